This design comes from an exercise in tuning for a short achievable clock period and few clock cycles on the open sky130 flow, not from production work.
Only simulation tests tie the RTL to the original design; equivalence was not proved.
Order is by start time. A run may have started before the one above it ended, and the first run may already hold edits.
The series may have gaps, and a smaller design here may also do less where the tests do not look.
Power figures rest on the tool's default switching activity, not on a simulated workload.

==> design/flow/design.v <==
module ALU(
  input [31:0] Data1,
  input [31:0] Data2,
  input [31:0] Instruction,
  input [3:0] Opcode_ALU,
  output reg [31:0] Result
);
  wire [15:0] Immediate_Branch;             
  assign Immediate_Branch= Instruction[15:0];
  always @(*) begin
    Result = 32'd0;
    case (Opcode_ALU)
      4'b0000: Result = Data1 + Data2;  
      4'b0001: Result = Data1 - Data2;  
      4'b0010: Result = Data1 + Data2;  
      4'b0011: Result = Data1 - Data2;  
      4'b0110: Result = Data1 & Data2;  
      4'b0111: Result = Data1 | Data2;  
      4'b0100: Result = Data1 + {{16{Immediate_Branch[15]}}, Immediate_Branch[15:0]};  
      4'b0101: Result = Data1 + {{16{1'b0}}, Immediate_Branch[15:0]};  
      4'b1000: Result = Data1 & {{16{Immediate_Branch[15]}}, Data2[15:0]};  
      4'b1001: Result = Data1 | {{16{Immediate_Branch[15]}}, Data2[15:0]};  
      4'b1010: Result = Data1 << Data2[4:0];  
      4'b1011: Result = Data1 >> Data2[4:0];  
      4'b1100: Result = ($signed(Data1) < $signed(Data2)) ? 1:0;  
      4'b1101:  Result = ($signed(Data1) < $signed({{16{1'b0}}, Immediate_Branch[15:0]}))?1:0 ;  
      default: Result = 32'd0;
    endcase
  end
endmodule
module Branching(
  input [31:0] Data1,
  input [31:0] Data2,
  input [31:0] Instruction,
  input [9:0] PC,    
  input [3:0] Opcode_Branch,
  output reg [9:0] Next_PC
);
wire [25:0] Immediate_Jump;
assign Immediate_Jump= Instruction[25:0];
wire [15:0] Immediate_Branch;
assign Immediate_Branch= Instruction[15:0];
  always @(*) begin
    Next_PC = PC;
    case (Opcode_Branch)
    4'b0000:Next_PC = ($signed(Data1) == $signed(Data2)) ? (PC + $signed(Immediate_Branch)) : PC ;    
    4'b0001: Next_PC = ($signed(Data1) != $signed(Data2)) ? (PC + $signed(Immediate_Branch)) : PC;    
    4'b0010:Next_PC = ($signed(Data1) > $signed(Data2)) ? (PC + $signed(Immediate_Branch)) :PC ;    
    4'b0011:Next_PC = ($signed(Data1) >= $signed(Data2)) ? (PC + $signed(Immediate_Branch)) : PC;     
    4'b0100:Next_PC = ($signed(Data1) < $signed(Data2)) ? (PC + $signed(Immediate_Branch)) : PC;    
    4'b0101:Next_PC = ($signed(Data1) <= $signed(Data2)) ? (PC + $signed(Immediate_Branch)) : PC;     
    4'b0110: Next_PC= Immediate_Jump-1;       
    4'b0111: Next_PC= Data1-1;         
    4'b1000:   begin
        Next_PC= $signed(Immediate_Jump)-1;      
    end
    default: Next_PC = PC;
    endcase
end
endmodule
module Decode(
  input [31:0] Instruction,
  output reg [3:0] Opcode_ALU, Opcode_Branch,
  output reg Opcode_Data,
  output reg[2:0] Mode
);
wire [5:0] opcode, func;
assign opcode= Instruction[31:26];
assign func= Instruction[5:0];
  always @(*) begin
    Mode = 3'b000;
    Opcode_Data = 0;   
    Opcode_ALU = 4'b0000;
    Opcode_Branch = 4'b1111;
    if(opcode == 6'b000000) begin
      Mode=3'b001;
      case(func)
        6'b100000: begin 
          Opcode_ALU = 4'b0000;    
        end
        6'b100010: begin             
          Opcode_ALU = 4'b0001; 
        end
        6'b100001: begin           
        Opcode_ALU = 4'b0010;
        end 
        6'b100011: begin           
          Opcode_ALU = 4'b0011; 
        end
        6'b100100: begin             
          Opcode_ALU = 4'b0110;
        end 
        6'b100101: begin              
          Opcode_ALU = 4'b0111;
        end 
        6'b000000: begin               
          Opcode_ALU = 4'b1010; 
        end
        6'b000010: begin             
          Opcode_ALU = 4'b1011; 
        end
        6'b101010: begin               
          Opcode_ALU = 4'b1100;
        end 
        6'b001000: begin             
          Mode = 3'b000;
          Opcode_Branch = 4'b0111;
        end
        default: Mode = 3'b101;
      endcase
    end
    else if(opcode == 6'b000010)begin
      Opcode_Branch = 4'b0110;  
    end
    else if(opcode == 6'b000011)begin
      Opcode_Branch= 4'b1000;  
    end
    else begin
      case(opcode)
        6'b001000: begin  
          Opcode_ALU = 4'b0100;
          Mode = 3'b010; 
          end 
        6'b001001: begin  
          Opcode_ALU = 4'b0101; 
          Mode = 3'b010; 
          end 
        6'b001100: begin  
          Opcode_ALU = 4'b1000; 
          Mode = 3'b010; 
          end  
        6'b001101: begin  
          Opcode_ALU = 4'b1001; 
          Mode = 3'b010; 
          end  
        6'b101011: begin  
          Opcode_Data = 1'b1; 
          Mode = 3'b011; 
          end 
        6'b100011: begin  
          Opcode_Data = 1'b0; 
          Mode = 3'b100; 
          end
        6'b001010: begin   
          Opcode_ALU = 4'b1101; 
          Mode = 3'b010; 
          end  
        6'b000100: Opcode_Branch = 4'b0000;   
        6'b000101: Opcode_Branch = 4'b0001;   
        6'b000111: Opcode_Branch = 4'b0010;   
        6'b011000: Opcode_Branch = 4'b0011;   
        6'b011001: Opcode_Branch = 4'b0100;   
        6'b010101: Opcode_Branch = 4'b0101;   
        default: Mode = 3'b101;
      endcase
    end
  end
endmodule
module Store_Load(
  input  reset,
  input [31:0] Data_Value,
  input [31:0] Address,
  input [31:0] Instruction,
  input Opcode_Data,
  output [31:0] Dataout,
  output [9:0] Mem_Address,
  output Mem_Write,
  output [31:0] Mem_Write_Data,
  input [31:0] Mem_Read_Data
);
  wire [15:0] Offset;
  assign Offset= Instruction[15:0];
  assign Mem_Address = Address[9:0] + Offset[9:0];
  assign Mem_Write = Opcode_Data & ~reset;
  assign Mem_Write_Data = Data_Value;
  assign Dataout = Mem_Read_Data;
endmodule
module Main_Controller(
  input clk, reset,
  output [9:0] imem_addr,        
  input [31:0] imem_data,        
  output [9:0] dmem_addr,        
  output dmem_we,                
  output [31:0] dmem_wdata,      
  input [31:0] dmem_rdata        
);
    reg [31:0] Register_Data [31:0];  
  wire [31:0] Instruction;  
  reg [9:0] PC;      
  wire [9:0] Next_PC;        
  assign imem_addr = PC;
  assign Instruction = imem_data;
  wire [3:0] Opcode_ALU;         
  wire [3:0] Opcode_Branch;      
  wire Opcode_Data;      
  wire [31:0] Result, Dataout;
  wire [2:0] Mode_Type;
  Decode I2(
    .Instruction(Instruction), 
    .Opcode_ALU(Opcode_ALU), 
    .Opcode_Branch(Opcode_Branch), 
    .Opcode_Data(Opcode_Data),
    .Mode(Mode_Type)
  );
wire [31:0] Data1, Data2;
assign Data1= Register_Data[Instruction[25:21]];
assign Data2= Register_Data[Instruction[20:16]];
  ALU I3(
    .Data1(Data1), 
    .Data2(Data2), 
    .Instruction(Instruction),
    .Opcode_ALU(Opcode_ALU), 
    .Result(Result)
  );
  Branching I4(
    .Data1(Data1),
    .Data2(Data2),
    .Instruction(Instruction), 
    .PC(PC), 
    .Opcode_Branch(Opcode_Branch), 
    .Next_PC(Next_PC)
  );
  Store_Load I5( 
    .reset(reset), 
    .Data_Value(Data2), 
    .Address(Data1),
    .Instruction(Instruction),
    .Opcode_Data(Opcode_Data),
    .Dataout(Dataout),
    .Mem_Address(dmem_addr),
    .Mem_Write(dmem_we),
    .Mem_Write_Data(dmem_wdata),
    .Mem_Read_Data(dmem_rdata)
  );
  integer i;
  always @(posedge clk) begin
    if (reset) begin
      PC <= 10'd0;
      for (i = 0; i < 32; i = i + 1)
        Register_Data[i] <= 32'd0;
    end
    else if(Mode_Type==3'b000)begin
      PC <= Next_PC + 1;                        
    end
    else if(Mode_Type==3'b001)begin
      PC <= PC + 1;
      Register_Data[Instruction[15:11]] <= Result;     
    end
    else if(Mode_Type==3'b010)begin
      PC <= PC + 1;                               
      Register_Data[Instruction[20:16]] <= Result;
    end
    else if(Mode_Type==3'b011)begin
      PC <= PC + 1;                                
    end
    else if(Mode_Type==3'b100)begin
      PC <= PC + 1;
      Register_Data[Instruction[20:16]] <= Dataout;          
    end
    else begin
      PC <= PC + 1;                                
    end
  end
endmodule
==> design/flow/run.sh <==
#!/bin/bash
# synth_recipe.tcl (not shown) runs the flow's synth.tcl, then flattens the netlist and writes it again
# the make line also repeats each setting of config.mk as NAME=value (left out here)
make -C /OpenROAD-flow-scripts/flow DESIGN_CONFIG=/design/flow/config.mk WORK_HOME=/design/flow/orfs CLKGATE_MAP_FILE= SYNTH_SCRIPT=/design/flow/synth_recipe.tcl finish
==> design/flow/config.mk <==
export PLATFORM = sky130hd
export DESIGN_NAME = Main_Controller
export DESIGN_NICKNAME = Main_Controller
export VERILOG_FILES = /design/flow/design.v
export SDC_FILE = /design/flow/constraint.sdc
export NUM_CORES = 4
export LEC_CHECK = 0
export CAP_MARGIN = 20
export CORE_MARGIN = 2
export CORE_UTILIZATION = 40
export PLACE_DENSITY = 0.6
export SLEW_MARGIN = 20
==> design/flow/constraint.sdc <==
create_clock -name core_clock -period 9.0 [get_ports {clk}]
set_input_delay 1.8000 -clock core_clock [delete_from_list [all_inputs] [get_ports {clk}]]
set_output_delay 1.8000 -clock core_clock [all_outputs]
set_load 0.01 [all_outputs]
==> run_results.csv, run 1 <==
group,metric,value,unit
status,status,"complete, no violations",
cts,cts_buffers,107,
floorplanning,die_x,408,µm
global_route,gr-usage-all-layers,31.1,%
global_route,antenna_found_initial,2,
sta,skew,0.0414,ns
synthesis,syn_avg_cell_area,12.7,µm²
synthesis,synth.yosys.warnings,4,
detailed_routing,wl,263000,µm
floorplanning,rows,148,
cts,hold_buffers,0,
critical_path,critPathLaunchType,"input port",
synthesis,synth_common_cells,"nor2_1, edfxtp_1, mux4_2",
cts,clkTransAtPathRegs,0.06,ns
detailed_routing,drtIter0Drc,7785,
sta,setup_viol,0,
synthesis,synth_cell_types,113,
detailed_routing,ant_nets,0,
critical_path,crit_path_max_fanout,35,
final_layout,syn_to_final_growth,12.7,%
critical_path,path_common_cell,"nor2_1",
sta,finalHoldViolCount,0,
detailed_routing,viasPerCell,6.61,
floorplanning,coreArea,0.162,mm²
synthesis,synth-edff-count,1024,
synthesis,async_reset_ff_share,0,%
min_path,min_path_type,"flip-flop to flip-flop",
synthesis,syn_area,0.0652,mm²
place,dpl_cell_area,0.0700,mm²
power,total_leakage_power,0.0262,µW
synthesis,synth_compound_area_share,7.19,%
synthesis,synth_top_family_by_area,"multiplexers",
critical_path,crit_chain,"buf_8 -> mux4_2 -> a22o_1 -> a221oi_1 -> and3_1 -> inv_2 -> ha_1 -> inv_1 -> a21oi_1 -> nor2_1 -> nor2_1 -> o21bai_1 -> a21oi_1 -> o21bai_1 -> a21oi_1 -> nor2_1 -> nor2_1 -> o21bai_1 -> xnor2_1 -> clkdlybuf4s50_1",
synthesis,synth_nets,5340,
global_route,grt_max_degree,58,
synthesis,netlist_instances,5128,
critical_path,endpoint_kind,"output pin",
critical_path,crit_buf_inv,4,
critical_path,cp_slowest_cell,"mux4_2",
critical_path,rrSetupSlack,2.32,ns
power,vdd_drop_max,0.000162,V
job,drv_cap,0,
sta,tightest_slew,1.05,ns
synthesis,synth-seq-cells,1034,
synthesis,synthSimpleGateAreaFrac,11.7,%
final_layout,design_area,0.0735,mm²
cts,cts_setup_buffers,0,
critical_path,crit_arrival,6.55,ns
detailed_routing,num_vias,49400,
sta,fin_tns_setup,0,ns
cts,cts_root_buf,"clkbuf_16",
floorplanning,ioPinCount,119,
place,post-dp-hpwl,168000,µm
critical_path,critical_path_class,"input port to output pin",
final_layout,drive_above_1_share,24.1,%
synthesis,ys_seq_area_share,47.5,%
cts,cts_num_sinks,1034,
floorplanning,die-area,0.166,mm²
sta,finalMaxSlewViolations,0,
critical_path,critPathRequiredTime,7.20,ns
sta,maxSlewHeadroom,29.5,%
global_route,grt_pass1_wl,368000,µm
synthesis,ys_dominant_reg_cell,"edfxtp_1",
cts,cts_htree_levels,3,
synthesis,synthTopCellsByArea,"edfxtp_1, mux4_2, nor2_1",
power,power_density,199,mW/mm²
global_route,grt_pass1_vias,48400,
synthesis,synth.most_common_cell,"nor2_1",
detailed_routing,dr_wl_met2,120000,µm
synthesis,yosysTopAreaCellShare,47.2,%
detailed_routing,drc,0,
detailed_routing,firstDrtPassIters,6,
cts,cts_tree,"yes",
detailed_routing,top_layer,"met5",
critical_path,crit_family,"compound AO/OA/AOI/OAI gates",
final_layout,finalNetCount,5418,
floorplanning,die_y,408,µm
place,place_congestion,1.01,
power,total_power,14600,µW
cts,clk_latency,0.76,ns
sta,rsz0062_at_grt,"no",
synthesis,synth_mux_area_share,25.2,%
final_layout,fillers,14500,
sta,fmax,120,MHz
critical_path,cp_slowest_stage_delay,0.61,ns
global_route,grt-ovfl-total,0,
cts,cts_resized,0,
sta,period_needed,8.35,ns
detailed_routing,wl_met3,32700,µm
synthesis,synth_xor_area_share,1.16,%
detailed_routing,met1_length,91900,µm
floorplanning,initial_core_util,40.2,%
place,io_buffer_count,118,
synthesis,synthAdderAreaFrac,2.85,%
detailed_routing,routedWlPerCell,35.2,µm
synthesis,yosys.area.top_type,"edfxtp_1",
cts,clockBufferDepth,3,
sta,finalCritPeriodShare,92.7,%
-- per-layer routing --
layer	track usage, %	vias up
met1	39.1	24900
met5	0	-
met3	7.63	873
met2	48.8	3765
met4	18.2	4
li1	-	19800
-- layout by cell type (no fill, tap or decap), types with 46 or more instances in the layout --
cell type and instances:
nand2_1 165, buf_4 241, buf_12 61, clkbuf_16 107, mux4_2 574, nor2_1 1072, inv_1 120, xnor2_1 55
ha_1 142, nand3_1 46, clkdlybuf4s50_1 108, mux2i_1 198, a21oi_1 200, edfxtp_1 1024, o21ai_0 106, nor3_1 164
-- final timing paths --
path / startpoint / to / cells after the start
setup / recovery: imem_data[22] / dmem_addr[9] / 20
hold / removal: PC[5] / PC[5] / 3
setup reg to reg: Register_Data[23][1] / PC[4] / 22
hold reg to reg: PC[5] / PC[5] / 3
-- power breakdown --
part           internal, µW  switching (µW)
combinational          1550            3030
sequential             5460            96.7
clock                  2470            2010
total                  9490            5140
-- final cells by class --
class	count	area (µm²)	share of cell area, %
repair buffers	417	4200	5.72
diodes	3	7.51	0.0102
clock buffers	121	2730	3.71
inverters	131	492	0.669
multi-input cells	3515	31700	43.1
flip-flops and latches	1034	30900	42.1
well taps	2175	2720	3.70
clock inverters	76	714	0.972
-- per-stage QoR --
step | hold WS (ns) | std cells | util [%] | worst slack, ns
2_1_floorplan | 0.684 | 5128 | - | 0.572
3_3_place_gp | 0.772 | 7271 | 43.2 | 0.469
3_5_place_dp | 0.756 | 7271 | 43.2 | 0.367
4_1_cts | 0.775 | 7468 | 45.3 | 0.759
5_1_grt | 0.820 | 7469 | 45.3 | 0.503
6_report | 0.764 | 7472 | 45.3 | 0.654
-- worst min-delay path: cells and delay by family (launching register included) --
| family | cells | cell delay, ns |
|---|---|---|
| AO/OA/AOI/OAI | 3 | 0.36 |
| flip-flops | 1 | 0.35 |
-- kinds of logic after synthesis --
group                      after synthesis
and+or+nand+nor                       1724
DFF                                   1034
muxes                                  859
AOI/OAI and AO/OA                      700
buffers and inverters                  579
adders and majority gates              146
xor gates and xnor gates                86
-- state kept, by name, summed over array words and instances (netlist names) --
name           cells
PC                10
Register_Data   1024
Testbench counts, summed over its fixed seeds: cycles 63,911.
==> run 2: changes to the inputs <==
==> design/flow/design.v (replaced) <==
module ALU(
  input [31:0] A,
  input [31:0] B,
  input [31:0] Imm,
  input Hi_Imm, Lo_Imm,
  input [6:0] Op,                
  output [31:0] Result
);
  wire [31:0] C = {Hi_Imm ? Imm[31:16] : B[31:16], Lo_Imm ? Imm[15:0] : B[15:0]};
  wire [31:0] sum = A + C;
  wire [31:0] dif = A - B;
  wire lt = $signed(A) < $signed(C);
  assign Result = ({32{Op[0]}} & sum) |
                  ({32{Op[1]}} & dif) |
                  ({32{Op[2]}} & (A & C)) |
                  ({32{Op[3]}} & (A | C)) |
                  ({32{Op[4]}} & (A << B[4:0])) |
                  ({32{Op[5]}} & (A >> B[4:0])) |
                  ({32{Op[6]}} & {31'd0, lt});
endmodule
module Branching(
  input [31:0] A,
  input [31:0] B,
  input [5:0] Br,                
  output Taken
);
  wire eq = (A == B);
  wire lt = $signed(A) < $signed(B);
  wire gt = ~lt & ~eq;
  assign Taken = (Br[0] & eq) | (Br[1] & ~eq) | (Br[2] & gt) |
                 (Br[3] & ~lt) | (Br[4] & lt) | (Br[5] & ~gt);
endmodule
module Decode(
  input [31:0] Instruction,
  output Is_Jump,                
  output Is_Jr,
  output Reg_Write,
  output Rd_Dest,                
  output Is_Load,
  output Is_Store,
  output [5:0] Branch,           
  output [6:0] Alu_Op,           
  output [31:0] Imm,             
  output Hi_Imm,                 
  output Lo_Imm                  
);
  wire [5:0] op = Instruction[31:26];
  wire [5:0] func = Instruction[5:0];
  wire [15:0] imm = Instruction[15:0];
  wire rtype = (op == 6'd0);
  wire f_add  = rtype & (func == 6'd32 || func == 6'd33);
  wire f_sub  = rtype & (func == 6'd34 || func == 6'd35);
  wire f_and  = rtype & (func == 6'd36);
  wire f_or   = rtype & (func == 6'd37);
  wire f_sll  = rtype & (func == 6'd0);
  wire f_srl  = rtype & (func == 6'd2);
  wire f_slt  = rtype & (func == 6'd42);
  wire f_jr   = rtype & (func == 6'd8);
  wire o_addi  = (op == 6'd8);
  wire o_addiu = (op == 6'd9);
  wire o_slti  = (op == 6'd10);
  wire o_andi  = (op == 6'd12);
  wire o_ori   = (op == 6'd13);
  wire o_lw    = (op == 6'd35);
  wire o_sw    = (op == 6'd43);
  assign Is_Jump = (op == 6'd2) | (op == 6'd3);
  assign Is_Jr = f_jr;
  assign Is_Load = o_lw;
  assign Is_Store = o_sw;
  assign Rd_Dest = rtype;
  assign Reg_Write = f_add | f_sub | f_and | f_or | f_sll | f_srl | f_slt |
                     o_addi | o_addiu | o_slti | o_andi | o_ori | o_lw;
  assign Branch = {op == 6'd21, op == 6'd25, op == 6'd24, op == 6'd7, op == 6'd5, op == 6'd4};
  assign Alu_Op = {f_slt | o_slti, f_srl, f_sll, f_or | o_ori, f_and | o_andi, f_sub,
                   f_add | o_addi | o_addiu};
  assign Imm = {{16{imm[15] & ~(o_addiu | o_slti)}}, imm};
  assign Hi_Imm = o_addi | o_addiu | o_slti | o_andi | o_ori;
  assign Lo_Imm = o_addi | o_addiu | o_slti;
endmodule
module Store_Load(
  input reset,
  input [31:0] A,
  input [31:0] B,
  input [9:0] Offset,
  input Is_Store,
  input Is_Load,
  input [31:0] Alu_Result,
  output [31:0] Result,
  output [9:0] Mem_Address,
  output Mem_Write,
  output [31:0] Mem_Write_Data,
  input [31:0] Mem_Read_Data
);
  assign Mem_Address = A[9:0] + Offset;
  assign Mem_Write = Is_Store & ~reset;
  assign Mem_Write_Data = B;
  assign Result = Is_Load ? Mem_Read_Data : Alu_Result;
endmodule
module Main_Controller(
  input clk, reset,
  output [9:0] imem_addr,        
  input [31:0] imem_data,        
  output [9:0] dmem_addr,        
  output dmem_we,                
  output [31:0] dmem_wdata,      
  input [31:0] dmem_rdata        
);
  reg [31:0] Register_Data [31:0];
  reg [9:0] PC;                  
  reg [31:0] e_a, e_b;           
  reg [31:0] e_imm;              
  reg e_hi_imm, e_lo_imm;        
  reg [9:0] e_off;               
  reg [4:0] e_rd;
  reg e_we, e_lw, e_sw, e_jr;
  reg [5:0] e_br;                
  reg [6:0] e_op;                
  reg [9:0] e_tgt, e_tgt1;       
  wire [31:0] alu_out;
  ALU I3(
    .A(e_a), .B(e_b), .Imm(e_imm), .Hi_Imm(e_hi_imm), .Lo_Imm(e_lo_imm),
    .Op(e_op), .Result(alu_out)
  );
  wire taken;
  Branching I4(.A(e_a), .B(e_b), .Br(e_br), .Taken(taken));
  wire [31:0] wb_data;
  Store_Load I5(
    .reset(reset), .A(e_a), .B(e_b), .Offset(e_off), .Is_Store(e_sw), .Is_Load(e_lw),
    .Alu_Result(alu_out), .Result(wb_data),
    .Mem_Address(dmem_addr), .Mem_Write(dmem_we), .Mem_Write_Data(dmem_wdata),
    .Mem_Read_Data(dmem_rdata)
  );
  wire redirect = taken | e_jr;
  wire [9:0] red_tgt  = e_jr ? e_a[9:0] : e_tgt;
  wire [9:0] red_tgt1 = e_jr ? e_a[9:0] + 10'd1 : e_tgt1;
  wire [9:0] fetch  = redirect ? red_tgt : PC;
  wire [9:0] fetch1 = redirect ? red_tgt1 : PC + 10'd1;
  assign imem_addr = fetch;
  wire [31:0] I = imem_data;
  wire [4:0] rs = I[25:21], rt = I[20:16], rd = I[15:11];
  wire d_j, d_jr, d_we, d_lw, d_sw, d_rdst, d_hi_imm, d_lo_imm;
  wire [5:0] d_br;
  wire [6:0] d_op;
  wire [31:0] d_imm;
  Decode I2(
    .Instruction(I), .Is_Jump(d_j), .Is_Jr(d_jr), .Reg_Write(d_we), .Rd_Dest(d_rdst),
    .Is_Load(d_lw), .Is_Store(d_sw), .Branch(d_br), .Alu_Op(d_op),
    .Imm(d_imm), .Hi_Imm(d_hi_imm), .Lo_Imm(d_lo_imm)
  );
  wire [31:0] rf_a = (e_we && e_rd == rs) ? wb_data : Register_Data[rs];
  wire [31:0] rf_b = (e_we && e_rd == rt) ? wb_data : Register_Data[rt];
  integer i;
  always @(posedge clk) begin
    if (reset) begin
      PC <= 10'd0;
      for (i = 0; i < 32; i = i + 1)
        Register_Data[i] <= 32'd0;
      e_we <= 1'b0;
      e_lw <= 1'b0;
      e_sw <= 1'b0;
      e_jr <= 1'b0;
      e_br <= 6'd0;
    end else begin
      if (e_we)
        Register_Data[e_rd] <= wb_data;
      PC <= d_j ? I[9:0] : fetch1;
      e_we <= d_we;
      e_lw <= d_lw;
      e_sw <= d_sw;
      e_jr <= d_jr;
      e_br <= d_br;
    end
    e_a <= rf_a;
    e_b <= rf_b;
    e_imm <= d_imm;
    e_hi_imm <= d_hi_imm;
    e_lo_imm <= d_lo_imm;
    e_off <= I[9:0];
    e_rd <= d_rdst ? rd : rt;
    e_op <= d_op;
    e_tgt <= fetch1 + I[9:0];
    e_tgt1 <= fetch1 + I[9:0] + 10'd1;
  end
endmodule
==> run 2 against run 1 <==
First-iteration DRC count decreased by 23%; non-clock buffer count fell by 160; critical path type is now flip-flop to output pin; via count decreased by 3.9%; setup slack improved by 0.59 ns.
==> run_results.csv, run 2 <==
group,metric,value,unit
cts,cts_buffers,118,
power,power_density,194,mW/mm²
detailed_routing,drc,0,
global_route,grt-ovfl-total,0,
synthesis,yosys.area.top_type,"edfxtp_1",
sta,skew,0.108,ns
critical_path,cp_slowest_stage_delay,0.72,ns
synthesis,ys_dominant_reg_cell,"edfxtp_1",
final_layout,drive_above_1_share,22.6,%
cts,hold_buffers,0,
synthesis,synthTopCellsByArea,"edfxtp_1, mux4_2, nor2_1",
critical_path,crit_path_max_fanout,41,
cts,clk_latency,0.80,ns
synthesis,synth_common_cells,"nor2_1, edfxtp_1, mux4_2",
floorplanning,initial_core_util,40.4,%
floorplanning,ioPinCount,119,
final_layout,final_core_util,44.8,%
synthesis,synth.yosys.warnings,1,
sta,finalCritPeriodShare,86.2,%
synthesis,syn_avg_cell_area,12.9,µm²
critical_path,critPathRequiredTime,7.20,ns
detailed_routing,drtIter0Drc,6002,
critical_path,critical_path_class,"flip-flop to output pin",
place,io_buffer_count,118,
synthesis,ys_seq_area_share,49.5,%
critical_path,endpoint_kind,"output pin",
detailed_routing,viasPerCell,6.38,
power,total_power,14600,µW
final_layout,instances_no_fill,7441,
cts,cts_num_sinks,1159,
synthesis,netlist_instances,5235,
synthesis,synth_cell_types,94,
status,status,"complete, no violations",
power,total_leakage_power,0.0253,µW
sta,rsz0062_at_grt,"no",
final_layout,largest_reg_flops,1024,
synthesis,synth-edff-count,1024,
floorplanning,rows,150,
final_layout,syn_to_final_growth,11.0,%
cts,cts_tree,"yes",
synthesis,yosysTopAreaCellShare,45.5,%
global_route,antenna_found_initial,19,
power,vdd_drop_max,0.000176,V
place,post-dp-hpwl,154000,µm
detailed_routing,firstDrtPassIters,5,
sta,finalHoldViolCount,0,
sta,fmax,129,MHz
synthesis,synth_nets,5485,
synthesis,syn_area,0.0676,mm²
final_layout,final_cell_mix,"nor2_1, edfxtp_1, mux4_2",
final_layout,layout_commonest_cell,"nor2_1",
global_route,grt_pass1_vias,47100,
sta,period_needed,7.76,ns
global_route,grt_max_degree,96,
sta,maxSlewHeadroom,24.3,%
min_path,min_from,"e_tgt1[6]",
global_route,grt_pass1_wl,346000,µm
critical_path,critPathLaunchType,"flip-flop",
sta,tightest_slew,1.11,ns
detailed_routing,ant_nets,0,
detailed_routing,num_vias,47500,
synthesis,synth.most_common_cell,"nor2_1",
job,drv_cap,0,
place,place_ws,2.10,ns
synthesis,async_reset_ff_share,0,%
sta,finalMaxSlewViolations,0,
cts,cts_setup_buffers,0,
sta,fin_tns_setup,0,ns
sta,fin_ws,1.24,ns
critical_path,critPathLaunch,"e_b[1]",
critical_path,r2r_start,"e_b[1]",
place,place_congestion,0.961,
cts,clockBufferDepth,3,
floorplanning,coreArea,0.167,mm²
final_layout,regMostFlops,"Register_Data",
min_path,min_path_type,"flip-flop to flip-flop",
floorplanning,die_y,415,µm
floorplanning,die-area,0.172,mm²
critical_path,cp_slowest_cell,"dfxtp_4",
cts,cts_resized,0,
global_route,gr-usage-all-layers,27.9,%
critical_path,crit_arrival,5.96,ns
place,placedCellCount,7213,
detailed_routing,routedWlPerCell,32.6,µm
final_layout,finalNetCount,5382,
sta,setup_viol,0,
cts,clkTransAtPathRegs,0.08,ns
synthesis,synth-seq-cells,1159,
cts,cts_htree_levels,3,
critical_path,crit_chain,"inv_1 -> fa_1 -> a211oi_2 -> nor3_1 -> nor2_1 -> o221ai_1 -> a31oi_1 -> mux2i_4 -> buf_4 -> mux2_2 -> clkdlybuf4s50_1",
detailed_routing,wl,243000,µm
floorplanning,die_x,415,µm
cts,cts_root_buf,"clkbuf_16",
==> run 2: cell count changes after synthesis, sizes merged, moves of 14 or more <==
cell	delta
mux2i	-159
dfxtp	+125
nor3	-96
clkbuf	+94
mux4	+89
a211oi	+66
buf	-62
nor2b	+52
nor2	+39
ha	+38
a22oi	-26
o21ai	+23
o22ai	-21
o21bai	+14
==> run 2: layer usage <==
layer  track usage (%)  up-vias  wire length (µm)
met1              36.3    24400             90300
met5                 0        -                85
li1                  -    19700                 -
met3              6.47      583             26100
met4              11.7       12             11900
met2              44.9     2854            115000
==> run 2: per-stage QoR <==
| step | hold WS [ns] | area (µm²) |
|---|---|---|
| 2_1_floorplan | 0.627 | 67600 |
| 6_report | 0.713 | 75000 |
| 3_5_place_dp | 0.698 | 70800 |
| 5_1_grt | 0.766 | 75000 |
| 4_1_cts | 0.717 | 74900 |
| 3_3_place_gp | 0.710 | 70800 |
==> run 2: worst max-delay path: cells and delay by family (launching register included) <==
kind            cells  cell delay [ns]
fa+ha+maj           1             0.58
buf+inv             3             1.22
flops               1             0.72
simple gates        2             0.49
mux                 2             1.01
compound gates      3             1.15
==> run 2: power breakdown <==
part,internal (µW),switching (µW)
logic,1190,1800
registers,6070,207
clock network,3040,2270
total,10300,4270
==> run 2: final timing paths <==
kind,to,slack (ns),depth (start not counted)
worst max-delay path,imem_addr[0],1.24,11
worst min-delay path,PC[6],0.71,3
worst max register to register,e_tgt1[9],2.17,20
worst min register to register,PC[6],0.71,3
==> run 2: area by class of cell <==
type | count | area, µm²
Clock inverter | 76 | 1000
Inverter | 145 | 544
Multi-Input combinational cell | 3451 | 31700
Antenna cell | 1 | 2.50
Clock buffer | 148 | 3120
Timing Repair Buffer | 257 | 2370
Sequential cell | 1159 | 33500
Tap cell | 2204 | 2760
Fill cell | 15100 | 92400
==> run 2: cells by family (layout without fill, tap and decap cells) <==
family | count (synthesis) | in the layout | synth area share [%]
and+or+nand+nor | 1686 | 1686 | 10.6
DFF | 1159 | 1159 | 49.5
muxes | 783 | 783 | 24.4
AOI/OAI and AO/OA | 704 | 704 | 6.82
buffers and inverters | 625 | 626 | 3.95
adders and majority gates | 184 | 184 | 3.45
xor gates and xnor gates | 94 | 94 | 1.22
other | 0 | 1 | 0
Testbench counts for the RTL of run 2, summed over its fixed seeds: cycles 64,001.
==> run 3: changes to the inputs <==
--- a/design/flow/design.v
+++ b/design/flow/design.v
@@ -22,13 +22,16 @@
   input [31:0] A,
   input [31:0] B,
   input [5:0] Br,                
-  output Taken
+  input Pred,                    
+  output Taken,
+  output Mispredict
 );
   wire eq = (A == B);
   wire lt = $signed(A) < $signed(B);
   wire gt = ~lt & ~eq;
   assign Taken = (Br[0] & eq) | (Br[1] & ~eq) | (Br[2] & gt) |
                  (Br[3] & ~lt) | (Br[4] & lt) | (Br[5] & ~gt);
+  assign Mispredict = (|Br) & (Taken ^ Pred);
 endmodule
 module Decode(
   input [31:0] Instruction,
@@ -107,6 +110,14 @@
 );
   reg [31:0] Register_Data [31:0];
   reg [9:0] PC;                  
+  reg        pt_v   [0:63];
+  reg [3:0]  pt_tag [0:63];
+  reg        pt_j   [0:63];      
+  reg [5:0]  pt_br  [0:63];
+  reg [4:0]  pt_rs  [0:63];
+  reg [4:0]  pt_rt  [0:63];
+  reg [9:0]  pt_tgt [0:63];
+  reg [1:0]  cnt    [0:63];
   reg [31:0] e_a, e_b;           
   reg [31:0] e_imm;              
   reg e_hi_imm, e_lo_imm;        
@@ -115,14 +126,21 @@
   reg e_we, e_lw, e_sw, e_jr;
   reg [5:0] e_br;                
   reg [6:0] e_op;                
-  reg [9:0] e_tgt, e_tgt1;       
+  reg e_pred;                    
+  reg [9:0] e_alt;               
+  reg [9:0] e_pc;
+  reg [5:0] p_br;
+  reg [4:0] p_rs, p_rt;
+  reg p_pred;
+  reg [9:0] p_alt;
+  reg [9:0] p_pc;
   wire [31:0] alu_out;
   ALU I3(
     .A(e_a), .B(e_b), .Imm(e_imm), .Hi_Imm(e_hi_imm), .Lo_Imm(e_lo_imm),
     .Op(e_op), .Result(alu_out)
   );
-  wire taken;
-  Branching I4(.A(e_a), .B(e_b), .Br(e_br), .Taken(taken));
+  wire e_taken, e_mis;
+  Branching I4(.A(e_a), .B(e_b), .Br(e_br), .Pred(e_pred), .Taken(e_taken), .Mispredict(e_mis));
   wire [31:0] wb_data;
   Store_Load I5(
     .reset(reset), .A(e_a), .B(e_b), .Offset(e_off), .Is_Store(e_sw), .Is_Load(e_lw),
@@ -130,12 +148,13 @@
     .Mem_Address(dmem_addr), .Mem_Write(dmem_we), .Mem_Write_Data(dmem_wdata),
     .Mem_Read_Data(dmem_rdata)
   );
-  wire redirect = taken | e_jr;
-  wire [9:0] red_tgt  = e_jr ? e_a[9:0] : e_tgt;
-  wire [9:0] red_tgt1 = e_jr ? e_a[9:0] + 10'd1 : e_tgt1;
-  wire [9:0] fetch  = redirect ? red_tgt : PC;
-  wire [9:0] fetch1 = redirect ? red_tgt1 : PC + 10'd1;
-  assign imem_addr = fetch;
+  wire [31:0] p_a = (e_we && e_rd == p_rs) ? wb_data : Register_Data[p_rs];
+  wire [31:0] p_b = (e_we && e_rd == p_rt) ? wb_data : Register_Data[p_rt];
+  wire p_taken, p_mis;
+  Branching I6(.A(p_a), .B(p_b), .Br(p_br), .Pred(p_pred), .Taken(p_taken), .Mispredict(p_mis));
+  wire squash = e_mis | e_jr | p_mis;
+  wire [9:0] alt = e_mis ? e_alt : e_jr ? e_a[9:0] : p_alt;
+  assign imem_addr = PC;
   wire [31:0] I = imem_data;
   wire [4:0] rs = I[25:21], rt = I[20:16], rd = I[15:11];
   wire d_j, d_jr, d_we, d_lw, d_sw, d_rdst, d_hi_imm, d_lo_imm;
@@ -147,28 +166,74 @@
     .Is_Load(d_lw), .Is_Store(d_sw), .Branch(d_br), .Alu_Op(d_op),
     .Imm(d_imm), .Hi_Imm(d_hi_imm), .Lo_Imm(d_lo_imm)
   );
+  wire d_isbr = |d_br;
+  wire d_ctl = d_j | d_jr | d_isbr;
   wire [31:0] rf_a = (e_we && e_rd == rs) ? wb_data : Register_Data[rs];
   wire [31:0] rf_b = (e_we && e_rd == rt) ? wb_data : Register_Data[rt];
+  wire [9:0] pc1 = PC + 10'd1;
+  wire [9:0] pc2 = PC + 10'd2;
+  wire [9:0] pcm1 = PC - 10'd1;
+  wire [9:0] d_tgt = pc1 + I[9:0];           
+  wire d_pred = cnt[PC[5:0]][1];
+  wire [5:0] ti = PC[5:0];
+  wire t_hit = pt_v[ti] && pt_tag[ti] == PC[9:6];
+  wire f_pred = cnt[pc1[5:0]][1];
+  wire fold_j  = t_hit & pt_j[ti] & ~d_ctl;
+  wire fold_br = t_hit & ~pt_j[ti] & ~d_ctl;
+  reg [9:0] npc;
+  always @(*) begin
+    if (squash)                   npc = alt;
+    else if (d_j)                 npc = I[9:0];
+    else if (d_isbr)              npc = d_pred ? d_tgt : pc1;
+    else if (fold_j)              npc = pt_tgt[ti];
+    else if (fold_br)             npc = f_pred ? pt_tgt[ti] : pc2;
+    else                          npc = pc1;
+  end
+  wire r_br = (|e_br) | (|p_br);
+  wire r_taken = (|e_br) ? e_taken : p_taken;
+  wire [5:0] r_idx = (|e_br) ? e_pc[5:0] : p_pc[5:0];
+  wire [1:0] r_cnt = cnt[r_idx];
   integer i;
   always @(posedge clk) begin
     if (reset) begin
       PC <= 10'd0;
       for (i = 0; i < 32; i = i + 1)
         Register_Data[i] <= 32'd0;
+      for (i = 0; i < 64; i = i + 1) begin
+        pt_v[i] <= 1'b0;
+        cnt[i] <= 2'b01;
+      end
       e_we <= 1'b0;
       e_lw <= 1'b0;
       e_sw <= 1'b0;
       e_jr <= 1'b0;
       e_br <= 6'd0;
+      p_br <= 6'd0;
     end else begin
       if (e_we)
         Register_Data[e_rd] <= wb_data;
-      PC <= d_j ? I[9:0] : fetch1;
-      e_we <= d_we;
-      e_lw <= d_lw;
-      e_sw <= d_sw;
-      e_jr <= d_jr;
-      e_br <= d_br;
+      PC <= npc;
+      e_we <= d_we & ~squash;
+      e_lw <= d_lw & ~squash;
+      e_sw <= d_sw & ~squash;
+      e_jr <= d_jr & ~squash;
+      e_br <= squash ? 6'd0 : d_br;
+      p_br <= (fold_br & ~squash) ? pt_br[ti] : 6'd0;
+      if (d_j | d_isbr) begin
+        pt_v[pcm1[5:0]] <= 1'b1;
+        pt_tag[pcm1[5:0]] <= pcm1[9:6];
+        pt_j[pcm1[5:0]] <= d_j;
+        pt_br[pcm1[5:0]] <= d_br;
+        pt_rs[pcm1[5:0]] <= rs;
+        pt_rt[pcm1[5:0]] <= rt;
+        pt_tgt[pcm1[5:0]] <= d_j ? I[9:0] : d_tgt;
+      end
+      if (r_br) begin
+        if (r_taken)
+          cnt[r_idx] <= (r_cnt == 2'b11) ? 2'b11 : r_cnt + 2'b01;
+        else
+          cnt[r_idx] <= (r_cnt == 2'b00) ? 2'b00 : r_cnt - 2'b01;
+      end
     end
     e_a <= rf_a;
     e_b <= rf_b;
@@ -178,7 +243,13 @@
     e_off <= I[9:0];
     e_rd <= d_rdst ? rd : rt;
     e_op <= d_op;
-    e_tgt <= fetch1 + I[9:0];
-    e_tgt1 <= fetch1 + I[9:0] + 10'd1;
+    e_pred <= d_pred;
+    e_alt <= d_pred ? pc1 : d_tgt;
+    e_pc <= PC;
+    p_rs <= pt_rs[ti];
+    p_rt <= pt_rt[ti];
+    p_pred <= f_pred;
+    p_alt <= f_pred ? pc2 : pt_tgt[ti];
+    p_pc <= pc1;
   end
 endmodule
--- a/design/flow/config.mk
+++ b/design/flow/config.mk
@@ -5,8 +5,11 @@
 export SDC_FILE = /design/flow/constraint.sdc
 export NUM_CORES = 4
 export LEC_CHECK = 0
+export ABC_CLOCK_PERIOD_IN_PS = 3500
 export CAP_MARGIN = 20
 export CORE_MARGIN = 2
 export CORE_UTILIZATION = 40
 export PLACE_DENSITY = 0.6
+export SETUP_SLACK_MARGIN = 5
 export SLEW_MARGIN = 20
+export TNS_END_PERCENT = 100
==> run 3 against run 2 <==
Clock skew shrank 0.030 ns; combinational power grew to 7.7 times the previous value; core utilization grew 2.4 points; register-to-register slack lost 0.21 ns; largest power group is now combinational logic.
==> run_results.csv, run 3 <==
group,metric,value,unit
status,status,"complete, no violations",
critical_path,cp_slowest_cell,"dfxtp_4",
cts,clkTransAtPathRegs,0.06,ns
cts,cts_root_buf,"clkbuf_16",
power,combPwrFrac,40.4,%
synthesis,netlist_instances,10300,
synthesis,yosys.area.top_type,"edfxtp_1",
global_route,grt_max_degree,95,
floorplanning,coreArea,0.424,mm²
sta,finalCritPeriodShare,78.3,%
synthesis,synth_common_cells,"edfxtp_1, mux4_2, nor2_1",
sta,finalHoldViolCount,0,
global_route,antenna_found_initial,58,
sta,fin_ws,1.96,ns
detailed_routing,drc,0,
min_path,min_path_type,"flip-flop to flip-flop",
detailed_routing,wl,648000,µm
sta,fmax,142,MHz
detailed_routing,viasPerCell,6.73,
cts,cts_buffers,354,
critical_path,cp_slowest_stage_delay,0.89,ns
final_layout,final_cell_mix,"edfxtp_1, mux4_2, nor2_1",
final_layout,multi_input_area,0.0717,mm²
cts,clockBufferDepth,4,
place,place_congestion,0.956,
synthesis,synth.most_common_cell,"edfxtp_1",
final_layout,design_area,0.200,mm²
synthesis,synth_top_family_by_area,"multiplexers",
power,seq_power_share,33.8,%
critical_path,critPathRequiredTime,9.90,ns
cts,cts_num_sinks,3365,
floorplanning,die_y,657,µm
final_layout,fillers,35700,
critical_path,endpoint_kind,"flip-flop",
synthesis,synthTopCellsByArea,"edfxtp_1, mux4_2, nor2_1",
power,clockPowerShare,25.8,%
power,p_switching,20400,µW
synthesis,ys_seq_area_share,57.9,%
sta,finalMaxSlewViolations,0,
floorplanning,die_x,657,µm
power,total_leakage_power,0.0638,µW
critical_path,crit_arrival,7.94,ns
global_route,grt-ovfl-total,0,
sta,skew,0.0783,ns
final_layout,layout_commonest_cell,"edfxtp_1",
place,place_ws,0.518,ns
detailed_routing,firstDrtPassIters,8,
job,drv_cap,0,
min_path,hold-path-endpoint,"pt_v[18]",
global_route,met2_usage,43.6,%
power,netSwitchingFraction,35.7,%
final_layout,regMostFlops,"Register_Data",
detailed_routing,num_vias,112000,
floorplanning,ioPinCount,119,
critical_path,critPathLaunchType,"flip-flop",
place,post-dp-hpwl,371000,µm
min_path,holdPathStages,2,
sta,rsz0062_at_grt,"yes",
cts,cts_tree,"yes",
global_route,met1_usage,38.5,%
critical_path,rrSetupSlack,1.96,ns
synthesis,synthAdderAreaFrac,1.41,%
final_layout,drive_above_1_share,36.8,%
floorplanning,initial_core_util,40.2,%
sta,tightest_slew,1.39,ns
sta,fin_tns_setup,0,ns
global_route,gr-usage-all-layers,29.3,%
synthesis,syn_avg_cell_area,16.5,µm²
final_layout,finalNetCount,10900,
power,power_density,286,mW/mm²
synthesis,syn_area,0.170,mm²
detailed_routing,ant_nets,0,
final_layout,largest_reg_flops,1024,
synthesis,async_reset_ff_share,0,%
global_route,grt-busiest-layer,"met2",
sta,setup_viol,0,
critical_path,worstRegToRegCells,17,
synthesis,synth-edff-count,3136,
critical_path,crit_chain,"buf_12 -> mux4_2 -> mux4_2 -> mux2i_1 -> mux2_2 -> ha_1 -> nand4_1 -> buf_4 -> nor2_1 -> a2bb2oi_1 -> a31oi_4 -> o221a_2 -> or2_4 -> and4_4 -> or4_4 -> or4_4 -> nor2b_2",
synthesis,ys_dominant_reg_cell,"edfxtp_1",
power,p_int,36900,µW
place,dpl_cell_area,0.180,mm²
power,vdd_drop_max,0.000233,V
global_route,grt_pass1_vias,109000,
floorplanning,rows,239,
synthesis,synth_nets,10600,
synthesis,synthSimpleGateAreaFrac,5.85,%
synthesis,synth.yosys.warnings,1,
place,io_buffer_count,118,
sta,period_needed,7.04,ns
critical_path,r2r-end,"p_br[5]",
global_route,grt_pass1_wl,886000,µm
detailed_routing,routedWlPerCell,38.9,µm
cts,clk_latency,1.00,ns
detailed_routing,drtIter0Drc,17800,
critical_path,critical_path_class,"flip-flop to flip-flop",
floorplanning,die-area,0.431,mm²
synthesis,synth-seq-cells,3365,
final_layout,seqCellArea,0.0989,mm²
synthesis,synth_cell_types,93,
min_path,min_from,"pt_v[18]",
synthesis,synth_mux_area_share,27.6,%
synthesis,synth_xor_area_share,0.596,%
sta,maxSlewHeadroom,7.11,%
critical_path,crit_path_max_fanout,27,
global_route,use_met3,7.49,%
synthesis,synth_compound_area_share,3.97,%
final_layout,syn_to_final_growth,17.4,%
synthesis,yosysTopAreaCellShare,55.3,%
critical_path,r2r_start,"p_rt[0]",
cts,cts_htree_levels,5,
==> run 3: cell types whose count changed after synthesis, moves of 82 or more <==
cell	delta
edfxtp_1	+2112
mux4_2	+1315
clkbuf_1	+330
nor2_1	+274
nand2_1	+158
buf_1	+101
o22ai_1	+95
dfxtp_1	+94
inv_1	+82
==> run 3: worst max path at each step <==
stage	startpoint	endpoint	slack [ns]	cells past startpoint
after floorplan	e_b[0]	p_br[0]	2.15	32
after global placement	e_lo_imm	cnt[55][0]	0.67	29
after detailed placement	e_lo_imm	e_lw	0.52	28
after CTS	e_lo_imm	cnt[37][1]	2.22	32
after global routing	e_lo_imm	p_br[5]	1.86	29
final	p_rt[0]	p_br[5]	1.96	17
==> run 3: stage by stage <==
step	util, %	instances	total power, µW	hold WS, ns
floorplan	-	10300	32400	0.392
global placement	42.5	15600	39100	0.455
detailed placement	42.5	15600	39300	0.460
CTS	46.5	16500	55700	0.469
global route	47.2	16700	58700	0.489
finish	47.2	16700	57300	0.471
==> run 3: cell type report <==
type / count / share of cell area, %
sequential: 3365 / 49.4
multi-input combinational: 5870 / 35.8
timing repair buffer: 843 / 4.99
clock buffer: 460 / 4.74
tap: 5663 / 3.54
clock inverter: 181 / 0.966
inverter: 230 / 0.463
antenna: 52 / 0.0650
==> run 3: power groups by stage <==
stage / Combinational, µW / Sequential (µW) / Clock [µW]
2_1_floorplan: 13400 / 19000 / 0
3_3_place_gp: 19400 / 19700 / 0
3_5_place_dp: 19600 / 19800 / 0
4_1_cts: 21500 / 19300 / 14900
5_1_grt: 23800 / 19400 / 15500
6_report: 23100 / 19400 / 14800
==> run 3: cell families (layout without fill, tap and decap cells) <==
logic type | Yosys count | after routing
AND/OR/NAND/NOR | 2305 | 2316
XOR/XNOR | 116 | 116
buffers and inverters | 1121 | 1714
multiplexers | 2202 | 2202
AO/OA/AOI/OAI | 1039 | 1046
adder cells (fa/ha/maj) | 190 | 190
flip-flops | 3365 | 3365
other | 0 | 52
==> run 3: repair_timing <==
item | in CTS | in global routing
gates resized for setup | 559 | 452
setup buffers | 209 | 66
hold buffers | 0 | 0
gates cloned | 52 | 27
pin swaps | 104 | 99
endpoints found under the setup margin | 3981 | 2307
endpoints found under the hold margin | 0 | 0
==> run 3: critical path: cells and delay by family, from the launching register on <==
kind / cells / cell delay [ns]
buffers and inverters: 2 / 0.53
DFF: 1 / 0.89
AOI/OAI and AO/OA: 3 / 0.99
adders and majority gates: 1 / 0.25
and+or+nand+nor: 7 / 1.94
muxes: 4 / 2.23
==> run 3: routing by layer <==
metal  share of wire, %  vias up  wire length, µm
met3                 13     1949            81700
met2                 44     8791           287000
met4                7.6       20            49500
li1                   -    42700                -
met1                 35    58700           229000
met5              0.023        -              151
Testbench counts for the RTL of run 3, summed over its fixed seeds: cycles 49,765.
==> run 4: changes to the inputs <==
==> design/flow/design.v (replaced) <==
module ALU(
  input [31:0] A,
  input [31:0] C,                
  input Cin,
  input [4:0] Shamt,             
  input [5:0] Sel,               
  output [31:0] Result
);
  wire [31:0] sum = A + C + {31'd0, Cin};
  wire lt = (A[31] & C[31]) | ((A[31] ^ C[31]) & sum[31]);
  assign Result = ({32{Sel[0]}} & sum) |
                  ({32{Sel[1]}} & (A & C)) |
                  ({32{Sel[2]}} & (A | C)) |
                  ({32{Sel[3]}} & (A << Shamt)) |
                  ({32{Sel[4]}} & (A >> Shamt)) |
                  ({32{Sel[5]}} & {31'd0, lt});
endmodule
module Branching(
  input [31:0] A,
  input [31:0] B,
  input [5:0] Br,                
  input Pred,                    
  output Taken,
  output Mispredict
);
  wire eq = (A == B);
  wire lt = $signed(A) < $signed(B);
  wire gt = ~lt & ~eq;
  assign Taken = (Br[0] & eq) | (Br[1] & ~eq) | (Br[2] & gt) |
                 (Br[3] & ~lt) | (Br[4] & lt) | (Br[5] & ~gt);
  assign Mispredict = (|Br) & (Taken ^ Pred);
endmodule
module Decode(
  input [31:0] Instruction,
  output Is_Jump,                
  output Is_Jr,
  output Reg_Write,
  output Rd_Dest,                
  output Is_Load,
  output Is_Store,
  output [5:0] Branch,           
  output [5:0] Alu_Sel,          
  output Use_Imm,                
  output Use_Imm_Lo,             
  output Invert,                 
  output [31:0] Imm              
);
  wire [5:0] op = Instruction[31:26];
  wire [5:0] func = Instruction[5:0];
  wire [15:0] imm = Instruction[15:0];
  wire rtype = (op == 6'd0);
  wire f_add  = rtype & (func == 6'd32 || func == 6'd33);
  wire f_sub  = rtype & (func == 6'd34 || func == 6'd35);
  wire f_and  = rtype & (func == 6'd36);
  wire f_or   = rtype & (func == 6'd37);
  wire f_sll  = rtype & (func == 6'd0);
  wire f_srl  = rtype & (func == 6'd2);
  wire f_slt  = rtype & (func == 6'd42);
  wire f_jr   = rtype & (func == 6'd8);
  wire o_addi  = (op == 6'd8);
  wire o_addiu = (op == 6'd9);
  wire o_slti  = (op == 6'd10);
  wire o_andi  = (op == 6'd12);
  wire o_ori   = (op == 6'd13);
  wire o_lw    = (op == 6'd35);
  wire o_sw    = (op == 6'd43);
  assign Is_Jump = (op == 6'd2) | (op == 6'd3);
  assign Is_Jr = f_jr;
  assign Is_Load = o_lw;
  assign Is_Store = o_sw;
  assign Rd_Dest = rtype;
  assign Reg_Write = f_add | f_sub | f_and | f_or | f_sll | f_srl | f_slt |
                     o_addi | o_addiu | o_slti | o_andi | o_ori | o_lw;
  assign Branch = {op == 6'd21, op == 6'd25, op == 6'd24, op == 6'd7, op == 6'd5, op == 6'd4};
  assign Alu_Sel = {f_slt | o_slti, f_srl, f_sll, f_or | o_ori, f_and | o_andi,
                    f_add | f_sub | o_addi | o_addiu};
  assign Use_Imm = o_addi | o_addiu | o_slti | o_andi | o_ori;
  assign Use_Imm_Lo = o_addi | o_addiu | o_slti;
  assign Invert = f_sub | f_slt | o_slti;
  assign Imm = {{16{imm[15] & ~(o_addiu | o_slti)}}, imm};
endmodule
module Store_Load(
  input clk,
  input reset,
  input Is_Load,                 
  input Store,                   
  input [9:0] Address,           
  input [31:0] Store_Data,
  output [31:0] Load_Data,
  output [9:0] Mem_Address,
  output Mem_Write,
  output [31:0] Mem_Write_Data,
  input [31:0] Mem_Read_Data
);
  reg sb_v;
  reg [9:0] sb_addr;
  reg [31:0] sb_data;
  assign Mem_Address = Is_Load ? Address : sb_addr;
  assign Mem_Write = sb_v & ~Is_Load & ~reset;
  assign Mem_Write_Data = sb_data;
  assign Load_Data = (sb_v && sb_addr == Address) ? sb_data : Mem_Read_Data;
  always @(posedge clk) begin
    if (reset)
      sb_v <= 1'b0;
    else if (Store)
      sb_v <= 1'b1;
    else if (~Is_Load)
      sb_v <= 1'b0;
    if (Store) begin
      sb_addr <= Address;
      sb_data <= Store_Data;
    end
  end
endmodule
module Main_Controller(
  input clk, reset,
  output [9:0] imem_addr,        
  input [31:0] imem_data,        
  output [9:0] dmem_addr,        
  output dmem_we,                
  output [31:0] dmem_wdata,      
  input [31:0] dmem_rdata        
);
  reg [31:0] Register_Data [31:0];
  reg [9:0] PC;                  
  reg        bt_v   [0:63];
  reg [3:0]  bt_tag [0:63];
  reg        bt_j   [0:63];      
  reg [5:0]  bt_br  [0:63];
  reg [4:0]  bt_rs  [0:63];
  reg [4:0]  bt_rt  [0:63];
  reg [9:0]  bt_tgt [0:63];
  reg [1:0]  cnt    [0:63];      
  reg        jb_v   [0:63];
  reg [3:0]  jb_tag [0:63];
  reg [5:0]  jb_br  [0:63];
  reg [4:0]  jb_rs  [0:63];
  reg [4:0]  jb_rt  [0:63];
  reg [9:0]  jb_tgt [0:63];      
  reg [9:0]  jb_nxt [0:63];      
  reg [1:0]  jb_cnt [0:63];
  reg [31:0] e_a;                
  reg [31:0] e_b;                
  reg [31:0] e_c;                
  reg e_cin;
  reg [5:0] e_sel;
  reg [4:0] e_rd;
  reg e_we, e_lw, e_sw, e_jr;
  reg [9:0] e_addr;              
  reg [5:0] e_br;                
  reg e_pred;                    
  reg [9:0] e_alt;               
  reg [5:0] e_ci;                
  reg [5:0] p_br;
  reg [4:0] p_rs, p_rt;
  reg p_pred;
  reg [9:0] p_alt;
  reg p_cj;                      
  reg [5:0] p_ci;
  reg [5:0] q_br;
  reg [31:0] q_a, q_b;
  reg q_pred;
  reg [9:0] q_alt;
  reg q_cj;
  reg [5:0] q_ci;
  reg lj_v;
  reg [9:0] lj_pc;
  wire q_taken, q_mis;
  Branching I6(.A(q_a), .B(q_b), .Br(q_br), .Pred(q_pred), .Taken(q_taken), .Mispredict(q_mis));
  wire [31:0] alu_out;
  ALU I3(.A(e_a), .C(e_c), .Cin(e_cin), .Shamt(e_b[4:0]), .Sel(e_sel), .Result(alu_out));
  wire e_taken, e_mis;
  Branching I4(.A(e_a), .B(e_b), .Br(e_br), .Pred(e_pred), .Taken(e_taken), .Mispredict(e_mis));
  wire [31:0] ld_data;
  Store_Load I5(
    .clk(clk), .reset(reset), .Is_Load(e_lw), .Store(e_sw & ~q_mis), .Address(e_addr),
    .Store_Data(e_b), .Load_Data(ld_data),
    .Mem_Address(dmem_addr), .Mem_Write(dmem_we), .Mem_Write_Data(dmem_wdata),
    .Mem_Read_Data(dmem_rdata)
  );
  wire [31:0] wb_data = e_lw ? ld_data : alu_out;
  wire squash = q_mis | e_mis | e_jr;
  wire [9:0] alt = q_mis ? q_alt : e_mis ? e_alt : e_a[9:0];
  wire [31:0] p_a = (e_we && e_rd == p_rs) ? wb_data : Register_Data[p_rs];
  wire [31:0] p_b = (e_we && e_rd == p_rt) ? wb_data : Register_Data[p_rt];
  assign imem_addr = PC;
  wire [31:0] I = imem_data;
  wire [4:0] rs = I[25:21], rt = I[20:16], rd = I[15:11];
  wire d_j, d_jr, d_we, d_lw, d_sw, d_rdst, d_imm_hi, d_imm_lo, d_inv;
  wire [5:0] d_br, d_sel;
  wire [31:0] d_imm;
  Decode I2(
    .Instruction(I), .Is_Jump(d_j), .Is_Jr(d_jr), .Reg_Write(d_we), .Rd_Dest(d_rdst),
    .Is_Load(d_lw), .Is_Store(d_sw), .Branch(d_br), .Alu_Sel(d_sel),
    .Use_Imm(d_imm_hi), .Use_Imm_Lo(d_imm_lo), .Invert(d_inv), .Imm(d_imm)
  );
  wire d_isbr = |d_br;
  wire [31:0] rf_a = (e_we && e_rd == rs) ? wb_data : Register_Data[rs];
  wire [31:0] rf_b = (e_we && e_rd == rt) ? wb_data : Register_Data[rt];
  wire [31:0] op2 = {d_imm_hi ? d_imm[31:16] : rf_b[31:16], d_imm_lo ? d_imm[15:0] : rf_b[15:0]};
  wire [9:0] pc1 = PC + 10'd1;
  wire [9:0] pc2 = PC + 10'd2;
  wire [9:0] jt = I[9:0];
  wire [9:0] d_tgt = pc1 + I[9:0];           
  wire d_pred = cnt[PC[5:0]][1];
  wire [5:0] i1 = pc1[5:0];
  wire h1 = bt_v[i1] && bt_tag[i1] == pc1[9:6];
  wire [9:0] t1 = bt_tgt[i1];
  wire pr1 = cnt[i1][1];
  wire h2 = jb_v[i1] && jb_tag[i1] == pc1[9:6];
  wire pr2 = jb_cnt[i1][1];
  wire [5:0] i0 = PC[5:0];
  wire h3 = jb_v[i0] && jb_tag[i0] == PC[9:6];
  wire pr3 = jb_cnt[i0][1];
  wire seq = ~d_j & ~d_jr & ~(d_isbr & d_pred);
  wire fold1_j  = seq & h1 & bt_j[i1];
  wire fold1_br = seq & h1 & ~bt_j[i1];
  wire fold2_br = fold1_j & h2;
  wire fold3_br = d_j & h3;
  reg [9:0] npc;
  always @(*) begin
    if (squash)                     npc = alt;
    else if (d_j)                   npc = h3 ? (pr3 ? jb_tgt[i0] : jb_nxt[i0]) : jt;
    else if (d_isbr & d_pred)       npc = d_tgt;
    else if (fold1_br)              npc = pr1 ? t1 : pc2;
    else if (fold1_j)               npc = h2 ? (pr2 ? jb_tgt[i1] : jb_nxt[i1]) : t1;
    else                            npc = pc1;
  end
  reg [5:0] n_br;
  reg [4:0] n_rs, n_rt;
  reg n_pred, n_cj;
  reg [9:0] n_alt;
  reg [5:0] n_ci;
  always @(*) begin
    if (d_j) begin
      n_br = h3 ? jb_br[i0] : 6'd0; n_rs = jb_rs[i0]; n_rt = jb_rt[i0]; n_pred = pr3;
      n_alt = pr3 ? jb_nxt[i0] : jb_tgt[i0]; n_cj = 1'b1; n_ci = i0;
    end else if (fold1_j) begin
      n_br = h2 ? jb_br[i1] : 6'd0; n_rs = jb_rs[i1]; n_rt = jb_rt[i1]; n_pred = pr2;
      n_alt = pr2 ? jb_nxt[i1] : jb_tgt[i1]; n_cj = 1'b1; n_ci = i1;
    end else begin
      n_br = fold1_br ? bt_br[i1] : 6'd0; n_rs = bt_rs[i1]; n_rt = bt_rt[i1]; n_pred = pr1;
      n_alt = pr1 ? pc2 : t1; n_cj = 1'b0; n_ci = i1;
    end
  end
  wire u_e = (|e_br) & ~q_mis;
  wire u_q = |q_br;
  wire [1:0] ce = cnt[e_ci];
  wire [1:0] cq = q_cj ? jb_cnt[q_ci] : cnt[q_ci];
  wire [1:0] ce_n = e_taken ? ((ce == 2'b11) ? 2'b11 : ce + 2'b01) : ((ce == 2'b00) ? 2'b00 : ce - 2'b01);
  wire [1:0] cq_n = q_taken ? ((cq == 2'b11) ? 2'b11 : cq + 2'b01) : ((cq == 2'b00) ? 2'b00 : cq - 2'b01);
  wire jb_w = lj_v & d_isbr;
  wire [5:0] jw = lj_pc[5:0];
  integer i;
  always @(posedge clk) begin
    if (reset) begin
      PC <= 10'd0;
      for (i = 0; i < 32; i = i + 1)
        Register_Data[i] <= 32'd0;
      for (i = 0; i < 64; i = i + 1) begin
        bt_v[i] <= 1'b0;
        jb_v[i] <= 1'b0;
        cnt[i] <= 2'b01;
      end
      e_we <= 1'b0;
      e_lw <= 1'b0;
      e_sw <= 1'b0;
      e_jr <= 1'b0;
      e_br <= 6'd0;
      p_br <= 6'd0;
      q_br <= 6'd0;
      lj_v <= 1'b0;
    end else begin
      if (e_we & ~q_mis)
        Register_Data[e_rd] <= wb_data;
      PC <= npc;
      e_we <= d_we & ~squash;
      e_lw <= d_lw & ~squash;
      e_sw <= d_sw & ~squash;
      e_jr <= d_jr & ~squash;
      e_br <= squash ? 6'd0 : d_br;
      p_br <= squash ? 6'd0 : n_br;
      q_br <= squash ? 6'd0 : p_br;
      lj_v <= ~squash & ((d_j & ~h3) | (fold1_j & ~h2));
      if (d_j | d_isbr) begin
        bt_v[i0] <= 1'b1;
        bt_tag[i0] <= PC[9:6];
        bt_j[i0] <= d_j;
        bt_br[i0] <= d_br;
        bt_rs[i0] <= rs;
        bt_rt[i0] <= rt;
        bt_tgt[i0] <= d_j ? jt : d_tgt;
      end
      for (i = 0; i < 64; i = i + 1) begin
        if (u_e && e_ci == i)
          cnt[i] <= ce_n;
        else if (u_q && !q_cj && q_ci == i)
          cnt[i] <= cq_n;
        if (jb_w && jw == i) begin
          jb_v[i] <= 1'b1;
          jb_cnt[i] <= cnt[i0];
        end else if (u_q && q_cj && q_ci == i)
          jb_cnt[i] <= cq_n;
      end
      if (jb_w) begin
        jb_tag[jw] <= lj_pc[9:6];
        jb_br[jw] <= d_br;
        jb_rs[jw] <= rs;
        jb_rt[jw] <= rt;
        jb_tgt[jw] <= d_tgt;
        jb_nxt[jw] <= pc1;
      end
    end
    lj_pc <= d_j ? PC : pc1;
    e_a <= rf_a;
    e_b <= rf_b;
    e_c <= d_inv ? ~op2 : op2;
    e_cin <= d_inv;
    e_sel <= d_sel;
    e_rd <= d_rdst ? rd : rt;
    e_addr <= rf_a[9:0] + I[9:0];
    e_pred <= d_pred;
    e_alt <= d_pred ? pc1 : d_tgt;
    e_ci <= i0;
    p_rs <= n_rs;
    p_rt <= n_rt;
    p_pred <= n_pred;
    p_alt <= n_alt;
    p_cj <= n_cj;
    p_ci <= n_ci;
    q_a <= p_a;
    q_b <= p_b;
    q_pred <= p_pred;
    q_alt <= p_alt;
    q_cj <= p_cj;
    q_ci <= p_ci;
  end
endmodule
==> run 4 against run 3 <==
The layout now fails its checks (max-capacitance violations, max-slew violations); clock power increased by 89%; setup slack better by 0.84 ns; maximum frequency rose by 13%; critical endpoint is now Register_Data[10][12]; largest power group unchanged.
==> run_results.csv, run 4 <==
group,metric,value,unit
status,status,"complete, but fails checks",
status,violations,"max-capacitance violations, max-slew violations",
synthesis,synth_cell_types,111,
global_route,antenna_found_initial,131,
final_layout,syn_to_final_growth,25.7,%
cts,clkTransAtPathRegs,0.08,ns
synthesis,yosys.area.top_type,"edfxtp_1",
global_route,grt-busiest-layer,"met2",
power,vdd_drop_max,0.000325,V
critical_path,crit_path_max_fanout,6,
final_layout,finalNetCount,19200,
cts,cts_num_sinks,6277,
sta,skew,0.179,ns
floorplanning,initial_core_util,40.1,%
synthesis,yosysTopAreaCellShare,56.3,%
sta,finalMaxSlewViolations,10,
global_route,gr-usage-all-layers,33.0,%
sta,finalCritPeriodShare,69.0,%
sta,tightest_slew,2.03,ns
detailed_routing,routedWlPerCell,45.5,µm
cts,hold_buffers,0,
synthesis,netlist_instances,17400,
sta,maxSlewHeadroom,-35.6,%
sta,period_needed,6.21,ns
critical_path,path_common_cell,"buf_6",
floorplanning,die_y,879,µm
synthesis,ys_dominant_reg_cell,"edfxtp_1",
global_route,grt_pass1_wl,1750000,µm
detailed_routing,viasPerCell,7.20,
floorplanning,ioPinCount,119,
cts,cts_buffers,672,
sta,setup_viol,0,
synthesis,synth_common_cells,"edfxtp_1, mux4_2, nor2_1",
detailed_routing,firstDrtPassIters,23,
synthesis,synthTopCellsByArea,"edfxtp_1, mux4_2, dfxtp_1",
critical_path,r2r-end,"Register_Data[10][12]",
sta,hold-worst-slack,0.330,ns
detailed_routing,wl,1350000,µm
critical_path,critPathLaunch,"q_b[8]",
final_layout,regMostFlops,"Register_Data",
place,post-dp-hpwl,734000,µm
floorplanning,die_x,879,µm
global_route,met2_usage,46.7,%
job,drv_cap,3,
synthesis,syn_area,0.306,mm²
global_route,grt_max_degree,124,
critical_path,cp_slowest_stage_delay,0.58,ns
sta,rsz0062_at_grt,"yes",
detailed_routing,ant_nets,0,
critical_path,crit_arrival,7.12,ns
final_layout,instances_no_fill,29800,
cts,clk_latency,1.25,ns
critical_path,endpoint_kind,"flip-flop",
synthesis,syn_avg_cell_area,17.6,µm²
min_path,min_path_type,"flip-flop to flip-flop",
final_layout,layout_commonest_cell,"edfxtp_1",
floorplanning,coreArea,0.764,mm²
place,io_buffer_count,118,
place,placedCellCount,26900,
final_layout,fillers,60500,
critical_path,cp_slowest_cell,"nand4_1",
cts,cts_htree_levels,6,
final_layout,largest_reg_flops,1024,
critical_path,rrSetupSlack,2.79,ns
final_layout,final_cell_mix,"edfxtp_1, mux4_2, nor2_4",
synthesis,ys_seq_area_share,59.8,%
place,place_congestion,1.01,
critical_path,critPathRequiredTime,9.92,ns
synthesis,synth-edff-count,5738,
synthesis,synth-seq-cells,6277,
detailed_routing,drtIter0Drc,39500,
critical_path,crit_end,"Register_Data[10][12]",
final_layout,drive_above_1_share,46.5,%
cts,cts_tree,"yes",
synthesis,synth.most_common_cell,"edfxtp_1",
critical_path,critPathLaunchType,"flip-flop",
global_route,grt_pass1_vias,200000,
critical_path,r2r_start,"q_b[8]",
power,power_density,293,mW/mm²
critical_path,worstRegToRegCells,25,
floorplanning,rows,321,
floorplanning,die-area,0.772,mm²
critical_path,critical_path_class,"flip-flop to flip-flop",
sta,finalHoldViolCount,0,
global_route,grt-ovfl-total,0,
sta,fin_tns_setup,0,ns
synthesis,async_reset_ff_share,0,%
cts,cts_root_buf,"clkbuf_16",
sta,fmax,161,MHz
global_route,met1_usage,42.3,%
detailed_routing,drc,0,
cts,clockBufferDepth,4,
detailed_routing,num_vias,214000,
synthesis,synth_nets,17600,
power,total_leakage_power,0.124,µW
global_route,use_met3,14.3,%
synthesis,synth.yosys.warnings,5,
run 4: cell families (layout without fill, tap and decap cells):
kind of cell	after synthesis	count (layout)	synth area share, %
multiplexers	3932	3932	27.6
buffers and inverters	1712	3774	2.48
AO/OA/AOI/OAI	2011	2013	4.56
XOR/XNOR	126	126	0.375
other	0	71	0
AND/OR/NAND/NOR	3163	3223	4.51
flip-flops	6277	6277	59.8
adder cells (fa/ha/maj)	165	173	0.683
run 4: metrics by stage:
step                      worst slack, ns  utilization (%)  total power [µW]  instance area [µm²]
after floorplan                      3.76                -             60800               308000
after global placement               1.84             42.2             73700               322000
after detailed placement             1.75             42.2             73700               322000
after CTS                            3.57             48.6            108000               371000
after global routing                 3.18             50.4            114000               385000
final                                2.79             50.4            113000               385000
run 4: critical path, delay by kind of cell (launching register included):
family / cells / cell delay, ns
compound gates: 3 / 0.79
mux: 2 / 0.53
buf+inv: 12 / 1.80
flops: 1 / 0.41
simple gates: 7 / 1.99
fa+ha+maj: 1 / 0.30
run 4: timing repair:
| item | in CTS | in global routing |
|---|---|---|
| cloned | 328 | 66 |
| endpoints found under the setup margin | 8720 | 4940 |
| gates resized for setup | 2587 | 2435 |
| buffers inserted | 921 | 224 |
| pin swaps | 378 | 316 |
run 4: worst min-delay path by stage:
| stage | from | end | slack, ns | cells past startpoint |
|---|---|---|---|---|
| after CTS | p_alt[5] | q_alt[5] | 0.33 | 0 |
| after global placement | p_alt[0] | q_alt[0] | 0.31 | 0 |
| final | p_alt[9] | q_alt[9] | 0.33 | 0 |
| after global routing | p_alt[9] | q_alt[9] | 0.33 | 0 |
| after detailed placement | p_alt[8] | q_alt[8] | 0.31 | 0 |
| after floorplan | p_alt[0] | q_alt[0] | 0.31 | 0 |
run 4: layer usage:
layer | wire, µm | vias to the layer above
met5 | 5750 | -
met1 | 457000 | 112000
li1 | - | 76400
met3 | 222000 | 5657
met4 | 108000 | 154
met2 | 561000 | 20100
run 4: area by class of cell:
cell class	instances	area [µm²]	area share, %
Clock buffer	877	18100	4.72
Clock inverter	358	3500	0.910
Inverter	193	916	0.238
Sequential cell	6277	183000	47.6
Multi-Input combinational cell	9467	131000	34.1
Tap cell	10200	12700	3.31
Timing Repair Buffer	2334	34600	8.99
Antenna cell	71	178	0.0462
Timing Repair inverter	12	158	0.0410
run 4: where the power goes:
group          total, µW  internal, µW  switching [µW]  leakage, µW
clock              28000         15600           12300       0.0106
sequential         35300         34200            1060       0.0582
combinational      49600         21300           28200       0.0554
total             113000         71200           41600        0.124
Testbench counts for the RTL of run 4, summed over its fixed seeds: cycles 47,516.
==> run 5: changes to the inputs <==
==> design/flow/design.v (replaced) <==
module ALU(
  input [31:0] A,
  input [31:0] C,                
  input Sub,                     
  input [4:0] Shamt,             
  input [5:0] Sel,               
  output [31:0] Result
);
  wire [31:0] sum = A + C;
  wire [31:0] dif = A - C;
  wire lt = (A[31] & ~C[31]) | (~(A[31] ^ C[31]) & dif[31]);
  assign Result = ({32{Sel[0] & ~Sub}} & sum) |
                  ({32{Sel[0] & Sub}} & dif) |
                  ({32{Sel[1]}} & (A & C)) |
                  ({32{Sel[2]}} & (A | C)) |
                  ({32{Sel[3]}} & (A << Shamt)) |
                  ({32{Sel[4]}} & (A >> Shamt)) |
                  ({32{Sel[5]}} & {31'd0, lt});
endmodule
module Branching(
  input [31:0] A,
  input [31:0] B,
  input [5:0] Br,                
  input Pred,                    
  output Taken,
  output Mispredict
);
  wire eq = (A == B);
  wire lt = $signed(A) < $signed(B);
  wire gt = ~lt & ~eq;
  assign Taken = (Br[0] & eq) | (Br[1] & ~eq) | (Br[2] & gt) |
                 (Br[3] & ~lt) | (Br[4] & lt) | (Br[5] & ~gt);
  assign Mispredict = (|Br) & (Taken ^ Pred);
endmodule
module Decode(
  input [31:0] Instruction,
  output Is_Jump,                
  output Is_Jr,
  output Reg_Write,
  output Rd_Dest,                
  output Is_Load,
  output Is_Store,
  output [5:0] Branch,           
  output [5:0] Alu_Sel,          
  output Use_Imm,                
  output Use_Imm_Lo,             
  output Invert,                 
  output [31:0] Imm              
);
  wire [5:0] op = Instruction[31:26];
  wire [5:0] func = Instruction[5:0];
  wire [15:0] imm = Instruction[15:0];
  wire rtype = (op == 6'd0);
  wire f_add  = rtype & (func == 6'd32 || func == 6'd33);
  wire f_sub  = rtype & (func == 6'd34 || func == 6'd35);
  wire f_and  = rtype & (func == 6'd36);
  wire f_or   = rtype & (func == 6'd37);
  wire f_sll  = rtype & (func == 6'd0);
  wire f_srl  = rtype & (func == 6'd2);
  wire f_slt  = rtype & (func == 6'd42);
  wire f_jr   = rtype & (func == 6'd8);
  wire o_addi  = (op == 6'd8);
  wire o_addiu = (op == 6'd9);
  wire o_slti  = (op == 6'd10);
  wire o_andi  = (op == 6'd12);
  wire o_ori   = (op == 6'd13);
  wire o_lw    = (op == 6'd35);
  wire o_sw    = (op == 6'd43);
  assign Is_Jump = (op == 6'd2) | (op == 6'd3);
  assign Is_Jr = f_jr;
  assign Is_Load = o_lw;
  assign Is_Store = o_sw;
  assign Rd_Dest = rtype;
  assign Reg_Write = f_add | f_sub | f_and | f_or | f_sll | f_srl | f_slt |
                     o_addi | o_addiu | o_slti | o_andi | o_ori | o_lw;
  assign Branch = {op == 6'd21, op == 6'd25, op == 6'd24, op == 6'd7, op == 6'd5, op == 6'd4};
  assign Alu_Sel = {f_slt | o_slti, f_srl, f_sll, f_or | o_ori, f_and | o_andi,
                    f_add | f_sub | o_addi | o_addiu};
  assign Use_Imm = o_addi | o_addiu | o_slti | o_andi | o_ori;
  assign Use_Imm_Lo = o_addi | o_addiu | o_slti;
  assign Invert = f_sub | f_slt | o_slti;
  assign Imm = {{16{imm[15] & ~(o_addiu | o_slti)}}, imm};
endmodule
module Store_Load(
  input clk,
  input reset,
  input Is_Load,                 
  input Is_Store,                
  input Store,                   
  input [9:0] Address,           
  input [31:0] Store_Data,
  output [31:0] Load_Data,
  output [9:0] Mem_Address,
  output Mem_Write,
  output [31:0] Mem_Write_Data,
  input [31:0] Mem_Read_Data
);
  reg sb_v;
  reg [9:0] sb_addr;
  reg [31:0] sb_data;
  assign Mem_Address = Is_Load ? Address : sb_addr;
  assign Mem_Write = sb_v & ~Is_Load & ~reset;
  assign Mem_Write_Data = sb_data;
  assign Load_Data = (sb_v && sb_addr == Address) ? sb_data : Mem_Read_Data;
  always @(posedge clk) begin
    if (reset)
      sb_v <= 1'b0;
    else if (Store)
      sb_v <= 1'b1;
    else if (~Is_Load)
      sb_v <= 1'b0;
    if (Is_Store) begin
      sb_addr <= Address;
      sb_data <= Store_Data;
    end
  end
endmodule
module Main_Controller(
  input clk, reset,
  output [9:0] imem_addr,        
  input [31:0] imem_data,        
  output [9:0] dmem_addr,        
  output dmem_we,                
  output [31:0] dmem_wdata,      
  input [31:0] dmem_rdata        
);
  localparam TW = 4;             
  localparam TN = 1 << TW;       
  reg [31:0] Register_Data [31:0];
  reg [9:0] PC;                  
  reg [TN-1:0] oh0;              
  reg        bt_v   [0:TN-1];
  reg [9:TW] bt_tag [0:TN-1];
  reg        bt_j   [0:TN-1];      
  reg [5:0]  bt_br  [0:TN-1];
  reg [4:0]  bt_rs  [0:TN-1];
  reg [4:0]  bt_rt  [0:TN-1];
  reg [9:0]  bt_tgt [0:TN-1];
  reg        bt_sk  [0:TN-1];      
  reg [1:0]  cnt    [0:TN-1];      
  reg        jb_v   [0:TN-1];
  reg [9:TW] jb_tag [0:TN-1];
  reg [5:0]  jb_br  [0:TN-1];
  reg [4:0]  jb_rs  [0:TN-1];
  reg [4:0]  jb_rt  [0:TN-1];
  reg [9:0]  jb_tgt [0:TN-1];      
  reg [9:0]  jb_nxt [0:TN-1];      
  reg        jb_sk  [0:TN-1];
  reg [1:0]  jb_cnt [0:TN-1];
  reg [31:0] e_a;                
  reg [31:0] e_b;                
  reg [31:0] e_c;                
  reg e_cin;
  reg e_sum;                     
  reg [5:0] e_sel;
  reg [4:0] e_rd;
  reg e_we, e_lw, e_sw, e_jr;
  reg [9:0] e_addr;              
  reg [5:0] e_br;                
  reg e_pred;                    
  reg [9:0] e_alt;               
  reg [TW-1:0] e_ci;                
  reg e_shok;                    
  reg [5:0] p_br;
  reg [4:0] p_rs, p_rt;
  reg p_pred, p_sk;
  reg [9:0] p_alt;
  reg p_cj;                      
  reg [TW-1:0] p_ci;
  reg [5:0] q_br;
  reg [31:0] q_a, q_b;
  reg q_pred, q_sk;
  reg [9:0] q_alt;
  reg q_cj;
  reg [TW-1:0] q_ci;
  reg w_we;
  reg [4:0] w_rd;
  reg [31:0] w_data;
  reg lj_v;
  reg [9:0] lj_pc;
  wire q_taken;
  wire q_wrong;
  Branching I6(.A(q_a), .B(q_b), .Br(q_br), .Pred(q_pred), .Taken(q_taken), .Mispredict(q_wrong));
  wire q_skip = q_taken & q_sk & e_shok;
  wire q_mis = q_wrong & ~q_skip;
  wire e_kill = q_wrong;
  wire e_fwd = e_we & ~e_kill;
  wire [31:0] alu_out;
  ALU I3(.A(e_a), .C(e_c), .Sub(e_cin), .Shamt(e_b[4:0]), .Sel(e_sel), .Result(alu_out));
  wire e_taken, e_mis;
  Branching I4(.A(e_a), .B(e_b), .Br(e_br), .Pred(e_pred), .Taken(e_taken), .Mispredict(e_mis));
  wire [31:0] ld_data;
  Store_Load I5(
    .clk(clk), .reset(reset), .Is_Load(e_lw), .Is_Store(e_sw), .Store(e_sw & ~e_kill), .Address(e_addr),
    .Store_Data(e_b), .Load_Data(ld_data),
    .Mem_Address(dmem_addr), .Mem_Write(dmem_we), .Mem_Write_Data(dmem_wdata),
    .Mem_Read_Data(dmem_rdata)
  );
  wire [31:0] wb_data = e_lw ? ld_data : alu_out;
  wire squash = q_mis | e_mis | e_jr;
  wire [9:0] alt = q_mis ? q_alt : e_mis ? e_alt : e_a[9:0];
  wire [31:0] w_ps = (w_we && w_rd == p_rs) ? w_data : Register_Data[p_rs];
  wire [31:0] w_pt = (w_we && w_rd == p_rt) ? w_data : Register_Data[p_rt];
  wire [31:0] p_a = (e_fwd && e_rd == p_rs) ? wb_data : w_ps;
  wire [31:0] p_b = (e_fwd && e_rd == p_rt) ? wb_data : w_pt;
  assign imem_addr = PC;
  wire [31:0] I = imem_data;
  wire [4:0] rs = I[25:21], rt = I[20:16], rd = I[15:11];
  wire d_j, d_jr, d_we, d_lw, d_sw, d_rdst, d_imm_hi, d_imm_lo, d_inv;
  wire [5:0] d_br, d_sel;
  wire [31:0] d_imm;
  Decode I2(
    .Instruction(I), .Is_Jump(d_j), .Is_Jr(d_jr), .Reg_Write(d_we), .Rd_Dest(d_rdst),
    .Is_Load(d_lw), .Is_Store(d_sw), .Branch(d_br), .Alu_Sel(d_sel),
    .Use_Imm(d_imm_hi), .Use_Imm_Lo(d_imm_lo), .Invert(d_inv), .Imm(d_imm)
  );
  wire d_isbr = |d_br;
  wire [31:0] w_rs = (w_we && w_rd == rs) ? w_data : Register_Data[rs];
  wire [31:0] w_rt = (w_we && w_rd == rt) ? w_data : Register_Data[rt];
  wire fwd_a = e_fwd && e_rd == rs;
  wire [31:0] rf_a = fwd_a ? wb_data : w_rs;
  wire [9:0] addr_w = w_rs[9:0] + I[9:0];
  wire [9:0] cs_s = e_a[9:0] ^ e_c[9:0] ^ I[9:0];
  wire [9:0] cs_c = (e_a[9:0] & e_c[9:0]) | (e_a[9:0] & I[9:0]) | (e_c[9:0] & I[9:0]);
  wire [9:0] addr_s = cs_s + {cs_c[8:0], 1'b0};
  wire [9:0] addr_l = ld_data[9:0] + I[9:0];
  wire [9:0] addr_e = e_lw ? addr_l : addr_s;
  wire stall = e_we && e_rd == rs && (d_lw | d_sw) && !e_lw && !e_sum;
  wire f_kill = squash | stall;
  wire [31:0] rf_b = (e_fwd && e_rd == rt) ? wb_data : w_rt;
  wire [31:0] op2 = {d_imm_hi ? d_imm[31:16] : rf_b[31:16], d_imm_lo ? d_imm[15:0] : rf_b[15:0]};
  wire [9:0] pc1 = PC + 10'd1;
  wire [9:0] pc2 = PC + 10'd2;
  wire [9:0] jt = I[9:0];
  wire [9:0] d_tgt = pc1 + I[9:0];           
  wire [TN-1:0] oh1 = {oh0[TN-2:0], oh0[TN-1]};
  reg bt_v1, bt_j1, bt_sk1, jb_v1, jb_sk1, jb_v0, jb_sk0;
  reg [9:TW] bt_tag1, jb_tag1, jb_tag0;
  reg [5:0] bt_br1, jb_br1, jb_br0;
  reg [4:0] bt_rs1, bt_rt1, jb_rs1, jb_rt1, jb_rs0, jb_rt0;
  reg [9:0] bt_tgt1, jb_tgt1, jb_nxt1, jb_tgt0, jb_nxt0;
  reg [1:0] cnt1, jb_cnt1, cnt0, jb_cnt0;
  integer k;
  always @(*) begin
    bt_v1 = 1'b0; bt_j1 = 1'b0; bt_sk1 = 1'b0; bt_tag1 = 0; bt_br1 = 6'd0;
    bt_rs1 = 5'd0; bt_rt1 = 5'd0; bt_tgt1 = 10'd0; cnt1 = 2'd0;
    jb_v1 = 1'b0; jb_sk1 = 1'b0; jb_tag1 = 0; jb_br1 = 6'd0; jb_rs1 = 5'd0; jb_rt1 = 5'd0;
    jb_tgt1 = 10'd0; jb_nxt1 = 10'd0; jb_cnt1 = 2'd0;
    jb_v0 = 1'b0; jb_sk0 = 1'b0; jb_tag0 = 0; jb_br0 = 6'd0; jb_rs0 = 5'd0; jb_rt0 = 5'd0;
    jb_tgt0 = 10'd0; jb_nxt0 = 10'd0; jb_cnt0 = 2'd0; cnt0 = 2'd0;
    for (k = 0; k < TN; k = k + 1) begin
      bt_v1   = bt_v1   | (oh1[k] & bt_v[k]);
      bt_j1   = bt_j1   | (oh1[k] & bt_j[k]);
      bt_sk1  = bt_sk1  | (oh1[k] & bt_sk[k]);
      bt_tag1 = bt_tag1 | ({(10-TW){oh1[k]}} & bt_tag[k]);
      bt_br1  = bt_br1  | ({6{oh1[k]}} & bt_br[k]);
      bt_rs1  = bt_rs1  | ({5{oh1[k]}} & bt_rs[k]);
      bt_rt1  = bt_rt1  | ({5{oh1[k]}} & bt_rt[k]);
      bt_tgt1 = bt_tgt1 | ({10{oh1[k]}} & bt_tgt[k]);
      cnt1    = cnt1    | ({2{oh1[k]}} & cnt[k]);
      jb_v1   = jb_v1   | (oh1[k] & jb_v[k]);
      jb_sk1  = jb_sk1  | (oh1[k] & jb_sk[k]);
      jb_tag1 = jb_tag1 | ({(10-TW){oh1[k]}} & jb_tag[k]);
      jb_br1  = jb_br1  | ({6{oh1[k]}} & jb_br[k]);
      jb_rs1  = jb_rs1  | ({5{oh1[k]}} & jb_rs[k]);
      jb_rt1  = jb_rt1  | ({5{oh1[k]}} & jb_rt[k]);
      jb_tgt1 = jb_tgt1 | ({10{oh1[k]}} & jb_tgt[k]);
      jb_nxt1 = jb_nxt1 | ({10{oh1[k]}} & jb_nxt[k]);
      jb_cnt1 = jb_cnt1 | ({2{oh1[k]}} & jb_cnt[k]);
      jb_v0   = jb_v0   | (oh0[k] & jb_v[k]);
      jb_sk0  = jb_sk0  | (oh0[k] & jb_sk[k]);
      jb_tag0 = jb_tag0 | ({(10-TW){oh0[k]}} & jb_tag[k]);
      jb_br0  = jb_br0  | ({6{oh0[k]}} & jb_br[k]);
      jb_rs0  = jb_rs0  | ({5{oh0[k]}} & jb_rs[k]);
      jb_rt0  = jb_rt0  | ({5{oh0[k]}} & jb_rt[k]);
      jb_tgt0 = jb_tgt0 | ({10{oh0[k]}} & jb_tgt[k]);
      jb_nxt0 = jb_nxt0 | ({10{oh0[k]}} & jb_nxt[k]);
      jb_cnt0 = jb_cnt0 | ({2{oh0[k]}} & jb_cnt[k]);
      cnt0    = cnt0    | ({2{oh0[k]}} & cnt[k]);
    end
  end
  wire d_pred = cnt0[1];
  wire [TW-1:0] i1 = pc1[TW-1:0];
  wire h1 = bt_v1 && bt_tag1 == pc1[9:TW];
  wire [9:0] t1 = bt_tgt1;
  wire pr1 = cnt1[1] & ~bt_sk1;
  wire h2 = jb_v1 && jb_tag1 == pc1[9:TW];
  wire pr2 = jb_cnt1[1] & ~jb_sk1;
  wire [TW-1:0] i0 = PC[TW-1:0];
  wire h3 = jb_v0 && jb_tag0 == PC[9:TW];
  wire pr3 = jb_cnt0[1] & ~jb_sk0;
  wire seq = ~d_j & ~d_jr & ~(d_isbr & d_pred);
  wire fold1_j  = seq & h1 & bt_j1;
  wire fold1_br = seq & h1 & ~bt_j1;
  wire fold2_br = fold1_j & h2;
  wire fold3_br = d_j & h3;
  reg [9:0] npc;
  always @(*) begin
    if (squash)                     npc = alt;
    else if (stall)                 npc = PC;
    else if (d_j)                   npc = h3 ? (pr3 ? jb_tgt0 : jb_nxt0) : jt;
    else if (d_isbr & d_pred)       npc = d_tgt;
    else if (fold1_br)              npc = pr1 ? t1 : pc2;
    else if (fold1_j)               npc = h2 ? (pr2 ? jb_tgt1 : jb_nxt1) : t1;
    else                            npc = pc1;
  end
  reg [5:0] n_br;
  reg [4:0] n_rs, n_rt;
  reg n_pred, n_cj, n_sk;
  reg [9:0] n_alt;
  reg [TW-1:0] n_ci;
  always @(*) begin
    if (d_j) begin
      n_br = h3 ? jb_br0 : 6'd0; n_rs = jb_rs0; n_rt = jb_rt0; n_pred = pr3; n_sk = jb_sk0;
      n_alt = pr3 ? jb_nxt0 : jb_tgt0; n_cj = 1'b1; n_ci = i0;
    end else if (fold1_j) begin
      n_br = h2 ? jb_br1 : 6'd0; n_rs = jb_rs1; n_rt = jb_rt1; n_pred = pr2; n_sk = jb_sk1;
      n_alt = pr2 ? jb_nxt1 : jb_tgt1; n_cj = 1'b1; n_ci = i1;
    end else begin
      n_br = fold1_br ? bt_br1 : 6'd0; n_rs = bt_rs1; n_rt = bt_rt1; n_pred = pr1; n_sk = bt_sk1;
      n_alt = pr1 ? pc2 : t1; n_cj = 1'b0; n_ci = i1;
    end
  end
  wire u_e = |e_br;
  wire u_q = |q_br;
  wire [1:0] ce = cnt[e_ci];
  wire [1:0] cq = q_cj ? jb_cnt[q_ci] : cnt[q_ci];
  wire [1:0] ce_n = e_taken ? ((ce == 2'b11) ? 2'b11 : ce + 2'b01) : ((ce == 2'b00) ? 2'b00 : ce - 2'b01);
  wire [1:0] cq_n = q_taken ? ((cq == 2'b11) ? 2'b11 : cq + 2'b01) : ((cq == 2'b00) ? 2'b00 : cq - 2'b01);
  wire jb_w = lj_v & d_isbr;
  wire [TW-1:0] jw = lj_pc[TW-1:0];
  integer i;
  always @(posedge clk) begin
    if (reset) begin
      PC <= 10'd0;
      oh0 <= 1;
      for (i = 0; i < 32; i = i + 1)
        Register_Data[i] <= 32'd0;
      for (i = 0; i < TN; i = i + 1) begin
        bt_v[i] <= 1'b0;
        jb_v[i] <= 1'b0;
        cnt[i] <= 2'b01;
      end
      e_we <= 1'b0;
      e_lw <= 1'b0;
      e_sw <= 1'b0;
      e_jr <= 1'b0;
      e_br <= 6'd0;
      p_br <= 6'd0;
      q_br <= 6'd0;
      lj_v <= 1'b0;
      w_we <= 1'b0;
    end else begin
      if (w_we)
        Register_Data[w_rd] <= w_data;
      w_we <= e_fwd;
      PC <= npc;
      for (i = 0; i < TN; i = i + 1)
        oh0[i] <= npc[TW-1:0] == i;
      e_we <= d_we & ~f_kill;
      e_lw <= d_lw & ~f_kill;
      e_sw <= d_sw & ~f_kill;
      e_jr <= d_jr & ~f_kill;
      e_br <= f_kill ? 6'd0 : d_br;
      p_br <= f_kill ? 6'd0 : n_br;
      q_br <= squash ? 6'd0 : p_br;
      lj_v <= ~f_kill & ((d_j & ~h3) | (fold1_j & ~h2));
      if (d_j | d_isbr) begin
        bt_v[i0] <= 1'b1;
        bt_tag[i0] <= PC[9:TW];
        bt_j[i0] <= d_j;
        bt_br[i0] <= d_br;
        bt_rs[i0] <= rs;
        bt_rt[i0] <= rt;
        bt_tgt[i0] <= d_j ? jt : d_tgt;
        bt_sk[i0] <= I[9:0] == 10'd1;
      end
      for (i = 0; i < TN; i = i + 1) begin
        if (u_e && e_ci == i)
          cnt[i] <= ce_n;
        else if (u_q && !q_cj && q_ci == i)
          cnt[i] <= cq_n;
        if (jb_w && jw == i) begin
          jb_v[i] <= 1'b1;
          jb_cnt[i] <= cnt0;
        end else if (u_q && q_cj && q_ci == i)
          jb_cnt[i] <= cq_n;
      end
      if (jb_w) begin
        jb_tag[jw] <= lj_pc[9:TW];
        jb_br[jw] <= d_br;
        jb_rs[jw] <= rs;
        jb_rt[jw] <= rt;
        jb_tgt[jw] <= d_tgt;
        jb_nxt[jw] <= pc1;
        jb_sk[jw] <= I[9:0] == 10'd1;
      end
    end
    lj_pc <= d_j ? PC : pc1;
    w_rd <= e_rd;
    w_data <= wb_data;
    e_a <= rf_a;
    e_b <= rf_b;
    e_c <= op2;
    e_cin <= d_inv;
    e_sum <= d_sel[0] & ~d_inv;
    e_sel <= d_sel;
    e_rd <= d_rdst ? rd : rt;
    e_addr <= fwd_a ? addr_e : addr_w;
    e_pred <= d_pred;
    e_alt <= d_pred ? pc1 : d_tgt;
    e_ci <= i0;
    e_shok <= ~d_j & ~d_jr & ~d_isbr;
    p_rs <= n_rs;
    p_rt <= n_rt;
    p_pred <= n_pred;
    p_sk <= n_sk;
    p_alt <= n_alt;
    p_cj <= n_cj;
    p_ci <= n_ci;
    q_a <= p_a;
    q_b <= p_b;
    q_pred <= p_pred;
    q_sk <= p_sk;
    q_alt <= p_alt;
    q_cj <= p_cj;
    q_ci <= p_ci;
  end
endmodule
==> run 5 against run 4 <==
The run now finishes clean; sequential share of layout area decreased by 2.7 points; core utilization decreased by 3.7 points; setup slack improved by 1.4 ns; largest cell class unchanged; largest power group unchanged; highest routed layer unchanged.
==> run_results.csv, run 5 <==
group,metric,value,unit
status,status,"complete, no violations",
sta,rsz0062_at_grt,"yes",
critical_path,crit_chain,"inv_1 -> ha_4 -> nor4_4 -> a2111oi_4 -> o41a_1 -> or3_4 -> a31oi_4 -> o21ai_2 -> a211oi_2 -> nor2_1 -> nor2_1 -> nor2_1 -> fa_2 -> a222oi_1 -> o2111ai_2 -> o22ai_4 -> mux2i_2 -> mux2_4",
power,clockPowerShare,26.8,%
place,placedCellCount,15300,
synthesis,synthTopCellsByArea,"edfxtp_1, mux4_2, dfxtp_1",
critical_path,critPathRequiredTime,9.83,ns
final_layout,largest_reg_flops,1024,
global_route,grt_max_degree,112,
sta,fin_tns_setup,0,ns
synthesis,synth.yosys.warnings,5,
synthesis,netlist_instances,10900,
final_layout,drive_above_1_share,27.5,%
place,io_buffer_count,118,
synthesis,synth_mux_area_share,22.4,%
synthesis,synthAdderAreaFrac,1.90,%
synthesis,synth-edff-count,2330,
global_route,grt_pass1_vias,108000,
floorplanning,die_y,616,µm
detailed_routing,firstDrtPassIters,9,
synthesis,synth_compound_area_share,10.4,%
critical_path,crit_arrival,5.63,ns
synthesis,syn_avg_cell_area,13.8,µm²
cts,clk_latency,0.95,ns
detailed_routing,viasPerCell,6.98,
detailed_routing,num_vias,113000,
sta,tightest_slew,1.25,ns
synthesis,synth-seq-cells,2731,
cts,cts_htree_levels,5,
floorplanning,die-area,0.380,mm²
synthesis,synth_cell_types,93,
final_layout,layout_commonest_cell,"edfxtp_1",
floorplanning,die_x,616,µm
floorplanning,rows,224,
min_path,holdPathStages,0,
critical_path,crit_family,"compound AO/OA/AOI/OAI gates",
power,seq_power_share,35.3,%
place,place_congestion,0.961,
critical_path,crit_path_max_fanout,7,
critical_path,path_common_cell,"nor2_1",
power,p_int,29400,µW
cts,cts_buffers,293,
sta,finalCritPeriodShare,53.3,%
cts,cts_tree,"yes",
job,drv_cap,0,
detailed_routing,ant_nets,0,
final_layout,syn_to_final_growth,16.2,%
synthesis,ys_dominant_reg_cell,"edfxtp_1",
min_path,min_path_type,"flip-flop to flip-flop",
synthesis,synth.most_common_cell,"edfxtp_1",
place,post-dp-hpwl,359000,µm
synthesis,async_reset_ff_share,0,%
critical_path,rrSetupSlack,4.20,ns
floorplanning,ioPinCount,119,
final_layout,fillers,32100,
sta,finalHoldViolCount,0,
power,total_power,46400,µW
floorplanning,coreArea,0.373,mm²
min_path,min_from,"p_alt[6]",
synthesis,ys_seq_area_share,52.0,%
critical_path,cp_slowest_cell,"fa_2",
final_layout,seqCellArea,0.0782,mm²
power,total_leakage_power,0.0589,µW
power,netSwitchingFraction,36.6,%
synthesis,synth_top_family_by_area,"multiplexers",
floorplanning,initial_core_util,40.2,%
detailed_routing,drc,0,
critical_path,crit_buf_inv,1,
synthesis,yosys.area.top_type,"edfxtp_1",
critical_path,cp_slowest_stage_delay,0.46,ns
sta,skew,0.0577,ns
detailed_routing,wl,637000,µm
final_layout,final_cell_mix,"edfxtp_1, mux4_2, and2_1",
sta,maxSlewHeadroom,16.7,%
synthesis,synth_xor_area_share,0.846,%
sta,period_needed,4.80,ns
final_layout,instances_no_fill,16200,
synthesis,synth_nets,11100,
min_path,hold-path-endpoint,"q_alt[6]",
cts,clkTransAtPathRegs,0.07,ns
sta,setup_viol,0,
power,vdd_drop_max,0.000228,V
critical_path,endpoint_kind,"flip-flop",
synthesis,synthSimpleGateAreaFrac,9.11,%
critical_path,critPathLaunchType,"flip-flop",
synthesis,syn_area,0.150,mm²
cts,cts_root_buf,"clkbuf_16",
power,p_switching,17000,µW
synthesis,yosysTopAreaCellShare,46.7,%
sta,finalMaxSlewViolations,0,
global_route,grt_pass1_wl,862000,µm
cts,clockBufferDepth,4,
detailed_routing,routedWlPerCell,39.4,µm
global_route,antenna_found_initial,64,
global_route,grt-ovfl-total,0,
power,combPwrFrac,37.8,%
critical_path,r2r-end,"e_c[0]",
global_route,gr-usage-all-layers,32.2,%
power,power_density,266,mW/mm²
sta,fmax,208,MHz
synthesis,synth_common_cells,"edfxtp_1, mux4_2, and2_1",
final_layout,finalNetCount,11200,
final_layout,multi_input_area,0.0700,mm²
cts,cts_num_sinks,2731,
final_layout,regMostFlops,"Register_Data",
critical_path,critical_path_class,"flip-flop to flip-flop",
sta,hold-worst-slack,0.326,ns
critical_path,r2r_start,"e_c[4]",
critical_path,worstRegToRegCells,18,
detailed_routing,drtIter0Drc,19900,
[run 5: layer usage]
layer  vias to the layer above  share of wire (%)  track usage [%]
met5                         -              0.058            0.429
met4                        34                7.2             19.0
met3                      2329                 15             10.6
met2                     10100                 44             48.6
met1                     56900                 34             40.5
li1                      43500                  -                -
[run 5: final cells by class]
type	instances	share of cell area (%)
diodes	74	0.106
clock buffers	389	4.75
clock inverters	144	0.800
inverters	276	0.614
multi-input cells	6859	40.2
flip-flops and latches	2731	44.9
well taps	4972	3.57
repair buffers	736	5.00
[run 5: power by group through the flow]
stage	combinational (µW)	clock [µW]	sequential, µW
6_report	17500	12400	16400
5_1_grt	18100	12900	16400
4_1_cts	16500	12500	16300
3_5_place_dp	15500	0	16600
3_3_place_gp	15300	0	16600
2_1_floorplan	10800	0	15600
[run 5: logic make-up after synthesis]
logic type | after synthesis
compound gates | 2191
mux | 1732
buf+inv | 1284
flops | 2731
xor+xnor | 143
simple gates | 2564
fa+ha+maj | 218
[run 5: how the worst max path moves through the flow]
stage | startpoint | end | slack (ns) | depth (start not counted)
6_report | e_c[4] | e_c[0] | 4.20 | 18
2_1_floorplan | imem_data[21] | e_addr[9] | 3.69 | 21
3_3_place_gp | imem_data[22] | e_addr[8] | 1.88 | 18
5_1_grt | e_a[15] | e_c[0] | 4.17 | 18
3_5_place_dp | imem_data[22] | e_addr[8] | 2.23 | 18
4_1_cts | e_a[1] | e_c[0] | 4.29 | 20
[run 5: through the flow]
stage          utilization (%)  area [µm²]  setup slack, ns
2_1_floorplan                -      151000             3.69
3_3_place_gp              42.1      157000             1.88
3_5_place_dp              42.2      157000             2.23
4_1_cts                   46.1      172000             4.29
5_1_grt                   46.7      174000             4.17
6_report                  46.7      174000             4.20
[run 5: what timing repair did]
| item | in CTS | in global routing |
|---|---|---|
| setup buffers | 172 | 82 |
| hold buffers | 0 | 0 |
| pin swaps | 105 | 104 |
| gates resized for setup | 586 | 294 |
| cloned | 38 | 16 |
| setup endpoints to repair | 2591 | 1515 |
[run 5: worst register-to-register path, delay by kind of cell, from the launching register on]
kind                     cells  cell delay, ns
multiplexers                 2            0.45
adder cells (fa/ha/maj)      2            0.77
AND/OR/NAND/NOR              5            1.02
flip-flops                   1            0.40
AO/OA/AOI/OAI                8            1.93
buffers and inverters        1            0.12
Testbench counts for the RTL of run 5, summed over its fixed seeds: cycles 46,299.
==> run 6: changes to the inputs <==
--- a/design/flow/design.v
+++ b/design/flow/design.v
@@ -6,9 +6,11 @@
   input [5:0] Sel,               
   output [31:0] Result
 );
-  wire [31:0] sum = A + C;
-  wire [31:0] dif = A - C;
-  wire lt = (A[31] & ~C[31]) | (~(A[31] ^ C[31]) & dif[31]);
+  wire [31:0] sum, dif;
+  Adder S0(.A(A), .B(C), .Cin(1'b0), .S(sum));
+  Adder S1(.A(A), .B(~C), .Cin(1'b1), .S(dif));
+  wire lt, eq;
+  Compare C0(.A(A), .B(C), .Lt(lt), .Eq(eq));
   assign Result = ({32{Sel[0] & ~Sub}} & sum) |
                   ({32{Sel[0] & Sub}} & dif) |
                   ({32{Sel[1]}} & (A & C)) |
@@ -17,6 +19,28 @@
                   ({32{Sel[4]}} & (A >> Shamt)) |
                   ({32{Sel[5]}} & {31'd0, lt});
 endmodule
+module Adder(
+  input [31:0] A,
+  input [31:0] B,
+  input Cin,
+  output [31:0] S
+);
+  wire [31:0] p = A ^ B;
+  reg [31:0] g, t;
+  integer k, s;
+  always @(*) begin
+    g = A & B;
+    t = p;
+    g[0] = g[0] | (p[0] & Cin);
+    for (s = 1; s < 32; s = s * 2)
+      for (k = 31; k >= 0; k = k - 1)
+        if ((k & s) != 0) begin
+          g[k] = g[k] | (t[k] & g[(k & ~(s - 1)) - 1]);
+          t[k] = t[k] & t[(k & ~(s - 1)) - 1];
+        end
+  end
+  assign S = p ^ {g[30:0], Cin};
+endmodule
 module Branching(
   input [31:0] A,
   input [31:0] B,
@@ -25,13 +49,35 @@
   output Taken,
   output Mispredict
 );
-  wire eq = (A == B);
-  wire lt = $signed(A) < $signed(B);
+  wire eq, lt;
+  Compare C0(.A(A), .B(B), .Lt(lt), .Eq(eq));
   wire gt = ~lt & ~eq;
   assign Taken = (Br[0] & eq) | (Br[1] & ~eq) | (Br[2] & gt) |
                  (Br[3] & ~lt) | (Br[4] & lt) | (Br[5] & ~gt);
   assign Mispredict = (|Br) & (Taken ^ Pred);
 endmodule
+module Compare(
+  input [31:0] A,
+  input [31:0] B,
+  output Lt,                     
+  output Eq
+);
+  wire [31:0] a = {~A[31], A[30:0]};
+  wire [31:0] b = {~B[31], B[30:0]};
+  reg [31:0] l, e;
+  integer k, s;
+  always @(*) begin
+    l = ~a & b;
+    e = ~(a ^ b);
+    for (s = 1; s < 32; s = s * 2)
+      for (k = 0; k < 32; k = k + 2 * s) begin
+        l[k] = l[k + s] | (e[k + s] & l[k]);
+        e[k] = e[k + s] & e[k];
+      end
+  end
+  assign Lt = l[0];
+  assign Eq = e[0];
+endmodule
 module Decode(
   input [31:0] Instruction,
   output Is_Jump,                
@@ -219,7 +265,10 @@
   wire [31:0] w_rt = (w_we && w_rd == rt) ? w_data : Register_Data[rt];
   wire fwd_a = e_fwd && e_rd == rs;
   wire [31:0] rf_a = fwd_a ? wb_data : w_rs;
-  wire [9:0] addr_w = w_rs[9:0] + I[9:0];
+  wire [5:0] aw_lo = {1'b0, w_rs[4:0]} + {1'b0, I[4:0]};
+  wire [4:0] aw_h0 = w_rs[9:5] + I[9:5];
+  wire [4:0] aw_h1 = w_rs[9:5] + I[9:5] + 5'd1;
+  wire [9:0] addr_w = {aw_lo[5] ? aw_h1 : aw_h0, aw_lo[4:0]};
   wire [9:0] cs_s = e_a[9:0] ^ e_c[9:0] ^ I[9:0];
   wire [9:0] cs_c = (e_a[9:0] & e_c[9:0]) | (e_a[9:0] & I[9:0]) | (e_c[9:0] & I[9:0]);
   wire [9:0] addr_s = cs_s + {cs_c[8:0], 1'b0};
==> run 6 against run 5 <==
Still clean; cell area increased by 1.2%; sequential share of layout area decreased by 0.52 points; clock-buffer cell count shrank 1; combinational power down 39%; sequential power shrank 8%; setup slack better by 0.43 ns; clock skew shrank 0.0056 ns; area after synthesis is 0.65% higher; critical path type is now input port to flip-flop; largest power group is now sequential cells.
==> run_results.csv, run 6 <==
group,metric,value,unit
final_layout,design_area,0.176,mm²
synthesis,syn_area,0.151,mm²
sta,finalMaxSlewViolations,0,
cts,cts_buffers,293,
job,drv_cap,0,
place,place_congestion,0.956,
floorplanning,die-area,0.382,mm²
critical_path,critPathRequiredTime,9.79,ns
critical_path,crit_path_max_fanout,24,
critical_path,cp_slowest_cell,"mux4_2",
final_layout,finalNetCount,11200,
power,vdd_drop_max,0.000176,V
min_path,min_path_type,"flip-flop to flip-flop",
cts,clockBufferDepth,4,
sta,skew,0.0521,ns
floorplanning,ioPinCount,119,
sta,period_needed,4.37,ns
cts,hold_buffers,0,
synthesis,netlist_instances,10800,
critical_path,path_common_cell,"mux4_2",
synthesis,synth.most_common_cell,"edfxtp_1",
final_layout,final_cell_mix,"edfxtp_1, mux4_2, and2_1",
critical_path,critPathLaunchType,"input port",
critical_path,crit_chain,"buf_16 -> buf_6 -> mux4_2 -> mux4_2 -> mux2i_4 -> o21ai_0 -> ha_1 -> a21oi_2 -> nor2_2 -> nand3_2 -> xnor2_2 -> xnor2_1 -> a21oi_1",
final_layout,drive_above_1_share,28.3,%
detailed_routing,wl,651000,µm
power,power_density,217,mW/mm²
synthesis,synth_common_cells,"edfxtp_1, mux4_2, and2_1",
floorplanning,die_x,618,µm
sta,maxSlewHeadroom,19.2,%
floorplanning,initial_core_util,40.2,%
critical_path,crit_arrival,5.16,ns
global_route,gr-usage-all-layers,32.9,%
final_layout,regMostFlops,"Register_Data",
final_layout,syn_to_final_growth,16.8,%
final_layout,instances_no_fill,16200,
sta,fin_tns_setup,0,ns
critical_path,endpoint_kind,"flip-flop",
detailed_routing,firstDrtPassIters,9,
power,total_leakage_power,0.0601,µW
synthesis,syn_avg_cell_area,14.0,µm²
detailed_routing,viasPerCell,6.99,
cts,clk_latency,0.95,ns
sta,finalCritPeriodShare,48.5,%
status,status,"complete, no violations",
synthesis,ys_dominant_reg_cell,"edfxtp_1",
global_route,antenna_found_initial,62,
critical_path,critical_path_class,"input port to flip-flop",
cts,cts_tree,"yes",
synthesis,yosys.area.top_type,"edfxtp_1",
detailed_routing,routedWlPerCell,40.1,µm
detailed_routing,ant_nets,0,
floorplanning,die_y,618,µm
sta,fmax,229,MHz
synthesis,synthTopCellsByArea,"edfxtp_1, mux4_2, dfxtp_1",
cts,cts_root_buf,"clkbuf_16",
synthesis,synth-edff-count,2330,
synthesis,synth_nets,11100,
synthesis,ys_seq_area_share,51.7,%
sta,rsz0062_at_grt,"yes",
floorplanning,coreArea,0.376,mm²
place,dpl_cell_area,0.159,mm²
sta,setup_viol,0,
sta,tightest_slew,1.21,ns
place,placedCellCount,15200,
cts,clkTransAtPathRegs,0.06,ns
sta,finalHoldViolCount,0,
global_route,grt_pass1_vias,108000,
global_route,grt_pass1_wl,881000,µm
detailed_routing,drc,0,
cts,cts_num_sinks,2731,
place,io_buffer_count,118,
synthesis,synth.yosys.warnings,7,
detailed_routing,num_vias,114000,
global_route,grt_max_degree,115,
power,total_power,38200,µW
synthesis,async_reset_ff_share,0,%
final_layout,layout_commonest_cell,"edfxtp_1",
synthesis,synth_cell_types,110,
place,post-dp-hpwl,374000,µm
critical_path,cp_slowest_stage_delay,0.58,ns
cts,cts_htree_levels,5,
critical_path,rrSetupSlack,4.80,ns
detailed_routing,drtIter0Drc,19100,
final_layout,largest_reg_flops,1024,
floorplanning,rows,225,
synthesis,yosysTopAreaCellShare,46.4,%
synthesis,synth-seq-cells,2731,
global_route,grt-ovfl-total,0,
-- run 6: cell types whose count changed after synthesis, sizes merged, moves of 22 or more --
cell | before | now
o21ai | 350 | 261
mux4 | 1289 | 1338
nand3 | 158 | 207
a21oi | 361 | 317
a22oi | 477 | 515
nor2 | 527 | 562
ha | 200 | 232
or2 | 35 | 7
a22o | 302 | 276
a211oi | 62 | 38
a221oi | 307 | 283
clkbuf | 631 | 607
inv | 274 | 252
-- run 6: path summary, 6_finish.rpt --
| kind | from | endpoint | cells after the start |
|---|---|---|---|
| worst min register to register | p_alt[4] | q_alt[4] | 0 |
| worst max-delay path | imem_data[22] | e_addr[9] | 13 |
| worst min-delay path | p_alt[4] | q_alt[4] | 0 |
| worst max register to register | e_a[29] | oh0[8] | 18 |
-- run 6: power by group --
group | total, µW | switching [µW] | internal [µW]
Sequential | 15100 | 726 | 14400
Clock | 12400 | 5320 | 7030
Combinational | 10700 | 6240 | 4450
-- run 6: what timing repair did --
item                       in CTS  in global routing
gates resized for setup       572                304
pin swaps                      91                108
cloned                         44                 14
setup endpoints to repair    2635               1280
buffers inserted              178                129
-- run 6: layout make-up --
type	instances	area [µm²]
multi-input combinational	6820	71300
inverter	254	1040
clock buffer	388	8150
tap	4994	6250
fill	32200	199000
clock inverter	142	1390
sequential	2731	78200
timing repair inverter	2	32.5
antenna	87	218
timing repair buffer	815	9610
-- run 6: stage by stage --
step	hold WS (ns)	util, %	setup WS, ns
finish	0.324	46.9	4.63
global route	0.333	46.9	4.57
CTS	0.319	46.1	4.76
detailed placement	0.315	42.2	2.24
global placement	0.310	42.2	2.18
floorplan	0.310	-	3.99
-- run 6: layer usage --
layer / vias up / wire length (µm) / global-route usage (%)
li1: 43600 / - / -
met1: 57400 / 224000 / 41.6
met2: 10300 / 279000 / 48.2
met3: 2258 / 102000 / 12.6
met4: 38 / 44800 / 18.7
met5: - / 550 / 0.530
-- run 6: cells by family after synthesis --
kind of cell | Yosys count | share of synthesized area [%]
buf+inv | 1253 | 3.35
simple gates | 2581 | 9.07
mux | 1760 | 22.8
compound gates | 2063 | 9.96
flops | 2731 | 51.7
fa+ha+maj | 259 | 2.26
xor+xnor | 142 | 0.834
-- run 6: worst max-delay path: cells and delay by family --
kind / cells / cell delay (ns)
XOR/XNOR: 2 / 0.35
multiplexers: 3 / 1.33
AO/OA/AOI/OAI: 3 / 0.43
adder cells (fa/ha/maj): 1 / 0.39
buffers and inverters: 2 / 0.47
AND/OR/NAND/NOR: 2 / 0.27
Testbench counts for the RTL of run 6, summed over its fixed seeds: cycles 46,299.
==> run 7: changes to the inputs <==
--- a/design/flow/config.mk
+++ b/design/flow/config.mk
@@ -8,8 +8,8 @@
 export ABC_CLOCK_PERIOD_IN_PS = 3500
 export CAP_MARGIN = 20
 export CORE_MARGIN = 2
-export CORE_UTILIZATION = 40
-export PLACE_DENSITY = 0.6
+export CORE_UTILIZATION = 55
+export PLACE_DENSITY = 0.72
 export SETUP_SLACK_MARGIN = 5
 export SLEW_MARGIN = 20
 export TNS_END_PERCENT = 100
==> run 7 against run 6 <==
Still clean; cell count decreased by 8.7%; sequential power is essentially flat; register-to-register slack worse by 0.11 ns; power grew 0.36%; die area decreased by 27%; clock power is essentially flat; synthesized cell count did not move; flip-flop and latch count did not move; maximum frequency down 1.8%; largest cell class unchanged.
==> run_results.csv, run 7 <==
group,metric,value,unit
status,status,"complete, no violations",
sta,setup_viol,0,
synthesis,synth-edff-count,2330,
global_route,antenna_found_initial,56,
critical_path,crit_family,"multiplexers",
global_route,grt_pass1_vias,110000,
synthesis,synthTopCellsByArea,"edfxtp_1, mux4_2, dfxtp_1",
synthesis,yosysTopAreaCellShare,46.4,%
critical_path,cp_slowest_cell,"mux4_2",
place,dpl_cell_area,0.157,mm²
place,post-dp-hpwl,347000,µm
final_layout,syn_to_final_growth,15.7,%
global_route,gr-usage-all-layers,43.0,%
critical_path,worstRegToRegCells,18,
sta,tightest_slew,1.26,ns
final_layout,finalNetCount,11200,
min_path,holdPathStages,0,
cts,cts_htree_levels,5,
critical_path,r2r-end,"oh0[6]",
detailed_routing,drtIter0Drc,22400,
cts,clockBufferDepth,4,
detailed_routing,num_vias,116000,
global_route,grt_pass1_wl,842000,µm
critical_path,crit_buf_inv,2,
sta,rsz0062_at_grt,"yes",
place,place_congestion,0.991,
floorplanning,die_x,528,µm
detailed_routing,drc,0,
job,drv_cap,0,
cts,cts_root_buf,"clkbuf_16",
sta,skew,0.0479,ns
cts,cts_tree,"yes",
detailed_routing,viasPerCell,7.81,
floorplanning,ioPinCount,119,
cts,cts_buffers,295,
synthesis,syn_avg_cell_area,14.0,µm²
cts,clk_latency,0.95,ns
synthesis,synth.most_common_cell,"edfxtp_1",
final_layout,drive_above_1_share,28.6,%
power,netSwitchingFraction,31.9,%
final_layout,regMostFlops,"Register_Data",
place,io_buffer_count,118,
power,power_density,220,mW/mm²
floorplanning,rows,192,
power,total_power,38300,µW
sta,fin_tns_setup,0,ns
critical_path,critPathLaunchType,"input port",
synthesis,async_reset_ff_share,0,%
sta,hold-worst-slack,0.307,ns
synthesis,netlist_instances,10800,
power,seq_power_share,39.7,%
floorplanning,die-area,0.279,mm²
final_layout,final_cell_mix,"edfxtp_1, mux4_2, and2_1",
power,combPwrFrac,27.4,%
synthesis,synth_common_cells,"edfxtp_1, mux4_2, and2_1",
floorplanning,die_y,528,µm
sta,finalHoldViolCount,0,
synthesis,ys_seq_area_share,51.7,%
sta,maxSlewHeadroom,15.7,%
cts,clkTransAtPathRegs,0.07,ns
final_layout,largest_reg_flops,1024,
sta,period_needed,4.45,ns
min_path,min_path_type,"flip-flop to flip-flop",
detailed_routing,ant_nets,0,
global_route,grt_max_degree,108,
critical_path,rrSetupSlack,4.69,ns
final_layout,layout_commonest_cell,"edfxtp_1",
synthesis,synth.yosys.warnings,7,
detailed_routing,firstDrtPassIters,9,
critical_path,crit_chain,"buf_16 -> buf_16 -> mux4_2 -> mux4_2 -> mux2i_2 -> o21ai_1 -> ha_1 -> xnor2_1 -> nand3_2 -> xnor2_2 -> xnor2_1 -> a21oi_1",
floorplanning,coreArea,0.273,mm²
sta,fmax,225,MHz
critical_path,cp_slowest_stage_delay,0.53,ns
critical_path,crit_path_max_fanout,21,
min_path,min_from,"p_alt[0]",
power,clockPowerShare,32.8,%
critical_path,critPathRequiredTime,9.81,ns
min_path,hold-path-endpoint,"q_alt[0]",
floorplanning,initial_core_util,55.2,%
sta,finalCritPeriodShare,49.4,%
power,p_int,26100,µW
cts,cts_num_sinks,2731,
detailed_routing,routedWlPerCell,41.6,µm
synthesis,synth_nets,11100,
critical_path,crit_arrival,5.26,ns
critical_path,critical_path_class,"input port to flip-flop",
cts,hold_buffers,0,
power,total_leakage_power,0.0602,µW
sta,finalMaxSlewViolations,0,
synthesis,ys_dominant_reg_cell,"edfxtp_1",
final_layout,design_area,0.174,mm²
detailed_routing,wl,617000,µm
critical_path,r2r_start,"e_a[27]",
synthesis,syn_area,0.151,mm²
power,p_switching,12200,µW
synthesis,synth_cell_types,110,
global_route,grt-ovfl-total,0,
critical_path,endpoint_kind,"flip-flop",
synthesis,yosys.area.top_type,"edfxtp_1",
synthesis,synth-seq-cells,2731,
power,vdd_drop_max,0.000194,V
## run 7: worst max-delay path by stage
stage                        from  depth (start not counted)  slack (ns)         to
floorplan           imem_data[21]                         19        3.99  e_addr[9]
global placement    imem_data[23]                         15        2.11  e_addr[9]
detailed placement  imem_data[21]                         12        2.25  e_addr[9]
CTS                 imem_data[21]                         14        4.70  e_addr[9]
global route            e_addr[1]                         18        4.51  e_addr[9]
finish              imem_data[21]                         12        4.55  e_addr[9]
## run 7: cell families (layout without fill, tap and decap cells)
family	Yosys count	in the layout	share of synthesized area, %
AOI/OAI and AO/OA	2063	2065	9.96
xor gates and xnor gates	142	142	0.834
and+or+nand+nor	2581	2592	9.07
muxes	1760	1760	22.8
other	0	68	0
adders and majority gates	259	259	2.26
DFF	2731	2731	51.7
buffers and inverters	1253	1617	3.35
## run 7: power groups by stage
stage | logic [µW] | clock network (µW) | registers (µW)
floorplan | 6500 | 0 | 14900
global placement | 9050 | 0 | 15400
global route | 10800 | 13000 | 15200
finish | 10500 | 12600 | 15200
CTS | 9740 | 12500 | 15200
detailed placement | 9160 | 0 | 15500
## run 7: area by class of cell
class                           count  area (µm²)
Fill cell                       19100       98700
Sequential cell                  2731       78200
Multi-Input combinational cell   6818       71300
Timing Repair Buffer              824        9480
Clock buffer                      382        8230
Tap cell                         3589        4490
Clock inverter                    154        1560
Inverter                          254        1030
Antenna cell                       68         170
Timing Repair inverter              3        37.5
## run 7: per-layer routing
metal	up-vias	track usage [%]	part of all wire [%]
li1	43600	-	-
met1	57200	54.5	32
met2	12100	60.1	42
met3	2866	20.1	18
met4	30	25.4	7.6
met5	-	0.883	0.11
## run 7: what timing repair did
action	in CTS	in global routing
pin swaps	107	90
endpoints found under the hold margin	0	0
setup endpoints to repair	2787	1498
buffers inserted	211	111
gates resized for setup	540	265
gates cloned	46	22
## run 7: through the flow
step | setup WS, ns | cells | utilization [%]
after floorplan | 3.99 | 10800 | -
after global placement | 2.11 | 13800 | 57.3
after detailed placement | 2.25 | 13800 | 57.3
after CTS | 4.70 | 14600 | 62.8
after global routing | 4.51 | 14800 | 63.8
final | 4.55 | 14800 | 63.9
==> run 8: changes to the inputs <==
--- a/design/flow/design.v
+++ b/design/flow/design.v
@@ -193,6 +193,14 @@
   reg [9:0]  jb_nxt [0:TN-1];      
   reg        jb_sk  [0:TN-1];
   reg [1:0]  jb_cnt [0:TN-1];
+  reg        kb_v   [0:TN-1];
+  reg [5:0]  kb_br  [0:TN-1];
+  reg [4:0]  kb_rs  [0:TN-1];
+  reg [4:0]  kb_rt  [0:TN-1];
+  reg [9:0]  kb_tgt [0:TN-1];
+  reg [9:0]  kb_nxt [0:TN-1];
+  reg        kb_sk  [0:TN-1];
+  reg [1:0]  kb_cnt [0:TN-1];
   reg [31:0] e_a;                
   reg [31:0] e_b;                
   reg [31:0] e_c;                
@@ -213,6 +221,16 @@
   reg [9:0] p_alt;
   reg p_cj;                      
   reg [TW-1:0] p_ci;
+  reg [5:0] p2_br;
+  reg [4:0] p2_rs, p2_rt;
+  reg p2_pred, p2_sk;
+  reg [9:0] p2_alt;
+  reg [TW-1:0] p2_ci;
+  reg [5:0] q2_br;
+  reg [31:0] q2_a, q2_b;
+  reg q2_pred, q2_sk;
+  reg [9:0] q2_alt;
+  reg [TW-1:0] q2_ci;
   reg [5:0] q_br;
   reg [31:0] q_a, q_b;
   reg q_pred, q_sk;
@@ -224,12 +242,20 @@
   reg [31:0] w_data;
   reg lj_v;
   reg [9:0] lj_pc;
+  reg l2_v;
+  reg [TW-1:0] l2_i;
   wire q_taken;
   wire q_wrong;
   Branching I6(.A(q_a), .B(q_b), .Br(q_br), .Pred(q_pred), .Taken(q_taken), .Mispredict(q_wrong));
   wire q_skip = q_taken & q_sk & e_shok;
-  wire q_mis = q_wrong & ~q_skip;
-  wire e_kill = q_wrong;
+  wire q2_taken, q2_bad;
+  Branching I7(.A(q2_a), .B(q2_b), .Br(q2_br), .Pred(q2_pred), .Taken(q2_taken), .Mispredict(q2_bad));
+  wire q2_wrong = q2_bad & ~q_wrong;
+  wire q2_skip = q2_taken & q2_sk & e_shok;
+  wire q1_mis = q_wrong & ~q_skip;
+  wire q2_mis = q2_wrong & ~q2_skip;
+  wire q_mis = q1_mis | q2_mis;
+  wire e_kill = q_wrong | q2_wrong;
   wire e_fwd = e_we & ~e_kill;
   wire [31:0] alu_out;
   ALU I3(.A(e_a), .C(e_c), .Sub(e_cin), .Shamt(e_b[4:0]), .Sel(e_sel), .Result(alu_out));
@@ -244,11 +270,15 @@
   );
   wire [31:0] wb_data = e_lw ? ld_data : alu_out;
   wire squash = q_mis | e_mis | e_jr;
-  wire [9:0] alt = q_mis ? q_alt : e_mis ? e_alt : e_a[9:0];
+  wire [9:0] alt = q1_mis ? q_alt : q2_mis ? q2_alt : e_mis ? e_alt : e_a[9:0];
   wire [31:0] w_ps = (w_we && w_rd == p_rs) ? w_data : Register_Data[p_rs];
   wire [31:0] w_pt = (w_we && w_rd == p_rt) ? w_data : Register_Data[p_rt];
   wire [31:0] p_a = (e_fwd && e_rd == p_rs) ? wb_data : w_ps;
   wire [31:0] p_b = (e_fwd && e_rd == p_rt) ? wb_data : w_pt;
+  wire [31:0] w_ps2 = (w_we && w_rd == p2_rs) ? w_data : Register_Data[p2_rs];
+  wire [31:0] w_pt2 = (w_we && w_rd == p2_rt) ? w_data : Register_Data[p2_rt];
+  wire [31:0] p2_a = (e_fwd && e_rd == p2_rs) ? wb_data : w_ps2;
+  wire [31:0] p2_b = (e_fwd && e_rd == p2_rt) ? wb_data : w_pt2;
   assign imem_addr = PC;
   wire [31:0] I = imem_data;
   wire [4:0] rs = I[25:21], rt = I[20:16], rd = I[15:11];
@@ -289,6 +319,11 @@
   reg [4:0] bt_rs1, bt_rt1, jb_rs1, jb_rt1, jb_rs0, jb_rt0;
   reg [9:0] bt_tgt1, jb_tgt1, jb_nxt1, jb_tgt0, jb_nxt0;
   reg [1:0] cnt1, jb_cnt1, cnt0, jb_cnt0;
+  reg kb_v1, kb_sk1, kb_v0, kb_sk0;
+  reg [5:0] kb_br1, kb_br0;
+  reg [4:0] kb_rs1, kb_rt1, kb_rs0, kb_rt0;
+  reg [9:0] kb_tgt1, kb_nxt1, kb_tgt0, kb_nxt0;
+  reg [1:0] kb_cnt1, kb_cnt0;
   integer k;
   always @(*) begin
     bt_v1 = 1'b0; bt_j1 = 1'b0; bt_sk1 = 1'b0; bt_tag1 = 0; bt_br1 = 6'd0;
@@ -297,6 +332,10 @@
     jb_tgt1 = 10'd0; jb_nxt1 = 10'd0; jb_cnt1 = 2'd0;
     jb_v0 = 1'b0; jb_sk0 = 1'b0; jb_tag0 = 0; jb_br0 = 6'd0; jb_rs0 = 5'd0; jb_rt0 = 5'd0;
     jb_tgt0 = 10'd0; jb_nxt0 = 10'd0; jb_cnt0 = 2'd0; cnt0 = 2'd0;
+    kb_v1 = 1'b0; kb_sk1 = 1'b0; kb_br1 = 6'd0; kb_rs1 = 5'd0; kb_rt1 = 5'd0;
+    kb_tgt1 = 10'd0; kb_nxt1 = 10'd0; kb_cnt1 = 2'd0;
+    kb_v0 = 1'b0; kb_sk0 = 1'b0; kb_br0 = 6'd0; kb_rs0 = 5'd0; kb_rt0 = 5'd0;
+    kb_tgt0 = 10'd0; kb_nxt0 = 10'd0; kb_cnt0 = 2'd0;
     for (k = 0; k < TN; k = k + 1) begin
       bt_v1   = bt_v1   | (oh1[k] & bt_v[k]);
       bt_j1   = bt_j1   | (oh1[k] & bt_j[k]);
@@ -326,6 +365,22 @@
       jb_nxt0 = jb_nxt0 | ({10{oh0[k]}} & jb_nxt[k]);
       jb_cnt0 = jb_cnt0 | ({2{oh0[k]}} & jb_cnt[k]);
       cnt0    = cnt0    | ({2{oh0[k]}} & cnt[k]);
+      kb_v1   = kb_v1   | (oh1[k] & kb_v[k]);
+      kb_sk1  = kb_sk1  | (oh1[k] & kb_sk[k]);
+      kb_br1  = kb_br1  | ({6{oh1[k]}} & kb_br[k]);
+      kb_rs1  = kb_rs1  | ({5{oh1[k]}} & kb_rs[k]);
+      kb_rt1  = kb_rt1  | ({5{oh1[k]}} & kb_rt[k]);
+      kb_tgt1 = kb_tgt1 | ({10{oh1[k]}} & kb_tgt[k]);
+      kb_nxt1 = kb_nxt1 | ({10{oh1[k]}} & kb_nxt[k]);
+      kb_cnt1 = kb_cnt1 | ({2{oh1[k]}} & kb_cnt[k]);
+      kb_v0   = kb_v0   | (oh0[k] & kb_v[k]);
+      kb_sk0  = kb_sk0  | (oh0[k] & kb_sk[k]);
+      kb_br0  = kb_br0  | ({6{oh0[k]}} & kb_br[k]);
+      kb_rs0  = kb_rs0  | ({5{oh0[k]}} & kb_rs[k]);
+      kb_rt0  = kb_rt0  | ({5{oh0[k]}} & kb_rt[k]);
+      kb_tgt0 = kb_tgt0 | ({10{oh0[k]}} & kb_tgt[k]);
+      kb_nxt0 = kb_nxt0 | ({10{oh0[k]}} & kb_nxt[k]);
+      kb_cnt0 = kb_cnt0 | ({2{oh0[k]}} & kb_cnt[k]);
     end
   end
   wire d_pred = cnt0[1];
@@ -338,6 +393,10 @@
   wire [TW-1:0] i0 = PC[TW-1:0];
   wire h3 = jb_v0 && jb_tag0 == PC[9:TW];
   wire pr3 = jb_cnt0[1] & ~jb_sk0;
+  wire h2b = h2 & ~pr2 & kb_v1;
+  wire pr2b = kb_cnt1[1] & ~kb_sk1;
+  wire h3b = h3 & ~pr3 & kb_v0;
+  wire pr3b = kb_cnt0[1] & ~kb_sk0;
   wire seq = ~d_j & ~d_jr & ~(d_isbr & d_pred);
   wire fold1_j  = seq & h1 & bt_j1;
   wire fold1_br = seq & h1 & ~bt_j1;
@@ -347,10 +406,10 @@
   always @(*) begin
     if (squash)                     npc = alt;
     else if (stall)                 npc = PC;
-    else if (d_j)                   npc = h3 ? (pr3 ? jb_tgt0 : jb_nxt0) : jt;
+    else if (d_j)                   npc = h3 ? (pr3 ? jb_tgt0 : h3b ? (pr3b ? kb_tgt0 : kb_nxt0) : jb_nxt0) : jt;
     else if (d_isbr & d_pred)       npc = d_tgt;
     else if (fold1_br)              npc = pr1 ? t1 : pc2;
-    else if (fold1_j)               npc = h2 ? (pr2 ? jb_tgt1 : jb_nxt1) : t1;
+    else if (fold1_j)               npc = h2 ? (pr2 ? jb_tgt1 : h2b ? (pr2b ? kb_tgt1 : kb_nxt1) : jb_nxt1) : t1;
     else                            npc = pc1;
   end
   reg [5:0] n_br;
@@ -360,16 +419,34 @@
   reg [TW-1:0] n_ci;
   always @(*) begin
     if (d_j) begin
-      n_br = h3 ? jb_br0 : 6'd0; n_rs = jb_rs0; n_rt = jb_rt0; n_pred = pr3; n_sk = jb_sk0;
+      n_br = h3 ? jb_br0 : 6'd0; n_rs = jb_rs0; n_rt = jb_rt0; n_pred = pr3; n_sk = jb_sk0 & ~h3b;
       n_alt = pr3 ? jb_nxt0 : jb_tgt0; n_cj = 1'b1; n_ci = i0;
     end else if (fold1_j) begin
-      n_br = h2 ? jb_br1 : 6'd0; n_rs = jb_rs1; n_rt = jb_rt1; n_pred = pr2; n_sk = jb_sk1;
+      n_br = h2 ? jb_br1 : 6'd0; n_rs = jb_rs1; n_rt = jb_rt1; n_pred = pr2; n_sk = jb_sk1 & ~h2b;
       n_alt = pr2 ? jb_nxt1 : jb_tgt1; n_cj = 1'b1; n_ci = i1;
     end else begin
       n_br = fold1_br ? bt_br1 : 6'd0; n_rs = bt_rs1; n_rt = bt_rt1; n_pred = pr1; n_sk = bt_sk1;
       n_alt = pr1 ? pc2 : t1; n_cj = 1'b0; n_ci = i1;
     end
   end
+  reg [5:0] n2_br;
+  reg [4:0] n2_rs, n2_rt;
+  reg n2_pred, n2_sk;
+  reg [9:0] n2_alt;
+  reg [TW-1:0] n2_ci;
+  always @(*) begin
+    if (d_j) begin
+      n2_br = h3b ? kb_br0 : 6'd0; n2_rs = kb_rs0; n2_rt = kb_rt0; n2_pred = pr3b; n2_sk = kb_sk0;
+      n2_alt = pr3b ? kb_nxt0 : kb_tgt0; n2_ci = i0;
+    end else begin
+      n2_br = (fold1_j & h2b) ? kb_br1 : 6'd0; n2_rs = kb_rs1; n2_rt = kb_rt1; n2_pred = pr2b; n2_sk = kb_sk1;
+      n2_alt = pr2b ? kb_nxt1 : kb_tgt1; n2_ci = i1;
+    end
+  end
+  wire u_q2 = (|q2_br) & ~q_wrong;
+  wire [1:0] cq2 = kb_cnt[q2_ci];
+  wire [1:0] cq2_n = q2_taken ? ((cq2 == 2'b11) ? 2'b11 : cq2 + 2'b01) : ((cq2 == 2'b00) ? 2'b00 : cq2 - 2'b01);
+  wire kb_w = l2_v & d_isbr;
   wire u_e = |e_br;
   wire u_q = |q_br;
   wire [1:0] ce = cnt[e_ci];
@@ -388,6 +465,7 @@
       for (i = 0; i < TN; i = i + 1) begin
         bt_v[i] <= 1'b0;
         jb_v[i] <= 1'b0;
+        kb_v[i] <= 1'b0;
         cnt[i] <= 2'b01;
       end
       e_we <= 1'b0;
@@ -397,7 +475,10 @@
       e_br <= 6'd0;
       p_br <= 6'd0;
       q_br <= 6'd0;
+      p2_br <= 6'd0;
+      q2_br <= 6'd0;
       lj_v <= 1'b0;
+      l2_v <= 1'b0;
       w_we <= 1'b0;
     end else begin
       if (w_we)
@@ -413,6 +494,9 @@
       e_br <= f_kill ? 6'd0 : d_br;
       p_br <= f_kill ? 6'd0 : n_br;
       q_br <= squash ? 6'd0 : p_br;
+      p2_br <= f_kill ? 6'd0 : n2_br;
+      q2_br <= squash ? 6'd0 : p2_br;
+      l2_v <= ~f_kill & ((d_j & h3 & ~pr3 & ~kb_v0) | (fold1_j & h2 & ~pr2 & ~kb_v1));
       lj_v <= ~f_kill & ((d_j & ~h3) | (fold1_j & ~h2));
       if (d_j | d_isbr) begin
         bt_v[i0] <= 1'b1;
@@ -434,6 +518,13 @@
           jb_cnt[i] <= cnt0;
         end else if (u_q && q_cj && q_ci == i)
           jb_cnt[i] <= cq_n;
+        if (jb_w && jw == i)
+          kb_v[i] <= 1'b0;
+        else if (kb_w && l2_i == i) begin
+          kb_v[i] <= 1'b1;
+          kb_cnt[i] <= cnt0;
+        end else if (u_q2 && q2_ci == i)
+          kb_cnt[i] <= cq2_n;
       end
       if (jb_w) begin
         jb_tag[jw] <= lj_pc[9:TW];
@@ -446,6 +537,27 @@
       end
     end
     lj_pc <= d_j ? PC : pc1;
+    l2_i <= d_j ? i0 : i1;
+    if (kb_w) begin
+      kb_br[l2_i] <= d_br;
+      kb_rs[l2_i] <= rs;
+      kb_rt[l2_i] <= rt;
+      kb_tgt[l2_i] <= d_tgt;
+      kb_nxt[l2_i] <= pc1;
+      kb_sk[l2_i] <= I[9:0] == 10'd1;
+    end
+    p2_rs <= n2_rs;
+    p2_rt <= n2_rt;
+    p2_pred <= n2_pred;
+    p2_sk <= n2_sk;
+    p2_alt <= n2_alt;
+    p2_ci <= n2_ci;
+    q2_a <= p2_a;
+    q2_b <= p2_b;
+    q2_pred <= p2_pred;
+    q2_sk <= p2_sk;
+    q2_alt <= p2_alt;
+    q2_ci <= p2_ci;
     w_rd <= e_rd;
     w_data <= wb_data;
     e_a <= rf_a;
--- a/design/flow/config.mk
+++ b/design/flow/config.mk
@@ -8,8 +8,8 @@
 export ABC_CLOCK_PERIOD_IN_PS = 3500
 export CAP_MARGIN = 20
 export CORE_MARGIN = 2
-export CORE_UTILIZATION = 55
-export PLACE_DENSITY = 0.72
+export CORE_UTILIZATION = 40
+export PLACE_DENSITY = 0.6
 export SETUP_SLACK_MARGIN = 5
 export SLEW_MARGIN = 20
 export TNS_END_PERCENT = 100
==> run 8 against run 7 <==
The layout now fails its checks (antenna violations); non-clock buffer count rose by 177; power rose by 71%; via count increased by 33%; first-iteration DRC count grew 31%; maximum frequency shrank 4.7%; die area is 80% higher; critical path depth is 4 lower; register-to-register slack lost 0.21 ns; clock power increased by 26%; cell area increased by 32%; largest cell class unchanged; highest routed layer unchanged.
==> run_results.csv, run 8 <==
group,metric,value,unit
floorplanning,die-area,0.501,mm²
sta,maxSlewHeadroom,5.13,%
cts,cts_buffers,373,
critical_path,cp_slowest_cell,"xnor2_1",
synthesis,syn_area,0.198,mm²
job,drv_cap,0,
sta,setup_viol,0,
detailed_routing,wl,876000,µm
global_route,grt_pass1_wl,1190000,µm
place,io_buffer_count,118,
cts,clk_latency,1.09,ns
critical_path,crit_chain,"buf_6 -> xnor2_1 -> and3_4 -> buf_6 -> nor2_1 -> a21oi_2 -> mux2i_2 -> mux2_4",
synthesis,yosysTopAreaCellShare,44.8,%
cts,cts_num_sinks,3482,
floorplanning,ioPinCount,119,
sta,tightest_slew,1.41,ns
global_route,grt-ovfl-total,0,
cts,cts_tree,"yes",
global_route,antenna_found_initial,92,
global_route,grt_max_degree,118,
status,violations,"antenna violations",
synthesis,synth.most_common_cell,"edfxtp_1",
detailed_routing,num_vias,154000,
critical_path,crit_family,"XOR/XNOR gates",
synthesis,synth-seq-cells,3482,
critical_path,cp_slowest_stage_delay,1.12,ns
synthesis,synth-edff-count,2954,
critical_path,worstRegToRegCells,20,
critical_path,crit_arrival,5.57,ns
status,status,"complete, but fails checks",
floorplanning,initial_core_util,40.2,%
sta,finalHoldViolCount,0,
critical_path,path_common_cell,"buf_6",
synthesis,ys_dominant_reg_cell,"edfxtp_1",
sta,skew,0.0999,ns
floorplanning,die_x,708,µm
synthesis,synth.yosys.warnings,9,
synthesis,async_reset_ff_share,0,%
detailed_routing,drc,0,
power,total_leakage_power,0.0776,µW
sta,period_needed,4.67,ns
sta,finalMaxSlewViolations,0,
detailed_routing,firstDrtPassIters,9,
synthesis,netlist_instances,14200,
cts,hold_buffers,0,
critical_path,crit_end,"e_c[1]",
final_layout,regMostFlops,"Register_Data",
synthesis,ys_seq_area_share,50.1,%
critical_path,critical_path_class,"input port to flip-flop",
synthesis,synth_nets,14600,
final_layout,finalNetCount,14600,
synthesis,syn_avg_cell_area,13.9,µm²
critical_path,critPathLaunchType,"input port",
critical_path,cp.depth,8,
synthesis,synth_common_cells,"edfxtp_1, mux4_2, and2_1",
place,post-dp-hpwl,486000,µm
place,place_congestion,0.941,
power,power_density,284,mW/mm²
cts,clockBufferDepth,4,
sta,fmax,214,MHz
floorplanning,rows,258,
final_layout,final_core_util,46.8,%
cts,cts_root_buf,"clkbuf_16",
global_route,grt_pass1_vias,143000,
critical_path,r2r_start,"q_a[19]",
final_layout,syn_to_final_growth,16.5,%
synthesis,synth_cell_types,97,
critical_path,rrSetupSlack,4.48,ns
sta,finalCritPeriodShare,51.9,%
critical_path,critPathRequiredTime,9.90,ns
floorplanning,coreArea,0.494,mm²
final_layout,drive_above_1_share,30.2,%
sta,fin_tns_setup,0,ns
detailed_routing,drtIter0Drc,29300,
critical_path,crit_path_max_fanout,24,
synthesis,yosys.area.top_type,"edfxtp_1",
synthesis,synthTopCellsByArea,"edfxtp_1, mux4_2, dfxtp_1",
floorplanning,die_y,708,µm
critical_path,r2r-end,"oh0[15]",
detailed_routing,viasPerCell,7.24,
critical_path,crit_buf_inv,2,
sta,hold-worst-slack,0.325,ns
detailed_routing,ant_nets,1,
cts,clkTransAtPathRegs,0.06,ns
global_route,gr-usage-all-layers,33.7,%
final_layout,layout_commonest_cell,"edfxtp_1",
final_layout,largest_reg_flops,1024,
power,vdd_drop_max,0.000305,V
min_path,min_path_type,"flip-flop to flip-flop",
detailed_routing,routedWlPerCell,41.3,µm
final_layout,final_cell_mix,"edfxtp_1, mux4_2, and2_1",
critical_path,critPathLaunch,"imem_data[18]",
cts,cts_htree_levels,5,
critical_path,endpoint_kind,"flip-flop",
sta,rsz0062_at_grt,"yes",
[run 8: metal layers]
layer	track usage, %	wire (µm)	vias up
li1	-	-	58300
met1	42.2	297000	77200
met2	47.7	365000	14900
met3	15.1	149000	3428
met4	20.2	64500	62
met5	1.21	1510	-
[run 8: power breakdown]
part | total [µW] | internal (µW) | switching (µW) | leakage [µW]
Sequential | 20900 | 19300 | 1560 | 0.0328
Combinational | 28800 | 11700 | 17100 | 0.0388
Clock | 15900 | 8870 | 7010 | 0.00598
[run 8: area by class of cell]
cell class | instances | area [µm²]
Clock inverter | 228 | 2290
Clock buffer | 466 | 9990
Tap cell | 6500 | 8130
Sequential cell | 3482 | 99500
Inverter | 282 | 1150
Timing Repair Buffer | 1001 | 12300
Antenna cell | 148 | 370
Timing Repair inverter | 1 | 5.00
Fill cell | 42400 | 263000
Multi-Input combinational cell | 9131 | 97000
[run 8: how the worst min path moves through the flow]
| stage | start | endpoint | depth (start not counted) |
|---|---|---|---|
| floorplan | p2_alt[0] | q2_alt[0] | 0 |
| global placement | p_alt[0] | q_alt[0] | 0 |
| detailed placement | p_alt[9] | q_alt[9] | 0 |
| CTS | p2_alt[3] | q2_alt[3] | 0 |
| global route | p2_alt[1] | q2_alt[1] | 0 |
| finish | p2_alt[3] | q2_alt[3] | 0 |
[run 8: repair_timing]
item | CTS | global route
cloned | 83 | 14
gates resized for setup | 929 | 481
pin swaps | 127 | 101
setup endpoints to repair | 2708 | 1336
setup buffers | 244 | 109
[run 8: cells by family (layout without fill, tap and decap cells)]
family                     count (synthesis)  count (layout)  synth area share [%]
muxes                                   2437            2437                  24.6
other                                      0             148                     0
and+or+nand+nor                         3169            3179                  8.25
DFF                                     3482            3482                  50.1
adders and majority gates                294             297                  1.94
AOI/OAI and AO/OA                       3051            3054                  11.1
xor gates and xnor gates                 161             164                 0.715
buffers and inverters                   1644            1978                  3.28
[run 8: metrics by stage]
step	cell area, µm²	total power [µW]	setup WS (ns)	std cells
after CTS	227000	63400	4.63	21000
after global placement	208000	46400	2.03	19900
after floorplan	200000	37100	3.95	14200
after detailed placement	208000	46400	1.90	19900
final	231000	65600	4.33	21200
after global routing	231000	66700	4.43	21100
[run 8: worst register-to-register path: stages (launching register included)]
cell and delay [ns]:
dfxtp_2 0.32, inv_2 0.04, ha_4 0.25, nand4_1 0.47
nor4_4 0.49, nand3_4 0.22, or3_1 0.35, a21o_1 0.21
mux2i_4 0.17, buf_12 0.15, xor2_4 0.10, buf_6 0.14
buf_6 0.10, o221ai_2 0.16, buf_6 0.19, nand3_4 0.14
o221ai_4 0.28, buf_6 0.14, buf_6 0.10, nand3b_1 0.19
nor3_1 0.24
Testbench counts for the RTL of run 8, summed over its fixed seeds: cycles 44,337.
==> run 9: changes to the inputs <==
--- a/design/flow/design.v
+++ b/design/flow/design.v
@@ -209,7 +209,9 @@
   reg [5:0] e_sel;
   reg [4:0] e_rd;
   reg e_we, e_lw, e_sw, e_jr;
-  reg [9:0] e_addr;              
+  reg [4:0] e_alo, e_ah0, e_ah1;
+  reg e_acy;
+  wire [9:0] e_addr = {e_acy ? e_ah1 : e_ah0, e_alo};
   reg [5:0] e_br;                
   reg e_pred;                    
   reg [9:0] e_alt;               
@@ -297,8 +299,7 @@
   wire [31:0] rf_a = fwd_a ? wb_data : w_rs;
   wire [5:0] aw_lo = {1'b0, w_rs[4:0]} + {1'b0, I[4:0]};
   wire [4:0] aw_h0 = w_rs[9:5] + I[9:5];
-  wire [4:0] aw_h1 = w_rs[9:5] + I[9:5] + 5'd1;
-  wire [9:0] addr_w = {aw_lo[5] ? aw_h1 : aw_h0, aw_lo[4:0]};
+  wire [5:0] aw_h1 = {w_rs[9:5], 1'b1} + {I[9:5], 1'b1};
   wire [9:0] cs_s = e_a[9:0] ^ e_c[9:0] ^ I[9:0];
   wire [9:0] cs_c = (e_a[9:0] & e_c[9:0]) | (e_a[9:0] & I[9:0]) | (e_c[9:0] & I[9:0]);
   wire [9:0] addr_s = cs_s + {cs_c[8:0], 1'b0};
@@ -313,7 +314,9 @@
   wire [9:0] jt = I[9:0];
   wire [9:0] d_tgt = pc1 + I[9:0];           
   wire [TN-1:0] oh1 = {oh0[TN-2:0], oh0[TN-1]};
-  reg bt_v1, bt_j1, bt_sk1, jb_v1, jb_sk1, jb_v0, jb_sk0;
+  reg bt_v1, bt_j1, bt_sk1, jb_v1, jb_sk1, jb_v0, jb_sk0, bt_v0;
+  reg [9:TW] bt_tag0;
+  reg [9:0] bt_tgt0;
   reg [9:TW] bt_tag1, jb_tag1, jb_tag0;
   reg [5:0] bt_br1, jb_br1, jb_br0;
   reg [4:0] bt_rs1, bt_rt1, jb_rs1, jb_rt1, jb_rs0, jb_rt0;
@@ -332,6 +335,7 @@
     jb_tgt1 = 10'd0; jb_nxt1 = 10'd0; jb_cnt1 = 2'd0;
     jb_v0 = 1'b0; jb_sk0 = 1'b0; jb_tag0 = 0; jb_br0 = 6'd0; jb_rs0 = 5'd0; jb_rt0 = 5'd0;
     jb_tgt0 = 10'd0; jb_nxt0 = 10'd0; jb_cnt0 = 2'd0; cnt0 = 2'd0;
+    bt_v0 = 1'b0; bt_tag0 = 0; bt_tgt0 = 10'd0;
     kb_v1 = 1'b0; kb_sk1 = 1'b0; kb_br1 = 6'd0; kb_rs1 = 5'd0; kb_rt1 = 5'd0;
     kb_tgt1 = 10'd0; kb_nxt1 = 10'd0; kb_cnt1 = 2'd0;
     kb_v0 = 1'b0; kb_sk0 = 1'b0; kb_br0 = 6'd0; kb_rs0 = 5'd0; kb_rt0 = 5'd0;
@@ -365,6 +369,9 @@
       jb_nxt0 = jb_nxt0 | ({10{oh0[k]}} & jb_nxt[k]);
       jb_cnt0 = jb_cnt0 | ({2{oh0[k]}} & jb_cnt[k]);
       cnt0    = cnt0    | ({2{oh0[k]}} & cnt[k]);
+      bt_v0   = bt_v0   | (oh0[k] & bt_v[k]);
+      bt_tag0 = bt_tag0 | ({(10-TW){oh0[k]}} & bt_tag[k]);
+      bt_tgt0 = bt_tgt0 | ({10{oh0[k]}} & bt_tgt[k]);
       kb_v1   = kb_v1   | (oh1[k] & kb_v[k]);
       kb_sk1  = kb_sk1  | (oh1[k] & kb_sk[k]);
       kb_br1  = kb_br1  | ({6{oh1[k]}} & kb_br[k]);
@@ -383,7 +390,8 @@
       kb_cnt0 = kb_cnt0 | ({2{oh0[k]}} & kb_cnt[k]);
     end
   end
-  wire d_pred = cnt0[1];
+  wire h0 = bt_v0 && bt_tag0 == PC[9:TW];
+  wire d_pred = cnt0[1] & h0;
   wire [TW-1:0] i1 = pc1[TW-1:0];
   wire h1 = bt_v1 && bt_tag1 == pc1[9:TW];
   wire [9:0] t1 = bt_tgt1;
@@ -407,7 +415,7 @@
     if (squash)                     npc = alt;
     else if (stall)                 npc = PC;
     else if (d_j)                   npc = h3 ? (pr3 ? jb_tgt0 : h3b ? (pr3b ? kb_tgt0 : kb_nxt0) : jb_nxt0) : jt;
-    else if (d_isbr & d_pred)       npc = d_tgt;
+    else if (d_isbr & d_pred)       npc = bt_tgt0;
     else if (fold1_br)              npc = pr1 ? t1 : pc2;
     else if (fold1_j)               npc = h2 ? (pr2 ? jb_tgt1 : h2b ? (pr2b ? kb_tgt1 : kb_nxt1) : jb_nxt1) : t1;
     else                            npc = pc1;
@@ -567,7 +575,10 @@
     e_sum <= d_sel[0] & ~d_inv;
     e_sel <= d_sel;
     e_rd <= d_rdst ? rd : rt;
-    e_addr <= fwd_a ? addr_e : addr_w;
+    e_alo <= fwd_a ? addr_e[4:0] : aw_lo[4:0];
+    e_ah0 <= fwd_a ? addr_e[9:5] : aw_h0;
+    e_ah1 <= fwd_a ? addr_e[9:5] : aw_h1[5:1];
+    e_acy <= ~fwd_a & aw_lo[5];
     e_pred <= d_pred;
     e_alt <= d_pred ? pc1 : d_tgt;
     e_ci <= i0;
==> run 9 against run 8 <==
The run now finishes clean; cell area rose by 1.0%; clock skew fell by 0.0098 ns; area after synthesis rose by 0.70%; sequential share of layout area fell by 0.39 points; routed wire length rose by 3.0%; sequential power rose by 2%; largest cell class unchanged; highest routed layer unchanged.
==> run_results.csv, run 9 <==
group,metric,value,unit
min_path,min_from,"p2_alt[0]",
sta,finalMaxSlewViolations,0,
sta,setup_viol,0,
sta,fin_tns_setup,0,ns
job,drv_cap,0,
sta,period_needed,4.47,ns
critical_path,cp_slowest_cell,"or4_4",
critical_path,critPathLaunchType,"flip-flop",
min_path,holdPathStages,0,
sta,finalCritPeriodShare,49.7,%
detailed_routing,drtIter0Drc,27800,
cts,cts_num_sinks,3488,
final_layout,drive_above_1_share,30.1,%
synthesis,yosys.area.top_type,"edfxtp_1",
cts,cts_buffers,370,
detailed_routing,firstDrtPassIters,19,
synthesis,syn_area,0.200,mm²
place,dpl_cell_area,0.210,mm²
sta,tightest_slew,1.40,ns
sta,finalHoldViolCount,0,
global_route,grt_pass1_wl,1220000,µm
detailed_routing,num_vias,157000,
sta,rsz0062_at_grt,"yes",
final_layout,regMostFlops,"Register_Data",
critical_path,worstRegToRegCells,18,
synthesis,synth.yosys.warnings,9,
detailed_routing,wl,902000,µm
synthesis,synth.most_common_cell,"edfxtp_1",
cts,clockBufferDepth,4,
critical_path,critical_path_class,"flip-flop to flip-flop",
power,total_leakage_power,0.0782,µW
critical_path,r2r_start,"q_b[31]",
global_route,gr-usage-all-layers,34.6,%
final_layout,layout_commonest_cell,"edfxtp_1",
synthesis,async_reset_ff_share,0,%
critical_path,endpoint_kind,"flip-flop",
cts,cts_tree,"yes",
critical_path,cp_slowest_stage_delay,0.64,ns
power,power_density,301,mW/mm²
floorplanning,ioPinCount,119,
detailed_routing,viasPerCell,7.29,
detailed_routing,drc,0,
synthesis,synth-seq-cells,3488,
cts,cts_root_buf,"clkbuf_16",
final_layout,finalNetCount,14800,
detailed_routing,ant_nets,0,
synthesis,ys_seq_area_share,49.8,%
floorplanning,die_x,710,µm
synthesis,synthTopCellsByArea,"edfxtp_1, mux4_2, dfxtp_1",
global_route,grt_max_degree,103,
final_layout,largest_reg_flops,1024,
synthesis,netlist_instances,14400,
sta,skew,0.0902,ns
critical_path,r2r-end,"e_a[29]",
global_route,grt_pass1_vias,146000,
floorplanning,die-area,0.505,mm²
detailed_routing,routedWlPerCell,42.0,µm
sta,maxSlewHeadroom,5.64,%
critical_path,crit_chain,"inv_2 -> ha_4 -> nand4_1 -> or4_4 -> nor3_4 -> buf_12 -> mux2i_4 -> or4b_4 -> a21boi_4 -> buf_4 -> and3_1 -> o21ai_4 -> and3_4 -> buf_6 -> buf_6 -> buf_12 -> nand2_8 -> mux2_2",
critical_path,crit_arrival,5.34,ns
status,status,"complete, no violations",
critical_path,rrSetupSlack,4.53,ns
final_layout,syn_to_final_growth,16.9,%
floorplanning,rows,259,
synthesis,synth_cell_types,87,
synthesis,syn_avg_cell_area,13.8,µm²
cts,clkTransAtPathRegs,0.07,ns
floorplanning,die_y,710,µm
min_path,min_path_type,"flip-flop to flip-flop",
global_route,grt-ovfl-total,0,
power,vdd_drop_max,0.000326,V
place,place_congestion,0.972,
floorplanning,coreArea,0.497,mm²
synthesis,synth_nets,14800,
synthesis,synth-edff-count,2954,
min_path,hold-path-endpoint,"q2_alt[0]",
cts,cts_htree_levels,5,
sta,fmax,224,MHz
synthesis,synth_common_cells,"edfxtp_1, mux4_2, and2_1",
final_layout,design_area,0.233,mm²
synthesis,ys_dominant_reg_cell,"edfxtp_1",
synthesis,yosysTopAreaCellShare,44.4,%
final_layout,final_cell_mix,"edfxtp_1, mux4_2, and2_1",
place,post-dp-hpwl,520000,µm
critical_path,crit_path_max_fanout,7,
cts,clk_latency,1.06,ns
place,io_buffer_count,118,
critical_path,critPathRequiredTime,9.87,ns
global_route,antenna_found_initial,108,
floorplanning,initial_core_util,40.1,%
-- run 9: cell count changes in the layout (fill, tap and decap cells not counted), moves of 41 or more --
| cell | before | now |
|---|---|---|
| a221oi_1 | 442 | 498 |
| o21ai_4 | 9 | 63 |
| a22oi_1 | 810 | 864 |
| a22o_1 | 445 | 486 |
| diode_2 | 148 | 102 |
| nand2_4 | 66 | 113 |
-- run 9: metal layers --
metal	share of wire [%]	wire (µm)	global-route usage (%)
met1	33	302000	43.1
met2	42	374000	48.9
met3	17	153000	15.0
met4	7.9	71700	22.5
met5	0.15	1370	1.65
-- run 9: worst max path at each step --
stage	start	to	cells past startpoint	slack, ns
after floorplan	imem_data[21]	e_acy	16	4.14
after global placement	imem_data[31]	p2_br[5]	13	1.85
after detailed placement	imem_data[31]	p2_br[5]	13	1.79
after CTS	oh0[2]	oh0[13]	13	4.52
after global routing	q_b[31]	e_a[28]	21	4.50
final	q_b[31]	e_a[29]	18	4.53
-- run 9: repair_timing --
action                                  4_1_cts  5_1_grt
hold buffers                                  0        0
resized for setup                          1064      485
gates cloned                                 77       16
setup buffers                               214       97
pin swaps                                   112       91
endpoints found under the setup margin     2756     1907
-- run 9: layout make-up --
| cell class | instances | area (µm²) |
|---|---|---|
| multi-input cells | 9291 | 99000 |
| repair buffers | 999 | 12100 |
| well taps | 6655 | 8330 |
| flip-flops and latches | 3488 | 99700 |
| repair inverters | 6 | 46.3 |
| clock inverters | 205 | 2370 |
| inverters | 267 | 1090 |
| fillers | 42900 | 264000 |
| diodes | 102 | 255 |
| clock buffers | 484 | 10400 |
-- run 9: per-stage QoR --
stage	total power [µW]	utilization (%)	hold slack, ns	setup slack, ns	instances
global placement	49700	42.2	0.310	1.85	20300
CTS	67500	46.2	0.312	4.52	21300
finish	70100	46.9	0.309	4.53	21500
global route	71300	46.9	0.334	4.50	21400
detailed placement	49700	42.2	0.312	1.79	20300
floorplan	38700	-	0.310	4.14	14400
-- run 9: kinds of logic after synthesis --
family / count (synthesis) / share of synthesized area, %
flops: 3488 / 49.8
compound gates: 3177 / 11.5
simple gates: 3147 / 8.08
mux: 2489 / 24.8
buf+inv: 1656 / 3.22
fa+ha+maj: 293 / 1.93
xor+xnor: 166 / 0.729
-- run 9: critical path: cells and delay by family (launching register included) --
family / cells / cell delay (ns)
AO/OA/AOI/OAI: 2 / 0.27
adder cells (fa/ha/maj): 1 / 0.26
buffers and inverters: 6 / 0.72
flip-flops: 1 / 0.33
multiplexers: 2 / 0.59
AND/OR/NAND/NOR: 7 / 2.14
-- run 9: where the power goes --
| group | internal (µW) | leakage [µW] | total (µW) | switching (µW) |
|---|---|---|---|---|
| clock | 9390 | 0.00621 | 16400 | 7010 |
| sequential | 19600 | 0.0324 | 21400 | 1810 |
| combinational | 12800 | 0.0395 | 32400 | 19600 |
| total | 41800 | 0.0782 | 70100 | 28400 |
Testbench counts for the RTL of run 9, summed over its fixed seeds: cycles 44,339.
==> run 10: changes to the inputs <==
--- a/design/flow/design.v
+++ b/design/flow/design.v
@@ -249,16 +249,19 @@
   wire q_taken;
   wire q_wrong;
   Branching I6(.A(q_a), .B(q_b), .Br(q_br), .Pred(q_pred), .Taken(q_taken), .Mispredict(q_wrong));
-  wire q_skip = q_taken & q_sk & e_shok;
+  wire e_used = e_we & (e_rd == imem_data[25:21] || e_rd == imem_data[20:16] ||
+                        (|p_br) & (e_rd == p_rs || e_rd == p_rt) ||
+                        (|p2_br) & (e_rd == p2_rs || e_rd == p2_rt));
+  wire q_skip = q_taken & q_sk & e_shok & ~e_used;
   wire q2_taken, q2_bad;
   Branching I7(.A(q2_a), .B(q2_b), .Br(q2_br), .Pred(q2_pred), .Taken(q2_taken), .Mispredict(q2_bad));
   wire q2_wrong = q2_bad & ~q_wrong;
-  wire q2_skip = q2_taken & q2_sk & e_shok;
+  wire q2_skip = q2_taken & q2_sk & e_shok & ~e_used;
   wire q1_mis = q_wrong & ~q_skip;
   wire q2_mis = q2_wrong & ~q2_skip;
   wire q_mis = q1_mis | q2_mis;
   wire e_kill = q_wrong | q2_wrong;
-  wire e_fwd = e_we & ~e_kill;
+  wire e_fwd = e_we;
   wire [31:0] alu_out;
   ALU I3(.A(e_a), .C(e_c), .Sub(e_cin), .Shamt(e_b[4:0]), .Sel(e_sel), .Result(alu_out));
   wire e_taken, e_mis;
@@ -491,7 +494,7 @@
     end else begin
       if (w_we)
         Register_Data[w_rd] <= w_data;
-      w_we <= e_fwd;
+      w_we <= e_we & ~e_kill;
       PC <= npc;
       for (i = 0; i < TN; i = i + 1)
         oh0[i] <= npc[TW-1:0] == i;
==> run 10 against run 9 <==
Still clean; sequential share of layout area rose by 0.19 points; via count grew 0.97%; area after synthesis increased by 0.15%.
==> run_results.csv, run 10 <==
group,metric,value,unit
status,status,"complete, no violations",
floorplanning,ioPinCount,119,
sta,fin_tns_setup,0,ns
final_layout,syn_to_final_growth,16.2,%
synthesis,synth_top_family_by_area,"multiplexers",
cts,clkTransAtPathRegs,0.06,ns
min_path,min_path_type,"flip-flop to flip-flop",
global_route,gr-usage-all-layers,34.7,%
synthesis,synth_common_cells,"edfxtp_1, mux4_2, and2_1",
place,io_buffer_count,118,
sta,hold-worst-slack,0.302,ns
critical_path,critPathLaunchType,"input port",
critical_path,endpoint_kind,"flip-flop",
critical_path,critPathRequiredTime,9.91,ns
critical_path,crit_arrival,5.16,ns
synthesis,async_reset_ff_share,0,%
global_route,grt_max_degree,106,
synthesis,synth_mux_area_share,24.4,%
detailed_routing,drtIter0Drc,30100,
power,vdd_drop_max,0.000288,V
synthesis,synth_compound_area_share,11.9,%
sta,finalMaxSlewViolations,0,
synthesis,syn_avg_cell_area,14.0,µm²
synthesis,ys_dominant_reg_cell,"edfxtp_1",
synthesis,ys_seq_area_share,49.7,%
synthesis,synth_nets,14700,
floorplanning,initial_core_util,40.2,%
final_layout,layout_commonest_cell,"edfxtp_1",
place,post-dp-hpwl,539000,µm
final_layout,regMostFlops,"Register_Data",
sta,rsz0062_at_grt,"yes",
detailed_routing,viasPerCell,7.33,
synthesis,synth.most_common_cell,"edfxtp_1",
sta,finalHoldViolCount,0,
global_route,antenna_found_initial,110,
detailed_routing,firstDrtPassIters,7,
job,drv_cap,0,
detailed_routing,num_vias,158000,
floorplanning,die_y,711,µm
power,power_density,289,mW/mm²
cts,cts_tree,"yes",
detailed_routing,wl,914000,µm
synthesis,syn_area,0.200,mm²
synthesis,synth_xor_area_share,0.760,%
synthesis,yosysTopAreaCellShare,44.4,%
power,total_power,67100,µW
final_layout,drive_above_1_share,30.0,%
global_route,grt_pass1_wl,1230000,µm
synthesis,synth-seq-cells,3488,
synthesis,synth-edff-count,2954,
floorplanning,rows,259,
synthesis,netlist_instances,14300,
detailed_routing,ant_nets,0,
floorplanning,coreArea,0.498,mm²
detailed_routing,routedWlPerCell,42.3,µm
sta,fmax,235,MHz
floorplanning,die_x,711,µm
critical_path,rrSetupSlack,4.76,ns
cts,hold_buffers,0,
cts,cts_root_buf,"clkbuf_16",
power,total_leakage_power,0.0789,µW
place,place_congestion,0.997,
final_layout,final_core_util,46.7,%
cts,cts_num_sinks,3488,
detailed_routing,drc,0,
synthesis,synthTopCellsByArea,"edfxtp_1, mux4_2, dfxtp_1",
synthesis,synth_cell_types,113,
floorplanning,die-area,0.505,mm²
global_route,grt_pass1_vias,147000,
final_layout,largest_reg_flops,1024,
critical_path,critical_path_class,"input port to flip-flop",
cts,clk_latency,1.08,ns
sta,maxSlewHeadroom,8.90,%
synthesis,synthSimpleGateAreaFrac,7.92,%
sta,tightest_slew,1.36,ns
sta,setup_viol,0,
critical_path,crit_path_max_fanout,37,
final_layout,finalNetCount,14700,
place,place_ws,2.42,ns
sta,period_needed,4.25,ns
sta,fin_ws,4.75,ns
synthesis,synthAdderAreaFrac,1.92,%
global_route,grt-ovfl-total,0,
synthesis,synth.yosys.warnings,9,
cts,cts_buffers,370,
sta,skew,0.107,ns
cts,clockBufferDepth,4,
sta,finalCritPeriodShare,47.2,%
final_layout,final_cell_mix,"edfxtp_1, mux4_2, and2_1",
synthesis,yosys.area.top_type,"edfxtp_1",
cts,cts_htree_levels,5,
==> run 10: kinds of logic (layout without fill, tap and decap cells) <==
family                     count (synthesis)  after routing
AOI/OAI and AO/OA                       3240           3241
DFF                                     3488           3488
adders and majority gates                292            292
buffers and inverters                   1658           2009
other                                      0            225
xor gates and xnor gates                 170            170
and+or+nand+nor                         3024           3041
muxes                                   2455           2455
==> run 10: cell type report <==
class,instances,area (µm²)
multi-input combinational,9199,98300
timing repair buffer,1050,11800
clock inverter,202,2150
antenna,225,563
fill,43100,265000
timing repair inverter,1,7.51
sequential,3488,99700
tap,6655,8330
clock buffer,488,10400
inverter,268,1080
==> run 10: path summary, 6_finish.rpt <==
kind,from,to,depth (start not counted)
worst max-delay path,imem_data[22],e_ah1[4],13
worst min-delay path,p_sk,q_sk,0
worst max register to register,q2_a[15],oh0[9],15
worst min register to register,p_sk,q_sk,0
==> run 10: worst max-delay path, cell delays in order <==
cell and delay, ns:
buf_16 0.23, buf_16 0.26, mux4_2 0.33, mux4_2 0.50, mux2i_1 0.22, nor2_1 0.10, a21oi_4 0.36, inv_1 0.15
fa_2 0.38, a21o_1 0.18, a21oi_2 0.14, xnor2_1 0.07, mux2_2 0.26
==> run 10: where the power goes <==
part	switching [µW]	total (µW)	leakage, µW	internal [µW]
combinational	17900	29900	0.0400	12000
clock	7010	16200	0.00610	9160
sequential	1630	21000	0.0329	19400
total	26500	67100	0.0789	40600
==> run 10: metal layers <==
metal / vias up / track usage (%) / wire, µm
li1: 59100 / - / -
met4: 66 / 20.6 / 66800
met2: 16000 / 47.7 / 372000
met3: 3381 / 17.2 / 164000
met5: - / 1.01 / 830
met1: 79600 / 43.8 / 311000
==> run 10: per-stage QoR <==
step | std cells | instance area [µm²]
floorplan | 14300 | 202000
global placement | 20200 | 210000
detailed placement | 20200 | 210000
CTS | 21200 | 229000
global route | 21400 | 232000
finish | 21600 | 232000
==> run 10: repair_timing <==
| action | 4_1_cts | 5_1_grt |
|---|---|---|
| endpoints found under the hold margin | 0 | 0 |
| setup endpoints to repair | 2727 | 1084 |
| gates cloned | 50 | 12 |
| setup buffers | 269 | 99 |
| resized for setup | 739 | 346 |
| pin swaps | 131 | 140 |
Testbench counts for the RTL of run 10, summed over its fixed seeds: cycles 44,675.

[re-timing with driven ports]
No port has a modelled driver above. Below, the same layouts with a new extraction and two added sets of constraints.
Step 1, drivers: a clkbuf_16 drives clk and a buf_2 each remaining input, both assumed.
Step 2 also shifts input and output timing later by t, the mid clock arrival at the registers, as if the neighbouring blocks saw the same clock.
a / b / c = ideal / step 1 / step 2; a / b = the first two.
run	shift t [ns]	setup slack, ns	latest minus earliest clock arrival (ns)	pins driven straight from the clock port
run 1	0.826	0.654 / 0.592 / 0.231	0.042 / 0.041	1
run 2	0.825	1.239 / 1.154 / 1.979	0.110 / 0.111	1
run 3	1.087	1.957 / 1.957 / 1.843	0.086 / 0.086	1
run 4	1.288	2.793 / 2.793 / 2.045	0.213 / 0.213	1
run 5	1.041	4.201 / 4.041 / 3.000	0.058 / 0.058	1
run 6	1.034	4.632 / 4.214 / 3.180	0.060 / 0.060	1
run 7	1.046	4.551 / 4.216 / 3.169	0.055 / 0.055	1
run 8	1.151	4.331 / 4.290 / 3.139	0.102 / 0.102	1
run 9	1.139	4.530 / 4.263 / 3.124	0.100 / 0.100	1
run 10	1.172	4.750 / 4.485 / 3.313	0.112 / 0.111	1
The setup slack of run 6, which loses most, moves by -0.418 ns with the drivers and by -1.452 ns with both steps.
